This is an optimization exercise on Yosys and OpenROAD, whose aim is small area, not a production implementation.
Function was checked by simulation only, so behaviour that the tests miss may differ from the original.
Runs are listed by start time; runs that overlapped did not see each other's results, and the first one shown may already differ from the original design.
Some runs may be left out. An edit can pass the tests and still lose a function that they never use.
Power figures rest on the tool's default switching activity, not on a simulated workload.

--- flow/design.v ---
`timescale 1ns / 1ps
module Snake(input up, input down, input left, input right, input reset, input clk,
output reg B, output reg R, output VS, output HS, output reg G, output [3:0] AN, output [6:0] seven,
input speed1, input speed2, input level1, input level2);
wire [10:0] hcount, vcount;	 
wire blank;	 
wire snakehead;	 
wire food;
reg obstacle1, obstacle2, obstacle3, obstacle4;
wire [15:0] BCDcode;  
wire [3:0] smallbin;  
wire [15:0] scorewire;
wire clk1khz;  
reg snakesegment1, snakesegment2, snakesegment3, snakesegment4, snakesegment5, snakesegment6, snakesegment7, snakesegment8, snakesegment9, snakesegment10, snakesegment11, snakesegment12, snakesegment13, snakesegment14, snakesegment15, snakesegment16, snakesegment17, snakesegment18, snakesegment19, snakesegment20, snakesegment21, snakesegment22, snakesegment23, snakesegment24, snakesegment25;
reg letter1, letter2, letter3, letter4, letter5, letter6, letter7, letter8, letter9, letter10, letter11, letter12, letter13, letter14, letter15, letter16, letter17, letter18, letter19, letter20, letter21, letter22, letter23, letter24;
reg [15:0] score;
reg [15:0] sc;  
reg [10:0] foodx, foody; 
reg [15:0]foodxcount, foodycount;
reg [1:0] level;
reg [10:0] x, y, x1, y1, x2, y2, x3, y3, x4, y4, x5, y5, x6, y6, x7, y7, x8, y8, x9, y9, x10, y10, x11, y11, x12, y12, x13, y13, x14, y14, x15, y15, x16, y16, x17, y17, x18, y18, x19, y19, x20, y20, x21, y21, x22, y22, x23, y23, x24, y24, x25, y25;
reg [10:0] hx, hy;  
reg slow_clk, slow_clk_d;  
wire move_en;
reg [4:0] state, next_state;
reg d_up, d_down, d_left, d_right;  
reg lose; 
parameter S_IDLE = 0;  
parameter S_UP = 1;  
parameter S_DOWN = 2;  
parameter S_LEFT = 4;  
parameter S_RIGHT = 8;  
assign scorewire = score;
clk1khz clock(clk, reset, clk1khz);
BCD bro(scorewire,BCDcode);
sevenalternate brah(BCDcode, smallbin, AN, clk1khz, clk, reset);
binarytoseven broo(smallbin, seven);
reg [18:0] slow_count;
reg [18:0] slow_next;
always @ (posedge clk) begin
if (reset == 1'b1) begin
slow_count <= 19'd0;
slow_clk <= 1'b0;
slow_clk_d <= 1'b0;
end
else begin
slow_next = slow_count + 1'b1;
slow_count <= slow_next;
case ({speed1,speed2})
2'd0: slow_clk <= slow_next[18];
2'd1: slow_clk <= slow_next[17];
2'd2: slow_clk <= slow_next[16];
default: slow_clk <= slow_next[15];
endcase
slow_clk_d <= slow_clk;
end
level <= {level1,level2};
end
assign move_en = slow_clk & ~slow_clk_d;
always @ (posedge clk)begin
sc = score;
if (reset == 1'b1) begin  
d_up <=0; d_down<=0; d_left<=0; d_right <=0;
foodxcount = 16'd400;
foodycount = 16'd400;
foodx <= foodxcount[10:0];
foody <= foodycount[10:0];
sc = 1'b0;
lose=1'b0;
state <= 5'd0;
snakesegment1 = 1'b0;
snakesegment2 = 1'b0;
snakesegment3 = 1'b0;
snakesegment4 = 1'b0;
snakesegment5 = 1'b0;
snakesegment6 = 1'b0;
snakesegment7 = 1'b0;
snakesegment8 = 1'b0;
snakesegment9 = 1'b0;
snakesegment10 = 1'b0;
snakesegment11 = 1'b0;
snakesegment12 = 1'b0;
snakesegment13 = 1'b0;
snakesegment14 = 1'b0;
snakesegment15 = 1'b0;
snakesegment16 = 1'b0;
snakesegment17 = 1'b0;
snakesegment18 = 1'b0;
snakesegment19 = 1'b0;
snakesegment20 = 1'b0;
snakesegment21 = 1'b0;
snakesegment22 = 1'b0;
snakesegment23 = 1'b0;
snakesegment24 = 1'b0;
snakesegment25 = 1'b0;
letter1 = 1'b0;
letter2 = 1'b0;
letter3 = 1'b0;
letter4 = 1'b0;
letter5 = 1'b0;
letter6 = 1'b0;
letter7 = 1'b0;
letter8 = 1'b0;
letter9 = 1'b0;
letter10 = 1'b0;
letter11 = 1'b0;
letter12 = 1'b0;
letter13 = 1'b0;
letter14 = 1'b0;
letter15 = 1'b0;
letter16 = 1'b0;
letter17 = 1'b0;
letter18 = 1'b0;
letter19 = 1'b0;
letter20 = 1'b0;
letter21 = 1'b0;
letter22 = 1'b0;
letter23 = 1'b0;
letter24 = 1'b0;
obstacle1 = 1'b0; obstacle2 = 1'b0; obstacle3 = 1'b0; obstacle4 = 1'b0;
end
else if (lose==1'b1)begin  
d_up <=0; d_down<=0; d_left<=0; d_right <=0;
state<=next_state;
	letter1 = ~blank & (hcount >=210 & hcount <= 220 &vcount >= 180 & vcount <= 280);
	letter2 = ~blank & (hcount >=210 & hcount <= 240 &vcount >= 270 & vcount <= 280);
	letter3 = ~blank & (hcount >=250 & hcount <= 280 &vcount >= 180 & vcount <= 190);
	letter4 = ~blank & (hcount >=270 & hcount <= 280 &vcount >= 180 & vcount <= 280);
	letter5 = ~blank & (hcount >=250 & hcount <= 280 &vcount >= 270 & vcount <= 280);
	letter6 = ~blank & (hcount >=250 & hcount <= 260 &vcount >= 180 & vcount <= 280);
	letter7 = ~blank & (hcount >=290 & hcount <= 320 &vcount >= 180 & vcount <= 190);
	letter8 = ~blank & (hcount >=290 & hcount <= 300 &vcount >= 180 & vcount <= 230);
	letter9 = ~blank & (hcount >=290 & hcount <= 320 &vcount >= 225 & vcount <= 235);
	letter10 = ~blank & (hcount >=310 & hcount <= 320 &vcount >= 230 & vcount <= 280);
	letter11 = ~blank & (hcount >=290 & hcount <= 320 &vcount >= 270 & vcount <= 280);
	letter12 = ~blank & (hcount >=330 & hcount <= 360 &vcount >= 180 & vcount <= 190);
	letter13 = ~blank & (hcount >=330 & hcount <= 340 &vcount >= 180 & vcount <= 280);
	letter14 = ~blank & (hcount >=330 & hcount <= 360 &vcount >= 225 & vcount <= 235);
	letter15 = ~blank & (hcount >=330 & hcount <= 360 &vcount >= 270 & vcount <= 280);
	letter16 = ~blank & (hcount >=370 & hcount <= 425 &vcount >= 180 & vcount <= 190);
	letter17 = ~blank & (hcount >=415 & hcount <= 425 &vcount >= 180 & vcount <= 230);
	letter18 = ~blank & (hcount >=370 & hcount <= 425 &vcount >= 225 & vcount <= 235);
	letter19 = ~blank & (hcount >=370 & hcount <= 380 &vcount >= 180 & vcount <= 280);
	letter20 = ~blank & (hcount >=380 & hcount <= 390  &vcount >= 235  & vcount <= 245);
	letter21 = ~blank & (hcount >=390 & hcount <= 400  &vcount >= 245  & vcount <= 255);
	letter22 = ~blank & (hcount >=400 & hcount <= 410  &vcount >= 255  & vcount <= 265);
	letter23 = ~blank & (hcount >=410 & hcount <= 420  &vcount >= 265  & vcount <= 275);
	letter24 = ~blank & (hcount >=415 & hcount <= 425  &vcount >= 270  & vcount <= 280);
end
else begin
foodxcount = (foodxcount + 5'd20)%10'd600;
foodycount = (foodycount + 5'd20)%9'd420;
if (up==1'b1 && d_down == 1'b0) begin
d_up <=1; d_down<=0; d_left<=0; d_right <=0; 
state <= next_state;
end
else if (down==1'b1 && d_up== 1'b0) begin
d_up <=0; d_down<=1; d_left<=0; d_right <=0;
state <= next_state;
end
else if (left==1'b1 && d_right==1'b0) begin
d_up <=0; d_down<=0; d_left<=1; d_right <=0;
state <= next_state;
end
else if (right==1'b1 && d_left==1'b0) begin
d_up <=0; d_down<=0; d_left<=0; d_right <=1;
state <= next_state;
end
end
	if (sc > 0)
	snakesegment1 = ~blank & (hcount >=x1+1 & hcount <= x1 + 19 &vcount >= y1+1 & vcount <= y1+19);
	if (sc > 1)
	snakesegment2 = ~blank & (hcount >=x2+1 & hcount <= x2 + 19 &vcount >= y2+1 & vcount <= y2+19);
	if (sc > 2)
	snakesegment3 = ~blank & (hcount >=x3+1 & hcount <= x3 + 19 &vcount >= y3+1 & vcount <= y3+19);
	if (sc > 3)
	snakesegment4 = ~blank & (hcount >=x4+1 & hcount <= x4 + 19 &vcount >= y4+1 & vcount <= y4+19);
	if (sc > 4)
	snakesegment5 = ~blank & (hcount >=x5+1 & hcount <= x5 + 19 &vcount >= y5+1 & vcount <= y5+19);
	if (sc > 5)
	snakesegment6 = ~blank & (hcount >=x6+1 & hcount <= x6 + 19 &vcount >= y6+1 & vcount <= y6+19);
	if (sc > 6)
	snakesegment7 = ~blank & (hcount >=x7+1 & hcount <= x7 + 19 &vcount >= y7+1 & vcount <= y7+19);
	if (sc > 7)
	snakesegment8 = ~blank & (hcount >=x8+1 & hcount <= x8 + 19 &vcount >= y8+1 & vcount <= y8+19);
	if (sc > 8)
	snakesegment9 = ~blank & (hcount >=x9+1 & hcount <= x9 + 19 &vcount >= y9+1 & vcount <= y9+19);
	if (sc > 9)
	snakesegment10 = ~blank & (hcount >=x10+1 & hcount <= x10 + 19 &vcount >= y10+1 & vcount <= y10+19);
	if (sc > 10)
	snakesegment11 = ~blank & (hcount >=x11+1 & hcount <= x11 + 19 &vcount >= y11+1 & vcount <= y11+19);
	if (sc > 11)
	snakesegment12 = ~blank & (hcount >=x12+1 & hcount <= x12 + 19 &vcount >= y12+1 & vcount <= y12+19);
	if (sc > 12)
	snakesegment13 = ~blank & (hcount >=x13+1 & hcount <= x13 + 19 &vcount >= y13+1 & vcount <= y13+19);
	if (sc > 13)
	snakesegment14 = ~blank & (hcount >=x14+1 & hcount <= x14 + 19 &vcount >= y14+1 & vcount <= y14+19);
	if (sc > 14)
	snakesegment15 = ~blank & (hcount >=x15+1 & hcount <= x15 + 19 &vcount >= y15+1 & vcount <= y15+19);
	if (sc > 15)
	snakesegment16 = ~blank & (hcount >=x16+1 & hcount <= x16 + 19 &vcount >= y16+1 & vcount <= y16+19);
	if (sc > 16)
	snakesegment17 = ~blank & (hcount >=x17+1 & hcount <= x17 + 19 &vcount >= y17+1 & vcount <= y17+19);
	if (sc > 17)
	snakesegment18 = ~blank & (hcount >=x18+1 & hcount <= x18 + 19 &vcount >= y18+1 & vcount <= y18+19);
	if (sc > 18)
	snakesegment19 = ~blank & (hcount >=x19+1 & hcount <= x19 + 19 &vcount >= y19+1 & vcount <= y19+19);
	if (sc > 19)
	snakesegment20 = ~blank & (hcount >=x20+1 & hcount <= x20 + 19 &vcount >= y20+1 & vcount <= y20+19);
	if (sc > 20)
	snakesegment21 = ~blank & (hcount >=x21+1 & hcount <= x21 + 19 &vcount >= y21+1 & vcount <= y21+19);
	if (sc > 21)
	snakesegment22 = ~blank & (hcount >=x22+1 & hcount <= x22 + 19 &vcount >= y22+1 & vcount <= y22+19);
	if (sc > 22)
	snakesegment23 = ~blank & (hcount >=x23+1 & hcount <= x23 + 19 &vcount >= y23+1 & vcount <= y23+19);
	if (sc > 23)
	snakesegment24 = ~blank & (hcount >=x24+1 & hcount <= x24 + 19 &vcount >= y24+1 & vcount <= y24+19);
	if (sc > 24)
	snakesegment25 = ~blank & (hcount >=x25+1 & hcount <= x25 + 19 &vcount >= y25+1 & vcount <= y25+19);
	if (level == 2'd1)
	begin
	obstacle1= ~blank & (hcount >= 1 & hcount <= 639 & vcount >= 1 & vcount <= 19);
	obstacle2= ~blank & (hcount >= 1 & hcount <= 639 & vcount >= 461 & vcount <= 479);
	obstacle3= ~blank & (hcount >= 1 & hcount <= 19 & vcount >= 1 & vcount <= 479);
	obstacle4= ~blank & (hcount >= 621 & hcount <= 639 & vcount >= 1 & vcount <= 479);
	end
	else if (level == 2'd2)
	begin
	obstacle1= ~blank & (hcount >= 221 & hcount <= 419 & vcount >= 61 & vcount <= 79);
	obstacle2= ~blank & (hcount >= 521 & hcount <= 539 & vcount >= 161 & vcount <= 319);
	obstacle3= ~blank & (hcount >= 221 & hcount <= 419 & vcount >= 401 & vcount <= 419);
	obstacle4= ~blank & (hcount >= 101 & hcount <= 119 & vcount >= 161 & vcount <= 319);
	end
	else if (level == 2'd3)
	begin
	obstacle1= ~blank & (hcount >= 161 & hcount <= 479 & vcount >= 81 & vcount <= 99);
	obstacle2= ~blank & (hcount >= 161 & hcount <= 479 & vcount >= 181 & vcount <= 199);
	obstacle3= ~blank & (hcount >= 161 & hcount <= 479 & vcount >= 281 & vcount <= 299);
	obstacle4= ~blank & (hcount >= 161 & hcount <= 479 & vcount >= 381 & vcount <= 399);
	end
	else
	begin
	obstacle1 = 1'b0; obstacle2 = 1'b0; obstacle3 = 1'b0; obstacle4 = 1'b0;
	end
		if((snakehead && snakesegment2) ||
(snakehead && snakesegment3) ||
(snakehead && snakesegment4) ||
(snakehead && snakesegment5) ||
(snakehead && snakesegment6) ||
(snakehead && snakesegment7) ||
(snakehead && snakesegment8) ||
(snakehead && snakesegment9) ||
(snakehead && snakesegment10) ||
(snakehead && snakesegment11) ||
(snakehead && snakesegment12) ||
(snakehead && snakesegment13) ||
(snakehead && snakesegment14) ||
(snakehead && snakesegment15) ||
(snakehead && snakesegment16) ||
(snakehead && snakesegment17) ||
(snakehead && snakesegment18) ||
(snakehead && snakesegment19) ||
(snakehead && snakesegment20) ||
(snakehead && snakesegment21) ||
(snakehead && snakesegment22) ||
(snakehead && snakesegment23) ||
(snakehead && snakesegment24) ||
(snakehead && snakesegment25) ||
(snakehead && obstacle1) ||
(snakehead && obstacle2) ||
(snakehead && obstacle3) ||
(snakehead && obstacle4)) begin
		lose=1'b1;
		end
			if (snakehead && food) begin	 
			sc=sc+1'd1;
			foodx <= foodxcount[10:0];
			foody <= foodycount[10:0];
			end
			if ((food && obstacle1) ||
(food && obstacle2) ||
(food && obstacle3) ||
(food && obstacle4) ||
(food && snakesegment1) ||
(food && snakesegment2) ||
(food && snakesegment3) ||
(food && snakesegment4) ||
(food && snakesegment5) ||
(food && snakesegment6) ||
(food && snakesegment7) ||
(food && snakesegment8) ||
(food && snakesegment9) ||
(food && snakesegment10) ||
(food && snakesegment11) ||
(food && snakesegment12) ||
(food && snakesegment13) ||
(food && snakesegment14) ||
(food && snakesegment15) ||
(food && snakesegment16) ||
(food && snakesegment17) ||
(food && snakesegment18) ||
(food && snakesegment19) ||
(food && snakesegment20) ||
(food && snakesegment21) ||
(food && snakesegment22) ||
(food && snakesegment23) ||
(food && snakesegment24) ||
(food && snakesegment25)) begin
			foodx <= foodxcount[10:0];
			foody <= foodycount[10:0];
			end
			score <= sc;
		B <= food;
		G <= snakehead || snakesegment1 || snakesegment2 || snakesegment3 || snakesegment4 || snakesegment5 || snakesegment6 || snakesegment7 || snakesegment8 || snakesegment9 || snakesegment10 || snakesegment11 || snakesegment12 || snakesegment13 || snakesegment14 || snakesegment15 || snakesegment16 || snakesegment17 || snakesegment18 || snakesegment19 || snakesegment20 || snakesegment21 || snakesegment22 || snakesegment23 || snakesegment24 || snakesegment25;
		R <= obstacle1|| obstacle2|| obstacle3|| obstacle4||
		letter1|| letter2|| letter3|| letter4|| letter5|| letter6|| letter7|| letter8|| letter9|| letter10|| letter11|| letter12|| letter13|| letter14|| letter15|| letter16|| letter17|| letter18|| letter19|| letter20|| letter21|| letter22|| letter23|| letter24;
end
always @(posedge clk) begin
if (reset == 1'b1) begin  
x25 <= 11'd300; y25 <= 11'd0; x24 <= 11'd280; y24 <= 11'd0; x23 <= 11'd260; y23 <= 11'd0; x22 <= 11'd240; y22 <= 11'd0; x21 <= 11'd220; y21 <= 11'd0; x20 <= 11'd200; y20 <= 11'd0; x19 <= 11'd180; y19 <= 11'd0; x18 <= 11'd160; y18 <= 11'd0; x17 <= 11'd140; y17 <= 11'd0; x16 <= 11'd120; y16 <= 11'd0; x15 <= 11'd100; y15 <= 11'd0; x14 <= 11'd80; y14 <= 11'd0; x13 <= 11'd60; y13 <= 11'd0; x12 <= 11'd40; y12 <= 11'd0; x11 <= 11'd20; y11 <= 11'd0; x10 <= 11'd0; y10 <= 11'd0; x9 <= 11'd0; y9 <= 11'd20; x8 <= 11'd0; y8 <= 11'd40; x7 <= 11'd0; y7 <= 11'd60; x6 <= 11'd0; y6 <= 11'd80; x5 <= 11'd0; y5 <= 11'd100; x4 <= 11'd20; y4 <= 11'd100; x3 <= 11'd40; y3 <= 11'd100; x2 <= 11'd60; y2 <= 11'd100; x1 <= 11'd80; y1 <= 11'd100; x <= 11'd100; y <= 11'd100;
next_state <= 5'd0;
end
else if (move_en) begin
hx = x; hy = y;
case (hx)   
11'd640: hx = 11'd0;  
-11'd20: hx = 11'd640;  
default: ;
endcase
case (hy)  
11'd460: hy = 11'd0;  
-11'd20: hy = 11'd460;  
default: ;
endcase
if (state == S_UP || state == S_DOWN || state == S_LEFT || state == S_RIGHT) begin
x25 <= x24; y25 <= y24; x24 <= x23; y24 <= y23; x23 <= x22; y23 <= y22; x22 <= x21; y22 <= y21; x21 <= x20; y21 <= y20; x20 <= x19; y20 <= y19; x19 <= x18; y19 <= y18; x18 <= x17; y18 <= y17; x17 <= x16; y17 <= y16; x16 <= x15; y16 <= y15; x15 <= x14; y15 <= y14; x14 <= x13; y14 <= y13; x13 <= x12; y13 <= y12; x12 <= x11; y12 <= y11; x11 <= x10; y11 <= y10; x10 <= x9; y10 <= y9; x9 <= x8; y9 <= y8; x8 <= x7; y8 <= y7; x7 <= x6; y7 <= y6; x6 <= x5; y6 <= y5; x5 <= x4; y5 <= y4; x4 <= x3; y4 <= y3; x3 <= x2; y3 <= y2; x2 <= x1; y2 <= y1;
x1 <= hx; y1 <= hy;
end
case (state)  
S_UP: hy = hy - 11'd20;  
S_DOWN: hy = hy + 11'd20;  
S_LEFT: hx = hx - 11'd20;  
S_RIGHT: hx = hx + 11'd20;  
default: ;  
endcase
x <= hx; y <= hy;
next_state <= {1'b0, d_right , d_left, d_down, d_up};
end
end
		vga_controller_640_60 vc(
		.pixel_clk(clk), 
		.reset(reset),
		.HS(HS), 
		.VS(VS), 
		.hcounter(hcount), 
		.vcounter(vcount), 
		.blank(blank));
	assign snakehead = ~blank & (hcount >= x & hcount <= x+20 & vcount >= y & vcount <= y+20);
	assign food= ~blank & (hcount >=foodx + 5 & hcount <= foodx + 15 &vcount >= foody + 5 & vcount <= foody + 15);
	endmodule
module BCD (input [15:0] binary, output reg [15:0] BCDcode);
	reg [3:0] Thousands;
	reg [3:0] Hundreds;
	reg [3:0] Tens;
	reg [3:0] Ones;
integer i;
always @ (binary)
begin
	Thousands = 4'd0;
	Hundreds = 4'd0;
	Tens = 4'd0;
	Ones = 4'd0;
	for (i=10; i>=0; i = i-1)
	begin
		if (Thousands >= 5)
			Thousands = Thousands +3;
		if (Hundreds >= 5)
			Hundreds = Hundreds + 3;
		if (Tens >= 5)
			Tens = Tens + 3;
		if (Ones >= 5)
			Ones = Ones + 3;
			Thousands = Thousands << 1;
			Thousands[0] = Hundreds[3];
			Hundreds = Hundreds << 1;
			Hundreds[0] = Tens[3];
			Tens = Tens << 1;
			Tens[0] = Ones[3];
			Ones = Ones << 1;
			Ones[0] = binary[i];
		end
		BCDcode = {Thousands, Hundreds, Tens, Ones};
	end
endmodule
module binarytoseven(bin, seven);
	input [3:0] bin; 
	output reg [6:0] seven;
	always @ (*)
		case (bin)
		4'b0000: seven= 7'b1000000;
		4'b0001: seven= 7'b1111001;
		4'b0010: seven= 7'b0100100;
		4'b0011: seven= 7'b0110000;
		4'b0100: seven= 7'b0011001;
		4'b0101: seven= 7'b0010010;
		4'b0110: seven= 7'b0000010;
		4'b0111: seven= 7'b1111000;
		4'b1000: seven= 7'b0000000;
		4'b1001: seven= 7'b0010000;
		4'b1010: seven= 7'b0001000;
		4'b1011: seven= 7'b0000011;
		4'b1100: seven= 7'b1000110;
		4'b1101: seven= 7'b0100001;
		4'b1110: seven= 7'b0000110;
		4'b1111: seven= 7'b0001110;
		default: seven= 7'b1111111;
		endcase
endmodule
module sevenalternate(bigbin, smallbin, AN, clk1khz, clk, reset);
input [15:0] bigbin;
output reg [3:0] smallbin;
output reg [3:0] AN;
input clk1khz; 
input clk;
input reset;
reg [1:0] count; 
reg clk1khz_d;
always @(posedge clk) begin
	if (reset) begin
		AN <= 4'b0000;
		smallbin <= 4'b0000;
		count <= 2'b00;
		clk1khz_d <= 1'b0;
	end
	else begin
		clk1khz_d <= clk1khz;
		if (clk1khz & ~clk1khz_d) begin
			case (count)
			2'b00: begin 
				AN<=4'b1110;
				smallbin <= bigbin[3:0];
			end
			2'b01: begin 
				AN<=4'b1101;
				smallbin<=bigbin[7:4];
			end
			2'b10: begin 
				AN<=4'b1011;
				smallbin<=bigbin[11:8];
			end
			default: begin 
				AN<=4'b0111;
				smallbin<=bigbin[15:12];
			end
			endcase
			count <= count+1'b1;
		end
	end
end
endmodule
module clk1khz(clk, reset, oclk);
input clk;
input reset;
output reg oclk;
reg [15:0] count;  
always @ (posedge clk) begin
 if (reset) begin
  count <= 16'd0;
  oclk <= 1'b0;
 end
 else begin
  count<=count+ 1'b1;
  if (count >= 16'b1100001101010000)  
	oclk<=1'b1;
  else
	oclk<=1'b0;
 end
end
endmodule
module vga_controller_640_60 (pixel_clk,reset,HS,VS,hcounter,vcounter,blank);
	input pixel_clk;	 
	input reset;
	output reg HS, VS;
	output reg blank;	 
	output reg [10:0] hcounter, vcounter;	 
	parameter HMAX = 800; 	 
	parameter VMAX = 525; 	 
	parameter HLINES = 640;	 
	parameter HFP = 648; 	 
	parameter HSP = 744; 	 
	parameter VLINES = 480;	 
	parameter VFP = 482; 	 
	parameter VSP = 484; 	 
	parameter SPP = 0;		 
	wire video_enable;	 
	always@(posedge pixel_clk)begin
		if (reset) blank <= 1'b0;
		else blank <= ~video_enable; 
	end
	always@(posedge pixel_clk)begin
		if (reset) hcounter <= 0;
		else if(hcounter == HMAX) hcounter <= 0;
		else hcounter <= hcounter + 1'b1;
	end
	always@(posedge pixel_clk)begin
		if (reset) vcounter <= 0;
		else if(hcounter == HMAX) begin
			if(vcounter == VMAX) vcounter <= 0;
			else vcounter <= vcounter + 1'b1; 
		end
	end
	always@(posedge pixel_clk)begin
		if (reset) HS <= ~SPP;
		else if(hcounter >= HFP && hcounter < HSP) HS <= SPP;
		else HS <= ~SPP; 
	end
	always@(posedge pixel_clk)begin
		if (reset) VS <= ~SPP;
		else if(vcounter >= VFP && vcounter < VSP) VS <= SPP;
		else VS <= ~SPP; 
	end
	assign video_enable = (hcounter < HLINES && vcounter < VLINES) ? 1'b1 : 1'b0;
endmodule
--- flow/run.sh ---
#!/bin/bash
# synth_recipe.tcl (not shown) runs the flow's synth.tcl, then flattens the netlist and writes it again
# the make line also repeats each setting of config.mk as NAME=value (left out here)
make -C /OpenROAD-flow-scripts/flow DESIGN_CONFIG=/design/flow/config.mk WORK_HOME=/design/flow/orfs CLKGATE_MAP_FILE= SYNTH_SCRIPT=/design/flow/synth_recipe.tcl finish
--- flow/config.mk ---
export PLATFORM = sky130hd
export DESIGN_NAME = Snake
export DESIGN_NICKNAME = Snake
export VERILOG_FILES = /design/flow/design.v
export SDC_FILE = /design/flow/constraint.sdc
export NUM_CORES = 4
export LEC_CHECK = 0
export CAP_MARGIN = 20
export CORE_MARGIN = 2
export CORE_UTILIZATION = 40
export SLEW_MARGIN = 20
--- flow/constraint.sdc ---
create_clock -name core_clock -period 12.0 [get_ports {clk}]
set_input_delay 2.4000 -clock core_clock [delete_from_list [all_inputs] [get_ports {clk}]]
set_output_delay 2.4000 -clock core_clock [all_outputs]
set_load 0.01 [all_outputs]
==> summary.md, run 1 <==
| Metric | Value |
|---|---|
| Outcome | `complete, no violations` |
| CTS Buf Count | `99` |
| Vias per cell | `5.67` |
| Setup TNS | `0 ns` |
| Max clock buf depth | `3` |
| Max rail drop VDD | `approximately 100 uV` |
| Async set-reset flop share out of synthesis | `0%` |
| Share of cells above drive strength 1 | `between 3 and 4%` |
| R2R setup slack | `2.44 ns` |
| Die width | `between 400 and 500 microns` |
| Synth Area in XOR/XNOR | `12.1%` |
| Yosys warns | `6` |
| Worst Hold End | `slow_count[0]` |
| GRT Total Usage | `between 20 and 25%` |
| CTS H-tree depth | `3` |
| Place WS | `2.59 ns` |
| Post-synth top area share | `slightly above 20%` |
| Post-synthesis sequential area ratio | `between 10% and 20%` |
| Slew Limit Fails | `0` |
| Via Count | `73800` |
| Layout Nets | `11600` |
| Final setup vio count | `0` |
| RSZ-0062 raised after global routing | `no` |
| Leak | `34.1 nW` |
| Drt first-iter violations | `~5300` |
| # rows | `165` |
| Final instance area | `86400 sq um` |
| Routed wire length | `roughly 240000 microns` |
| Clock Skews | `around 0.056 ns` |
| Post_cts resized | `0` |
| Final hold vios | `0` |
| Arrival time worst endpoint | `10.18 ns` |
| Placed cell area | `slightly above 80000 sq um` |
| Compound-Gate Fraction of Synth Area | `18.1%` |
| Setup Fix Bufs, Post-CTS | `0` |
| Commonest non-fill, non-tap cell in the layout | `nand2_1` |
| Worst Setup Start Kind | `register` |
| Cell taking the most area after synthesis | `ha_1` |
| GPL Wtd Cong | `roughly 0.90` |
| Syn Std Cell Area | `between 80000 and 90000 sq um` |
| Core area | `just over 200000 sq um` |
| R2R cell count | `37` |
| Vias in the first global route | `70600` |
| Global-route wire length before repair | `between 300000 and 400000 microns` |
| Mean Syn Cell Area | `about 7.5 sq um` |
| Worst hold path class | `reg -> reg` |
| Worst Tran Pin Value | `about 1.2 ns` |
| Delay of the slowest cell on the worst path | `0.67 ns` |
| Min Tclk post-route | `between 9 and 10 ns` |
| EDFF count, synth | `22` |
| Predominant post-synthesis flop cell | `dfxtp_1` |
| DRT Pass-1 Iters | `6` |
| Post-synthesis simple-gate area fraction | `roughly 24%` |
| Die H | `approximately 450 microns` |
| Multi-input logic area | `a little over 60000 sq um` |
| # clock sinks | `790` |
| Pin count of the biggest net entering global routing | `around 220` |
| Slowest stage cell on the critical path | `o31ai_1` |
| Most frequent cells in the layout | `1673 x nand2_1, 1317 x ha_1, 930 x a21oi_1` |
| P per Cell Area | `about 85 nW/um^2` |
| Rel. slew slack | `approximately a fifth` |
| Crit path max fanout | `8` |
| Crit end category | `register` |
| Fmax | `105 MHz` |
| Period utilization | `roughly four fifths` |
| Antenna Nets Post-Route | `0` |
| Number of distinct library cells after synthesis | `between 100 and 150` |
| HPWL Detailed | `between 150000 and 200000 microns` |
| Main combinational cell family by area after synthesis | `simple AND/OR/NAND/NOR gates` |
| # DRC | `0` |
| Reg2reg end | `seven[3]` |
| Max cap viols | `0` |
| Area Growth Syn to Fin | `6.27%` |
| Die area | `207000 sq um` |
| Seq. cell area | `16100 sq um` |
| Fill cell count | `20400` |
| Synth Area in Adders | `20.4%` |
| CTS tree | `built` |
| Worst-Skew Late Latency | `about 0.75 ns` |
| Average routed wire per standard cell | `18.2 microns` |
| Gate Count Post-Synth | `~11000` |
| Clk slew on worst S/H paths | `~0.060 ns` |
| Mux contribution to synthesized area | `less than 1%` |
| Worst EP required | `about 13 ns` |
| Initial core utilization | `40.2%` |
| Cell mode on critical path | `ha_1` |
| Syn nets | `approximately 12000` |
| Setup CP Type | `reg -> reg` |
| Final setup margin | `about 2.4 ns` |
| Root buf cell | `clkbuf_16` |
| # hold bufs at CTS | `0` |
| FF+latch count, synth | `790` |
| Worst hold path depth | `1` |
| Num ports | `26` |
| Min-delay src | `slow_count[0]` |
| End-of-flow core utilization | `between 40% and 50%` |
| RR Startpoint | `score[9]` |
| Overflow left after global routing | `0` |
| Top cells by area, synth | `ha_1 20%, dfxtp_1 19%, nand2_1 7.7%` |
| Initial antenna violation count | `5` |
| Port buffer count | `25` |
synthesized netlist by cell type (all sizes together) (172+ instances only):
| cell type | instances |
|---|---|
| o21a | 195 |
| nand2b | 314 |
| xnor2 | 447 |
| nand2 | 1674 |
| nor2b | 319 |
| ha | 1317 |
| nand3 | 531 |
| nor3 | 176 |
| nand4 | 218 |
| nor2 | 592 |
| a21oi | 935 |
| clkbuf | 678 |
| a21o | 172 |
| inv | 275 |
| xor2 | 673 |
| o21ai | 483 |
| dfxtp | 768 |
critical path, delay by kind of cell (launching register included):
family / cells / cell delay [ns]
XOR/XNOR: 7 / 1.68
buffers and inverters: 2 / 0.39
adder cells (fa/ha/maj): 8 / 2.13
AO/OA/AOI/OAI: 10 / 3.21
flip-flops: 1 / 0.45
multiplexers: 2 / 0.61
AND/OR/NAND/NOR: 8 / 0.94
how the worst max path moves through the flow:
| stage | from | end | depth (start not counted) |
|---|---|---|---|
| after floorplan | score[9] | seven[3] | 38 |
| after global placement | foodycount[2] | foody[3] | 24 |
| after detailed placement | foodycount[2] | foody[3] | 24 |
| after CTS | score[9] | seven[3] | 37 |
| after global routing | score[9] | seven[3] | 37 |
| final | score[9] | seven[3] | 37 |
routing by layer:
layer  share of wire, %  routed length (microns)  vias up  GRT usage [%]
li1                   -                        -    36600              -
met1                 48                   114000    35300           31.1
met2                 45                   106000     1598           36.6
met3                4.5                    10800      304           2.54
met4                2.2                     5100        6           5.37
met5              0.021                       49        -              0
cell families after synthesis:
| family | count (synthesis) |
|---|---|
| DFF | 790 |
| xor gates and xnor gates | 1120 |
| adders and majority gates | 1323 |
| buffers and inverters | 1010 |
| and+or+nand+nor | 4150 |
| AOI/OAI and AO/OA | 2349 |
| muxes | 58 |
power breakdown:
group / internal, mW / switching (mW)
Clock: 1.95 / 1.33
Sequential: 2.66 / 0.0971
Combinational: 0.478 / 0.850
Total: 5.08 / 2.28
area by class of cell:
class                      instances  share of cell area (%)
antenna                            3                 0.00869
clock buffer                     125                    3.18
clock inverter                    57                   0.973
inverter                         279                    1.22
multi-input combinational       9000                    71.1
sequential                       790                    18.7
tap                             2672                    3.87
timing repair buffer              99                    1.01
state kept, by name (all words and copies together) (netlist names), 16 cells and up:
name,flops
foodxcount,16
score,16
clock.count,16
slow_count,19
foodycount,16
metrics by stage:
step | hold slack (ns) | total power [mW] | cells
floorplan | 0.398 | 3.84 | 10800
detailed placement | 0.420 | 4.11 | 12800
CTS | 0.435 | 7.41 | 13000
global route | 0.459 | 7.69 | 13000
global placement | 0.411 | 4.08 | 12800
finish | 0.429 | 7.36 | 13000
==> run 2: changes to the inputs <==
==> flow/design.v (replaced) <==
`timescale 1ns / 1ps
module Snake(input up, input down, input left, input right, input reset, input clk,
output reg B, output reg R, output VS, output HS, output reg G, output [3:0] AN, output [6:0] seven,
input speed1, input speed2, input level1, input level2);
reg [10:0] hc, vc;
reg blank, hs_r, vs_r;
assign HS = hs_r;
assign VS = vs_r;
wire h_end = (hc == 11'd800);
always @(posedge clk) begin
	if (reset) begin
		hc <= 11'd0; vc <= 11'd0; blank <= 1'b0; hs_r <= 1'b1; vs_r <= 1'b1;
	end else begin
		hc <= h_end ? 11'd0 : hc + 11'd1;
		if (h_end) vc <= (vc == 11'd525) ? 11'd0 : vc + 11'd1;
		blank <= ~(hc < 11'd640 && vc < 11'd480);
		hs_r <= ~(hc >= 11'd648 && hc < 11'd744);
		vs_r <= ~(vc >= 11'd482 && vc < 11'd484);
	end
end
wire vis = ~blank;
wire [8:0] hq = hc[10:2];
wire [1:0] hr = hc[1:0];
wire [8:0] vq = vc[10:2];
wire [1:0] vr = vc[1:0];
reg [18:0] slow_count;
reg slow_clk, slow_clk_d;
reg [1:0] level;
wire [18:0] slow_next = slow_count + 19'd1;
always @(posedge clk) begin
	if (reset) begin
		slow_count <= 19'd0; slow_clk <= 1'b0; slow_clk_d <= 1'b0;
	end else begin
		slow_count <= slow_next;
		case ({speed1,speed2})
		2'd0: slow_clk <= slow_next[18];
		2'd1: slow_clk <= slow_next[17];
		2'd2: slow_clk <= slow_next[16];
		default: slow_clk <= slow_next[15];
		endcase
		slow_clk_d <= slow_clk;
	end
	level <= {level1,level2};
end
wire move_en = slow_clk & ~slow_clk_d;
reg [3:0] d;           
reg [3:0] state, nstate;
reg lose;
always @(posedge clk) begin
	if (reset) begin
		d <= 4'd0; state <= 4'd0;
	end else if (lose) begin
		d <= 4'd0; state <= nstate;
	end else if (up & ~d[1]) begin
		d <= 4'b0001; state <= nstate;
	end else if (down & ~d[0]) begin
		d <= 4'b0010; state <= nstate;
	end else if (left & ~d[3]) begin
		d <= 4'b0100; state <= nstate;
	end else if (right & ~d[2]) begin
		d <= 4'b1000; state <= nstate;
	end
end
reg [8:0] px [0:25];   
reg [8:0] py [0:25];
wire [8:0] hx = (px[0] == 9'd160) ? 9'd0 : (px[0] == 9'd507) ? 9'd160 : px[0];
wire [8:0] hy = (py[0] == 9'd115) ? 9'd0 : (py[0] == 9'd507) ? 9'd115 : py[0];
wire moving = |state;
wire shift = move_en & moving;
integer k;
always @(posedge clk) begin
	if (reset) begin
		px[0] <= 9'd25; py[0] <= 9'd25;
		px[1] <= 9'd20; py[1] <= 9'd25;
		px[2] <= 9'd15; py[2] <= 9'd25;
		px[3] <= 9'd10; py[3] <= 9'd25;
		px[4] <= 9'd5;  py[4] <= 9'd25;
		px[5] <= 9'd0;  py[5] <= 9'd25;
		px[6] <= 9'd0;  py[6] <= 9'd20;
		px[7] <= 9'd0;  py[7] <= 9'd15;
		px[8] <= 9'd0;  py[8] <= 9'd10;
		px[9] <= 9'd0;  py[9] <= 9'd5;
		for (k = 10; k <= 25; k = k + 1) begin
			px[k] <= (k - 10) * 5; py[k] <= 9'd0;
		end
		nstate <= 4'd0;
	end else if (move_en) begin
		px[0] <= hx + (state[3] ? 9'd5 : state[2] ? -9'd5 : 9'd0);
		py[0] <= hy + (state[1] ? 9'd5 : state[0] ? -9'd5 : 9'd0);
		if (moving) begin
			px[1] <= hx; py[1] <= hy;
			for (k = 2; k <= 25; k = k + 1) begin
				px[k] <= px[k-1]; py[k] <= py[k-1];
			end
		end
		nstate <= d;
	end
end
reg [15:0] score;
reg [25:1] segq;
reg [25:1] seg;
wire [5:0] hqh = hq[8:3], vqh = vq[8:3];
wire [5:0] hqh1 = hqh - 6'd1, vqh1 = vqh - 6'd1;
wire hqz = (hqh == 6'd0), vqz = (vqh == 6'd0);
wire [4:0] hp = hc[4:0], vp = vc[4:0];
function automatic segA; input [2:0] xl; input [4:0] p;
	case (xl)
	3'd0: segA = (p >= 5'd1) & (p <= 5'd19);
	3'd1: segA = (p >= 5'd5) & (p <= 5'd23);
	3'd2: segA = (p >= 5'd9) & (p <= 5'd27);
	3'd3: segA = (p >= 5'd13);
	3'd4: segA = (p >= 5'd17);
	3'd5: segA = (p >= 5'd21);
	3'd6: segA = (p >= 5'd25);
	default: segA = (p >= 5'd29);
	endcase
endfunction
function automatic segB; input [2:0] xl; input [4:0] p;
	case (xl)
	3'd4: segB = (p <= 5'd3);
	3'd5: segB = (p <= 5'd7);
	3'd6: segB = (p <= 5'd11);
	3'd7: segB = (p <= 5'd15);
	default: segB = 1'b0;
	endcase
endfunction
function automatic headA; input [2:0] xl; input [4:0] p;
	case (xl)
	3'd0: headA = (p <= 5'd20);
	3'd1: headA = (p >= 5'd4) & (p <= 5'd24);
	3'd2: headA = (p >= 5'd8) & (p <= 5'd28);
	3'd3: headA = (p >= 5'd12);
	3'd4: headA = (p >= 5'd16);
	3'd5: headA = (p >= 5'd20);
	3'd6: headA = (p >= 5'd24);
	default: headA = (p >= 5'd28);
	endcase
endfunction
function automatic headB; input [2:0] xl; input [4:0] p;
	case (xl)
	3'd3: headB = (p <= 5'd0);
	3'd4: headB = (p <= 5'd4);
	3'd5: headB = (p <= 5'd8);
	3'd6: headB = (p <= 5'd12);
	3'd7: headB = (p <= 5'd16);
	default: headB = 1'b0;
	endcase
endfunction
function automatic swin;
	input [5:0] qh, qh1; input qz; input [4:0] p; input [8:0] x;
	swin = ((qh == x[8:3]) & segA(x[2:0], p)) | ((qh1 == x[8:3]) & ~qz & segB(x[2:0], p));
endfunction
function automatic hwin;
	input [5:0] qh, qh1; input qz; input [4:0] p; input [8:0] x;
	hwin = ((qh == x[8:3]) & headA(x[2:0], p)) | ((qh1 == x[8:3]) & ~qz & headB(x[2:0], p));
endfunction
always @(*) begin
	for (k = 1; k <= 25; k = k + 1) begin
		if (reset)
			seg[k] = 1'b0;
		else if (score > k - 1)
			seg[k] = vis & swin(hqh, hqh1, hqz, hp, px[k]) & swin(vqh, vqh1, vqz, vp, py[k]);
		else
			seg[k] = segq[k];
	end
end
wire snakehead = vis & hwin(hqh, hqh1, hqz, hp, px[0]) & hwin(vqh, vqh1, vqz, vp, py[0]);
reg [4:0] fi, fj, fci, fcj;
wire [10:0] fx0 = {fi, 4'b0} + {fi, 2'b0} + 11'd5;
wire [10:0] fy0 = {fj, 4'b0} + {fj, 2'b0} + 11'd5;
wire [10:0] fdx = hc - fx0;
wire [10:0] fdy = vc - fy0;
wire food = vis & (hc >= fx0) & (fdx <= 11'd10) & (vc >= fy0) & (fdy <= 11'd10);
reg [3:0] obst;
always @(*) begin
	case (level)
	2'd1: obst = {
		vis & (hc >= 1 & hc <= 639 & vc >= 1 & vc <= 19),
		vis & (hc >= 1 & hc <= 639 & vc >= 461 & vc <= 479),
		vis & (hc >= 1 & hc <= 19 & vc >= 1 & vc <= 479),
		vis & (hc >= 621 & hc <= 639 & vc >= 1 & vc <= 479)};
	2'd2: obst = {
		vis & (hc >= 221 & hc <= 419 & vc >= 61 & vc <= 79),
		vis & (hc >= 521 & hc <= 539 & vc >= 161 & vc <= 319),
		vis & (hc >= 221 & hc <= 419 & vc >= 401 & vc <= 419),
		vis & (hc >= 101 & hc <= 119 & vc >= 161 & vc <= 319)};
	2'd3: obst = {
		vis & (hc >= 161 & hc <= 479 & vc >= 81 & vc <= 99),
		vis & (hc >= 161 & hc <= 479 & vc >= 181 & vc <= 199),
		vis & (hc >= 161 & hc <= 479 & vc >= 281 & vc <= 299),
		vis & (hc >= 161 & hc <= 479 & vc >= 381 & vc <= 399)};
	default: obst = 4'd0;
	endcase
end
wire obstacle = |obst;
wire [10:0] h = hc, v = vc;
wire letters = vis & (
	(h >=210 & h <= 220 & v >= 180 & v <= 280) |
	(h >=210 & h <= 240 & v >= 270 & v <= 280) |
	(h >=250 & h <= 280 & v >= 180 & v <= 190) |
	(h >=270 & h <= 280 & v >= 180 & v <= 280) |
	(h >=250 & h <= 280 & v >= 270 & v <= 280) |
	(h >=250 & h <= 260 & v >= 180 & v <= 280) |
	(h >=290 & h <= 320 & v >= 180 & v <= 190) |
	(h >=290 & h <= 300 & v >= 180 & v <= 230) |
	(h >=290 & h <= 320 & v >= 225 & v <= 235) |
	(h >=310 & h <= 320 & v >= 230 & v <= 280) |
	(h >=290 & h <= 320 & v >= 270 & v <= 280) |
	(h >=330 & h <= 360 & v >= 180 & v <= 190) |
	(h >=330 & h <= 340 & v >= 180 & v <= 280) |
	(h >=330 & h <= 360 & v >= 225 & v <= 235) |
	(h >=330 & h <= 360 & v >= 270 & v <= 280) |
	(h >=370 & h <= 425 & v >= 180 & v <= 190) |
	(h >=415 & h <= 425 & v >= 180 & v <= 230) |
	(h >=370 & h <= 425 & v >= 225 & v <= 235) |
	(h >=370 & h <= 380 & v >= 180 & v <= 280) |
	(h >=380 & h <= 390 & v >= 235 & v <= 245) |
	(h >=390 & h <= 400 & v >= 245 & v <= 255) |
	(h >=400 & h <= 410 & v >= 255 & v <= 265) |
	(h >=410 & h <= 420 & v >= 265 & v <= 275) |
	(h >=415 & h <= 425 & v >= 270 & v <= 280));
wire show_letters = ~reset & lose & letters;
wire hit = snakehead & (obstacle | (|seg[25:2]));
wire eat = snakehead & food;
wire relocate = eat | (food & (obstacle | (|seg)));
wire [4:0] fci_n = (fci == 5'd29) ? 5'd0 : fci + 5'd1;
wire [4:0] fcj_n = (fcj == 5'd20) ? 5'd0 : fcj + 5'd1;
always @(posedge clk) begin
	segq <= seg;
	lose <= (~reset & lose) | hit;
	score <= (reset ? 16'd0 : score) + eat;
	if (reset) begin
		fci <= 5'd20; fcj <= 5'd20; fi <= 5'd20; fj <= 5'd20;
	end else begin
		if (~lose) begin
			fci <= fci_n; fcj <= fcj_n;
		end
		if (relocate) begin
			fi <= lose ? fci : fci_n;
			fj <= lose ? fcj : fcj_n;
		end
	end
	B <= food;
	G <= snakehead | (|seg);
	R <= obstacle | show_letters;
end
reg [15:0] kcount;
reg [1:0] dcount;
reg [3:0] an_r;
reg [3:0] smallbin;
assign AN = an_r;
reg [3:0] th, hu, te, on;
integer i;
always @(*) begin
	th = 4'd0; hu = 4'd0; te = 4'd0; on = 4'd0;
	for (i = 10; i >= 0; i = i - 1) begin
		if (th >= 5) th = th + 3;
		if (hu >= 5) hu = hu + 3;
		if (te >= 5) te = te + 3;
		if (on >= 5) on = on + 3;
		th = {th[2:0], hu[3]};
		hu = {hu[2:0], te[3]};
		te = {te[2:0], on[3]};
		on = {on[2:0], score[i]};
	end
end
wire tick = (kcount == 16'd50001);
always @(posedge clk) begin
	if (reset) begin
		kcount <= 16'd0; dcount <= 2'd0; an_r <= 4'b0000; smallbin <= 4'd0;
	end else begin
		kcount <= kcount + 16'd1;
		if (tick) begin
			case (dcount)
			2'd0: begin an_r <= 4'b1110; smallbin <= on; end
			2'd1: begin an_r <= 4'b1101; smallbin <= te; end
			2'd2: begin an_r <= 4'b1011; smallbin <= hu; end
			default: begin an_r <= 4'b0111; smallbin <= th; end
			endcase
			dcount <= dcount + 2'd1;
		end
	end
end
reg [6:0] seg7;
assign seven = seg7;
always @(*)
	case (smallbin)
	4'h0: seg7 = 7'b1000000;
	4'h1: seg7 = 7'b1111001;
	4'h2: seg7 = 7'b0100100;
	4'h3: seg7 = 7'b0110000;
	4'h4: seg7 = 7'b0011001;
	4'h5: seg7 = 7'b0010010;
	4'h6: seg7 = 7'b0000010;
	4'h7: seg7 = 7'b1111000;
	4'h8: seg7 = 7'b0000000;
	4'h9: seg7 = 7'b0010000;
	4'ha: seg7 = 7'b0001000;
	4'hb: seg7 = 7'b0000011;
	4'hc: seg7 = 7'b1000110;
	4'hd: seg7 = 7'b0100001;
	4'he: seg7 = 7'b0000110;
	default: seg7 = 7'b0001110;
	endcase
endmodule
--- a/flow/config.mk
+++ b/flow/config.mk
@@ -5,6 +5,7 @@
 export SDC_FILE = /design/flow/constraint.sdc
 export NUM_CORES = 4
 export LEC_CHECK = 0
+export ABC_AREA = 1
 export CAP_MARGIN = 20
 export CORE_MARGIN = 2
 export CORE_UTILIZATION = 40
==> summary.md, run 2 <==
| Metric | Value |
|---|---|
| Largest registers | `px (234), py (234), segq (25)` |
| Die area | `108000 sq um` |
| Vias per cell | `between 5 and 6` |
| Routed wire length | `approximately 160000 microns` |
| Non-filler instance count after layout | `between 7000 and 8000` |
| Core area | `~100000 sq um` |
| Final hold vios | `0` |
| Overflow left after global routing | `0` |
| Max clock buf depth | `3` |
| Delay of the slowest cell on the worst path | `between 0.3 and 0.4 ns` |
| CP top delay family | `simple AND/OR/NAND/NOR gates` |
| GRT Total Usage | `between 20% and 30%` |
| Worst Tran Pin Value | `approximately 1.1 ns` |
| FF+latch count, synth | `626` |
| RSZ-0062 raised after global routing | `no` |
| Crit end category | `register` |
| Async set-reset flop share out of synthesis | `0%` |
| Final setup margin | `between 4 and 5 ns` |
| RR Startpoint | `score[9]` |
| Cell mode on critical path | `nand2_1` |
| Arrival time worst endpoint | `around 8 ns` |
| Worst Hold End | `slow_count[0]` |
| Post-placement cell count | `between 7000 and 8000` |
| Share of cells above drive strength 1 | `under 10%` |
| Final setup vio count | `0` |
| Top cells by area, synth | `dfxtp_1 30%, nand2_1 8.8%, nor2_1 7.9%` |
| Layout Nets | `around 6300` |
| EDFF count, synth | `0` |
| Antenna Nets Post-Route | `0` |
| Via Count | `around 44000` |
| Cell taking the most area after synthesis | `dfxtp_1` |
| Root buf cell | `clkbuf_16` |
| CTS tree | `built` |
| Drt first-iter violations | `4314` |
| Synth top cells by count | `985 x nand2_1, 892 x nor2_1, 626 x dfxtp_1, 604 x inv_1, 579 x o21ai_0` |
| Post-synthesis sequential area ratio | `between 20% and 30%` |
| Commonest non-fill, non-tap cell in the layout | `nand2_1` |
| Pin count of the biggest net entering global routing | `234` |
| Clock Skews | `between 0.02 and 0.03 ns` |
| Predominant post-synthesis flop cell | `dfxtp_1` |
| GPL Wtd Cong | `between 0.9 and 1` |
| Number of distinct library cells after synthesis | `slightly below 70` |
| Most frequent cell after synthesis | `nand2_1` |
| # clock sinks | `626` |
| Clk slew on worst S/H paths | `0.06 ns` |
| R2R cell count | `approximately 60` |
| Slowest stage cell on the critical path | `dfxtp_1` |
| Average routed wire per standard cell | `between 20 and 25 microns` |
| Port buffer count | `25` |
| Num ports | `26` |
| Fill cell count | `between 10000 and 15000` |
| Post-synth top area share | `29.7%` |
| CTS Buf Count | `75` |
| Min Tclk post-route | `between 7 and 8 ns` |
| Global-route wire length before repair | `about 250000 microns` |
| Crit. path cell count | `59` |
| Max rail drop VDD | `120 uV` |
| # DRC | `0` |
| Crit path max fanout | `6` |
| Syn Std Cell Area | `42200 sq um` |
| Setup Fix Bufs, Post-CTS | `0` |
| Min-delay src | `slow_count[0]` |
| # hold bufs at CTS | `0` |
| Rel. slew slack | `between 20% and 30%` |
| Syn nets | `roughly 6500` |
| Fmax | `137 MHz` |
| DRT Pass-1 Iters | `9` |
| Yosys warns | `3` |
| Most frequent cells in the layout | `984 x nand2_1, 890 x nor2_1, 614 x dfxtp_1` |
| Vias in the first global route | `just over 40000` |
| Die width | `between 300 and 400 microns` |
| Area Growth Syn to Fin | `9.38%` |
| Gate Count Post-Synth | `between 6000 and 7000` |
| CTS H-tree depth | `3` |
| Worst-Skew Late Latency | `between 0.6 and 0.7 ns` |
| CP bufs+invs | `9` |
| Initial antenna violation count | `5` |
| HPWL Detailed | `approximately 110000 microns` |
| Slew Limit Fails | `0` |
| Worst hold path class | `reg -> reg` |
| Setup TNS | `0 ns` |
| Multi-input logic area | `26100 sq um` |
| Leak | `between 15 and 20 nW` |
| P per Cell Area | `about 100 nW/um^2` |
| R2R setup slack | `4.68 ns` |
| Max cap viols | `0` |
| Post_cts resized | `0` |
| # rows | `~120` |
| Reg2reg end | `seven[3]` |
| Mean Syn Cell Area | `roughly 6.6 sq um` |
| Outcome | `complete, no violations` |
| Setup CP Type | `reg -> reg` |
| Initial core utilization | `slightly above 40%` |
| Place WS | `between 4 and 5 ns` |
| Worst Setup Start Kind | `register` |
| Die H | `329 microns` |
| Seq. cell area | `about 13000 sq um` |
| Period utilization | `between 60 and 70%` |
| Worst hold path depth | `1` |
| Worst EP required | `approximately 13 ns` |
-- run 2: cell types whose count changed after synthesis, sizes merged, moves of 305 or more --
cell / delta
nand2b: -314
inv: +340
xor2: -391
ha: -1220
clkbuf: -429
a21oi: -529
nor2: +305
nor2b: -319
nand2: -656
-- run 2: routing by layer --
layer | GRT usage (%) | vias to the layer above | part of all wire [%]
met5 | 0 | - | 0.025
met4 | 18.5 | 6 | 7.1
met3 | 3.88 | 511 | 6.3
met2 | 47.6 | 1688 | 45
met1 | 36.6 | 20700 | 42
li1 | - | 21200 | -
-- run 2: logic make-up (layout without fill, tap and decap cells) --
logic type	after synthesis	after routing	synth area share (%)
buffers and inverters	958	871	8.74
DFF	626	626	29.7
adders and majority gates	99	99	2.97
other	0	1	0
AOI/OAI and AO/OA	1489	1489	20.9
and+or+nand+nor	2687	2687	27.5
xor gates and xnor gates	491	491	10.2
-- run 2: metrics by stage --
stage               cell area, sq um  hold slack [ns]  util, %  power, mW
floorplan                      42200            0.402        -       2.30
global placement               43600            0.417     41.5       2.40
detailed placement             43600            0.429     41.5       2.40
CTS                            46200            0.443     44.0       4.80
global route                   46200            0.480     44.0       4.92
finish                         46200            0.441     44.0       4.77
-- run 2: area by class of cell --
class | count | area share [%]
Multi-Input combinational cell | 4766 | 56.5
Sequential cell | 626 | 27.2
Inverter | 632 | 5.17
Clock buffer | 111 | 4.82
Tap cell | 1391 | 3.77
Timing Repair Buffer | 101 | 1.85
Clock inverter | 27 | 0.732
Antenna cell | 1 | 0.00542
-- run 2: how the worst max path moves through the flow --
stage | startpoint | end
after floorplan | score[9] | seven[3]
after detailed placement | score[9] | seven[3]
after global placement | score[9] | seven[3]
after global routing | score[9] | seven[3]
after CTS | score[9] | seven[3]
final | score[9] | seven[3]
-- run 2: power breakdown --
| group | internal, mW | leakage, nW | switching [mW] |
|---|---|---|---|
| Sequential | 2.09 | 5.06 | 0.0115 |
| Combinational | 0.0715 | 12.8 | 0.190 |
| Clock | 1.42 | 1.26 | 0.990 |
| Total | 3.58 | 19.1 | 1.19 |
==> run 3: changes to the inputs <==
--- a/flow/design.v
+++ b/flow/design.v
@@ -96,7 +96,13 @@
 		nstate <= d;
 	end
 end
-reg [15:0] score;
+reg [4:0] sc_hi;
+reg [1:0] sc_th;
+reg [3:0] sc_hu, sc_te, sc_on;
+wire sc_big = (sc_hi != 5'd0) | (sc_th != 2'd0) | (sc_hu != 4'd0);
+function automatic sc_ge; input integer n;
+	sc_ge = sc_big | (sc_te > n / 10) | ((sc_te == n / 10) & (sc_on >= n % 10));
+endfunction
 reg [25:1] segq;
 reg [25:1] seg;
 wire [5:0] hqh = hq[8:3], vqh = vq[8:3];
@@ -146,6 +152,13 @@
 	default: headB = 1'b0;
 	endcase
 endfunction
+function automatic swinc; input [10:0] c; input [8:0] x;
+	reg [5:0] qh, qh1;
+	begin
+		qh = c[10:5]; qh1 = qh - 6'd1;
+		swinc = ((qh == x[8:3]) & segA(x[2:0], c[4:0])) | ((qh1 == x[8:3]) & (qh != 6'd0) & segB(x[2:0], c[4:0]));
+	end
+endfunction
 function automatic swin;
 	input [5:0] qh, qh1; input qz; input [4:0] p; input [8:0] x;
 	swin = ((qh == x[8:3]) & segA(x[2:0], p)) | ((qh1 == x[8:3]) & ~qz & segB(x[2:0], p));
@@ -154,12 +167,39 @@
 	input [5:0] qh, qh1; input qz; input [4:0] p; input [8:0] x;
 	hwin = ((qh == x[8:3]) & headA(x[2:0], p)) | ((qh1 == x[8:3]) & ~qz & headB(x[2:0], p));
 endfunction
+wire [10:0] hc_n = h_end ? 11'd0 : hc + 11'd1;
+wire [10:0] vc_n = (vc == 11'd525) ? 11'd0 : vc + 11'd1;
+wire [8:0] cmpx = (hc_n[1:0] == 2'd1) ? hc_n[10:2] : hc_n[10:2] - 9'd5;
+wire [8:0] cmpy = (vc_n[1:0] == 2'd1) ? vc_n[10:2] : vc_n[10:2] - 9'd5;
+wire opx = (hc_n[1:0] == 2'd1), clx = (hc_n[1:0] == 2'd0);
+wire opy = (vc_n[1:0] == 2'd1), cly = (vc_n[1:0] == 2'd0);
+wire vwrap = (vc == 11'd525);
+reg [25:1] nx, my;
+reg [25:1] ex, ey, nx_s, my_s;
+always @(*) begin
+	for (k = 1; k <= 25; k = k + 1) begin
+		ex[k] = (px[k] == cmpx);
+		ey[k] = (py[k] == cmpy);
+		nx_s[k] = ~h_end & ((ex[k] & opx) | (nx[k] & ~(ex[k] & clx)));
+		my_s[k] = h_end ? (~vwrap & ((ey[k] & opy) | (my[k] & ~(ey[k] & cly)))) : my[k];
+	end
+end
+always @(posedge clk) begin
+	if (reset) begin
+		nx <= 25'd0; my <= 25'd0;
+	end else if (shift) begin
+		nx <= {nx_s[24:1], swinc(hc_n, hx)};
+		my <= {my_s[24:1], swinc(h_end ? vc_n : vc, hy)};
+	end else begin
+		nx <= nx_s; my <= my_s;
+	end
+end
 always @(*) begin
 	for (k = 1; k <= 25; k = k + 1) begin
 		if (reset)
 			seg[k] = 1'b0;
-		else if (score > k - 1)
-			seg[k] = vis & swin(hqh, hqh1, hqz, hp, px[k]) & swin(vqh, vqh1, vqz, vp, py[k]);
+		else if (sc_ge(k))
+			seg[k] = vis & nx[k] & my[k];
 		else
 			seg[k] = segq[k];
 	end
@@ -228,7 +268,23 @@
 always @(posedge clk) begin
 	segq <= seg;
 	lose <= (~reset & lose) | hit;
-	score <= (reset ? 16'd0 : score) + eat;
+	if (reset) begin
+		sc_hi <= 5'd0; sc_th <= 2'd0; sc_hu <= 4'd0; sc_te <= 4'd0; sc_on <= {3'd0, eat};
+	end else if (eat) begin
+		if (sc_th == 2'd2 && sc_hu == 4'd0 && sc_te == 4'd4 && sc_on == 4'd7) begin
+			sc_hi <= sc_hi + 5'd1; sc_th <= 2'd0; sc_hu <= 4'd0; sc_te <= 4'd0; sc_on <= 4'd0;
+		end else if (sc_on != 4'd9) begin
+			sc_on <= sc_on + 4'd1;
+		end else begin
+			sc_on <= 4'd0;
+			if (sc_te != 4'd9) sc_te <= sc_te + 4'd1;
+			else begin
+				sc_te <= 4'd0;
+				if (sc_hu != 4'd9) sc_hu <= sc_hu + 4'd1;
+				else begin sc_hu <= 4'd0; sc_th <= sc_th + 2'd1; end
+			end
+		end
+	end
 	if (reset) begin
 		fci <= 5'd20; fcj <= 5'd20; fi <= 5'd20; fj <= 5'd20;
 	end else begin
@@ -244,41 +300,22 @@
 	G <= snakehead | (|seg);
 	R <= obstacle | show_letters;
 end
-reg [15:0] kcount;
 reg [1:0] dcount;
 reg [3:0] an_r;
 reg [3:0] smallbin;
 assign AN = an_r;
-reg [3:0] th, hu, te, on;
-integer i;
-always @(*) begin
-	th = 4'd0; hu = 4'd0; te = 4'd0; on = 4'd0;
-	for (i = 10; i >= 0; i = i - 1) begin
-		if (th >= 5) th = th + 3;
-		if (hu >= 5) hu = hu + 3;
-		if (te >= 5) te = te + 3;
-		if (on >= 5) on = on + 3;
-		th = {th[2:0], hu[3]};
-		hu = {hu[2:0], te[3]};
-		te = {te[2:0], on[3]};
-		on = {on[2:0], score[i]};
-	end
-end
-wire tick = (kcount == 16'd50001);
+wire tick = (slow_count[15:0] == 16'd50001);
 always @(posedge clk) begin
 	if (reset) begin
-		kcount <= 16'd0; dcount <= 2'd0; an_r <= 4'b0000; smallbin <= 4'd0;
-	end else begin
-		kcount <= kcount + 16'd1;
-		if (tick) begin
-			case (dcount)
-			2'd0: begin an_r <= 4'b1110; smallbin <= on; end
-			2'd1: begin an_r <= 4'b1101; smallbin <= te; end
-			2'd2: begin an_r <= 4'b1011; smallbin <= hu; end
-			default: begin an_r <= 4'b0111; smallbin <= th; end
-			endcase
-			dcount <= dcount + 2'd1;
-		end
+		dcount <= 2'd0; an_r <= 4'b0000; smallbin <= 4'd0;
+	end else if (tick) begin
+		case (dcount)
+		2'd0: begin an_r <= 4'b1110; smallbin <= sc_on; end
+		2'd1: begin an_r <= 4'b1101; smallbin <= sc_te; end
+		2'd2: begin an_r <= 4'b1011; smallbin <= sc_hu; end
+		default: begin an_r <= 4'b0111; smallbin <= {2'b00, sc_th}; end
+		endcase
+		dcount <= dcount + 2'd1;
 	end
 end
 reg [6:0] seg7;
==> flow/flow/run.sh (new file) <==
#!/bin/bash
# Layout flow: the standard synthesis, then the combinational logic between the
# registers is re-mapped with an area-oriented ABC script (registers, their names and
# cell types are kept as the standard synthesis made them), then the standard layout.
# Each tool's output goes to a log file of its own in the work folder.
set -euo pipefail
WORK=$(pwd)
R=$WORK/orfs/results/$FLOW_PLATFORM/Snake/base
LIB=$FLOW_HOME/platforms/$FLOW_PLATFORM/lib/sky130_fd_sc_hd__tt_025C_1v80.lib

bash standard.sh synth > $WORK/flow_synth.log 2>&1

cp $R/1_2_yosys.v $WORK/standard_1_2_yosys.v
sed -e "s#@LIB@#$LIB#g" -e "s#@IN@#$WORK/standard_1_2_yosys.v#g" -e "s#@OUT@#$WORK/reopt.v#g" \
    -e "s#@ABC@#$WORK/flow/area.abc#g" $WORK/flow/reopt.ys > $WORK/reopt_run.ys
yosys -s $WORK/reopt_run.ys > $WORK/flow_reopt.log 2>&1

cp $WORK/reopt.v $R/1_2_yosys.v
rm -f $R/1_synth.odb $R/1_synth.sdc
bash standard.sh finish > $WORK/flow_finish.log 2>&1
==> flow/flow/area.abc (new file) <==
strash; ifraig; scorr; dc2; strash; balance; rewrite; refactor; balance; rewrite; rewrite -z; balance; refactor -z; rewrite -z; balance; dch -f; amap; topo
==> flow/flow/reopt.ys (new file) <==
read_liberty -ignore_miss_func @LIB@
read_verilog @IN@
hierarchy -top Snake
setattr -mod -set keep_hierarchy 1 sky130_fd_sc_hd__dfxtp_1 sky130_fd_sc_hd__dfrtp_1 sky130_fd_sc_hd__dfstp_1 sky130_fd_sc_hd__edfxtp_1 sky130_fd_sc_hd__dfxbp_1
tee -o @OUT@.before.stat stat -liberty @LIB@
flatten
opt_clean
abc -liberty @LIB@ -dont_use sky130_fd_sc_hd__lpflow_bleeder_1 -dont_use sky130_fd_sc_hd__lpflow_clkbufkapwr_1 -dont_use sky130_fd_sc_hd__lpflow_clkbufkapwr_16 -dont_use sky130_fd_sc_hd__lpflow_clkbufkapwr_2 -dont_use sky130_fd_sc_hd__lpflow_clkbufkapwr_4 -dont_use sky130_fd_sc_hd__lpflow_clkbufkapwr_8 -dont_use sky130_fd_sc_hd__lpflow_clkinvkapwr_1 -dont_use sky130_fd_sc_hd__lpflow_clkinvkapwr_16 -dont_use sky130_fd_sc_hd__lpflow_clkinvkapwr_2 -dont_use sky130_fd_sc_hd__lpflow_clkinvkapwr_4 -dont_use sky130_fd_sc_hd__lpflow_clkinvkapwr_8 -dont_use sky130_fd_sc_hd__lpflow_decapkapwr_12 -dont_use sky130_fd_sc_hd__lpflow_decapkapwr_3 -dont_use sky130_fd_sc_hd__lpflow_decapkapwr_4 -dont_use sky130_fd_sc_hd__lpflow_decapkapwr_6 -dont_use sky130_fd_sc_hd__lpflow_decapkapwr_8 -dont_use sky130_fd_sc_hd__lpflow_inputiso0n_1 -dont_use sky130_fd_sc_hd__lpflow_inputiso0p_1 -dont_use sky130_fd_sc_hd__lpflow_inputiso1n_1 -dont_use sky130_fd_sc_hd__lpflow_inputiso1p_1 -dont_use sky130_fd_sc_hd__lpflow_inputisolatch_1 -dont_use sky130_fd_sc_hd__lpflow_isobufsrc_1 -dont_use sky130_fd_sc_hd__lpflow_isobufsrc_16 -dont_use sky130_fd_sc_hd__lpflow_isobufsrc_2 -dont_use sky130_fd_sc_hd__lpflow_isobufsrc_4 -dont_use sky130_fd_sc_hd__lpflow_isobufsrc_8 -dont_use sky130_fd_sc_hd__lpflow_isobufsrckapwr_16 -dont_use sky130_fd_sc_hd__lpflow_lsbuf_lh_hl_isowell_tap_1 -dont_use sky130_fd_sc_hd__lpflow_lsbuf_lh_hl_isowell_tap_2 -dont_use sky130_fd_sc_hd__lpflow_lsbuf_lh_hl_isowell_tap_4 -dont_use sky130_fd_sc_hd__lpflow_lsbuf_lh_isowell_4 -dont_use sky130_fd_sc_hd__lpflow_lsbuf_lh_isowell_tap_1 -dont_use sky130_fd_sc_hd__lpflow_lsbuf_lh_isowell_tap_2 -dont_use sky130_fd_sc_hd__lpflow_lsbuf_lh_isowell_tap_4 -dont_use sky130_fd_sc_hd__probe_p_8 -dont_use sky130_fd_sc_hd__probec_p_8  -script @ABC@
opt_clean -purge
setundef -zero
hilomap -singleton -hicell sky130_fd_sc_hd__conb_1 HI -locell sky130_fd_sc_hd__conb_1 LO
insbuf -buf sky130_fd_sc_hd__buf_4 A X
splitnets
opt_clean -purge
tee -o @OUT@.after.stat stat -liberty @LIB@
select Snake
write_verilog -noattr -nohex -nodec -selected @OUT@
==> flow/standard.sh (new file) <==
#!/bin/bash
# synth_recipe.tcl (not shown) runs the flow's synth.tcl, then flattens the netlist and writes it again
# the make line also repeats each setting of config.mk as NAME=value (left out here)
make -C /OpenROAD-flow-scripts/flow DESIGN_CONFIG=/design/flow/config.mk WORK_HOME=/design/flow/orfs CLKGATE_MAP_FILE= SYNTH_SCRIPT=/design/flow/synth_recipe.tcl "${@:-finish}"
removed: flow/run.sh
==> summary.md, run 3 <==
| Metric | Value |
|---|---|
| GRT Total Usage | `between 20% and 30%` |
| Final instance area | `35000 sq um` |
| Num ports | `26` |
| Initial core utilization | `40.3%` |
| Worst Hold End | `slow_clk_d` |
| Share of cells above drive strength 1 | `4.61%` |
| Crit path max fanout | `30` |
| Antenna Nets Post-Route | `0` |
| Vias per cell | `6.05` |
| Drt first-iter violations | `approximately 2500` |
| RSZ-0062 raised after global routing | `no` |
| Area Growth Syn to Fin | `14.6%` |
| Worst Setup Start Kind | `register` |
| R2R cell count | `24` |
| Initial antenna violation count | `1` |
| Worst Tran Pin Value | `between 1 and 1.5 ns` |
| Arrival time worst endpoint | `7.08 ns` |
| Yosys warns | `3` |
| Worst hold path class | `reg -> reg` |
| CTS tree | `built` |
| Reg2reg end | `my[5]` |
| Worst-Skew Late Latency | `approximately 0.63 ns` |
| Port buffer count | `25` |
| RR Startpoint | `vc[5]` |
| Worst EP required | `~12 ns` |
| Most frequent cells in the layout | `662 x dfxtp_1, 660 x o22ai_1, 657 x clkinv_1` |
| P per Cell Area | `141 nW/um^2` |
| Rel. slew slack | `under 10%` |
| # hold bufs at CTS | `0` |
| DRT Pass-1 Iters | `5` |
| Post-placement cell count | `between 4000 and 5000` |
| Global-route wire length before repair | `151000 microns` |
| GPL Wtd Cong | `about 1` |
| Slowest stage cell on the critical path | `nor4_1` |
| Syn Std Cell Area | `30600 sq um` |
| Crit path cell chain | `nor2_1 > clkinv_1 > nor2_1 > clkinv_1 > nor4_1 > nor3_1 > nor3_1 > a21oi_1 > nor2_1 > nand2_1 > clkinv_1 > nand2_1 > o21ai_2 > buf_4 > clkinv_1 > a222oi_1 > o2111ai_1 > a221oi_1 > o221ai_1 > o21a_1 > nor2_1 > nor2_1 > a21oi_1 > o22ai_1` |
| Slew Limit Fails | `0` |
| R2R setup slack | `about 5.4 ns` |
| Outcome | `complete, no violations` |
| Max rail drop VDD | `~120 uV` |
| Setup Fix Bufs, Post-CTS | `0` |
| Setup TNS | `0 ns` |
| Core area | `roughly 76000 sq um` |
| Final hold vios | `0` |
| Die area | `just under 80000 sq um` |
| Vias in the first global route | `27600` |
| Max clock buf depth | `3` |
| Crit end category | `register` |
| Clk slew on worst S/H paths | `0.06 ns` |
| HPWL Detailed | `roughly 66000 microns` |
| Non-filler instance count after layout | `approximately 5000` |
| Routed wire length | `about 94000 microns` |
| Post_cts resized | `0` |
| Overflow left after global routing | `0` |
| Diodes inserted | `0` |
| Gate Count Post-Synth | `between 3000 and 4000` |
| Clock Skews | `roughly 0.028 ns` |
| Placed cell area | `between 30000 and 40000 sq um` |
| Min-delay src | `slow_clk` |
| Die H | `~280 microns` |
| Final setup vio count | `0` |
| # DRC | `0` |
| Via Count | `between 30000 and 40000` |
| Setup CP Type | `reg -> reg` |
| Layout Nets | `3985` |
| Leak | `~11 nW` |
| Commonest non-fill, non-tap cell in the layout | `dfxtp_1` |
| Syn nets | `~3800` |
| Pin count of the biggest net entering global routing | `between 200 and 250` |
| # rows | `~100` |
| Period utilization | `~55%` |
| Min Tclk post-route | `approximately 6.6 ns` |
| End-of-flow core utilization | `46.2%` |
| # clock sinks | `between 600 and 700` |
| Delay of the slowest cell on the worst path | `0.95 ns` |
| Die width | `around 280 microns` |
| Average routed wire per standard cell | `roughly 19 microns` |
| Mean Syn Cell Area | `around 8 sq um` |
| Root buf cell | `clkbuf_16` |
| CTS Buf Count | `74` |
| CTS H-tree depth | `3` |
| Worst hold path depth | `2` |
| Largest registers | `px (234), py (234)` |
| Fmax | `between 150 and 200 MHz` |
| Max cap viols | `0` |
| Cell mode on critical path | `nor2_1` |
run 3: metrics by stage:
| stage | hold WS, ns | worst slack (ns) | total power, mW |
|---|---|---|---|
| after floorplan | 0.398 | 0.566 | 2.50 |
| after global placement | 0.416 | 5.47 | 2.62 |
| after detailed placement | 0.423 | 5.47 | 2.62 |
| after CTS | 0.432 | 5.41 | 4.98 |
| after global routing | 0.460 | 4.70 | 5.10 |
| final | 0.429 | 5.36 | 4.93 |
run 3: worst max path at each step:
stage                     startpoint  endpoint  depth (start not counted)
after detailed placement       vc[5]     my[5]                         24
after floorplan                reset    nx[10]                          3
after CTS                      vc[5]     my[5]                         24
after global placement         vc[5]     my[5]                         24
final                          vc[5]     my[5]                         24
after global routing           vc[5]     my[5]                         24
run 3: critical path: cells and delay by family, from the launching register on:
family	cells	cell delay [ns]
simple gates	10	2.63
compound gates	9	1.82
flops	1	0.50
buf+inv	5	1.47
run 3: final cells by class:
type                    instances  area [sq um]
flip-flops and latches        663         13300
clock buffers                 107          2130
inverters                     658          2470
multi-input cells            2506         14900
fillers                      7713         40800
well taps                     978          1220
repair buffers                 72           626
clock inverters                28           412
run 3: power breakdown:
| part | total [mW] | internal, mW | leakage (nW) | switching [mW] |
|---|---|---|---|---|
| combinational | 0.323 | 0.0950 | 4.59 | 0.228 |
| clock | 2.36 | 1.40 | 1.24 | 0.960 |
| sequential | 2.25 | 2.23 | 5.35 | 0.0224 |
run 3: metal layers:
| metal | routed length (microns) | global-route usage (%) | up-vias |
|---|---|---|---|
| met4 | 2570 | 7.42 | 2 |
| met2 | 43900 | 38.9 | 884 |
| met3 | 4990 | 3.10 | 191 |
| li1 | - | - | 15100 |
| met5 | 7 | 0 | - |
| met1 | 42600 | 31.6 | 14200 |
==> run 4: changes to the inputs <==
--- a/flow/design.v
+++ b/flow/design.v
@@ -2,17 +2,19 @@
 module Snake(input up, input down, input left, input right, input reset, input clk,
 output reg B, output reg R, output VS, output HS, output reg G, output [3:0] AN, output [6:0] seven,
 input speed1, input speed2, input level1, input level2);
-reg [10:0] hc, vc;
+reg [9:0] hc_r, vc_r;    
+wire [10:0] hc = {1'b0, hc_r};
+wire [10:0] vc = {1'b0, vc_r};
 reg blank, hs_r, vs_r;
 assign HS = hs_r;
 assign VS = vs_r;
 wire h_end = (hc == 11'd800);
 always @(posedge clk) begin
 	if (reset) begin
-		hc <= 11'd0; vc <= 11'd0; blank <= 1'b0; hs_r <= 1'b1; vs_r <= 1'b1;
+		hc_r <= 10'd0; vc_r <= 10'd0; blank <= 1'b0; hs_r <= 1'b1; vs_r <= 1'b1;
 	end else begin
-		hc <= h_end ? 11'd0 : hc + 11'd1;
-		if (h_end) vc <= (vc == 11'd525) ? 11'd0 : vc + 11'd1;
+		hc_r <= h_end ? 10'd0 : hc_r + 10'd1;
+		if (h_end) vc_r <= (vc_r == 10'd525) ? 10'd0 : vc_r + 10'd1;
 		blank <= ~(hc < 11'd640 && vc < 11'd480);
 		hs_r <= ~(hc >= 11'd648 && hc < 11'd744);
 		vs_r <= ~(vc >= 11'd482 && vc < 11'd484);
@@ -61,36 +63,39 @@
 		d <= 4'b1000; state <= nstate;
 	end
 end
-reg [8:0] px [0:25];   
-reg [8:0] py [0:25];
-wire [8:0] hx = (px[0] == 9'd160) ? 9'd0 : (px[0] == 9'd507) ? 9'd160 : px[0];
-wire [8:0] hy = (py[0] == 9'd115) ? 9'd0 : (py[0] == 9'd507) ? 9'd115 : py[0];
+reg [8:0] px0, py0;
+reg [7:0] sx [1:25];
+reg [6:0] sy [1:25];
+wire [8:0] hx = (px0 == 9'd160) ? 9'd0 : (px0 == 9'd507) ? 9'd160 : px0;
+wire [8:0] hy = (py0 == 9'd115) ? 9'd0 : (py0 == 9'd507) ? 9'd115 : py0;
+wire [7:0] hx_s = (hx >= 9'd160) ? 8'd160 : hx[7:0];
+wire [6:0] hy_s = (hy >= 9'd120) ? 7'd120 : hy[6:0];
 wire moving = |state;
 wire shift = move_en & moving;
 integer k;
 always @(posedge clk) begin
 	if (reset) begin
-		px[0] <= 9'd25; py[0] <= 9'd25;
-		px[1] <= 9'd20; py[1] <= 9'd25;
-		px[2] <= 9'd15; py[2] <= 9'd25;
-		px[3] <= 9'd10; py[3] <= 9'd25;
-		px[4] <= 9'd5;  py[4] <= 9'd25;
-		px[5] <= 9'd0;  py[5] <= 9'd25;
-		px[6] <= 9'd0;  py[6] <= 9'd20;
-		px[7] <= 9'd0;  py[7] <= 9'd15;
-		px[8] <= 9'd0;  py[8] <= 9'd10;
-		px[9] <= 9'd0;  py[9] <= 9'd5;
+		px0 <= 9'd25; py0 <= 9'd25;
+		sx[1] <= 8'd20; sy[1] <= 7'd25;
+		sx[2] <= 8'd15; sy[2] <= 7'd25;
+		sx[3] <= 8'd10; sy[3] <= 7'd25;
+		sx[4] <= 8'd5;  sy[4] <= 7'd25;
+		sx[5] <= 8'd0;  sy[5] <= 7'd25;
+		sx[6] <= 8'd0;  sy[6] <= 7'd20;
+		sx[7] <= 8'd0;  sy[7] <= 7'd15;
+		sx[8] <= 8'd0;  sy[8] <= 7'd10;
+		sx[9] <= 8'd0;  sy[9] <= 7'd5;
 		for (k = 10; k <= 25; k = k + 1) begin
-			px[k] <= (k - 10) * 5; py[k] <= 9'd0;
+			sx[k] <= (k - 10) * 5; sy[k] <= 7'd0;
 		end
 		nstate <= 4'd0;
 	end else if (move_en) begin
-		px[0] <= hx + (state[3] ? 9'd5 : state[2] ? -9'd5 : 9'd0);
-		py[0] <= hy + (state[1] ? 9'd5 : state[0] ? -9'd5 : 9'd0);
+		px0 <= hx + (state[3] ? 9'd5 : state[2] ? -9'd5 : 9'd0);
+		py0 <= hy + (state[1] ? 9'd5 : state[0] ? -9'd5 : 9'd0);
 		if (moving) begin
-			px[1] <= hx; py[1] <= hy;
+			sx[1] <= hx_s; sy[1] <= hy_s;
 			for (k = 2; k <= 25; k = k + 1) begin
-				px[k] <= px[k-1]; py[k] <= py[k-1];
+				sx[k] <= sx[k-1]; sy[k] <= sy[k-1];
 			end
 		end
 		nstate <= d;
@@ -178,8 +183,8 @@
 reg [25:1] ex, ey, nx_s, my_s;
 always @(*) begin
 	for (k = 1; k <= 25; k = k + 1) begin
-		ex[k] = (px[k] == cmpx);
-		ey[k] = (py[k] == cmpy);
+		ex[k] = ({1'b0, sx[k]} == cmpx);
+		ey[k] = ({2'b0, sy[k]} == cmpy);
 		nx_s[k] = ~h_end & ((ex[k] & opx) | (nx[k] & ~(ex[k] & clx)));
 		my_s[k] = h_end ? (~vwrap & ((ey[k] & opy) | (my[k] & ~(ey[k] & cly)))) : my[k];
 	end
@@ -188,8 +193,8 @@
 	if (reset) begin
 		nx <= 25'd0; my <= 25'd0;
 	end else if (shift) begin
-		nx <= {nx_s[24:1], swinc(hc_n, hx)};
-		my <= {my_s[24:1], swinc(h_end ? vc_n : vc, hy)};
+		nx <= {nx_s[24:1], swinc(hc_n, {1'b0, hx_s})};
+		my <= {my_s[24:1], swinc(h_end ? vc_n : vc, {2'b0, hy_s})};
 	end else begin
 		nx <= nx_s; my <= my_s;
 	end
@@ -204,7 +209,7 @@
 			seg[k] = segq[k];
 	end
 end
-wire snakehead = vis & hwin(hqh, hqh1, hqz, hp, px[0]) & hwin(vqh, vqh1, vqz, vp, py[0]);
+wire snakehead = vis & hwin(hqh, hqh1, hqz, hp, px0) & hwin(vqh, vqh1, vqz, vp, py0);
 reg [4:0] fi, fj, fci, fcj;
 wire [10:0] fx0 = {fi, 4'b0} + {fi, 2'b0} + 11'd5;
 wire [10:0] fy0 = {fj, 4'b0} + {fj, 2'b0} + 11'd5;
@@ -301,20 +306,21 @@
 	R <= obstacle | show_letters;
 end
 reg [1:0] dcount;
-reg [3:0] an_r;
+reg an_on;             
 reg [3:0] smallbin;
-assign AN = an_r;
+assign AN = an_on ? ~(4'b0001 << (dcount - 2'd1)) : 4'b0000;
 wire tick = (slow_count[15:0] == 16'd50001);
 always @(posedge clk) begin
 	if (reset) begin
-		dcount <= 2'd0; an_r <= 4'b0000; smallbin <= 4'd0;
+		dcount <= 2'd0; an_on <= 1'b0; smallbin <= 4'd0;
 	end else if (tick) begin
 		case (dcount)
-		2'd0: begin an_r <= 4'b1110; smallbin <= sc_on; end
-		2'd1: begin an_r <= 4'b1101; smallbin <= sc_te; end
-		2'd2: begin an_r <= 4'b1011; smallbin <= sc_hu; end
-		default: begin an_r <= 4'b0111; smallbin <= {2'b00, sc_th}; end
+		2'd0: smallbin <= sc_on;
+		2'd1: smallbin <= sc_te;
+		2'd2: smallbin <= sc_hu;
+		default: smallbin <= {2'b00, sc_th};
 		endcase
+		an_on <= 1'b1;
 		dcount <= dcount + 2'd1;
 	end
 end
--- a/flow/config.mk
+++ b/flow/config.mk
@@ -8,5 +8,7 @@
 export ABC_AREA = 1
 export CAP_MARGIN = 20
 export CORE_MARGIN = 2
-export CORE_UTILIZATION = 40
+export CORE_UTILIZATION = 60
+export CTS_BUF_LIST = sky130_fd_sc_hd__clkbuf_8
+export CTS_CLUSTER_SIZE = 30
 export SLEW_MARGIN = 20
==> summary.md, run 4 <==
| Metric | Value |
|---|---|
| Crit end category | `register` |
| Fill cell count | `roughly 3600` |
| Outcome | `complete, no violations` |
| Crit path cell chain | `clkinv_1 > nor2_1 > clkinv_1 > nor2_1 > clkinv_1 > nor2_1 > clkinv_1 > nor2_1 > clkinv_1 > nor2_1 > clkinv_1 > o21ai_0 > nand2_1 > nor2_1 > nand2_1 > a21oi_4 > clkinv_1 > a2111oi_0 > o211ai_1 > o21ai_0 > o21ai_0 > nand2_1 > o21ai_0 > nor2b_1` |
| Met2 wire length | `roughly 40000 microns` |
| Syn nets | `around 3400` |
| Crit path max fanout | `27` |
| Setup Fix Bufs, Post-CTS | `0` |
| Routed wl met3 | `slightly below 6000 microns` |
| Vias in the first global route | `approximately 26000` |
| Average routed wire per standard cell | `around 20 microns` |
| Diodes inserted | `0` |
| Vias per cell | `between 6 and 7` |
| Yosys warns | `3` |
| Max reg flops | `200` |
| Slew Limit Fails | `0` |
| Layout Nets | `3576` |
| Gate Count Post-Synth | `about 3400` |
| Post_cts resized | `0` |
| Clock Skews | `about 0.032 ns` |
| Drt first-iter violations | `between 2000 and 3000` |
| Worst-Skew Late Latency | `0.70 ns` |
| Initial core utilization | `between 60% and 70%` |
| Core area | `about 44000 sq um` |
| # clock sinks | `roughly 580` |
| GRT Total Usage | `between 30% and 40%` |
| Overflow left after global routing | `0` |
| # DRC | `0` |
| Pin count of the biggest net entering global routing | `approximately 200` |
| Final setup vio count | `0` |
| Fmax | `147 MHz` |
| Syn Std Cell Area | `27000 sq um` |
| Area Growth Syn to Fin | `12.5%` |
| DRT Pass-1 Iters | `6` |
| CTS H-tree depth | `3` |
| Die width | `216 microns` |
| Max cap viols | `0` |
| Arrival time worst endpoint | `approximately 7.4 ns` |
| Slowest stage cell on the critical path | `clkinv_1` |
| Period utilization | `a little under three fifths` |
| Global-route wire length before repair | `roughly 130000 microns` |
| CP top delay family | `simple AND/OR/NAND/NOR gates` |
| # rows | `77` |
| Root buf cell | `clkbuf_8` |
| Min Tclk post-route | `6.79 ns` |
| CP bufs+invs | `7` |
| Max clock buf depth | `3` |
| Met1 Routed Length | `around 34000 microns` |
| Worst Setup Start Kind | `register` |
| Worst EP required | `about 13 ns` |
| Largest registers | `sx (200), sy (175)` |
| RSZ-0062 raised after global routing | `no` |
| Mean Syn Cell Area | `7.95 sq um` |
| Final hold vios | `0` |
| GPL Wtd Cong | `approximately 1` |
| Highest routing layer actually used | `met4` |
| Die H | `216 microns` |
| Commonest non-fill, non-tap cell in the layout | `dfxtp_1` |
| Clk slew on worst S/H paths | `approximately 0.06 ns` |
| P per Cell Area | `about 130 nW/um^2` |
| Share of cells above drive strength 1 | `between 5 and 6%` |
| Leak | `between 9 and 10 nW` |
| Routed wire length | `83500 microns` |
| Num ports | `26` |
| HPWL Detailed | `around 57000 microns` |
| Via Count | `around 28000` |
| End-of-flow core utilization | `between 60 and 70%` |
| Antenna Nets Post-Route | `0` |
| Die area | `around 47000 sq um` |
| Cell mode on critical path | `clkinv_1` |
| Setup TNS | `0 ns` |
| Delay of the slowest cell on the worst path | `just under 0.9 ns` |
| # hold bufs at CTS | `0` |
| Worst Tran Pin Value | `1.13 ns` |
| Initial antenna violation count | `0` |
| Rel. slew slack | `24.9%` |
| Setup CP Type | `reg -> reg` |
| CTS tree | `built` |
| Most frequent cells in the layout | `582 x dfxtp_1, 548 x clkinv_1, 518 x o22ai_1` |
| Port buffer count | `25` |
| Reg with most FFs | `sx` |
| Max rail drop VDD | `roughly 110 uV` |
| Worst hold path class | `reg -> reg` |
| CTS Buf Count | `between 90 and 100` |
run 4: report_power, final:
| part | leakage (nW) | switching (mW) | internal, mW | total (mW) |
|---|---|---|---|---|
| registers | 4.71 | 0.0188 | 1.96 | 1.98 |
| logic | 4.20 | 0.228 | 0.0912 | 0.320 |
| clock network | 1.08 | 0.797 | 0.941 | 1.74 |
run 4: per-stage QoR:
stage	area, sq um	instances	hold slack [ns]	total power [mW]	setup slack, ns
3_5_place_dp	28500	4060	0.433	2.33	5.03
2_1_floorplan	27000	3402	0.398	2.22	1.34
5_1_grt	30400	4222	0.449	4.17	4.43
4_1_cts	30400	4221	0.441	4.04	5.00
6_report	30400	4222	0.436	4.04	5.21
3_3_place_gp	28500	4060	0.421	2.32	5.21
run 4: layer usage:
layer	GRT usage [%]	vias to the layer above
li1	-	13300
met1	44.1	13100
met2	59.2	1199
met3	5.43	251
met4	15.0	0
met5	0	-
run 4: path summary, 6_finish.rpt:
| path | start | to | slack, ns | depth (start not counted) |
|---|---|---|---|---|
| min reg2reg | slow_clk | slow_clk_d | 0.44 | 2 |
| max reg2reg | hc_r[3] | nx[1] | 5.21 | 24 |
| min | slow_clk | slow_clk_d | 0.44 | 2 |
| max | hc_r[3] | nx[1] | 5.21 | 24 |
run 4: tightest hold or removal path, delay by kind of cell, from the launching register on:
kind | cells | cell delay (ns)
DFF | 1 | 0.30
buffers and inverters | 1 | 0.06
and+or+nand+nor | 1 | 0.04
run 4: layout make-up:
type,instances,area [sq um],share of cell area [%]
Inverter,548,2060,6.76
Clock inverter,41,259,0.852
Multi-Input combinational cell,2271,13400,44.1
Sequential cell,583,11700,38.4
Tap cell,592,741,2.44
Timing Repair Buffer,67,612,2.01
Clock buffer,120,1650,5.43
==> run 5: changes to the inputs <==
--- a/flow/config.mk
+++ b/flow/config.mk
@@ -9,6 +9,6 @@
 export CAP_MARGIN = 20
 export CORE_MARGIN = 2
 export CORE_UTILIZATION = 60
-export CTS_BUF_LIST = sky130_fd_sc_hd__clkbuf_8
-export CTS_CLUSTER_SIZE = 30
+export CTS_BUF_LIST = sky130_fd_sc_hd__clkbuf_4
+export CTS_CLUSTER_SIZE = 20
 export SLEW_MARGIN = 20
==> summary.md, run 5 <==
| Metric | Value |
|---|---|
| Worst-Skew Late Latency | `around 1.0 ns` |
| Min Tclk post-route | `between 6 and 7 ns` |
| Worst hold path class | `reg -> reg` |
| Worst Setup Start Kind | `register` |
| Non-filler instance count after layout | `approximately 4300` |
| Cell mode on critical path | `clkinv_1` |
| Yosys warns | `3` |
| Drt first-iter violations | `2945` |
| Vias per cell | `about 6.6` |
| CTS tree | `built` |
| Mean Syn Cell Area | `~8 sq um` |
| Syn Std Cell Area | `27000 sq um` |
| Rel. slew slack | `approximately 27%` |
| Worst Tran Pin Value | `approximately 1.1 ns` |
| # hold bufs at CTS | `0` |
| Final hold slack | `0.417 ns` |
| CP top delay family | `simple AND/OR/NAND/NOR gates` |
| Overflow left after global routing | `0` |
| P per Cell Area | `around 130 nW/um^2` |
| Max cap viols | `0` |
| Final instance area | `slightly above 30000 sq um` |
| Largest registers | `sx (200), sy (175)` |
| Clock Skews | `roughly 0.085 ns` |
| Area Growth Syn to Fin | `12.3%` |
| Num ports | `26` |
| Max reg flops | `200` |
| Crit. path cell count | `24` |
| RSZ-0062 raised after global routing | `no` |
| Global-route wire length before repair | `~140000 microns` |
| Via Count | `about 28000` |
| Outcome | `complete, no violations` |
| Root buf cell | `clkbuf_4` |
| Reg with most FFs | `sx` |
| # clock sinks | `about 600` |
| Crit path cell chain | `clkinv_1 > nor2_1 > clkinv_1 > nor2_1 > clkinv_1 > nor2_1 > clkinv_1 > nor2_1 > clkinv_1 > nor2_1 > clkinv_1 > o21ai_0 > nand2_1 > nor2_1 > nand2_1 > a21oi_4 > clkinv_1 > a2111oi_0 > o211ai_1 > o21ai_0 > o21ai_0 > nand2_1 > o21ai_0 > nor2b_1` |
| Die H | `216 microns` |
| Final hold vios | `0` |
| Gate Count Post-Synth | `3402` |
| Share of cells above drive strength 1 | `between 7 and 8%` |
| Slew Limit Fails | `0` |
| Period utilization | `between 50 and 60%` |
| HPWL Detailed | `about 57000 microns` |
| # rows | `77` |
| Delay of the slowest cell on the worst path | `0.87 ns` |
| Pin count of the biggest net entering global routing | `202` |
| Die width | `216 microns` |
| Layout Nets | `about 3600` |
| Setup TNS | `0 ns` |
| Most frequent cells in the layout | `582 x dfxtp_1, 574 x clkinv_1, 518 x o22ai_1` |
| Final setup margin | `around 5.2 ns` |
| Place WS | `approximately 5.0 ns` |
| Setup CP Type | `reg -> reg` |
| Antenna Nets Post-Route | `0` |
| CTS H-tree depth | `4` |
| Average routed wire per standard cell | `just under 20 microns` |
| Crit end category | `register` |
| Fill cell count | `3642` |
| DRT Pass-1 Iters | `7` |
| Fmax | `147 MHz` |
| Clk slew on worst S/H paths | `0.07 ns` |
| Crit path max fanout | `27` |
| Port buffer count | `25` |
| Worst EP required | `about 13 ns` |
| Setup Fix Bufs, Post-CTS | `0` |
| Post-placement cell count | `4060` |
| Commonest non-fill, non-tap cell in the layout | `dfxtp_1` |
| Slowest stage cell on the critical path | `clkinv_1` |
| Final setup vio count | `0` |
| GPL Wtd Cong | `0.985` |
| Core area | `around 44000 sq um` |
| End-of-flow core utilization | `between 60% and 70%` |
| R2R cell count | `24` |
| Syn nets | `3412` |
| # DRC | `0` |
| Vias in the first global route | `roughly 27000` |
| Die area | `46800 sq um` |
| Worst hold path depth | `2` |
| Placed cell area | `between 20000 and 30000 sq um` |
| CP bufs+invs | `7` |
| GRT Total Usage | `35.1%` |
| Routed wire length | `roughly 84000 microns` |
| Arrival time worst endpoint | `7.72 ns` |
| Max rail drop VDD | `roughly 120 uV` |
| Max clock buf depth | `3` |
| Initial antenna violation count | `2` |
| Initial core utilization | `between 60 and 70%` |
| Post_cts resized | `0` |
| CTS Buf Count | `152` |
| Pwr Total | `3.98 mW` |
| Leak | `around 10 nW` |
run 5: worst paths after layout:
path | from | to | slack [ns]
setup / recovery | hc_r[3] | nx[1] | 5.17
hold / removal | sx[5][7] | sx[6][7] | 0.42
setup reg to reg | hc_r[3] | nx[1] | 5.17
hold reg to reg | sx[5][7] | sx[6][7] | 0.42
run 5: final cells by class:
class                           instances  area [sq um]  share of cell area, %
Clock buffer                          214          1610                   5.29
Sequential cell                       583         11700                   38.5
Antenna cell                            6          15.0                 0.0495
Clock inverter                         41           234                  0.771
Tap cell                              592           741                   2.44
Multi-Input combinational cell       2271         13400                   44.2
Timing Repair Buffer                   68           616                   2.03
Inverter                              548          2060                   6.78
run 5: worst reg2reg max path, cell delays in order, from the launching register on:
cell       delay [ns]
dfxtp_1          0.66
clkinv_1         0.38
nor2_1           0.33
clkinv_1         0.20
nor2_1           0.21
clkinv_1         0.11
nor2_1           0.18
clkinv_1         0.14
nor2_1           0.19
clkinv_1         0.12
nor2_1           0.14
clkinv_1         0.09
o21ai_0          0.26
nand2_1          0.23
nor2_1           0.34
nand2_1          0.22
a21oi_4          0.63
clkinv_1         0.87
a2111oi_0        0.62
o211ai_1         0.18
o21ai_0          0.17
o21ai_0          0.11
nand2_1          0.12
o21ai_0          0.08
nor2b_1          0.14
run 5: power breakdown:
part / leakage (nW) / switching, mW / total, mW / internal (mW)
combinational: 4.21 / 0.227 / 0.319 / 0.0919
clock: 1.10 / 0.823 / 1.69 / 0.862
sequential: 4.71 / 0.0186 / 1.98 / 1.96
run 5: layer usage:
layer	vias to the layer above	GRT usage [%]	routed length, microns
met2	1302	58.7	39900
met1	13300	43.4	34000
met4	0	17.1	3480
met5	-	0	0
met3	243	6.99	6410
li1	13500	-	-
==> run 6: changes to the inputs <==
==> flow/flow/run.sh (replaced) <==
#!/bin/bash
# Layout flow: the standard synthesis; then the combinational logic between the
# registers is re-mapped with area-oriented ABC scripts (the registers, their names
# and cell types stay as the standard synthesis made them) and the smallest result is
# kept; then the standard layout, with a clock tree built from fewer, larger clusters.
# Each tool's output goes to a log file of its own in the work folder.
set -euo pipefail
WORK=$(pwd)
R=$WORK/orfs/results/$FLOW_PLATFORM/Snake/base
LIB=$FLOW_HOME/platforms/$FLOW_PLATFORM/lib/sky130_fd_sc_hd__tt_025C_1v80.lib

bash standard.sh synth > $WORK/flow_synth.log 2>&1
cp $R/1_2_yosys.v $WORK/standard_1_2_yosys.v

best=""; best_area=""
pids=()
for s in $WORK/flow/*.abc; do
  n=$(basename $s .abc)
  sed -e "s#@LIB@#$LIB#g" -e "s#@IN@#$WORK/standard_1_2_yosys.v#g" -e "s#@OUT@#$WORK/reopt_$n.v#g" \
      -e "s#@ABC@#$s#g" $WORK/flow/reopt.ys > $WORK/reopt_$n.ys
  ( timeout 1200 yosys -s $WORK/reopt_$n.ys > $WORK/flow_reopt_$n.log 2>&1 || true ) &
  pids+=($!)
done
for p in "${pids[@]}"; do wait $p || true; done
for s in $WORK/flow/*.abc; do
  n=$(basename $s .abc)
  f=$WORK/reopt_$n.v.after.stat
  [[ -s $WORK/reopt_$n.v && -f $f ]] || continue
  a=$(grep "Chip area for top module" $f | awk '{print $NF}')
  echo "$n $a" >> $WORK/reopt_areas.txt
  if [[ -z "$best_area" ]] || awk "BEGIN{exit !($a < $best_area)}"; then best=$n; best_area=$a; fi
done
echo "chosen: $best $best_area" >> $WORK/reopt_areas.txt
if [[ -n "$best" ]]; then
  cp $WORK/reopt_$best.v $R/1_2_yosys.v
  rm -f $R/1_synth.odb $R/1_synth.sdc
fi

if [[ -f $WORK/flow/cts_args.txt ]]; then
  export CTS_ARGS="$(cat $WORK/flow/cts_args.txt)"
fi
bash standard.sh finish > $WORK/flow_finish.log 2>&1
==> flow/flow/cts_args.txt (new file) <==
-sink_clustering_enable -repair_clock_nets -dont_use_dummy_load -buf_list sky130_fd_sc_hd__clkbuf_16 -sink_clustering_size 30 -sink_clustering_max_diameter 60
==> flow/flow/k.abc (new file) <==
strash; ifraig; scorr; dc2; strash; balance; rewrite; refactor; balance; rewrite; rewrite -z; balance; refactor -z; rewrite -z; balance; dch -f; amap; topo
--- a/flow/config.mk
+++ b/flow/config.mk
@@ -9,6 +9,4 @@
 export CAP_MARGIN = 20
 export CORE_MARGIN = 2
 export CORE_UTILIZATION = 60
-export CTS_BUF_LIST = sky130_fd_sc_hd__clkbuf_4
-export CTS_CLUSTER_SIZE = 20
 export SLEW_MARGIN = 20
removed: flow/flow/area.abc
==> summary.md, run 6 <==
| Metric | Value |
|---|---|
| Max reg flops | `200` |
| Syn nets | `around 3400` |
| CTS tree | `built` |
| Rel. slew slack | `26.3%` |
| Final setup margin | `approximately 5.3 ns` |
| Arrival time worst endpoint | `between 7 and 8 ns` |
| Overflow left after global routing | `0` |
| Diodes inserted | `0` |
| CTS H-tree depth | `2` |
| Min Tclk post-route | `between 6 and 7 ns` |
| GPL Wtd Cong | `a little under 1` |
| Post_cts resized | `0` |
| Antenna Nets Post-Route | `0` |
| Worst Tran Pin Value | `~1.1 ns` |
| Via Count | `27500` |
| Syn Std Cell Area | `roughly 27000 sq um` |
| Mean Syn Cell Area | `7.95 sq um` |
| Area Growth Syn to Fin | `9.04%` |
| Pwr Total | `roughly 3.5 mW` |
| Drt first-iter violations | `around 2900` |
| Clk slew on worst S/H paths | `around 0.1 ns` |
| Worst-Skew Late Latency | `about 0.6 ns` |
| Commonest non-fill, non-tap cell in the layout | `dfxtp_1` |
| # clock sinks | `~600` |
| Die H | `around 220 microns` |
| Layout Nets | `between 3000 and 4000` |
| # DRC | `0` |
| Vias in the first global route | `between 20000 and 30000` |
| # hold bufs at CTS | `0` |
| Setup TNS | `0 ns` |
| Setup Fix Bufs, Post-CTS | `0` |
| Pin count of the biggest net entering global routing | `roughly 200` |
| CTS Buf Count | `39` |
| Final setup vio count | `0` |
| Fmax | `about 150 MHz` |
| Worst hold path depth | `2` |
| Die area | `46800 sq um` |
| HPWL Detailed | `approximately 57000 microns` |
| Root buf cell | `clkbuf_16` |
| P per Cell Area | `around 120 nW/um^2` |
| Initial core utilization | `about three fifths` |
| DRT Pass-1 Iters | `9` |
| Crit path max fanout | `27` |
| Gate Count Post-Synth | `between 3000 and 4000` |
| Most frequent cells in the layout | `582 x dfxtp_1, 548 x clkinv_1, 518 x o22ai_1` |
| Global-route wire length before repair | `~130000 microns` |
| Vias per cell | `~6.7` |
| Worst Setup Start Kind | `register` |
| Final hold slack | `0.424 ns` |
| Max cap viols | `0` |
| # rows | `77` |
| Max rail drop VDD | `120 uV` |
| Max clock buf depth | `3` |
| Num ports | `26` |
| Die width | `~220 microns` |
| Multi-input logic area | `13400 sq um` |
| GRT Total Usage | `about a third` |
| Initial antenna violation count | `0` |
| Port buffer count | `25` |
| Place WS | `between 5 and 6 ns` |
| Core area | `around 44000 sq um` |
| Setup CP Type | `reg -> reg` |
| Share of cells above drive strength 1 | `approximately 2.9%` |
| Routed wire length | `between 80000 and 90000 microns` |
| Yosys warns | `3` |
| RSZ-0062 raised after global routing | `no` |
| Fill cell count | `3702` |
| Outcome | `complete, no violations` |
| Seq. cell area | `roughly 12000 sq um` |
| Period utilization | `55.9%` |
| Crit end category | `register` |
| Worst EP required | `between 10 and 15 ns` |
| Reg with most FFs | `sx` |
| Average routed wire per standard cell | `roughly 20 microns` |
| Clock Skews | `between 0.07 and 0.08 ns` |
| Post-placement cell count | `between 4000 and 5000` |
| Slew Limit Fails | `0` |
| Largest registers | `sx (200), sy (175)` |
| Leak | `between 9 and 10 nW` |
| R2R cell count | `24` |
| Final hold vios | `0` |
| Non-filler instance count after layout | `around 4000` |
| Worst hold path class | `reg -> reg` |
[run 6: layout make-up]
cell class                 instances  share of cell area, %
inverter                         548                   6.98
tap                              592                   2.51
sequential                       583                   39.6
timing repair buffer              67                   2.08
clock buffer                      39                   3.31
multi-input combinational       2271                   45.5
[run 6: worst max-delay path, stage by stage, from the launching register on]
cell and delay [ns]:
dfxtp_1 0.65, clkinv_1 0.38, nor2_1 0.33, clkinv_1 0.20, nor2_1 0.21, clkinv_1 0.11
nor2_1 0.18, clkinv_1 0.14, nor2_1 0.19, clkinv_1 0.12, nor2_1 0.13, clkinv_1 0.09
o21ai_0 0.26, nand2_1 0.23, nor2_1 0.34, nand2_1 0.21, a21oi_4 0.61, clkinv_1 0.84
a2111oi_0 0.61, o211ai_1 0.18, o21ai_0 0.17, o21ai_0 0.11, nand2_1 0.13, o21ai_0 0.07
nor2b_1 0.14
[run 6: layer usage]
layer  GRT usage, %  part of all wire [%]  up-vias
li1               -                     -    13200
met1           44.3                    41    13000
met2           59.0                    49     1155
met3           3.82                   6.8      177
met4           12.5                   3.3        0
met5              0                     0        -
[run 6: report_power, final]
group / total (mW) / internal [mW] / switching, mW
clock network: 1.22 / 0.576 / 0.640
registers: 1.98 / 1.96 / 0.0188
logic: 0.318 / 0.0912 / 0.226
[run 6: worst paths after layout]
kind | from | to | slack [ns]
max reg2reg | hc_r[3] | nx[1] | 5.29
max | hc_r[3] | nx[1] | 5.29
min reg2reg | sy[4][6] | sy[5][6] | 0.42
min | sy[4][6] | sy[5][6] | 0.42
[run 6: per-stage QoR]
stage,instance area [sq um],utilization [%]
3_5_place_dp,28500,64.2
2_1_floorplan,27000,-
5_1_grt,29500,66.5
4_1_cts,29400,66.4
3_3_place_gp,28500,64.2
6_report,29500,66.5
==> run 7: changes to the inputs <==
==> flow/flow/cts_args.txt (replaced) <==
-sink_clustering_enable -repair_clock_nets -dont_use_dummy_load -buf_list sky130_fd_sc_hd__clkbuf_8 -sink_clustering_size 20 -sink_clustering_max_diameter 50
==> summary.md, run 7 <==
| Metric | Value |
|---|---|
| Outcome | `complete, no violations` |
| Yosys warns | `3` |
| Fmax | `148 MHz` |
| Post_cts resized | `0` |
| Switching portion of total power | `about a quarter` |
| Global-route wire length before repair | `roughly 130000 microns` |
| Initial antenna violation count | `0` |
| GRT Total Usage | `34.2%` |
| # hold bufs at CTS | `0` |
| Post-placement cell count | `4060` |
| Min Tclk post-route | `slightly below 7 ns` |
| P_int | `between 2 and 2.5 mW` |
| CTS H-tree depth | `2` |
| Drt first-iter violations | `3159` |
| Reg2reg end | `nx[1]` |
| Worst hold path depth | `2` |
| Commonest non-fill, non-tap cell in the layout | `dfxtp_1` |
| Pin count of the biggest net entering global routing | `roughly 200` |
| Layout Nets | `between 3000 and 4000` |
| GPL Wtd Cong | `slightly below 1` |
| Area Growth Syn to Fin | `7.82%` |
| Leak | `9.26 nW` |
| Min-delay src | `sx[1][6]` |
| Setup TNS | `0 ns` |
| # clock sinks | `~580` |
| Clk pwr share | `between 20% and 30%` |
| HPWL Detailed | `roughly 57000 microns` |
| Root buf cell | `clkbuf_8` |
| Largest registers | `sx (200), sy (175)` |
| Setup CP Type | `reg -> reg` |
| Slew Limit Fails | `0` |
| Crit. path cell count | `24` |
| Non-filler instance count after layout | `4109` |
| Syn Std Cell Area | `27000 sq um` |
| Worst Setup Start Kind | `register` |
| Max clock buf depth | `3` |
| Worst EP required | `~13 ns` |
| Clk slew on worst S/H paths | `~0.11 ns` |
| Die area | `roughly 47000 sq um` |
| Sequential Power Share | `about three fifths` |
| Worst Tran Pin Value | `roughly 1.1 ns` |
| Pwr Total | `3.27 mW` |
| CP bufs+invs | `7` |
| Share of cells above drive strength 1 | `between 3 and 4%` |
| Port buffer count | `25` |
| # rows | `77` |
| R2R cell count | `24` |
| Num ports | `26` |
| # DRC | `0` |
| Overflow left after global routing | `0` |
| Worst Hold End | `sx[2][6]` |
| Routed wire length | `82200 microns` |
| Final setup vio count | `0` |
| Most frequent cells in the layout | `582 x dfxtp_1, 548 x clkinv_1, 518 x o22ai_1` |
| CTS Buf Count | `48` |
| Vias per cell | `around 6.7` |
| Final hold vios | `0` |
| Cell mode on critical path | `clkinv_1` |
| Setup Fix Bufs, Post-CTS | `0` |
| Vias in the first global route | `around 25000` |
| Gate Count Post-Synth | `between 3000 and 4000` |
| Arrival time worst endpoint | `7.29 ns` |
| Antenna Nets Post-Route | `0` |
| Crit end category | `register` |
| Clock Skews | `0.111 ns` |
| CTS tree | `built` |
| Max rail drop VDD | `135 uV` |
| Period utilization | `56.4%` |
| Crit path max fanout | `27` |
| Die H | `~220 microns` |
| Delay of the slowest cell on the worst path | `roughly 0.87 ns` |
| Initial core utilization | `between 60% and 70%` |
| Combinational share of power | `roughly 9.7%` |
| Average routed wire per standard cell | `20.0 microns` |
| Via Count | `roughly 28000` |
| Diodes inserted | `0` |
| Max reg flops | `200` |
| Core area | `44300 sq um` |
| P per Cell Area | `between 100 and 150 nW/um^2` |
| Max cap viols | `0` |
| Worst hold path class | `reg -> reg` |
| Rel. slew slack | `between 20% and 30%` |
| R2R setup slack | `between 5 and 6 ns` |
| NetSw | `between 800 and 900 uW` |
| Syn nets | `between 3000 and 4000` |
| CP top delay family | `simple AND/OR/NAND/NOR gates` |
| Mean Syn Cell Area | `7.95 sq um` |
| Reg with most FFs | `sx` |
| RSZ-0062 raised after global routing | `no` |
| Crit path cell chain | `clkinv_1 > nor2_1 > clkinv_1 > nor2_1 > clkinv_1 > nor2_1 > clkinv_1 > nor2_1 > clkinv_1 > nor2_1 > clkinv_1 > o21ai_0 > nand2_1 > nor2_1 > nand2_1 > a21oi_4 > clkinv_1 > a2111oi_0 > o211ai_1 > o21ai_0 > o21ai_0 > nand2_1 > o21ai_0 > nor2b_1` |
| Slowest stage cell on the critical path | `clkinv_1` |
| Die width | `216 microns` |
| RR Startpoint | `hc_r[3]` |
| DRT Pass-1 Iters | `7` |
| Worst-Skew Late Latency | `about 0.7 ns` |
[run 7: cell types whose count changed in the layout (fill, tap and decap cells not counted), sizes merged]
| cell | delta |
|---|---|
| clkbuf | +9 |
[run 7: metrics by stage]
step	utilization, %	setup slack [ns]	instance area, sq um	hold slack [ns]
3_3_place_gp	64.2	5.21	28500	0.421
2_1_floorplan	-	1.34	27000	0.398
3_5_place_dp	64.2	5.03	28500	0.433
4_1_cts	65.7	5.01	29100	0.441
5_1_grt	65.8	4.44	29100	0.434
6_report	65.8	5.23	29100	0.421
[run 7: final cells by class]
class                           count  area (sq um)
Clock buffer                       48           661
Timing Repair Buffer               67           599
Multi-Input combinational cell   2271         13400
Inverter                          548          2060
Sequential cell                   583         11700
Tap cell                          592           741
Fill cell                        3745         15200
[run 7: power by group through the flow]
stage | registers, mW | logic [mW] | clock network [mW]
final | 1.98 | 0.318 | 0.981
after global routing | 1.98 | 0.346 | 1.06
after CTS | 1.98 | 0.309 | 0.995
after detailed placement | 2.02 | 0.307 | 0
after global placement | 2.02 | 0.300 | 0
after floorplan | 2.02 | 0.204 | 0
[run 7: tightest hold or removal path, cell delays in order, from the launching register on]
cell and delay, ns:
dfxtp_1 0.31, clkinv_1 0.07, o22ai_1 0.07
[run 7: worst max path at each step]
stage                        from    end  slack, ns
after floorplan             reset  nx[2]       1.34
after global placement    hc_r[3]  nx[1]       5.21
after detailed placement  hc_r[3]  nx[1]       5.03
after CTS                 hc_r[3]  nx[1]       5.01
after global routing      hc_r[3]  nx[1]       4.44
final                     hc_r[3]  nx[1]       5.23
[run 7: routing by layer]
metal	vias to the layer above	part of all wire (%)	global-route usage [%]	wire [microns]
met5	-	0	0	0
met4	0	3.8	12.9	3150
met3	220	7.2	4.65	5930
met2	1210	48	58.4	39200
met1	12900	41	44.1	33900
li1	13200	-	-	-
==> run 8: changes to the inputs <==
==> flow/flow/cts_args.txt (replaced) <==
-sink_clustering_enable -repair_clock_nets -dont_use_dummy_load -buf_list sky130_fd_sc_hd__clkbuf_8 -sink_clustering_size 18 -sink_clustering_max_diameter 50
==> flow/flow/d1.abc (new file) <==
strash; ifraig; scorr; dc2; balance; rewrite; refactor; balance; rewrite; rewrite -z; balance; refactor -z; rewrite -z; balance; &get -n; &deepsyn -T 100 -S 1; &put; dch -f; amap; topo
==> flow/flow/d2.abc (new file) <==
strash; ifraig; scorr; dc2; balance; rewrite; refactor; balance; rewrite; rewrite -z; balance; refactor -z; rewrite -z; balance; &get -n; &deepsyn -T 100 -S 2; &put; dch -f; amap; topo
==> flow/flow/d3.abc (new file) <==
strash; &get -n; &deepsyn -T 100 -S 3; &put; dch -f; amap; topo
==> summary.md, run 8 <==
| Metric | Value |
|---|---|
| Layout Nets | `approximately 3300` |
| Largest registers | `sx (200), sy (175)` |
| Area Growth Syn to Fin | `7.72%` |
| Place WS | `6.06 ns` |
| Average routed wire per standard cell | `around 20 microns` |
| Die H | `about 210 microns` |
| R2R setup slack | `between 5 and 6 ns` |
| Min Tclk post-route | `around 6.1 ns` |
| End-of-flow core utilization | `65.6%` |
| Diodes inserted | `0` |
| Crit end category | `register` |
| Max clock buf depth | `3` |
| # DRC | `0` |
| Initial core utilization | `approximately 60%` |
| RSZ-0062 raised after global routing | `no` |
| HPWL Detailed | `between 50000 and 60000 microns` |
| Post_cts resized | `0` |
| Reg2reg end | `sc_hu[3]` |
| Worst Tran Pin Value | `about 1.1 ns` |
| Syn nets | `around 3100` |
| Port buffer count | `25` |
| Rel. slew slack | `between 20% and 30%` |
| Crit path max fanout | `27` |
| Non-filler instance count after layout | `approximately 3800` |
| Delay of the slowest cell on the worst path | `roughly 0.72 ns` |
| Slew Limit Fails | `0` |
| Max reg flops | `200` |
| Clock Skews | `a little over 0.08 ns` |
| Clk slew on worst S/H paths | `approximately 0.11 ns` |
| Num ports | `26` |
| Slowest stage cell on the critical path | `clkinv_1` |
| # clock sinks | `roughly 600` |
| Setup CP Type | `reg -> reg` |
| Commonest non-fill, non-tap cell in the layout | `dfxtp_1` |
| Initial antenna violation count | `1` |
| CTS H-tree depth | `2` |
| Fmax | `164 MHz` |
| Max rail drop VDD | `between 90 and 100 uV` |
| Routed wire length | `76900 microns` |
| Root buf cell | `clkbuf_8` |
| # hold bufs at CTS | `0` |
| Final instance area | `between 20000 and 30000 sq um` |
| Gate Count Post-Synth | `3139` |
| Vias per cell | `between 6 and 7` |
| # rows | `75` |
| CTS tree | `built` |
| Worst hold path depth | `2` |
| Share of cells above drive strength 1 | `2.98%` |
| Period utilization | `around half` |
| Overflow left after global routing | `0` |
| Worst Setup Start Kind | `register` |
| Worst EP required | `~13 ns` |
| Die width | `210 microns` |
| R2R cell count | `20` |
| Pin count of the biggest net entering global routing | `220` |
| CP startpoint | `hc_r[1]` |
| Global-route wire length before repair | `between 100000 and 150000 microns` |
| Drt first-iter violations | `around 2900` |
| DRT Pass-1 Iters | `7` |
| Placed cell area | `26800 sq um` |
| Syn Std Cell Area | `25500 sq um` |
| Mean Syn Cell Area | `between 8 and 9 sq um` |
| Worst-Skew Late Latency | `0.70 ns` |
| Cell mode on critical path | `nor2_1` |
| Die area | `between 40000 and 50000 sq um` |
| CTS Buf Count | `49` |
| GRT Total Usage | `between 30% and 40%` |
| Final hold vios | `0` |
| Antenna Nets Post-Route | `0` |
| Crit path cell chain | `nor2_1 > clkinv_1 > nor3_1 > a22oi_1 > a2111oi_0 > o21ai_0 > o41ai_1 > o2111ai_1 > nand4bb_1 > nor2_1 > nand2_1 > nor2_1 > nand2_1 > nor2_1 > and2_0 > nand2_1 > nor2_1 > clkinv_1 > o21ai_0 > a21oi_1` |
| Worst Setup EP | `sc_hu[3]` |
| Worst hold path class | `reg -> reg` |
| Core area | `roughly 42000 sq um` |
| Max cap viols | `0` |
| Post-placement cell count | `~3700` |
| Yosys warns | `3` |
| RR Startpoint | `hc_r[1]` |
| Via Count | `25400` |
| Arrival time worst endpoint | `6.65 ns` |
| Final setup margin | `~6 ns` |
| Reg with most FFs | `sx` |
| Outcome | `complete, no violations` |
| Setup TNS | `0 ns` |
| Leak | `8.72 nW` |
| P per Cell Area | `about 110 nW/um^2` |
| Most frequent cells in the layout | `582 x dfxtp_1, 527 x clkinv_1, 524 x o22ai_1` |
| Final setup vio count | `0` |
| Setup Fix Bufs, Post-CTS | `0` |
| Vias in the first global route | `roughly 23000` |
| GPL Wtd Cong | `0.970` |
-- run 8: critical path, delay by kind of cell (launching register included) --
kind                   cells  cell delay, ns
AO/OA/AOI/OAI              7            1.74
flip-flops                 1            0.40
AND/OR/NAND/NOR           11            2.99
buffers and inverters      2            0.82
-- run 8: worst min path at each step --
stage                          end           start  slack (ns)
finish                    state[1]       nstate[1]        0.43
global route              state[2]       nstate[2]        0.45
CTS                       sx[7][7]        sx[6][7]        0.42
detailed placement  slow_count[18]  slow_count[18]        0.45
global placement           hc_r[0]         hc_r[0]        0.42
floorplan                  hc_r[0]         hc_r[0]        0.41
-- run 8: metrics by stage --
step	hold WS, ns	power (mW)
6_report	0.431	3.13
5_1_grt	0.452	3.23
4_1_cts	0.422	3.14
3_5_place_dp	0.453	2.17
3_3_place_gp	0.425	2.17
2_1_floorplan	0.414	2.11
-- run 8: layer usage --
metal	GRT usage, %	wire length, microns
met1	49.3	34700
met2	51.2	33500
met3	6.60	6860
met4	8.93	1770
met5	0	0
-- run 8: layout make-up --
| type | instances | area, sq um |
|---|---|---|
| flip-flops and latches | 583 | 11700 |
| repair buffers | 62 | 567 |
| inverters | 528 | 1980 |
| well taps | 539 | 674 |
| multi-input cells | 2028 | 11900 |
| fillers | 3764 | 14400 |
| clock buffers | 49 | 674 |
-- run 8: power breakdown --
group / leakage (nW) / total, mW / switching, mW / internal, mW
sequential: 4.71 / 1.96 / 0.0109 / 1.95
clock: 0.352 / 0.994 / 0.630 / 0.364
combinational: 3.66 / 0.177 / 0.128 / 0.0487
total: 8.72 / 3.13 / 0.769 / 2.36
==> run 9: changes to the inputs <==
--- a/flow/flow/run.sh
+++ b/flow/flow/run.sh
@@ -39,4 +39,5 @@
 if [[ -f $WORK/flow/cts_args.txt ]]; then
   export CTS_ARGS="$(cat $WORK/flow/cts_args.txt)"
 fi
+export BUFFER_PORTS_ARGS="-buffer_cell sky130_fd_sc_hd__buf_1"
 bash standard.sh finish > $WORK/flow_finish.log 2>&1
removed: flow/flow/d1.abc
removed: flow/flow/d2.abc
removed: flow/flow/d3.abc
==> summary.md, run 9 <==
| Metric | Value |
|---|---|
| Outcome | `complete, no violations` |
| HPWL Detailed | `around 57000 microns` |
| Final instance area | `about 29000 sq um` |
| R2R setup slack | `just over 5 ns` |
| Clk slew on worst S/H paths | `about 0.11 ns` |
| Largest registers | `sx (200), sy (175)` |
| Min Tclk post-route | `around 6.9 ns` |
| Initial antenna violation count | `0` |
| GPL Wtd Cong | `0.970` |
| RR Startpoint | `hc_r[3]` |
| Gate Count Post-Synth | `~3400` |
| P per Cell Area | `between 100 and 150 nW/um^2` |
| Final setup vio count | `0` |
| Max clock buf depth | `3` |
| Highest routing layer actually used | `met4` |
| Worst Setup Start Kind | `register` |
| Setup CP Type | `reg -> reg` |
| # clock sinks | `583` |
| Core area | `approximately 44000 sq um` |
| Worst hold path class | `reg -> reg` |
| Drt first-iter violations | `3095` |
| Num ports | `26` |
| Most frequent cells in the layout | `582 x dfxtp_1, 548 x clkinv_1, 518 x o22ai_1` |
| Fmax | `approximately 150 MHz` |
| Pin count of the biggest net entering global routing | `between 200 and 250` |
| Mean Syn Cell Area | `a little under 8 sq um` |
| Setup Fix Bufs, Post-CTS | `0` |
| Period utilization | `57.4%` |
| Syn nets | `3412` |
| Rel. slew slack | `between 10% and 20%` |
| CTS Buf Count | `50` |
| Share of cells above drive strength 1 | `3.27%` |
| Overflow left after global routing | `0` |
| Initial core utilization | `a little over 60%` |
| Diodes inserted | `0` |
| Reg with most FFs | `sx` |
| CTS H-tree depth | `2` |
| Clock Skews | `0.120 ns` |
| Setup TNS | `0 ns` |
| GRT Total Usage | `roughly a third` |
| Vias per cell | `between 6 and 7` |
| Met1 Routed Length | `~34000 microns` |
| Worst EP required | `12.55 ns` |
| Yosys warns | `3` |
| Max reg flops | `200` |
| Routed wire length | `81800 microns` |
| Routed wl met3 | `approximately 5500 microns` |
| Met2 wire length | `just under 40000 microns` |
| Syn Std Cell Area | `~27000 sq um` |
| Root buf cell | `clkbuf_8` |
| Global-route wire length before repair | `132000 microns` |
| # DRC | `0` |
| Final hold vios | `0` |
| Min-delay src | `sy[4][5]` |
| Average routed wire per standard cell | `slightly below 20 microns` |
| DRT Pass-1 Iters | `6` |
| Leak | `9.20 nW` |
| Worst-Skew Late Latency | `approximately 0.7 ns` |
| Placed cell area | `between 20000 and 30000 sq um` |
| Area Growth Syn to Fin | `7.32%` |
| Die area | `around 47000 sq um` |
| Die H | `roughly 220 microns` |
| # hold bufs at CTS | `0` |
| Post_cts resized | `0` |
| Die width | `between 200 and 250 microns` |
| Max cap viols | `0` |
| Antenna Nets Post-Route | `0` |
| End-of-flow core utilization | `65.5%` |
| CP startpoint | `hc_r[3]` |
| Commonest non-fill, non-tap cell in the layout | `dfxtp_1` |
| Port buffer count | `25` |
| RSZ-0062 raised after global routing | `no` |
| Via Count | `around 27000` |
| Crit path max fanout | `27` |
| Slew Limit Fails | `0` |
| CTS tree | `built` |
| Crit end category | `register` |
| # rows | `77` |
| Worst Tran Pin Value | `roughly 1.2 ns` |
| Layout Nets | `3532` |
| Arrival time worst endpoint | `between 7 and 8 ns` |
| Vias in the first global route | `between 20000 and 30000` |
| Max rail drop VDD | `108 uV` |
run 9: final timing paths:
kind,cells after the start,end
setup reg to reg,24,nx[1]
hold reg to reg,2,sy[5][5]
setup / recovery,24,nx[1]
hold / removal,2,sy[5][5]
run 9: metal layers:
metal | vias up | track usage, %
met4 | 0 | 14.5
li1 | 13200 | -
met5 | - | 0
met3 | 224 | 4.88
met1 | 12900 | 42.8
met2 | 1143 | 58.8
run 9: per-stage QoR:
stage / power (mW) / cells / setup WS (ns) / hold WS (ns)
after detailed placement: 2.33 / 4062 / 4.90 / 0.428
after global placement: 2.32 / 4062 / 5.19 / 0.422
after global routing: 3.40 / 4112 / 4.44 / 0.453
after floorplan: 2.22 / 3402 / 1.34 / 0.398
after CTS: 3.30 / 4112 / 4.94 / 0.425
final: 3.29 / 4112 / 5.12 / 0.422
run 9: power breakdown:
group | switching, mW | internal, mW
clock network | 0.628 | 0.371
registers | 0.0186 | 1.96
logic | 0.227 | 0.0889
total | 0.874 | 2.42
run 9: cell type report:
| type | count | area, sq um |
|---|---|---|
| Sequential cell | 583 | 11700 |
| Inverter | 548 | 2060 |
| Timing Repair Buffer | 68 | 437 |
| Multi-Input combinational cell | 2271 | 13400 |
| Tap cell | 592 | 741 |
| Clock buffer | 50 | 688 |
| Fill cell | 3870 | 15300 |
run 9: worst max-delay path, stage by stage (launching register included):
cell       delay (ns)
dfxtp_1          0.64
clkinv_1         0.38
nor2_1           0.33
clkinv_1         0.20
nor2_1           0.24
clkinv_1         0.13
nor2_1           0.23
clkinv_1         0.15
nor2_1           0.19
clkinv_1         0.12
nor2_1           0.14
clkinv_1         0.10
o21ai_0          0.30
nand2_1          0.24
nor2_1           0.31
nand2_1          0.19
a21oi_4          0.60
clkinv_1         0.86
a2111oi_0        0.67
o211ai_1         0.17
o21ai_0          0.16
o21ai_0          0.10
nand2_1          0.12
o21ai_0          0.07
nor2b_1          0.14
==> run 10: changes to the inputs <==
--- a/flow/config.mk
+++ b/flow/config.mk
@@ -8,5 +8,5 @@
 export ABC_AREA = 1
 export CAP_MARGIN = 20
 export CORE_MARGIN = 2
-export CORE_UTILIZATION = 60
+export CORE_UTILIZATION = 75
 export SLEW_MARGIN = 20
==> summary.md, run 10 <==
| Metric | Value |
|---|---|
| Crit path max fanout | `35` |
| Reg2reg end | `nx[1]` |
| # rows | `69` |
| Diodes inserted | `0` |
| R2R setup slack | `about 5.3 ns` |
| R2R cell count | `23` |
| Fmax | `between 100 and 150 MHz` |
| HPWL Detailed | `54800 microns` |
| Num ports | `26` |
| Arrival time worst endpoint | `~7.3 ns` |
| CP startpoint | `hc_r[5]` |
| Port buffer count | `25` |
| Max clock buf depth | `3` |
| Non-filler instance count after layout | `slightly below 4000` |
| Worst Setup Start Kind | `register` |
| Min Tclk post-route | `6.70 ns` |
| Final hold vios | `0` |
| Initial core utilization | `between 70% and 80%` |
| Overflow left after global routing | `0` |
| Crit end category | `register` |
| Rel. slew slack | `around 29%` |
| Final setup vio count | `0` |
| Setup Fix Bufs, Post-CTS | `0` |
| Vias per cell | `7.16` |
| # DRC | `0` |
| Vias in the first global route | `roughly 27000` |
| CTS H-tree depth | `2` |
| Layout Nets | `3527` |
| Max rail drop VDD | `about 150 uV` |
| Average routed wire per standard cell | `a little over 20 microns` |
| Share of cells above drive strength 1 | `under 10%` |
| Gate Count Post-Synth | `around 3400` |
| Antenna Nets Post-Route | `0` |
| Outcome | `complete, no violations` |
| Syn nets | `roughly 3400` |
| Area Growth Syn to Fin | `6.66%` |
| P per Cell Area | `roughly 110 nW/um^2` |
| Slew Limit Fails | `0` |
| Initial antenna violation count | `0` |
| Worst Hold End | `slow_clk_d` |
| Post_cts resized | `0` |
| Syn Std Cell Area | `around 27000 sq um` |
| Min-delay src | `slow_clk` |
| Drt first-iter violations | `3753` |
| Setup TNS | `0 ns` |
| # hold bufs at CTS | `0` |
| Setup CP Type | `reg -> reg` |
| Clk slew on worst S/H paths | `around 0.10 ns` |
| Max reg flops | `200` |
| Leak | `roughly 9 nW` |
| Most frequent cells in the layout | `582 x dfxtp_1, 548 x clkinv_1, 518 x o22ai_1` |
| Die H | `194 microns` |
| Via Count | `28500` |
| # clock sinks | `about 580` |
| Worst hold path depth | `2` |
| Routed wire length | `around 80000 microns` |
| Worst hold path class | `reg -> reg` |
| Core area | `around 36000 sq um` |
| Worst-Skew Late Latency | `0.69 ns` |
| CTS Buf Count | `47` |
| Max cap viols | `0` |
| Pin count of the biggest net entering global routing | `270` |
| GRT Total Usage | `between 40 and 50%` |
| DRT Pass-1 Iters | `10` |
| Clock Skews | `approximately 0.083 ns` |
| Period utilization | `a little under three fifths` |
| RR Startpoint | `hc_r[5]` |
| Commonest non-fill, non-tap cell in the layout | `dfxtp_1` |
| Largest registers | `sx (200), sy (175)` |
| RSZ-0062 raised after global routing | `no` |
| Worst EP required | `around 13 ns` |
| Yosys warns | `3` |
| Die width | `between 150 and 200 microns` |
| Global-route wire length before repair | `130000 microns` |
| Die area | `roughly 38000 sq um` |
| Mean Syn Cell Area | `~7.9 sq um` |
| CTS tree | `built` |
| Root buf cell | `clkbuf_8` |
| Post-placement cell count | `around 3900` |
| Reg with most FFs | `sx` |
| GPL Wtd Cong | `roughly 1.1` |
| Worst Tran Pin Value | `around 1.1 ns` |
run 10: worst max path at each step:
stage                     slack, ns  cells after the start  endpoint
after floorplan                1.34                      5     nx[2]
after global placement         5.62                      7    my[25]
after detailed placement       5.50                     23     nx[1]
after CTS                      5.55                     23     nx[1]
after global routing           4.78                     23     nx[1]
final                          5.30                     23     nx[1]
run 10: area by class of cell:
type,count,area [sq um]
multi-input combinational,2271,13400
sequential,583,11700
fill,2377,6740
inverter,548,2060
clock buffer,47,647
tap,461,577
timing repair buffer,66,465
run 10: power breakdown:
| part | internal (mW) | total, mW | switching [mW] | leakage (nW) |
|---|---|---|---|---|
| registers | 1.96 | 1.98 | 0.0196 | 4.71 |
| clock network | 0.350 | 0.966 | 0.616 | 0.338 |
| logic | 0.0902 | 0.320 | 0.230 | 4.14 |
run 10: critical path, stage by stage, from the launching register on:
cell and delay, ns:
dfxtp_1 0.79, clkinv_1 0.60, nor2_1 0.41, nand2_1 0.11, nor3_2 0.16, buf_4 0.28
clkinv_1 0.09, buf_4 0.26, o211ai_1 0.33, nand2_1 0.20, clkinv_1 0.12, nand2_1 0.11
nor2_1 0.33, nand2_1 0.17, a21oi_2 0.17, buf_4 0.30, clkinv_1 0.67, a2111oi_0 0.70
o211ai_1 0.18, o21ai_0 0.16, o21ai_0 0.11, nand2_1 0.12, o21ai_0 0.08, nor2b_1 0.14
run 10: stage by stage:
step	total power, mW	worst slack, ns	hold slack (ns)	util [%]	instance area, sq um
finish	3.26	5.30	0.443	81.1	28800
global route	3.35	4.78	0.457	81.1	28800
CTS	3.24	5.55	0.445	80.9	28800
detailed placement	2.32	5.50	0.433	79.1	28100
global placement	2.31	5.62	0.419	79.1	28100
floorplan	2.22	1.34	0.398	-	27000
run 10: layer usage:
metal / GRT usage, % / vias up / part of all wire, %
li1: - / 13200 / -
met4: 21.4 / 0 / 5.0
met2: 68.4 / 1758 / 47
met3: 6.26 / 355 / 9.5
met5: 0 / - / 0
met1: 50.9 / 13200 / 38
==> run 11: changes to the inputs <==
--- a/flow/flow/run.sh
+++ b/flow/flow/run.sh
@@ -2,7 +2,8 @@
 # Layout flow: the standard synthesis; then the combinational logic between the
 # registers is re-mapped with area-oriented ABC scripts (the registers, their names
 # and cell types stay as the standard synthesis made them) and the smallest result is
-# kept; then the standard layout, with a clock tree built from fewer, larger clusters.
+# kept; then the standard layout, with a clock tree built from fewer, larger clusters
+# and the smallest buffer on each port.
 # Each tool's output goes to a log file of its own in the work folder.
 set -euo pipefail
 WORK=$(pwd)
==> flow/flow/d1.abc (new file) <==
strash; ifraig; scorr; dc2; balance; rewrite; refactor; balance; rewrite; rewrite -z; balance; refactor -z; rewrite -z; balance; &get -n; &deepsyn -T 150 -S 1; &put; dch -f; amap; topo
==> flow/flow/d2.abc (new file) <==
strash; ifraig; scorr; dc2; balance; rewrite; refactor; balance; rewrite; rewrite -z; balance; refactor -z; rewrite -z; balance; &get -n; &deepsyn -T 150 -S 2; &put; dch -f; amap; topo
==> flow/flow/d3.abc (new file) <==
strash; &get -n; &deepsyn -T 150 -S 3; &put; dch -f; amap; topo
==> flow/flow/d4.abc (new file) <==
strash; ifraig; scorr; dc2; balance; rewrite; refactor; balance; rewrite; rewrite -z; balance; refactor -z; rewrite -z; balance; &get -n; &deepsyn -T 150 -S 4; &put; strash; dc2; dch -f; amap; topo
--- a/flow/config.mk
+++ b/flow/config.mk
@@ -8,5 +8,5 @@
 export ABC_AREA = 1
 export CAP_MARGIN = 20
 export CORE_MARGIN = 2
-export CORE_UTILIZATION = 75
+export CORE_UTILIZATION = 60
 export SLEW_MARGIN = 20
==> summary.md, run 11 <==
| Metric | Value |
|---|---|
| Outcome | `complete, no violations` |
| Initial core utilization | `between 60% and 70%` |
| RSZ-0062 raised after global routing | `no` |
| Root buf cell | `clkbuf_8` |
| CTS H-tree depth | `2` |
| # hold bufs at CTS | `0` |
| Max clock buf depth | `3` |
| Mean Syn Cell Area | `about 8.1 sq um` |
| Layout Nets | `around 3300` |
| Crit path cell chain | `clkinv_1 > nor2_1 > clkinv_1 > nor2_1 > clkinv_1 > nand2_1 > clkinv_1 > nor2b_1 > buf_4 > or2_0 > a31oi_1 > a2111oi_0 > o221ai_1 > nor2b_1 > o21ai_0 > o21a_1 > o32ai_1` |
| Gate Count Post-Synth | `roughly 3200` |
| Syn nets | `between 3000 and 4000` |
| Reg with most FFs | `sx` |
| DRT Pass-1 Iters | `8` |
| Slowest stage cell on the critical path | `clkinv_1` |
| Average routed wire per standard cell | `20.4 microns` |
| Num ports | `26` |
| Yosys warns | `3` |
| End-of-flow core utilization | `about two thirds` |
| GRT Total Usage | `between 30% and 40%` |
| Worst hold path class | `reg -> reg` |
| Pin count of the biggest net entering global routing | `roughly 260` |
| Rel. slew slack | `a little under a fifth` |
| CP bufs+invs | `5` |
| Cell mode on critical path | `clkinv_1` |
| GPL Wtd Cong | `around 0.94` |
| Commonest non-fill, non-tap cell in the layout | `dfxtp_1` |
| CTS tree | `built` |
| Worst EP required | `around 13 ns` |
| Most frequent cells in the layout | `582 x dfxtp_1, 531 x o22ai_1, 527 x clkinv_1` |
| Fmax | `about 150 MHz` |
| Final setup vio count | `0` |
| Die H | `roughly 210 microns` |
| Crit end category | `register` |
| Clk slew on worst S/H paths | `0.11 ns` |
| Clock Skews | `between 0.06 and 0.07 ns` |
| # rows | `75` |
| Port buffer count | `25` |
| Worst-Skew Late Latency | `just under 0.7 ns` |
| Period utilization | `between 50% and 60%` |
| Core area | `roughly 42000 sq um` |
| CP top delay family | `simple AND/OR/NAND/NOR gates` |
| Area Growth Syn to Fin | `7.32%` |
| CTS Buf Count | `49` |
| Arrival time worst endpoint | `just over 7 ns` |
| Initial antenna violation count | `1` |
| Worst Setup Start Kind | `register` |
| Slew Limit Fails | `0` |
| # clock sinks | `583` |
| Final hold vios | `0` |
| Overflow left after global routing | `0` |
| Antenna Nets Post-Route | `0` |
| Delay of the slowest cell on the worst path | `between 0.8 and 0.9 ns` |
| Max cap viols | `0` |
| Place WS | `roughly 4.5 ns` |
| Die width | `around 210 microns` |
| Crit path max fanout | `26` |
| Syn Std Cell Area | `roughly 26000 sq um` |
| Final setup margin | `roughly 5.4 ns` |
| Max reg flops | `200` |
| Setup Fix Bufs, Post-CTS | `0` |
| Post_cts resized | `0` |
| Routed wire length | `78000 microns` |
| P per Cell Area | `about 120 nW/um^2` |
| Leak | `a little under 9 nW` |
| Largest registers | `sx (200), sy (175)` |
| Share of cells above drive strength 1 | `between 3 and 4%` |
| Min Tclk post-route | `approximately 6.6 ns` |
| Vias per cell | `between 6 and 7` |
| Vias in the first global route | `approximately 23000` |
| Setup CP Type | `reg -> reg` |
| Drt first-iter violations | `3208` |
| Max rail drop VDD | `approximately 130 uV` |
| Via Count | `25600` |
| # DRC | `0` |
| Die area | `44300 sq um` |
| Worst Tran Pin Value | `between 1 and 1.5 ns` |
| Global-route wire length before repair | `124000 microns` |
| HPWL Detailed | `roughly 53000 microns` |
## run 11: layer usage
metal | share of wire [%] | up-vias | wire length (microns) | track usage, %
met4 | 3.9 | 0 | 3010 | 14.4
met1 | 43 | 12100 | 33300 | 47.3
met3 | 8.2 | 169 | 6390 | 5.02
met5 | 0 | - | 0 | 0
li1 | - | 12200 | - | -
met2 | 45 | 1098 | 35300 | 54.8
## run 11: power breakdown
part           switching [mW]  internal, mW  leakage, nW  total [mW]
sequential             0.0280          1.97         4.72        2.00
combinational           0.212        0.0916         3.71       0.304
clock                   0.628         0.364        0.352       0.992
total                   0.868          2.43         8.78        3.30
## run 11: layout make-up
type | count | area (sq um)
fillers | 3745 | 14600
multi-input cells | 2047 | 11900
flip-flops and latches | 583 | 11700
inverters | 530 | 2000
clock buffers | 49 | 674
well taps | 539 | 674
repair buffers | 70 | 465
diodes | 1 | 2.50
## run 11: worst paths after layout
path                  from  endpoint  slack, ns  cells past startpoint
hold / removal    sx[1][1]  sx[2][1]       0.44                      2
setup reg to reg   vc_r[1]    my[25]       5.41                     17
setup / recovery   vc_r[1]    my[25]       5.41                     17
hold reg to reg   sx[1][1]  sx[2][1]       0.44                      2
## run 11: per-stage QoR
stage / TNS, ns / instances / power [mW] / instance area (sq um) / hold slack (ns)
after floorplan: -259.39 / 3160 / 2.23 / 25600 / 0.400
after global placement: 0 / 3767 / 2.33 / 26700 / 0.430
final: 0 / 3819 / 3.30 / 27400 / 0.443
after global routing: 0 / 3818 / 3.40 / 27400 / 0.473
after detailed placement: 0 / 3767 / 2.34 / 26700 / 0.437
after CTS: 0 / 3816 / 3.30 / 27400 / 0.446
## run 11: worst register-to-register path: cells and delay by family (launching register included)
family | cells | cell delay [ns]
simple gates | 6 | 2.35
buf+inv | 5 | 2.19
compound gates | 6 | 1.41
flops | 1 | 0.52
==> run 12: changes to the inputs <==
--- a/flow/flow/run.sh
+++ b/flow/flow/run.sh
@@ -2,8 +2,7 @@
 # Layout flow: the standard synthesis; then the combinational logic between the
 # registers is re-mapped with area-oriented ABC scripts (the registers, their names
 # and cell types stay as the standard synthesis made them) and the smallest result is
-# kept; then the standard layout, with a clock tree built from fewer, larger clusters
-# and the smallest buffer on each port.
+# kept; then the standard layout, with a clock tree built from fewer, larger clusters.
 # Each tool's output goes to a log file of its own in the work folder.
 set -euo pipefail
 WORK=$(pwd)
==> flow/flow/cts_args.txt (replaced) <==
-sink_clustering_enable -repair_clock_nets -dont_use_dummy_load -buf_list sky130_fd_sc_hd__clkbuf_4 -sink_clustering_size 10 -sink_clustering_max_diameter 40
removed: flow/flow/d1.abc
removed: flow/flow/d2.abc
removed: flow/flow/d3.abc
removed: flow/flow/d4.abc
==> summary.md, run 12 <==
| Metric | Value |
|---|---|
| RR Startpoint | `hc_r[3]` |
| DRT Pass-1 Iters | `6` |
| Clock Skews | `0.122 ns` |
| Largest registers | `sx (200), sy (175)` |
| Overflow left after global routing | `0` |
| Clk slew on worst S/H paths | `0.08 ns` |
| Mean Syn Cell Area | `around 7.9 sq um` |
| Crit path max fanout | `27` |
| GPL Wtd Cong | `0.970` |
| # DRC | `0` |
| Area Growth Syn to Fin | `7.09%` |
| Setup CP Type | `reg -> reg` |
| CTS H-tree depth | `3` |
| Most frequent cells in the layout | `582 x dfxtp_1, 548 x clkinv_1, 518 x o22ai_1` |
| Crit path cell chain | `clkinv_1 > nor2_1 > clkinv_1 > nor2_1 > clkinv_1 > nor2_1 > clkinv_1 > nor2_1 > clkinv_1 > nor2_1 > clkinv_1 > o21ai_0 > nand2_1 > nor2_1 > nand2_1 > a21oi_4 > clkinv_1 > a2111oi_0 > o211ai_1 > o21ai_0 > o21ai_0 > nand2_1 > o21ai_0 > nor2b_1` |
| Final instance area | `around 29000 sq um` |
| # rows | `between 70 and 80` |
| P_int | `about 2.4 mW` |
| Arrival time worst endpoint | `7.53 ns` |
| Worst-Skew Late Latency | `~0.86 ns` |
| Reg with most FFs | `sx` |
| Share of cells above drive strength 1 | `under 10%` |
| Yosys warns | `3` |
| Worst hold path depth | `2` |
| Port buffer count | `25` |
| Initial core utilization | `61.0%` |
| Die area | `46800 sq um` |
| Antenna Nets Post-Route | `0` |
| Switching portion of total power | `between 20% and 30%` |
| Period utilization | `between 50% and 60%` |
| Fill cell count | `roughly 3900` |
| Final hold vios | `0` |
| Vias per cell | `around 6.7` |
| Routed wire length | `around 80000 microns` |
| NetSw | `between 800 and 900 uW` |
| Clk pwr share | `between 20 and 30%` |
| Setup Fix Bufs, Post-CTS | `0` |
| CP top delay family | `simple AND/OR/NAND/NOR gates` |
| Average routed wire per standard cell | `~20 microns` |
| GRT Total Usage | `34.3%` |
| Combinational share of power | `just under 10%` |
| RSZ-0062 raised after global routing | `no` |
| Worst EP required | `between 10 and 15 ns` |
| Final setup vio count | `0` |
| Crit end category | `register` |
| Min-delay src | `slow_clk` |
| Min Tclk post-route | `roughly 7 ns` |
| Via Count | `27600` |
| Post_cts resized | `0` |
| Initial antenna violation count | `1` |
| Leak | `between 9 and 10 nW` |
| Placed cell area | `about 28000 sq um` |
| Die H | `216 microns` |
| Rel. slew slack | `around 24%` |
| Gate Count Post-Synth | `about 3400` |
| CP bufs+invs | `7` |
| Reg2reg end | `nx[1]` |
| Outcome | `complete, no violations` |
| Slew Limit Fails | `0` |
| R2R setup slack | `roughly 5.2 ns` |
| HPWL Detailed | `around 57000 microns` |
| Syn nets | `~3400` |
| Layout Nets | `about 3600` |
| Pwr Total | `3.24 mW` |
| Root buf cell | `clkbuf_4` |
| Worst Tran Pin Value | `~1.1 ns` |
| Global-route wire length before repair | `approximately 130000 microns` |
| CTS Buf Count | `83` |
| Worst hold path class | `reg -> reg` |
| Commonest non-fill, non-tap cell in the layout | `dfxtp_1` |
| Die width | `roughly 220 microns` |
| Drt first-iter violations | `3030` |
| R2R cell count | `24` |
| # clock sinks | `about 600` |
| Sequential Power Share | `between 60 and 70%` |
| Syn Std Cell Area | `between 20000 and 30000 sq um` |
| Slowest stage cell on the critical path | `clkinv_1` |
| Core area | `44300 sq um` |
| Worst Hold End | `slow_clk_d` |
| Vias in the first global route | `between 20000 and 30000` |
| Max rail drop VDD | `approximately 110 uV` |
| Cell mode on critical path | `clkinv_1` |
| CTS tree | `built` |
| Num ports | `26` |
| Max reg flops | `200` |
| P per Cell Area | `112 nW/um^2` |
| Delay of the slowest cell on the worst path | `between 0.8 and 0.9 ns` |
| # hold bufs at CTS | `0` |
| Pin count of the biggest net entering global routing | `247` |
| Max clock buf depth | `3` |
| Fmax | `around 150 MHz` |
| Setup TNS | `0 ns` |
| Max cap viols | `0` |
| Worst Setup Start Kind | `register` |
-- run 12: layout make-up --
| type | count | area [sq um] | share of cell area [%] |
|---|---|---|---|
| multi-input cells | 2271 | 13400 | 46.3 |
| repair buffers | 68 | 437 | 1.51 |
| well taps | 592 | 741 | 2.56 |
| flip-flops and latches | 583 | 11700 | 40.4 |
| clock buffers | 83 | 623 | 2.15 |
| inverters | 548 | 2060 | 7.11 |
| diodes | 1 | 2.50 | 0.00864 |
-- run 12: worst max path at each step --
stage | startpoint | endpoint | cells past startpoint
detailed placement | hc_r[3] | nx[1] | 24
finish | hc_r[3] | nx[1] | 24
global placement | hc_r[0] | nx[1] | 23
floorplan | reset | nx[2] | 5
global route | hc_r[3] | nx[1] | 24
CTS | hc_r[3] | nx[1] | 24
-- run 12: per-layer routing --
metal  wire length (microns)  share of wire [%]  up-vias  track usage (%)
met1                   34000                 42    12900             43.0
met3                    5330                6.5      244             5.26
met2                   38800                 47     1131             58.3
met5                       0                  0        -                0
met4                    3720                4.5        0             16.0
li1                        -                  -    13300                -
-- run 12: power groups by stage --
stage / registers, mW / logic, mW / clock network, mW
6_report: 1.98 / 0.316 / 0.952
3_5_place_dp: 2.02 / 0.306 / 0
4_1_cts: 1.98 / 0.307 / 0.966
5_1_grt: 1.98 / 0.345 / 1.04
2_1_floorplan: 2.02 / 0.204 / 0
3_3_place_gp: 2.02 / 0.299 / 0
-- run 12: metrics by stage --
| step | util [%] | hold slack (ns) | cells | setup slack, ns |
|---|---|---|---|---|
| 3_5_place_dp | 63.9 | 0.428 | 4062 | 4.90 |
| 5_1_grt | 65.3 | 0.460 | 4146 | 4.38 |
| 2_1_floorplan | - | 0.398 | 3402 | 1.34 |
| 4_1_cts | 65.3 | 0.440 | 4145 | 4.88 |
| 3_3_place_gp | 63.9 | 0.422 | 4062 | 5.19 |
| 6_report | 65.3 | 0.439 | 4146 | 5.16 |
-- run 12: tightest hold or removal path, cell delays in order, from the launching register on --
cell and delay [ns]:
dfxtp_1 0.30, clkinv_1 0.06, nor2_1 0.04
==> run 13: changes to the inputs <==
==> flow/flow/cts_args.txt (replaced) <==
-sink_clustering_enable -repair_clock_nets -dont_use_dummy_load -buf_list sky130_fd_sc_hd__clkbuf_8 -sink_clustering_size 24 -sink_clustering_max_diameter 45
==> summary.md, run 13 <==
| Metric | Value |
|---|---|
| Num ports | `26` |
| Setup CP Type | `reg -> reg` |
| HPWL Detailed | `57200 microns` |
| Die width | `roughly 220 microns` |
| Max cap viols | `0` |
| Place WS | `4.90 ns` |
| Most frequent cells in the layout | `582 x dfxtp_1, 548 x clkinv_1, 518 x o22ai_1` |
| DRT Pass-1 Iters | `9` |
| Syn nets | `between 3000 and 4000` |
| Vias per cell | `around 6.7` |
| Outcome | `complete, no violations` |
| Post_cts resized | `0` |
| Grt met2 use | `between 50% and 60%` |
| Slew Limit Fails | `0` |
| Max rail drop VDD | `between 100 and 150 uV` |
| Reg with most FFs | `sx` |
| # hold bufs at CTS | `0` |
| Worst Tran Pin Value | `1.20 ns` |
| RSZ-0062 raised after global routing | `no` |
| Drt first-iter violations | `2940` |
| Pin count of the biggest net entering global routing | `around 250` |
| Rel. slew slack | `about a fifth` |
| Clk slew on worst S/H paths | `0.11 ns` |
| Met1 GRT Util | `~43%` |
| Port buffer count | `25` |
| Final instance area | `about 29000 sq um` |
| Average routed wire per standard cell | `roughly 20 microns` |
| Placed cell area | `between 20000 and 30000 sq um` |
| Share of cells above drive strength 1 | `roughly 3.5%` |
| Area Growth Syn to Fin | `7.78%` |
| Final hold vios | `0` |
| Worst hold path class | `reg -> reg` |
| Worst EP required | `12.53 ns` |
| Overflow left after global routing | `0` |
| Fill cell count | `3827` |
| Via Count | `27500` |
| # clock sinks | `between 500 and 600` |
| Max reg flops | `200` |
| Antenna Nets Post-Route | `0` |
| GPL Wtd Cong | `0.970` |
| Fmax | `~150 MHz` |
| Yosys warns | `3` |
| Leak | `slightly above 9 nW` |
| Min Tclk post-route | `6.86 ns` |
| GR Util met3 | `4.60%` |
| Root buf cell | `clkbuf_8` |
| Arrival time worst endpoint | `7.38 ns` |
| Mean Syn Cell Area | `7.95 sq um` |
| P per Cell Area | `~120 nW/um^2` |
| Setup TNS | `0 ns` |
| Die area | `~47000 sq um` |
| CTS tree | `built` |
| Die H | `~220 microns` |
| # rows | `77` |
| Period utilization | `between 50% and 60%` |
| Diodes inserted | `0` |
| Most congested layer reported by global routing | `met2` |
| Syn Std Cell Area | `27000 sq um` |
| Layout Nets | `3541` |
| Gate Count Post-Synth | `between 3000 and 4000` |
| Worst-Skew Late Latency | `0.73 ns` |
| Vias in the first global route | `~26000` |
| Crit path max fanout | `27` |
| Initial core utilization | `between 60% and 70%` |
| Commonest non-fill, non-tap cell in the layout | `dfxtp_1` |
| Max clock buf depth | `3` |
| CTS Buf Count | `59` |
| Clock Skews | `0.127 ns` |
| Global-route wire length before repair | `between 100000 and 150000 microns` |
| Final setup margin | `between 5 and 6 ns` |
| Routed wire length | `~80000 microns` |
| # DRC | `0` |
| Final setup vio count | `0` |
| Pwr Total | `3.37 mW` |
| End-of-flow core utilization | `65.7%` |
| CTS H-tree depth | `2` |
| Crit end category | `register` |
| Worst Setup Start Kind | `register` |
| Initial antenna violation count | `0` |
| Setup Fix Bufs, Post-CTS | `0` |
| GRT Total Usage | `about a third` |
| Core area | `between 40000 and 50000 sq um` |
| Largest registers | `sx (200), sy (175)` |
==> run 13: report_power, final <==
| part | switching, mW | internal, mW | leakage (nW) | total, mW |
|---|---|---|---|---|
| combinational | 0.229 | 0.0889 | 4.13 | 0.318 |
| clock | 0.642 | 0.433 | 0.424 | 1.08 |
| sequential | 0.0188 | 1.96 | 4.71 | 1.98 |
| total | 0.890 | 2.48 | 9.27 | 3.37 |
==> run 13: area by class of cell <==
| type | count | area [sq um] | area share (%) |
|---|---|---|---|
| inverter | 548 | 2060 | 7.06 |
| clock buffer | 59 | 812 | 2.79 |
| tap | 592 | 741 | 2.54 |
| sequential | 583 | 11700 | 40.1 |
| multi-input combinational | 2271 | 13400 | 46.0 |
| timing repair buffer | 68 | 437 | 1.50 |
==> run 13: final timing paths <==
path                            cells past startpoint       end     start  slack [ns]
worst min register to register                      2  sy[5][5]  sy[4][5]        0.37
worst max register to register                     24     nx[1]   hc_r[3]        5.14
worst min-delay path                                2  sy[5][5]  sy[4][5]        0.37
worst max-delay path                               24     nx[1]   hc_r[3]        5.14
==> run 13: stage by stage <==
stage,std cells,hold slack [ns]
after floorplan,3402,0.398
after global placement,4062,0.422
after detailed placement,4062,0.428
after CTS,4121,0.371
after global routing,4121,0.387
final,4121,0.374
==> run 13: routing by layer <==
metal	routed length, microns	vias to the layer above
li1	-	13200
met1	34000	12900
met2	38900	1103
met3	5280	260
met4	3670	0
met5	0	-
==> run 13: worst max-delay path, stage by stage, from the launching register on <==
cell and delay, ns:
dfxtp_1 0.63, clkinv_1 0.38, nor2_1 0.33, clkinv_1 0.20, nor2_1 0.24, clkinv_1 0.13
nor2_1 0.21, clkinv_1 0.14, nor2_1 0.18, clkinv_1 0.12, nor2_1 0.14, clkinv_1 0.10
o21ai_0 0.29, nand2_1 0.24, nor2_1 0.31, nand2_1 0.20, a21oi_4 0.62, clkinv_1 0.86
a2111oi_0 0.67, o211ai_1 0.17, o21ai_0 0.16, o21ai_0 0.10, nand2_1 0.12, o21ai_0 0.07
nor2b_1 0.14
==> run 14: changes to the inputs <==
==> flow/flow/cts_args.txt (replaced) <==
-sink_clustering_enable -repair_clock_nets -dont_use_dummy_load -buf_list sky130_fd_sc_hd__clkbuf_4 -sink_clustering_size 10 -sink_clustering_max_diameter 40
--- a/flow/config.mk
+++ b/flow/config.mk
@@ -6,7 +6,7 @@
 export NUM_CORES = 4
 export LEC_CHECK = 0
 export ABC_AREA = 1
-export CAP_MARGIN = 20
+export CAP_MARGIN = 0
 export CORE_MARGIN = 2
 export CORE_UTILIZATION = 60
-export SLEW_MARGIN = 20
+export SLEW_MARGIN = 0
==> summary.md, run 14 <==
| Metric | Value |
|---|---|
| Crit path max fanout | `27` |
| Final setup margin | `~4.7 ns` |
| Worst EP required | `approximately 13 ns` |
| Antenna Nets Post-Route | `0` |
| # rows | `77` |
| Vias in the first global route | `about 26000` |
| Area Growth Syn to Fin | `7.07%` |
| Initial core utilization | `61.0%` |
| Outcome | `complete, no violations` |
| Die area | `46800 sq um` |
| Arrival time worst endpoint | `roughly 8 ns` |
| Setup TNS | `0 ns` |
| Drt first-iter violations | `~3000` |
| GRT Total Usage | `about a third` |
| Max rail drop VDD | `between 100 and 150 uV` |
| Max clock buf depth | `3` |
| Place WS | `4.90 ns` |
| # DRC | `0` |
| End-of-flow core utilization | `65.3%` |
| Clock Skews | `between 0.1 and 0.15 ns` |
| Period utilization | `around three fifths` |
| Final hold slack | `~0.44 ns` |
| Gate Count Post-Synth | `about 3400` |
| Fmax | `around 140 MHz` |
| Num ports | `26` |
| Worst-Skew Late Latency | `roughly 0.88 ns` |
| Via Count | `approximately 28000` |
| Share of cells above drive strength 1 | `around 4.2%` |
| Most frequent cells in the layout | `582 x dfxtp_1, 548 x clkinv_1, 518 x o22ai_1` |
| Global-route wire length before repair | `about 130000 microns` |
| Layout Nets | `~3600` |
| Clk slew on worst S/H paths | `about 0.08 ns` |
| CTS Buf Count | `a little over 80` |
| Overflow left after global routing | `0` |
| Mean Syn Cell Area | `between 7 and 8 sq um` |
| Min Tclk post-route | `between 7 and 8 ns` |
| Port buffer count | `25` |
| Routed wire length | `about 82000 microns` |
| RR Startpoint | `hc_r[3]` |
| Pin count of the biggest net entering global routing | `approximately 250` |
| Slew Limit Fails | `0` |
| Largest registers | `sx (200), sy (175)` |
| Max cap viols | `0` |
| Rel. slew slack | `21.3%` |
| Syn nets | `about 3400` |
| Final hold vios | `0` |
| Average routed wire per standard cell | `approximately 20 microns` |
| Worst Tran Pin Value | `around 1.2 ns` |
| Die width | `roughly 220 microns` |
| CTS tree | `built` |
| Setup Fix Bufs, Post-CTS | `0` |
| Min-delay src | `slow_clk` |
| Vias per cell | `approximately 6.7` |
| GPL Wtd Cong | `0.970` |
| Crit end category | `register` |
| Worst Setup Start Kind | `register` |
| Syn Std Cell Area | `approximately 27000 sq um` |
| Max reg flops | `200` |
| Leak | `9.22 nW` |
| HPWL Detailed | `~57000 microns` |
| Setup CP Type | `reg -> reg` |
| RSZ-0062 raised after global routing | `no` |
| DRT Pass-1 Iters | `7` |
| Post-placement cell count | `4062` |
| Worst hold path class | `reg -> reg` |
| Pwr Total | `3.25 mW` |
| Initial antenna violation count | `1` |
| Core area | `44300 sq um` |
| Placed cell area | `28300 sq um` |
| Non-filler instance count after layout | `just over 4000` |
| Commonest non-fill, non-tap cell in the layout | `dfxtp_1` |
| Root buf cell | `clkbuf_4` |
| Die H | `216 microns` |
| Final setup vio count | `0` |
| Reg with most FFs | `sx` |
| # hold bufs at CTS | `0` |
| CP startpoint | `hc_r[3]` |
| CTS H-tree depth | `3` |
| # clock sinks | `just under 600` |
| P per Cell Area | `112 nW/um^2` |
| Final instance area | `~29000 sq um` |
| Yosys warns | `3` |
| Post_cts resized | `0` |
==> run 14: cell type report <==
cell class / instances / area (sq um)
fillers: 3879 / 15400
multi-input cells: 2271 / 13400
flip-flops and latches: 583 / 11700
inverters: 548 / 2060
well taps: 592 / 741
clock buffers: 83 / 623
repair buffers: 68 / 433
diodes: 3 / 7.51
==> run 14: power breakdown <==
group	internal (mW)	switching [mW]	total [mW]
logic	0.0887	0.227	0.316
registers	1.96	0.0186	1.98
clock network	0.317	0.637	0.954
total	2.36	0.883	3.25
==> run 14: per-layer routing <==
layer	track usage (%)	part of all wire, %	routed length (microns)	vias to the layer above
li1	-	-	-	13300
met1	43.0	42	34000	13000
met2	58.3	47	38900	1167
met3	5.26	6.5	5310	256
met4	16.0	4.5	3700	0
met5	0	0	0	-
==> run 14: final timing paths <==
path / slack (ns) / endpoint / depth (start not counted)
worst min-delay path: 0.44 / slow_clk_d / 2
worst max register to register: 4.66 / nx[1] / 24
worst min register to register: 0.44 / slow_clk_d / 2
worst max-delay path: 4.66 / nx[1] / 24
==> run 14: worst max-delay path, stage by stage, from the launching register on <==
cell       delay [ns]
dfxtp_1          0.65
clkinv_1         0.38
nor2_1           0.36
clkinv_1         0.21
nor2_1           0.23
clkinv_1         0.13
nor2_1           0.21
clkinv_1         0.14
nor2_1           0.18
clkinv_1         0.12
nor2_1           0.14
clkinv_1         0.10
o21ai_0          0.29
nand2_1          0.24
nor2_1           0.31
nand2_1          0.17
a21oi_2          0.89
clkinv_1         1.05
a2111oi_0        0.66
o211ai_1         0.17
o21ai_0          0.16
o21ai_0          0.10
nand2_1          0.12
o21ai_0          0.07
nor2b_1          0.14
==> run 15: changes to the inputs <==
--- a/flow/flow/run.sh
+++ b/flow/flow/run.sh
@@ -2,7 +2,8 @@
 # Layout flow: the standard synthesis; then the combinational logic between the
 # registers is re-mapped with area-oriented ABC scripts (the registers, their names
 # and cell types stay as the standard synthesis made them) and the smallest result is
-# kept; then the standard layout, with a clock tree built from fewer, larger clusters.
+# kept; then the standard layout, with a clock tree built from fewer, larger clusters
+# and the smallest buffer on each port.
 # Each tool's output goes to a log file of its own in the work folder.
 set -euo pipefail
 WORK=$(pwd)
==> flow/flow/d2.abc (new file) <==
strash; ifraig; scorr; dc2; balance; rewrite; refactor; balance; rewrite; rewrite -z; balance; refactor -z; rewrite -z; balance; &get -n; &deepsyn -T 200 -S 2; &put; dch -f; amap; topo
==> flow/flow/d7.abc (new file) <==
strash; ifraig; scorr; dc2; balance; rewrite; refactor; balance; rewrite; rewrite -z; balance; refactor -z; rewrite -z; balance; &get -n; &deepsyn -T 200 -S 7; &put; dch -f; amap; topo
==> flow/flow/d8.abc (new file) <==
strash; ifraig; scorr; dc2; balance; rewrite; refactor; balance; rewrite; rewrite -z; balance; refactor -z; rewrite -z; balance; &get -n; &deepsyn -T 200 -S 8; &put; dch -f; amap; topo
==> flow/flow/d9.abc (new file) <==
strash; ifraig; scorr; dc2; balance; rewrite; refactor; balance; rewrite; rewrite -z; balance; refactor -z; rewrite -z; balance; &get -n; &deepsyn -T 200 -S 9; &put; strash; dc2; dch -f; amap; topo
--- a/flow/config.mk
+++ b/flow/config.mk
@@ -6,7 +6,7 @@
 export NUM_CORES = 4
 export LEC_CHECK = 0
 export ABC_AREA = 1
-export CAP_MARGIN = 0
+export CAP_MARGIN = 20
 export CORE_MARGIN = 2
 export CORE_UTILIZATION = 60
-export SLEW_MARGIN = 0
+export SLEW_MARGIN = 20
==> summary.md, run 15 <==
| Metric | Value |
|---|---|
| Die width | `roughly 210 microns` |
| Worst-Skew Late Latency | `around 0.86 ns` |
| Initial antenna violation count | `2` |
| GPL Wtd Cong | `0.973` |
| Crit path cell chain | `nor2_1 > clkinv_1 > nor2_1 > a31oi_1 > a2111oi_0 > a41oi_1 > nor3_1 > clkinv_1 > nor4_1 > and3_1 > nand2_1 > nor2_1 > nand2_1 > o21ai_0 > nor2_1 > and2_0 > a211oi_1` |
| Largest registers | `sx (200), sy (175)` |
| Crit end category | `register` |
| CTS Buf Count | `between 80 and 90` |
| GRT Total Usage | `between 30% and 40%` |
| Worst hold path class | `reg -> reg` |
| Setup TNS | `0 ns` |
| Post_cts resized | `0` |
| Num ports | `26` |
| Worst hold path depth | `2` |
| HPWL Detailed | `~51000 microns` |
| Cell mode on critical path | `nor2_1` |
| Worst Setup Start Kind | `register` |
| Placed cell area | `approximately 26000 sq um` |
| Root buf cell | `clkbuf_4` |
| Non-filler instance count after layout | `approximately 3700` |
| Arrival time worst endpoint | `6.58 ns` |
| Max reg flops | `200` |
| Final hold vios | `0` |
| Pin count of the biggest net entering global routing | `247` |
| Final setup vio count | `0` |
| Via Count | `approximately 25000` |
| Reg with most FFs | `sx` |
| Max cap viols | `0` |
| Slowest stage cell on the critical path | `clkinv_1` |
| Vias per cell | `6.68` |
| Die area | `between 40000 and 50000 sq um` |
| Vias in the first global route | `approximately 23000` |
| Initial core utilization | `60.6%` |
| Mean Syn Cell Area | `about 8.3 sq um` |
| CTS tree | `built` |
| Overflow left after global routing | `0` |
| # DRC | `0` |
| Max rail drop VDD | `94.4 uV` |
| Layout Nets | `between 3000 and 4000` |
| CTS H-tree depth | `3` |
| Antenna Nets Post-Route | `0` |
| Slew Limit Fails | `0` |
| Clock Skews | `~0.12 ns` |
| Post-placement cell count | `between 3000 and 4000` |
| Rel. slew slack | `between 20% and 30%` |
| # rows | `75` |
| Syn nets | `about 3100` |
| DRT Pass-1 Iters | `9` |
| Worst EP required | `approximately 13 ns` |
| Outcome | `complete, no violations` |
| R2R cell count | `17` |
| Area Growth Syn to Fin | `6.90%` |
| # clock sinks | `around 580` |
| Average routed wire per standard cell | `a little under 20 microns` |
| Die H | `about 210 microns` |
| Place WS | `between 5 and 6 ns` |
| RSZ-0062 raised after global routing | `no` |
| Max clock buf depth | `3` |
| Gate Count Post-Synth | `between 3000 and 4000` |
| Syn Std Cell Area | `between 20000 and 30000 sq um` |
| Period utilization | `around half` |
| Setup CP Type | `reg -> reg` |
| # hold bufs at CTS | `0` |
| Final instance area | `around 27000 sq um` |
| Final setup margin | `6.19 ns` |
| Crit path max fanout | `28` |
| Delay of the slowest cell on the worst path | `approximately 0.8 ns` |
| Most frequent cells in the layout | `582 x dfxtp_1, 519 x clkinv_1, 515 x o22ai_1` |
| Worst Tran Pin Value | `1.14 ns` |
| Min Tclk post-route | `between 5 and 6 ns` |
| Global-route wire length before repair | `~120000 microns` |
| Core area | `41800 sq um` |
| Routed wire length | `74000 microns` |
| Commonest non-fill, non-tap cell in the layout | `dfxtp_1` |
| Clk slew on worst S/H paths | `0.11 ns` |
| Yosys warns | `3` |
| Setup Fix Bufs, Post-CTS | `0` |
| Share of cells above drive strength 1 | `3.96%` |
| Fmax | `172 MHz` |
| Drt first-iter violations | `around 2800` |
| Port buffer count | `25` |
| P per Cell Area | `approximately 110 nW/um^2` |
| Leak | `~8.6 nW` |
==> run 15: per-stage QoR <==
stage	total power [mW]	utilization (%)	hold slack [ns]
5_1_grt	3.21	64.8	0.461
6_report	3.10	64.8	0.432
3_5_place_dp	2.19	63.3	0.435
2_1_floorplan	2.13	-	0.414
3_3_place_gp	2.19	63.3	0.427
4_1_cts	3.11	64.7	0.421
==> run 15: report_power, final <==
group          internal, mW  switching, mW  total, mW
Combinational        0.0511          0.137      0.188
Clock                 0.309          0.635      0.944
Sequential             1.95         0.0137       1.97
==> run 15: final timing paths <==
kind	start	slack [ns]	end
max	hc_r[1]	6.19	sc_th[1]
min	sx[12][0]	0.43	sx[13][0]
max reg2reg	hc_r[1]	6.19	sc_th[1]
min reg2reg	sx[12][0]	0.43	sx[13][0]
==> run 15: critical path, delay by kind of cell, from the launching register on <==
kind | cells | cell delay [ns]
flip-flops | 1 | 0.38
AND/OR/NAND/NOR | 10 | 3.12
buffers and inverters | 2 | 1.08
AO/OA/AOI/OAI | 5 | 1.13
==> run 15: routing by layer <==
layer  track usage, %  vias up  wire, microns
met5                0        -              0
met4             10.9        0           2160
met3             5.25      168           6070
met2             53.6     1028          33700
met1             46.0    11800          32100
li1                 -    12100              -
==> run 15: cell type report <==
type / instances / area (sq um)
Tap cell: 539 / 674
Antenna cell: 3 / 7.51
Multi-Input combinational cell: 1964 / 11800
Sequential cell: 583 / 11700
Clock buffer: 81 / 608
Fill cell: 3640 / 14700
Timing Repair Buffer: 59 / 367
Inverter: 520 / 1950
==> run 16: changes to the inputs <==
--- a/flow/flow/run.sh
+++ b/flow/flow/run.sh
@@ -19,7 +19,7 @@
   n=$(basename $s .abc)
   sed -e "s#@LIB@#$LIB#g" -e "s#@IN@#$WORK/standard_1_2_yosys.v#g" -e "s#@OUT@#$WORK/reopt_$n.v#g" \
       -e "s#@ABC@#$s#g" $WORK/flow/reopt.ys > $WORK/reopt_$n.ys
-  ( timeout 1200 yosys -s $WORK/reopt_$n.ys > $WORK/flow_reopt_$n.log 2>&1 || true ) &
+  ( timeout 2400 yosys -s $WORK/reopt_$n.ys > $WORK/flow_reopt_$n.log 2>&1 || true ) &
   pids+=($!)
 done
 for p in "${pids[@]}"; do wait $p || true; done
==> flow/flow/d10.abc (new file) <==
strash; ifraig; scorr; dc2; balance; rewrite; refactor; balance; rewrite; rewrite -z; balance; refactor -z; rewrite -z; balance; &get -n; &deepsyn -T 400 -S 10; &put; dch -f; amap; topo
==> flow/flow/d11.abc (new file) <==
strash; ifraig; scorr; dc2; balance; rewrite; refactor; balance; rewrite; rewrite -z; balance; refactor -z; rewrite -z; balance; &get -n; &deepsyn -T 400 -S 11; &put; dch -f; amap; topo
==> flow/flow/d12.abc (new file) <==
strash; ifraig; scorr; dc2; balance; rewrite; refactor; balance; rewrite; rewrite -z; balance; refactor -z; rewrite -z; balance; &get -n; &deepsyn -T 400 -S 12; &put; strash; dc2; dch -f; amap; topo
==> flow/flow/d2.abc (replaced) <==
strash; ifraig; scorr; dc2; balance; rewrite; refactor; balance; rewrite; rewrite -z; balance; refactor -z; rewrite -z; balance; &get -n; &deepsyn -T 400 -S 2; &put; dch -f; amap; topo
removed: flow/flow/d7.abc
removed: flow/flow/d8.abc
removed: flow/flow/d9.abc
==> summary.md, run 16 <==
| Metric | Value |
|---|---|
| Syn nets | `~3100` |
| Crit end category | `register` |
| Crit. path cell count | `20` |
| RR Startpoint | `hc_r[1]` |
| Max rail drop VDD | `~86 uV` |
| Commonest non-fill, non-tap cell in the layout | `dfxtp_1` |
| Reg with most FFs | `sx` |
| Root buf cell | `clkbuf_4` |
| Die width | `210 microns` |
| Period utilization | `a little over half` |
| Gate Count Post-Synth | `just over 3000` |
| Via Count | `~26000` |
| Die area | `roughly 44000 sq um` |
| Global-route wire length before repair | `between 100000 and 150000 microns` |
| # rows | `75` |
| Mean Syn Cell Area | `8.19 sq um` |
| # hold bufs at CTS | `0` |
| Routed wire length | `~79000 microns` |
| Num ports | `26` |
| Clk slew on worst S/H paths | `between 0.1 and 0.15 ns` |
| Arrival time worst endpoint | `roughly 7.0 ns` |
| Worst Tran Pin Value | `around 1.2 ns` |
| Worst-Skew Late Latency | `around 0.90 ns` |
| R2R cell count | `20` |
| GPL Wtd Cong | `0.986` |
| Setup TNS | `0 ns` |
| Core area | `about 42000 sq um` |
| Largest registers | `sx (200), sy (175)` |
| Post_cts resized | `0` |
| Final hold vios | `0` |
| Max reg flops | `200` |
| Area Growth Syn to Fin | `7.06%` |
| Antenna Nets Post-Route | `0` |
| Fmax | `approximately 160 MHz` |
| Slowest stage cell on the critical path | `clkinv_1` |
| Final setup vio count | `0` |
| Vias in the first global route | `roughly 24000` |
| Outcome | `complete, no violations` |
| Reg2reg end | `nx[5]` |
| HPWL Detailed | `53100 microns` |
| Most frequent cells in the layout | `582 x dfxtp_1, 533 x clkinv_1, 529 x o22ai_1` |
| CP startpoint | `hc_r[1]` |
| Final instance area | `between 20000 and 30000 sq um` |
| # DRC | `0` |
| Drt first-iter violations | `~3000` |
| Setup CP Type | `reg -> reg` |
| P per Cell Area | `125 nW/um^2` |
| Leak | `between 8 and 9 nW` |
| Port buffer count | `25` |
| Initial core utilization | `approximately three fifths` |
| Placed cell area | `about 27000 sq um` |
| Initial antenna violation count | `3` |
| CTS H-tree depth | `3` |
| Clock Skews | `0.129 ns` |
| R2R setup slack | `5.74 ns` |
| Worst EP required | `12.74 ns` |
| Setup Fix Bufs, Post-CTS | `0` |
| Max clock buf depth | `3` |
| Average routed wire per standard cell | `approximately 21 microns` |
| Worst Setup EP | `nx[5]` |
| Vias per cell | `~6.8` |
| GRT Total Usage | `35.0%` |
| Pwr Total | `between 3 and 4 mW` |
| Delay of the slowest cell on the worst path | `between 0.7 and 0.8 ns` |
| Crit path cell chain | `clkinv_1 > nor2_1 > clkinv_1 > nor2_1 > clkinv_1 > nor2_1 > clkinv_1 > nor2_1 > clkinv_1 > o21ai_2 > buf_4 > clkinv_1 > or2_0 > a222oi_1 > o2111ai_1 > a221oi_1 > o221ai_1 > o21ai_0 > o21ai_0 > o22ai_1` |
| Syn Std Cell Area | `roughly 25000 sq um` |
| Min Tclk post-route | `roughly 6.3 ns` |
| Share of cells above drive strength 1 | `4.22%` |
| DRT Pass-1 Iters | `9` |
| Final hold slack | `approximately 0.40 ns` |
| CTS Buf Count | `81` |
| Slew Limit Fails | `0` |
| Layout Nets | `~3300` |
| Pin count of the biggest net entering global routing | `240` |
| # clock sinks | `around 580` |
| Rel. slew slack | `approximately a fifth` |
| Crit path max fanout | `29` |
| CP top delay family | `buffers and inverters` |
| Yosys warns | `3` |
| RSZ-0062 raised after global routing | `no` |
| CP bufs+invs | `7` |
| Worst hold path class | `reg -> reg` |
| Cell mode on critical path | `clkinv_1` |
| Max cap viols | `0` |
| Worst Setup Start Kind | `register` |
| CTS tree | `built` |
| Overflow left after global routing | `0` |
| Die H | `around 210 microns` |
run 16: area by class of cell:
class | instances | area, sq um
fillers | 3694 | 14600
multi-input cells | 1983 | 11800
diodes | 2 | 5.00
inverters | 536 | 2020
clock buffers | 81 | 608
flip-flops and latches | 583 | 11700
repair buffers | 66 | 427
well taps | 539 | 674
run 16: worst min-delay path by stage:
| stage | cells past startpoint | end | startpoint | slack [ns] |
|---|---|---|---|---|
| global route | 2 | sx[4][0] | sx[3][0] | 0.46 |
| floorplan | 2 | slow_clk_d | slow_clk | 0.40 |
| detailed placement | 2 | slow_clk_d | slow_clk | 0.41 |
| CTS | 2 | sx[4][0] | sx[3][0] | 0.42 |
| finish | 2 | sx[4][0] | sx[3][0] | 0.40 |
| global placement | 2 | slow_clk_d | slow_clk | 0.41 |
run 16: where the power goes:
group,switching (mW),total [mW],internal [mW]
combinational,0.250,0.371,0.122
clock,0.645,0.955,0.310
sequential,0.0548,2.07,2.02
total,0.949,3.40,2.45
run 16: through the flow:
step           cells  setup slack (ns)  util [%]
6_report        3790              5.74      65.0
5_1_grt         3789              5.32      65.0
4_1_cts         3787              5.96      64.9
3_5_place_dp    3706              5.69      63.4
3_3_place_gp    3706              5.77      63.4
2_1_floorplan   3102              1.10         -
run 16: tightest hold or removal path, stage by stage, from the launching register on:
cell	delay, ns
dfxtp_1	0.32
clkinv_1	0.07
a22oi_1	0.08
run 16: per-layer routing:
metal  routed length [microns]  up-vias  GRT usage (%)
met5                        26        -              0
met1                     34000    12100           47.1
met4                      3130        4           14.9
li1                          -    12100              -
met3                      6530      221           5.91
met2                     35500     1225           55.8

[what the ideal ports hide]
How much do the figures lean on ideal ports? The routed layouts below were timed once more, with nothing changed but the port constraints. Step 1 assumes that a clkbuf_16 drives the clock port and a buf_2 every other input. Step 2 times the ports against the registers' clock, not the clock port: input delays grow and output delays shrink by t, the midpoint of the rising clock arrivals with the driver on. Slacks: ideal / step 1 / step 2; pairs: ideal / step 1.
run | t, ns | setup slack, ns | latest minus earliest clock arrival (ns) | worst register clock-pin slew, ns | pins driven straight from the clock port
run 1 | 0.817 | 2.437 / 2.437 / 2.437 | 0.081 / 0.080 | 0.07 / 0.07 | 1
run 2 | 0.708 | 4.679 / 4.679 / 4.679 | 0.031 / 0.032 | 0.07 / 0.07 | 1
run 3 | 0.680 | 5.356 / 5.356 / 5.356 | 0.028 / 0.028 | 0.07 / 0.07 | 1
run 4 | 0.747 | 5.206 / 5.206 / 5.206 | 0.033 / 0.032 | 0.07 / 0.07 | 1
run 5 | 1.044 | 5.175 / 5.175 / 5.175 | 0.084 / 0.085 | 0.08 / 0.08 | 1
run 6 | 0.629 | 5.288 / 5.288 / 5.288 | 0.094 / 0.094 | 0.11 / 0.11 | 1
run 7 | 0.715 | 5.230 / 5.230 / 5.230 | 0.111 / 0.111 | 0.12 / 0.12 | 1
run 8 | 0.711 | 5.918 / 5.918 / 5.918 | 0.082 / 0.081 | 0.11 / 0.11 | 1
run 9 | 0.710 | 5.117 / 5.117 / 5.117 | 0.122 / 0.121 | 0.11 / 0.11 | 1
run 10 | 0.693 | 5.300 / 5.300 / 5.300 | 0.096 / 0.096 | 0.11 / 0.11 | 1
run 11 | 0.720 | 5.409 / 5.409 / 4.796 | 0.071 / 0.072 | 0.11 / 0.11 | 1
run 12 | 0.848 | 5.158 / 5.158 / 5.158 | 0.143 / 0.142 | 0.11 / 0.11 | 1
run 13 | 0.724 | 5.144 / 5.144 / 5.144 | 0.127 / 0.127 | 0.11 / 0.11 | 1
run 14 | 0.866 | 4.661 / 4.661 / 4.661 | 0.139 / 0.140 | 0.11 / 0.11 | 1
run 15 | 0.860 | 6.186 / 6.186 / 6.014 | 0.138 / 0.137 | 0.12 / 0.12 | 1
run 16 | 0.891 | 5.740 / 5.740 / 5.512 | 0.129 / 0.129 | 0.12 / 0.12 | 1
After both steps setup and hold are still met in every run listed. The setup slack of run 11, which loses most, moves by 0.000 ns with the drivers and by -0.613 ns with both steps.
